This is an optimization exercise on Yosys and OpenROAD, whose aim is small area and a short achievable clock period, not a production implementation. RTL that was checked went through simulation tests only; none was proved equivalent to the original. Runs are listed by start time; runs that overlapped did not see each other's results, and the first one shown may already differ from the original design. Not every run is shown, and edits may drop behaviour that the tests do not exercise. For runs 4 to 8, 14, 24 and 28, only the layout was checked, not whether the RTL still works. Power is estimated from default activity; no workload was simulated.

`run.sh`:
```
#!/bin/bash
# synth_recipe.tcl (not shown) runs the flow's synth.tcl, then flattens the netlist and writes it again
# the make line also repeats each setting of config.mk as NAME=value (left out here)
make -C /OpenROAD-flow-scripts/flow DESIGN_CONFIG=/design/flow/config.mk WORK_HOME=/design/flow/orfs CLKGATE_MAP_FILE= SYNTH_SCRIPT=/design/flow/synth_recipe.tcl finish
```
`config.mk`:
```
export PLATFORM = sky130hd
export DESIGN_NAME = process
export DESIGN_NICKNAME = process
export VERILOG_FILES = /design/flow/design.v
export SDC_FILE = /design/flow/constraint.sdc
export NUM_CORES = 4
export LEC_CHECK = 0
export CAP_MARGIN = 20
export CORE_MARGIN = 2
export CORE_UTILIZATION = 40
export SLEW_MARGIN = 20
```
`constraint.sdc`:
```
create_clock -name core_clock -period 7.5 [get_ports {clk}]
set_input_delay 1.5000 -clock core_clock [delete_from_list [all_inputs] [get_ports {clk}]]
set_output_delay 1.5000 -clock core_clock [all_outputs]
set_load 0.01 [all_outputs]
```
`design.v`:
```
module process(opcode,data,clk,rst,fout);
input [9:0]opcode;
input [4:0]data;
input clk,rst;
output [7:0]fout;
wire [7:0]r1,r2,r3,r4,a1,aout,bout,r11,r22,r33,r44;
wire [2:0]s,d;
wire [3:0]alf,de;
wire g;
control con(opcode,clk,alf,de,s,d,g);
muxl mu1(r11,r22,r33,r44,data,s,clk,a1);
alu al1(r1,a1,alf,clk,g,aout);
bus bu1(aout,clk,bout);
demux dd1(bout,d,clk,r1,r2,r3,r4);
regs reg1(r1,rst,clk,r11);
regs reg2(r2,rst,clk,r22);
regs reg3(r3,rst,clk,r33);
regs reg4(r4,rst,clk,r44);
assign fout=aout;
endmodule
module control(opcode,clk,alufn,dd,sou,des,r);
input [9:0]opcode;
input clk;
output reg[3:0]alufn,dd;
output reg[2:0]sou,des;
output reg r;
always@(posedge clk)
begin
dd<=opcode[9:6];
sou<=opcode[5:3];
des<=opcode[2:0];
case(opcode[9:6])
0:begin
r<=1'b1;
alufn<=4'b0000;
end
1:begin
r<=1'b0;
alufn<=4'b0000;
end
2:begin
r<=1'b0;
alufn<=4'b0001;
end
3:begin
r<=1'b0;
alufn<=4'b0010;
end
4:begin
r<=1'b0;
alufn<=4'b0011;
end
5:begin
r<=1'b0;
alufn<=4'b0100;
end
6:begin
r<=1'b0;
alufn<=4'b0101;
end
7:begin
r<=1'b0;
alufn<=4'b0110;
end
8:begin
r<=1'b0;
alufn<=4'b0111;
end
9:begin
r<=1'b0;
alufn<=4'b1000;
end
10:begin
r<=1'b0;
alufn<=4'b1001;
end
11:begin
r<=1'b0;
alufn<=4'b1010;
end
12:begin
r<=1'b0;
alufn<=4'b1011;
end
endcase
end
endmodule
module alu(a,b,ch,clk,rst,out);
input [7:0]a,b;
input clk,rst;
input[3:0]ch;
output [7:0]out;
reg [7:0]out;
wire [7:0]q;
div8 s1(a,b,q);
always@(posedge clk)
begin
if(rst)
begin
out<=8'b0;
end
else if(!rst)
begin
case(ch)
0 : out<=a+b;
1 : out<=a-b;
2 : out<=a*b;
3 : out<=q;
4 : out<=~a;
5 : out<=a&b;
6: out<=a|b;
7 : out<=a^b;
8 : out<=b<<1;
9 : out<=b>>1;
10 : out<={b[0],b[7:1]};
11 : out<={b[6:0],b[7]};
endcase
end
end
endmodule
module div8(divs,div,q);
input [7:0]divs,div;
output [7:0]q;
wire [3:0]r1,r2,r3,r4,r5;
assign q[7:5]=0;
div4 d1(divs[7:4],div[3:0],r1[3:0],q[4]);
div4 d2({r1[2:0],divs[3]},div[3:0],r2[3:0],q[3]);
div4 d3({r2[2:0],divs[2]},div[3:0],r3[3:0],q[2]);
div4 d4({r3[2:0],divs[1]},div[3:0],r4[3:0],q[1]);
div4 d5({r4[2:0],divs[0]},div[3:0],r5[3:0],q[0]);
endmodule
module div4(divs,div,rem,q);
input [3:0]divs,div;
output [3:0]rem;
output q;
reg [3:0]rem;
reg q;
wire [3:0]r,c;
cas1 c1(divs[0],div[0],1'b0,r[0],c[0]);
cas1 c2(divs[1],div[1],c[0],r[1],c[1]);
cas1 c3(divs[2],div[2],c[1],r[2],c[2]);
cas1 c4(divs[3],div[3],c[2],r[3],c[3]);
always@(divs or c or r)
begin
if(c[3])
begin
q=1'b0;
rem=divs;
end
else
begin
q=1'b1;
rem=r;
end
end
endmodule
module cas1(a,b,c,diff,brow);
input a,b,c;
output diff,brow;
assign diff=a^b^c;
assign brow=((~a)&b)|(b&c)|((~a)&c);
endmodule
module demux(busout,des,clk,rea,reb,rec,red);
input [7:0]busout;
input clk;
input[2:0]des;
output reg[7:0]rea,reb,rec,red;
always@(posedge clk)
begin
case(des)
0:begin
rea<=8'b0;
reb<=8'b0;
rec<=8'b0;
red<=8'b0;
end
1:rea<=busout;
2:reb<=busout;
3:rec<=busout;
4:red<=busout;
endcase
end
endmodule
module muxl(rea1,reb1,rec1,red1,exin,sou,clk,alin);
input [7:0] rea1,reb1,rec1,red1;
input	[4:0] exin;
input[2:0] sou;
input clk;
output reg [7:0]alin;
always@(posedge clk)
begin
case(sou)
0:alin<=8'b0;
1:alin<=rea1;
2:alin<=reb1;
3:alin<=rec1;
4:alin<=red1;
5:alin<=exin;
endcase
end
endmodule
module bus(aluout,clk,buout);
input[7:0]aluout;
input clk;
output[7:0]buout;
reg [7:0]buout;
always@(posedge clk)
begin
buout<=aluout;
end
endmodule
module regs(re,rst,clk,re1);
input [7:0]re;
input rst,clk;
output [7:0]re1;
reg [7:0]re1;
always@(posedge clk)
begin
if(rst)
begin
re1<=8'b0;
end
else
begin
re1<=re;
end
end
endmodule
```
==> results of run 1 <==
## timing repair
item                                    CTS  global route
endpoints found under the setup margin    1             1
pin swaps                                 4             9
hold buffers                              0             0
resized for setup                         2             5
setup buffers                             3             5
## power by group through the flow
| stage | clock [mW] | combinational [mW] | sequential [mW] |
|---|---|---|---|
| global route | 0.520 | 0.569 | 0.691 |
| global placement | 0 | 0.479 | 0.695 |
| CTS | 0.499 | 0.498 | 0.683 |
| floorplan | 0 | 0.363 | 0.665 |
| finish | 0.488 | 0.512 | 0.683 |
| detailed placement | 0 | 0.488 | 0.695 |
## state kept, by name, indices dropped and copies added (netlist names)
name and cells:
con.alufn 4, con.r 1, mu1.alin 8, dd1.red 8, reg1.re1 8, con.sou 3
reg3.re1 8, al1.out 8, reg4.re1 8, dd1.rea 8, dd1.reb 8, bu1.buout 8
reg2.re1 8, dd1.rec 8, con.des 3
## worst max-delay path, delay by kind of cell, from the launching register on
family / cells / cell delay (ns)
adder cells (fa/ha/maj): 11 / 3.77
multiplexers: 2 / 0.48
buffers and inverters: 3 / 0.21
AO/OA/AOI/OAI: 8 / 1.33
AND/OR/NAND/NOR: 7 / 0.93
flip-flops: 1 / 0.41
## per-stage QoR
step	setup slack (ns)	setup TNS, ns	hold slack [ns]
after floorplan	0.00811	0	0.393
after global placement	0.162	0	0.360
after detailed placement	-0.0684	-0.0684	0.362
after CTS	0.0300	0	0.379
after global routing	-0.00193	-0.00193	0.389
final	0.318	0	0.376
## metal layers
layer  vias up  part of all wire, %
met5         -                    0
met4         0                  2.2
met3        23                  6.5
met2       127                   46
met1      2115                   46
li1       2226                    -
## path summary, 6_finish.rpt
kind	start	to	slack (ns)	cells past startpoint
worst max-delay path	dd1.rea[4]	al1.out[0]	0.32	31
worst max register to register	dd1.rea[4]	al1.out[0]	0.32	31
worst min-delay path	al1.out[2]	bu1.buout[2]	0.38	0
worst min register to register	al1.out[2]	bu1.buout[2]	0.38	0
## layout by cell type, fill, tap and decap left out, types with 11 or more instances in the layout
cell type        instances
nor2_1                  59
dfxtp_1                 54
inv_1                   48
ha_1                    48
edfxtp_1                45
nand2_1                 41
nor2b_1                 31
a21oi_1                 31
and3_1                  26
xnor2_1                 25
clkdlybuf4s50_1         23
o21ai_0                 21
buf_4                   19
nor3_1                  15
fa_1                    15
and2_1                  11
## cell families after synthesis
| family | Yosys count |
|---|---|
| buffers and inverters | 83 |
| AO/OA/AOI/OAI | 113 |
| multiplexers | 20 |
| AND/OR/NAND/NOR | 210 |
| adder cells (fa/ha/maj) | 72 |
| flip-flops | 99 |
| XOR/XNOR | 33 |
## area by class of cell
class                   count  area, sq um  share of cell area, %
inverters                  53          199                   2.85
flip-flops and latches     99         2430                   34.8
clock buffers               9          225                   3.23
repair buffers             43          378                   5.41
clock inverters             7         97.6                   1.40
multi-input cells         448         3410                   48.9
well taps                 188          235                   3.37
==> qor.yml, run 1 <==
synth_xor_area_share_pct: 4.69
clkLatencyLatePin_ns: 0.35
yosys-top-cells-count: "nor2_1 (60), dfxtp_1 (54), ha_1 (49), inv_1 (49), edfxtp_1 (45)"
synth.distinct_cells: 65
pwr-share-comb_pct: 30.4
antenna_found_initial: 0
die_y_um: 128
cts_root_buffer: "clkbuf_16"
ys.flop_type: "dfxtp_1"
first_pass_iters: 6
synth-edff-count: 45
timing.hold.worst.class: "reg2reg"
insertedDiodeCount: 0
placed_area_sq_mm: 0.00659
die_area_sq_mm: 0.0164
synth_top_family_by_area: "simple AND/OR/NAND/NOR gates"
dieWidth_um: 128
synthSimpleGateAreaFrac_pct: 17.2
finalSetupViolCount: 0
drv_cap: 0
wire_per_inst_um: 17.4
port_buffers: 24
core_area_sq_mm: 0.0151
p_per_area_mw_per_mm2: 241
stdcell_area_sq_mm: 0.00698
clock_path_buffers: 2
yosys_warnings: 7
worst_slew_pin_slew_ns: 0.958
max_freq_ghz: 0.139
pwr-share-seq_pct: 40.6
slew_headroom_pct: 35.9
synth_area_sq_mm: 0.00616
synth_compound_area_share_pct: 12.5
netSwitchingPower_mw: 0.563
cts_num_sinks: 99
dp_cells: 823
clk_pin_slew_ns: 0.08
p_int_mw: 1.12
clockPowerShare_pct: 29.0
post_drt_via_cell_ratio: 5.30
fillers: 1441
grt_max_degree: 33
grt_util_met1_pct: 26.1
total_leakage_power_nw: 2.92
fin_util_pct: 46.1
busiest_layer: "met2"
final-hold-violation-count: 0
synth_fa_ha_area_share_pct: 16.8
grt_pass1_vias: 4411
clock_skew_ns: 0.0119
critPathKind: "reg2reg"
slowest_delay_ns: 0.43
synth_fp_nets: 715
yosysTopAreaCell: "edfxtp_1"
dp_hpwl_um: 10900
track_usage_pct: 19.0
initial_utilization_pct: 40.7
rows: 45
numCtsBuffers: 9
slew_violations: 0
ys_seq_area_share_pct: 39.5
drive_gt1_share_pct: 11.4
synth_top_area_share_pct: 21.9
gp_congestion: 0.899
crit_fanout: 6
ys_seq_elements: 99
grt_first_pass_wirelength_um: 24000
irDropWorstVdd_mv: 0.174
fin_crit_ns: 7.18
via_count: 4491
drt_iter0_drc: 285
nets: 739
cts_tree: "done"
finalWirelength_um: 14700
synth_area_leaders: "edfxtp_1 (22%), dfxtp_1 (18%), ha_1 (9.9%), fa_1 (6.2%), nor2_1 (3.7%)"
synth_most_common_cell: "nor2_1"
status: "complete, no violations"
synth.avg_cell_area_sq_um: 9.78
end_kind: "flop"
cp_slowest_cell: "fa_1"
final_cells: 847
syn2layout_area_growth_pct: 13.3
post-route-period-util_pct: 95.8
swShare_pct: 33.4
synthCells: 630
cp_data_required_time_ns: 7.79
arrival_ns: 7.47
cts_max_level: 3
gr-usage-met3_pct: 4.38
drc_errors: 0
start_kind: "flop"
async_flop_share_pct: 0
use_met2_pct: 29.5
drtAntennaViolNets: 0
io_pins: 25
synthMuxAreaShare_pct: 3.76
total_power_mw: 1.68
grt.overflow.total: 0
==> run 2, diff against run 1 <==
==> design.v (replaced) <==
module process(opcode,data,clk,rst,fout);
input [9:0]opcode;
input [4:0]data;
input clk,rst;
output [7:0]fout;
reg [3:0] fc;
reg sd, sh;
reg [2:0] d;
reg [7:0] qa;
reg [7:0] A, O, B;
reg [7:0] R1, R2, R3, R4;
wire [3:0] op = opcode[9:6];
wire [2:0] so = opcode[5:3];
always @(posedge clk) begin
  if (op <= 4'd12) fc <= op;
  sd <= (so == 3'd5);
  sh <= so[2] & so[1];
  d  <= opcode[2:0];
  if (rst) qa <= 8'b0;
  else case (so)
    3'd1: qa <= R1;
    3'd2: qa <= R2;
    3'd3: qa <= R3;
    3'd4: qa <= R4;
    default: qa <= 8'b0;
  endcase
  if (sd) A <= {3'b000, data};
  else if (!sh) A <= qa;
  B <= O;
  case (d)
    3'd0: begin R1 <= 8'b0; R2 <= 8'b0; R3 <= 8'b0; R4 <= 8'b0; end
    3'd1: R1 <= B;
    3'd2: R2 <= B;
    3'd3: R3 <= B;
    3'd4: R4 <= B;
    default: ;
  endcase
end
wire [7:0] a = R1;
wire [7:0] b = A;
wire [3:0] D = b[3:0];
wire [4:0] q;
wire [3:0] m4, m3, m2, m1;
wire [4:0] t4 = {1'b0, a[7:4]} - {1'b0, D};
assign q[4] = ~t4[4];
assign m4 = q[4] ? t4[3:0] : a[7:4];
wire [3:0] p3 = {m4[2:0], a[3]};
wire [4:0] t3 = {1'b0, p3} - {1'b0, D};
assign q[3] = ~t3[4];
assign m3 = q[3] ? t3[3:0] : p3;
wire [3:0] p2 = {m3[2:0], a[2]};
wire [4:0] t2 = {1'b0, p2} - {1'b0, D};
assign q[2] = ~t2[4];
assign m2 = q[2] ? t2[3:0] : p2;
wire [3:0] p1 = {m2[2:0], a[1]};
wire [4:0] t1 = {1'b0, p1} - {1'b0, D};
assign q[1] = ~t1[4];
assign m1 = q[1] ? t1[3:0] : p1;
wire [3:0] p0 = {m1[2:0], a[0]};
assign q[0] = (p0 >= D);
reg [7:0] y;
always @* begin
  case (fc)
    4'd1: y = a + b;
    4'd2: y = a - b;
    4'd3: y = a * b;
    4'd4: y = {3'b000, q};
    4'd5: y = ~a;
    4'd6: y = a & b;
    4'd7: y = a | b;
    4'd8: y = a ^ b;
    4'd9: y = {b[6:0], 1'b0};
    4'd10: y = {1'b0, b[7:1]};
    4'd11: y = {b[0], b[7:1]};
    4'd12: y = {b[6:0], b[7]};
    default: y = 8'b0;
  endcase
end
always @(posedge clk) O <= y;
assign fout = O;
endmodule
==> run 2 against run 1 <==
Against the previous run:
- via count decreased by 18%
- critical path depth decreased by 2
- utilization decreased by 0.074 points
- global-route usage decreased by 0.24 points
- total power decreased by 22%
- setup slack improved by 0.30 ns
- cell area decreased by 17%
- final cell count decreased by 18%
- first-iteration DRC count decreased by 4.6%
- largest cell class unchanged
- largest power group unchanged
- highest routed layer unchanged
==> qor.yml, run 2 <==
cts_setup_buffers: 0
initial_utilization_pct: 40.7
grt.overflow.total: 0
total_power_mw: 1.31
max_freq_ghz: 0.145
p_per_area_mw_per_mm2: 226
crit_family: "compound AO/OA/AOI/OAI gates"
grt_first_pass_wirelength_um: 19500
drv_cap: 0
grt_pass1_vias: 3637
ys_seq_elements: 73
critPathBufInv: 2
crit_fanout: 9
finalSetupViolCount: 0
arrival_ns: 7.09
gp_congestion: 0.887
synth_fp_nets: 590
p_int_mw: 0.886
port_buffers: 24
most-common-layout-cells: "ha_1 (60), nor2_1 (52), inv_1 (46)"
cts_num_sinks: 73
slew_headroom_pct: 35.2
cts_resized: 0
worst_slew_pin_slew_ns: 0.968
cp_slowest_cell: "edfxtp_1"
dp_slack_ns: 0.704
critPathKind: "reg2reg"
synth-edff-count: 41
slew_violations: 0
yosys_warnings: 1
start_kind: "flop"
synthCells: 496
synth.distinct_cells: 59
synth.avg_cell_area_sq_um: 10.3
finalWorstSetupSlack_ns: 0.623
die_y_um: 117
synth_area_leaders: "edfxtp_1 (24%), ha_1 (15%), dfxtp_1 (13%), fa_1 (6.6%), nor2_1 (3.8%)"
cts_max_level: 3
drtAntennaViolNets: 0
core_area_sq_mm: 0.0126
synth_most_common_cell: "ha_1"
cts_root_buffer: "clkbuf_16"
pwr-share-seq_pct: 38.8
yosys-top-cells-count: "ha_1 (60), nor2_1 (52), inv_1 (46), edfxtp_1 (41), dfxtp_1 (32)"
dieWidth_um: 117
synth_area_sq_mm: 0.00512
ys_seq_area_share_pct: 36.6
cts-hold-fix-buffers: 0
die_area_sq_mm: 0.0137
drc_errors: 0
post_drt_via_cell_ratio: 5.29
tns_ns: 0
antenna_found_initial: 0
yosysTopAreaCell: "edfxtp_1"
timing.hold.worst.class: "reg2reg"
drt_iter0_drc: 272
track_usage_pct: 18.7
drive_gt1_share_pct: 6.51
final-hold-violation-count: 0
layout_commonest_cell: "ha_1"
numCtsBuffers: 9
rsz0062_at_grt: "false"
clk_pin_slew_ns: 0.06
clock_skew_ns: 0.00830
irDropWorstVdd_mv: 0.196
async_flop_share_pct: 0
finalWirelength_um: 11900
clockPowerShare_pct: 29.0
synth_top_area_share_pct: 24.0
insertedDiodeCount: 0
rows: 41
slowest_delay_ns: 0.56
fin_crit_ns: 6.88
post-route-period-util_pct: 91.7
status: "complete, no violations"
cts_tree: "done"
clock_path_buffers: 2
whs_ns: 0.356
ys.flop_type: "edfxtp_1"
io_pins: 25
grt_max_degree: 18
swShare_pct: 32.3
dp_hpwl_um: 9000
first_pass_iters: 6
end_kind: "flop"
syn2layout_area_growth_pct: 13.0
cp_data_required_time_ns: 7.71
nets: 611
via_count: 3670
clkLatencyLatePin_ns: 0.33
wire_per_inst_um: 17.2
total_leakage_power_nw: 2.43
pwr-share-comb_pct: 32.2
netSwitchingPower_mw: 0.422
==> run 2: metal layers <==
metal / wire, um / global-route usage (%)
met1: 5500 / 25.8
met4: 84 / 4.55
met5: 0 / 0
met2: 5730 / 30.7
met3: 622 / 3.71
==> run 2: cell type report <==
| class | count | area, sq um |
|---|---|---|
| Tap cell | 172 | 215 |
| Sequential cell | 73 | 1870 |
| Fill cell | 1188 | 6780 |
| Timing Repair Buffer | 28 | 270 |
| Clock inverter | 6 | 33.8 |
| Clock buffer | 10 | 229 |
| Inverter | 46 | 173 |
| Multi-Input combinational cell | 359 | 2990 |
==> run 2: path summary, 6_finish.rpt <==
kind,to,start,slack (ns),depth (start not counted)
max,O[0],R1[4],0.62,29
min,B[5],O[5],0.36,0
max reg2reg,O[0],R1[4],0.62,29
min reg2reg,B[5],O[5],0.36,0
==> run 2: through the flow <==
step / cells / instance area (sq um) / utilization, %
floorplan: 496 / 5120 / -
global placement: 677 / 5510 / 43.9
detailed placement: 677 / 5510 / 43.9
CTS: 693 / 5780 / 46.0
global route: 694 / 5780 / 46.0
finish: 694 / 5780 / 46.0
==> run 2: cell families (layout without fill, tap and decap cells) <==
family	after synthesis	in the layout	synth area share, %
muxes	14	14	2.93
DFF	73	73	36.6
adders and majority gates	77	77	21.3
and+or+nand+nor	143	143	15.0
xor gates and xnor gates	32	32	6.16
AOI/OAI and AO/OA	93	93	13.1
buffers and inverters	64	90	5.01
==> run 2: power groups by stage <==
stage / Combinational, mW / Sequential, mW / Clock, mW
2_1_floorplan: 0.306 / 0.497 / 0
3_3_place_gp: 0.403 / 0.516 / 0
3_5_place_dp: 0.416 / 0.517 / 0
4_1_cts: 0.421 / 0.509 / 0.386
5_1_grt: 0.474 / 0.515 / 0.404
6_report: 0.421 / 0.507 / 0.379
==> run 3, diff against run 2 <==
--- a/config.mk
+++ b/config.mk
@@ -9,3 +9,4 @@
 export CORE_MARGIN = 2
 export CORE_UTILIZATION = 40
+export SETUP_SLACK_MARGIN = 3
 export SLEW_MARGIN = 20
==> run 3 against run 2 <==
Against the previous run:
- largest cell class unchanged
- clock power is essentially flat
- synthesized cell count is the same
- total power grew 11%
- first-iteration DRC count shrank 8.8%
- sequential share of layout area shrank 2.0 points
- routed wire length grew 6.3%
- combinational power grew 35%
- setup slack gained 1.1 ns
- sequential power is essentially flat
- area after synthesis is the same
- fmax grew 20%
==> qor.yml, run 3 <==
status: "complete, no violations"
drt_iter0_drc: 248
cp_data_required_time_ns: 7.72
synth_most_common_cell: "ha_1"
first_pass_iters: 4
ys_seq_area_share_pct: 36.6
layout_commonest_cell: "ha_1"
cts_root_buffer: "clkbuf_16"
cp_slowest_cell: "edfxtp_1"
synth_area_sq_mm: 0.00512
yosys_warnings: 1
synth_fp_nets: 590
yosysTopAreaCell: "edfxtp_1"
dp_hpwl_um: 9030
dp_cells: 676
drive_gt1_share_pct: 15.6
grt.overflow.total: 0
worst_slew_pin_slew_ns: 1.25
port_buffers: 24
numCtsBuffers: 9
total_leakage_power_nw: 2.59
p_per_area_mw_per_mm2: 236
dp_slack_ns: 1.11
timing.hold.worst.class: "reg2reg"
crit_path_end: "O[0]"
placed_area_sq_mm: 0.00558
grt_max_degree: 17
rsz0062_at_grt: "true"
crit_fanout: 6
synth_top_area_share_pct: 24.0
irDropWorstVdd_mv: 0.287
synth-edff-count: 41
slew_headroom_pct: 15.6
stdcell_area_sq_mm: 0.00616
ys.flop_type: "edfxtp_1"
core_area_sq_mm: 0.0126
post-route-period-util_pct: 76.7
r2r_start: "R1[4]"
initial_utilization_pct: 40.7
clock_path_buffers: 2
yosys-top-cells-count: "ha_1 (60), nor2_1 (52), inv_1 (46), edfxtp_1 (41), dfxtp_1 (32)"
synth.distinct_cells: 59
critPathKind: "reg2reg"
track_usage_pct: 19.7
whs_ns: 0.355
drv_cap: 0
clock_skew_ns: 0.00853
crit_top_cell: "o21a_1"
final_cells: 722
tns_ns: 0
clk_pin_slew_ns: 0.06
r2r_end: "O[0]"
grt_pass1_vias: 3823
dieWidth_um: 117
gp_congestion: 0.878
drtAntennaViolNets: 0
antenna_found_initial: 0
io_pins: 25
grt_first_pass_wirelength_um: 20100
synth_area_leaders: "edfxtp_1 (24%), ha_1 (15%), dfxtp_1 (13%), fa_1 (6.6%), nor2_1 (3.8%)"
cts_num_sinks: 73
fin_util_pct: 49.0
end_kind: "flop"
clkLatencyLatePin_ns: 0.33
most-common-layout-cells: "ha_1 (57), nor2_1 (52), inv_1 (42)"
cp-startpoint: "R1[4]"
async_flop_share_pct: 0
slowest_delay_ns: 0.45
cts-hold-fix-buffers: 0
total_power_mw: 1.45
die_y_um: 117
via_count: 3787
reg2regPathDepth: 29
fin_crit_ns: 5.75
cts_tree: "done"
finalWorstSetupSlack_ns: 1.75
cts_max_level: 3
nets: 639
rows: 41
die_area_sq_mm: 0.0137
ys_seq_elements: 73
ff2ff_setup_slack_ns: 1.75
max_freq_ghz: 0.174
wire_per_inst_um: 17.6
finalSetupViolCount: 0
final-hold-violation-count: 0
insertedDiodeCount: 0
start_kind: "flop"
arrival_ns: 5.97
syn2layout_area_growth_pct: 20.3
drc_errors: 0
synth.avg_cell_area_sq_um: 10.3
synthCells: 496
slew_violations: 0
finalWirelength_um: 12700
post_drt_via_cell_ratio: 5.25
## run 3: metal layers
layer / up-vias / track usage, % / share of wire [%]
met5: - / 0 / 0
met4: 0 / 7.45 / 2.6
met3: 26 / 2.63 / 4.9
met2: 94 / 32.9 / 48
met1: 1814 / 26.0 / 44
li1: 1853 / - / -
## run 3: how the worst min path moves through the flow
stage                     from  endpoint  slack (ns)  cells after the start
after floorplan           O[0]      B[0]        0.38                      0
after global placement    O[1]      B[1]        0.34                      0
after detailed placement  O[1]      B[1]        0.34                      0
after CTS                 O[5]      B[5]        0.36                      0
after global routing      O[3]      B[3]        0.36                      0
final                     O[5]      B[5]        0.36                      0
## run 3: cells by family (layout without fill, tap and decap cells)
family          after synthesis  count (layout)  synth area share [%]
compound gates               93              93                  13.1
xor+xnor                     32              32                  6.16
fa+ha+maj                    77              77                  21.3
buf+inv                      64             118                  5.01
flops                        73              73                  36.6
mux                          14              14                  2.93
simple gates                143             143                  15.0
## run 3: cell type report
cell class | instances | area [sq um]
flip-flops and latches | 73 | 1870
inverters | 46 | 180
repair buffers | 56 | 500
well taps | 172 | 215
clock inverters | 7 | 46.3
fillers | 1127 | 6410
multi-input cells | 359 | 3120
clock buffers | 9 | 225
## run 3: report_power, final
| part | switching, mW | internal [mW] | total [mW] |
|---|---|---|---|
| Clock | 0.156 | 0.223 | 0.379 |
| Combinational | 0.269 | 0.300 | 0.570 |
| Sequential | 0.0416 | 0.464 | 0.505 |
| Total | 0.467 | 0.986 | 1.45 |
## run 3: critical path, delay by kind of cell, from the launching register on
family                     cells  cell delay (ns)
DFF                            1             0.45
and+or+nand+nor                8             1.17
adders and majority gates      6             1.53
buffers and inverters          2             0.16
AOI/OAI and AO/OA             12             1.96
muxes                          1             0.34
## run 3: what timing repair did
item / in CTS / in global routing
pin swaps: 12 / 13
endpoints found under the setup margin: 4 / 3
buffers inserted: 24 / 6
endpoints found under the hold margin: 0 / 0
gates resized for setup: 11 / 9
==> run 4, diff against run 3 <==
--- a/design.v
+++ b/design.v
@@ -39,24 +39,22 @@
 wire [7:0] a = R1;
 wire [7:0] b = A;
+function [3:0] dstep;  
+  input [2:0] m; input aj; input [3:0] D;
+  reg q, b0, b1; reg [2:0] s;
+  begin
+    q = (m > D[3:1]) | ((m == D[3:1]) & (aj | ~D[0]));
+    b0 = ~aj & D[0];
+    b1 = (~m[0] & D[1]) | (~m[0] & b0) | (D[1] & b0);
+    s = {m[1] ^ D[2] ^ b1, m[0] ^ D[1] ^ b0, aj ^ D[0]};
+    dstep = {q, q ? s : {m[1:0], aj}};
+  end
+endfunction
 wire [3:0] D = b[3:0];
-wire [4:0] q;
-wire [3:0] m4, m3, m2, m1;
-wire [4:0] t4 = {1'b0, a[7:4]} - {1'b0, D};
-assign q[4] = ~t4[4];
-assign m4 = q[4] ? t4[3:0] : a[7:4];
-wire [3:0] p3 = {m4[2:0], a[3]};
-wire [4:0] t3 = {1'b0, p3} - {1'b0, D};
-assign q[3] = ~t3[4];
-assign m3 = q[3] ? t3[3:0] : p3;
-wire [3:0] p2 = {m3[2:0], a[2]};
-wire [4:0] t2 = {1'b0, p2} - {1'b0, D};
-assign q[2] = ~t2[4];
-assign m2 = q[2] ? t2[3:0] : p2;
-wire [3:0] p1 = {m2[2:0], a[1]};
-wire [4:0] t1 = {1'b0, p1} - {1'b0, D};
-assign q[1] = ~t1[4];
-assign m1 = q[1] ? t1[3:0] : p1;
-wire [3:0] p0 = {m1[2:0], a[0]};
-assign q[0] = (p0 >= D);
+wire [3:0] s4 = dstep(a[7:5], a[4], D);
+wire [3:0] s3 = dstep(s4[2:0], a[3], D);
+wire [3:0] s2 = dstep(s3[2:0], a[2], D);
+wire [3:0] s1 = dstep(s2[2:0], a[1], D);
+wire [3:0] s0 = dstep(s1[2:0], a[0], D);
+wire [4:0] q = {s4[3], s3[3], s2[3], s1[3], s0[3]};
 reg [7:0] y;
 always @* begin
==> flow/run.sh (new file) <==
#!/bin/bash
# Standard layout, but without mapping adders to the slow fa/ha cells, so
# abc can restructure the arithmetic for speed.
set -euo pipefail
bash standard.sh ADDER_MAP_FILE= finish > standard.log 2>&1
==> standard.sh (new file) <==
#!/bin/bash
# synth_recipe.tcl (not shown) runs the flow's synth.tcl, then flattens the netlist and writes it again
# the make line also repeats each setting of config.mk as NAME=value (left out here)
make -C /OpenROAD-flow-scripts/flow DESIGN_CONFIG=/design/flow/config.mk WORK_HOME=/design/flow/orfs CLKGATE_MAP_FILE= SYNTH_SCRIPT=/design/flow/synth_recipe.tcl "${@:-finish}"
removed: run.sh
==> run 4 against run 3 <==
Against the previous run:
- still clean
- fmax increased by 12%
- routed wire length rose by 35%
- setup slack better by 0.62 ns
- largest power group is now sequential cells
- highest routed layer unchanged
==> qor.yml, run 4 <==
async_flop_share_pct: 0
whs_ns: 0.358
final_cells: 921
die_area_sq_mm: 0.0155
stdcell_area_sq_mm: 0.00693
yosysTopAreaCell: "edfxtp_1"
cts_tree: "done"
min_from: "O[7]"
rsz0062_at_grt: "true"
synth_area_sq_mm: 0.00580
start_kind: "flop"
clock_skew_ns: 0.00545
cts_max_level: 3
first_pass_iters: 6
numCtsBuffers: 9
fin_crit_ns: 5.13
gp_congestion: 0.854
total_leakage_power_nw: 2.50
drv_cap: 0
fin_util_pct: 48.2
insertedDiodeCount: 0
synth_most_common_cell: "nand2_1"
layout_commonest_cell: "nand2_1"
synth.avg_cell_area_sq_um: 8.29
ys.flop_type: "edfxtp_1"
die_y_um: 124
synth_top_area_share_pct: 21.2
total_power_mw: 1.43
io_pins: 25
cp_data_required_time_ns: 7.77
clk_pin_slew_ns: 0.06
cts_num_sinks: 73
grt.overflow.total: 0
drive_gt1_share_pct: 16.7
synth.distinct_cells: 84
timing.hold.worst.class: "reg2reg"
wire_per_inst_um: 18.6
r2r_start: "R1[5]"
cts_root_buffer: "clkbuf_16"
drt_iter0_drc: 615
dp_hpwl_um: 11200
yosys-top-cells-count: "nand2_1 (80), nor2_1 (69), xnor2_1 (59), edfxtp_1 (41)"
finalWorstSetupSlack_ns: 2.37
dp_cells: 860
antenna_found_initial: 0
grt_max_degree: 31
worst_slew_pin_slew_ns: 1.01
yosys_warnings: 1
end_kind: "flop"
initial_utilization_pct: 40.4
dp_slack_ns: 1.29
slew_headroom_pct: 32.3
ys_seq_area_share_pct: 32.3
via_count: 5496
clkLatencyLatePin_ns: 0.33
clock_path_buffers: 2
arrival_ns: 5.40
drtAntennaViolNets: 0
post_drt_via_cell_ratio: 5.97
placed_area_sq_mm: 0.00610
ys_seq_elements: 73
core_area_sq_mm: 0.0144
final-hold-violation-count: 0
rows: 44
post-route-period-util_pct: 68.4
most-common-layout-cells: "nand2_1 (80), nor2_1 (67), xnor2_1 (58)"
cts-hold-fix-buffers: 0
cp-startpoint: "R1[5]"
synth_area_leaders: "edfxtp_1 (21%), dfxtp_1 (11%), xnor2_1 (8.9%), nand2_1 (5.2%), nor2_1 (4.5%)"
grt_pass1_vias: 5339
drc_errors: 0
max_freq_ghz: 0.195
syn2layout_area_growth_pct: 19.5
finalSetupViolCount: 0
irDropWorstVdd_mv: 0.290
synth-edff-count: 41
synthCells: 700
critPathKind: "reg2reg"
nets: 749
port_buffers: 24
dieWidth_um: 124
status: "complete, no violations"
finalWirelength_um: 17100
track_usage_pct: 21.2
slew_violations: 0
tns_ns: 0
crit_fanout: 6
synth_fp_nets: 717
p_per_area_mw_per_mm2: 207
grt_first_pass_wirelength_um: 26800
## run 4: timing repair
item / in CTS / in global routing
setup buffers: 38 / 7
gates resized for setup: 18 / 17
pin swaps: 11 / 11
endpoints found under the setup margin: 4 / 3
## run 4: critical path: stages (launching register included)
cell	delay, ns
edfxtp_1	0.48
buf_6	0.18
and2b_2	0.21
nor4_4	0.30
or2_4	0.21
o211ai_1	0.10
a211o_4	0.38
o31ai_4	0.33
o41ai_2	0.16
a31oi_1	0.25
a31oi_2	0.12
buf_4	0.17
a21oi_4	0.18
o22ai_1	0.15
a311oi_4	0.42
a31oi_4	0.16
o311a_1	0.33
a311o_1	0.34
xnor2_1	0.14
maj3_2	0.32
o21ai_2	0.13
## run 4: where the power goes
group	internal, mW	leakage (nW)	switching [mW]
registers	0.460	0.672	0.0417
logic	0.205	1.67	0.266
clock network	0.295	0.158	0.167
total	0.960	2.50	0.474
## run 4: path summary, 6_finish.rpt
kind / endpoint / slack, ns / cells past startpoint
min reg2reg: B[7] / 0.36 / 0
max reg2reg: O[0] / 2.37 / 20
max: O[0] / 2.37 / 20
min: B[7] / 0.36 / 0
## run 4: layout make-up
type | instances | area, sq um
multi-input cells | 560 | 3810
flip-flops and latches | 73 | 1870
clock buffers | 9 | 225
fillers | 1341 | 7440
well taps | 184 | 230
inverters | 13 | 56.3
repair buffers | 75 | 634
clock inverters | 7 | 101
## run 4: cell families after synthesis
group / after synthesis / synth area share [%]
DFF: 73 / 32.3
muxes: 13 / 2.44
adders and majority gates: 16 / 2.80
AOI/OAI and AO/OA: 183 / 23.1
buffers and inverters: 67 / 5.02
and+or+nand+nor: 270 / 22.6
xor gates and xnor gates: 78 / 11.8
## run 4: metal layers
layer | vias up | share of wire (%) | GRT usage (%)
met1 | 2645 | 43 | 26.9
met2 | 209 | 49 | 36.5
met3 | 34 | 5.9 | 3.44
li1 | 2608 | - | -
met4 | 0 | 2.3 | 7.73
met5 | - | 0 | 0
==> run 5, diff against run 4 <==
==> run.sh (new file) <==
#!/bin/bash
# synth_recipe.tcl (not shown) runs the flow's synth.tcl, then flattens the netlist and writes it again
# the make line also repeats each setting of config.mk as NAME=value (left out here)
make -C /OpenROAD-flow-scripts/flow DESIGN_CONFIG=/design/flow/config.mk WORK_HOME=/design/flow/orfs CLKGATE_MAP_FILE= SYNTH_SCRIPT=/design/flow/synth_recipe.tcl finish
removed: flow/run.sh
removed: standard.sh
==> run 5 against run 4 <==
Against the previous run:
- still clean on timing, DRC and antenna
- sequential share of layout area up 1.4 points
- critical path depth up 11
- synthesized cell count down 21%
- sequential power up 1%
- die area down 7.8%
- worst hold slack worse by 0.0039 ns
- clock power down 6.9%
- cell area down 4.8%
- total power up 16%
- highest routed layer unchanged
==> qor.yml, run 5 <==
status: "complete, no violations"
clkLatencyLatePin_ns: 0.32
wire_per_inst_um: 18.7
end_kind: "flop"
stdcell_area_sq_mm: 0.00660
synth_area_leaders: "edfxtp_1 (23%), ha_1 (15%), dfxtp_1 (12%), fa_1 (5.3%), xnor2_1 (4.9%)"
cts_num_sinks: 73
whs_ns: 0.355
dieWidth_um: 120
crit_fanout: 12
rows: 42
min_to: "B[4]"
cts_max_level: 3
drtAntennaViolNets: 0
max_freq_ghz: 0.167
final-hold-violation-count: 0
synth_top_area_share_pct: 23.1
syn2layout_area_growth_pct: 23.7
pwr-share-comb_pct: 43.7
slowest_delay_ns: 0.46
synth_most_common_cell: "ha_1"
ys.flop_type: "edfxtp_1"
nets: 704
finalSetupViolCount: 0
synth_fp_nets: 645
r2r_end: "O[0]"
antenna_found_initial: 0
p_int_mw: 1.10
cts_tree: "done"
timing.hold.worst.class: "reg2reg"
async_flop_share_pct: 0
drv_cap: 0
synth_area_sq_mm: 0.00534
crit_family: "adder cells"
r2r_start: "A[1]"
min_from: "O[4]"
synthCells: 552
ff2ff_setup_slack_ns: 1.53
grt_max_degree: 28
ys_seq_elements: 73
cp_slowest_cell: "fa_2"
arrival_ns: 6.15
yosysTopAreaCell: "edfxtp_1"
gp_congestion: 0.936
port_buffers: 24
worst_slew_pin_slew_ns: 1.00
placed_area_sq_mm: 0.00581
hold_depth: 0
post_drt_via_cell_ratio: 5.50
tns_ns: 0
numCtsBuffers: 9
layout_commonest_cell: "nor2_1"
slew_headroom_pct: 32.8
core_area_sq_mm: 0.0131
first_pass_iters: 5
clock_skew_ns: 0.00532
track_usage_pct: 20.9
grt_first_pass_wirelength_um: 23000
finalWirelength_um: 14800
drive_gt1_share_pct: 18.0
netSwitchingPower_mw: 0.566
insertedDiodeCount: 0
total_leakage_power_nw: 2.78
cp_data_required_time_ns: 7.68
rsz0062_at_grt: "true"
dp_hpwl_um: 10300
slew_violations: 0
ys_seq_area_share_pct: 35.1
io_pins: 25
drt_iter0_drc: 356
p_per_area_mw_per_mm2: 252
pwr-share-seq_pct: 30.5
synth.avg_cell_area_sq_um: 9.67
drc_errors: 0
total_power_mw: 1.66
grt_pass1_vias: 4293
clock_path_buffers: 2
synth-edff-count: 41
grt.overflow.total: 0
clockPowerShare_pct: 25.8
irDropWorstVdd_mv: 0.274
die_area_sq_mm: 0.0143
cts_root_buffer: "clkbuf_16"
cts-hold-fix-buffers: 0
yosys_warnings: 1
initial_utilization_pct: 40.6
fin_crit_ns: 5.97
most-common-layout-cells: "nor2_1 (59), ha_1 (56), edfxtp_1 (41)"
clk_pin_slew_ns: 0.06
synth.distinct_cells: 58
critPathKind: "reg2reg"
via_count: 4356
post-route-period-util_pct: 79.6
die_y_um: 120
yosys-top-cells-count: "ha_1 (62), nor2_1 (61), edfxtp_1 (41), nand2_1 (39), inv_1 (36)"
swShare_pct: 34.0
reg2regPathDepth: 31
critPathBufInv: 4
start_kind: "flop"
==> run 5: changes by cell type after synthesis, sizes merged, moves of 21 or more <==
cell,before,now
a21oi,42,21
clkbuf,39,17
ha,0,62
inv,12,37
nand2,80,39
xnor2,59,30
==> run 5: layout make-up <==
type,count,area (sq um)
fill,1228,6540
clock buffer,12,283
multi-input combinational,423,3440
tap,176,220
inverter,37,161
clock inverter,4,31.3
sequential,73,1870
timing repair buffer,67,596
==> run 5: power groups by stage <==
stage / clock [mW] / sequential, mW / combinational (mW)
3_3_place_gp: 0 / 0.517 / 0.551
5_1_grt: 0.458 / 0.512 / 0.786
6_report: 0.430 / 0.507 / 0.726
2_1_floorplan: 0 / 0.496 / 0.437
4_1_cts: 0.439 / 0.508 / 0.656
3_5_place_dp: 0 / 0.517 / 0.563
==> run 5: routing by layer <==
layer,routed length [um],up-vias,track usage (%)
met5,0,-,0
met4,444,0,8.97
met3,893,33,3.42
met2,6970,157,33.4
met1,6510,2068,28.2
li1,-,2098,-
==> run 5: what timing repair did <==
action | in CTS | in global routing
setup endpoints to repair | 4 | 4
cloned | 0 | 0
setup buffers | 21 | 18
pin swaps | 14 | 13
gates resized for setup | 29 | 10
==> run 5: kinds of logic after synthesis <==
| group | Yosys count | share of synthesized area, % |
|---|---|---|
| simple gates | 177 | 16.2 |
| compound gates | 119 | 16.0 |
| fa+ha+maj | 78 | 20.2 |
| flops | 73 | 35.1 |
| buf+inv | 56 | 3.94 |
| xor+xnor | 36 | 5.91 |
| mux | 13 | 2.72 |
==> run 5: worst max path at each step <==
stage / cells past startpoint / startpoint / to / slack (ns)
finish: 31 / A[1] / O[0] / 1.53
global route: 33 / A[1] / O[0] / 1.28
CTS: 33 / A[1] / O[0] / 1.67
detailed placement: 29 / A[2] / O[0] / 1.07
global placement: 32 / A[2] / O[0] / 1.26
floorplan: 32 / A[0] / O[0] / 1.62
==> run 5: worst register-to-register path, delay by kind of cell, from the launching register on <==
| family | cells | cell delay [ns] |
|---|---|---|
| simple gates | 8 | 0.74 |
| flops | 1 | 0.42 |
| fa+ha+maj | 5 | 1.66 |
| compound gates | 11 | 1.65 |
| buf+inv | 4 | 0.61 |
| mux | 2 | 0.60 |
| xor+xnor | 1 | 0.17 |
==> run 5: per-stage QoR <==
stage,util [%],setup WS [ns],cells
after detailed placement,44.2,1.07,737
after global placement,44.2,1.26,737
after CTS,48.8,1.67,774
final,50.2,1.53,792
after floorplan,-,1.62,552
after global routing,50.2,1.28,792
==> run 6, diff against run 5 <==
==> design.v (replaced) <==
module process(opcode,data,clk,rst,fout);
input [9:0]opcode;
input [4:0]data;
input clk,rst;
output [7:0]fout;
reg [3:0] fc;
reg sd, sh;
reg [2:0] d;
reg [7:0] qa;
reg [7:0] A, O, B;
reg [7:0] R1, R2, R3, R4;
reg [7:1] a3;       
reg [1:0] dq;       
reg [2:0] dm;       
wire [3:0] op = opcode[9:6];
wire [2:0] so = opcode[5:3];
wire [7:0] r1n = (d == 3'd0) ? 8'b0 : (d == 3'd1) ? B : R1;
wire [7:0] an = sd ? {3'b000, data} : sh ? A : qa;
function [3:0] dstep;  
  input [2:0] m; input aj; input [3:0] D;
  reg q, b0, b1; reg [2:0] s;
  begin
    q = (m > D[3:1]) | ((m == D[3:1]) & (aj | ~D[0]));
    b0 = ~aj & D[0];
    b1 = (~m[0] & D[1]) | (~m[0] & b0) | (D[1] & b0);
    s = {m[1] ^ D[2] ^ b1, m[0] ^ D[1] ^ b0, aj ^ D[0]};
    dstep = {q, q ? s : {m[1:0], aj}};
  end
endfunction
wire [3:0] n4 = dstep(r1n[7:5], r1n[4], an[3:0]);
wire [3:0] n3 = dstep(n4[2:0], r1n[3], an[3:0]);
always @(posedge clk) begin
  if (op <= 4'd12) fc <= op;
  sd <= (so == 3'd5);
  sh <= so[2] & so[1];
  d  <= opcode[2:0];
  if (rst) qa <= 8'b0;
  else case (so)
    3'd1: qa <= R1;
    3'd2: qa <= R2;
    3'd3: qa <= R3;
    3'd4: qa <= R4;
    default: qa <= 8'b0;
  endcase
  A <= an;
  B <= O;
  case (d)
    3'd0: begin R1 <= 8'b0; R2 <= 8'b0; R3 <= 8'b0; R4 <= 8'b0; end
    3'd1: R1 <= B;
    3'd2: R2 <= B;
    3'd3: R3 <= B;
    3'd4: R4 <= B;
    default: ;
  endcase
  a3 <= r1n[7:1] + r1n[6:0];
  dq <= {n4[3], n3[3]};
  dm <= n3[2:0];
end
wire [7:0] a = R1;
wire [7:0] b = A;
wire [3:0] s2 = dstep(dm, a[2], b[3:0]);
wire [3:0] s1 = dstep(s2[2:0], a[1], b[3:0]);
wire [3:0] s0 = dstep(s1[2:0], a[0], b[3:0]);
wire [4:0] q = {dq, s2[3], s1[3], s0[3]};
wire [7:0] m3 = {a3, a[0]};
function [7:0] pp;
  input [1:0] dg; input [7:0] x, x3;
  case (dg)
    2'd0: pp = 8'b0;
    2'd1: pp = x;
    2'd2: pp = {x[6:0], 1'b0};
    default: pp = x3;
  endcase
endfunction
wire [7:0] p0 = pp(b[1:0], a, m3);
wire [7:0] p1 = pp(b[3:2], a, m3);
wire [7:0] p2 = pp(b[5:4], a, m3);
wire [7:0] p3 = pp(b[7:6], a, m3);
wire [7:0] prod = p0 + {p1[5:0], 2'b0} + {p2[3:0], 4'b0} + {p3[1:0], 6'b0};
reg [7:0] y;
always @* begin
  case (fc)
    4'd1: y = a + b;
    4'd2: y = a - b;
    4'd3: y = prod;
    4'd4: y = {3'b000, q};
    4'd5: y = ~a;
    4'd6: y = a & b;
    4'd7: y = a | b;
    4'd8: y = a ^ b;
    4'd9: y = {b[6:0], 1'b0};
    4'd10: y = {1'b0, b[7:1]};
    4'd11: y = {b[0], b[7:1]};
    4'd12: y = {b[6:0], b[7]};
    default: y = 8'b0;
  endcase
end
always @(posedge clk) O <= y;
assign fout = O;
endmodule
==> flow/run.sh (new file) <==
#!/bin/bash
# Standard layout, but without mapping adders to the slow fa/ha cells, so
# abc can restructure the arithmetic for speed.
set -euo pipefail
bash standard.sh ADDER_MAP_FILE= finish > standard.log 2>&1
==> standard.sh (new file) <==
#!/bin/bash
# synth_recipe.tcl (not shown) runs the flow's synth.tcl, then flattens the netlist and writes it again
# the make line also repeats each setting of config.mk as NAME=value (left out here)
make -C /OpenROAD-flow-scripts/flow DESIGN_CONFIG=/design/flow/config.mk WORK_HOME=/design/flow/orfs CLKGATE_MAP_FILE= SYNTH_SCRIPT=/design/flow/synth_recipe.tcl "${@:-finish}"
--- a/config.mk
+++ b/config.mk
@@ -9,4 +9,4 @@
 export CORE_MARGIN = 2
 export CORE_UTILIZATION = 40
-export SETUP_SLACK_MARGIN = 3
+export SETUP_SLACK_MARGIN = 4
 export SLEW_MARGIN = 20
removed: run.sh
==> run 6 against run 5 <==
Against the previous run:
- sequential share of layout area grew 2.9 points
- via count grew 13%
- global-route usage grew 0.30 points
- count of clock-buffer cells in the layout grew 1
- non-clock buffer count grew 2
==> qor.yml, run 6 <==
status: "complete, no violations"
grt_max_degree: 32
final_cells: 846
tns_ns: 0
ys_seq_area_share_pct: 36.9
drv_cap: 0
die_area_sq_mm: 0.0150
ys_seq_elements: 85
crit_cells: 11
min_to: "B[2]"
drc_errors: 0
rows: 43
drt_iter0_drc: 501
min_from: "O[2]"
synth_fp_nets: 642
wire_per_inst_um: 18.9
p_per_area_mw_per_mm2: 215
port_buffers: 24
crit_family: "compound AO/OA/AOI/OAI gates"
max_freq_ghz: 0.292
synth_most_common_cell: "nor2_1"
critPathBufInv: 1
reg2regPathDepth: 10
hold_depth: 0
dieWidth_um: 122
synth-edff-count: 37
r2r_end: "O[7]"
post-route-period-util_pct: 45.7
whs_ns: 0.352
yosys-top-cells-count: "nor2_1 (57), dfxtp_1 (48), nand2_1 (46), xnor2_1 (39), edfxtp_1 (37)"
worst_slew_pin_slew_ns: 0.932
synth_area_leaders: "edfxtp_1 (20%), dfxtp_1 (17%), xnor2_1 (6.1%), nor2_1 (3.8%), and2_1 (3.7%)"
r2r_start: "fc[2]"
yosysTopAreaCell: "edfxtp_1"
crit_fanout: 6
cts_tree: "done"
synthCells: 625
drtAntennaViolNets: 0
finalSetupViolCount: 0
grt_pass1_vias: 4479
yosys_warnings: 1
clock_path_buffers: 2
clock_skew_ns: 0.0101
start_kind: "input pin"
fillers: 1336
slew_headroom_pct: 37.7
track_usage_pct: 21.2
async_flop_share_pct: 0
end_kind: "flop"
cts_num_sinks: 85
rsz0062_at_grt: "false"
nets: 678
clk_pin_slew_ns: 0.07
dp_cells: 793
timing.hold.worst.class: "reg2reg"
most-common-layout-cells: "nor2_1 (56), dfxtp_1 (48), buf_4 (44)"
die_y_um: 122
irDropWorstVdd_mv: 0.114
via_count: 4901
arrival_ns: 3.66
syn2layout_area_growth_pct: 17.9
crit_chain: "dlygate4sd2_1 > nand2_2 > o21ai_4 > nand2_1 > and4_1 > a211o_4 > a211oi_4 > a211oi_2 > maj3_2 > o21a_1 > a221o_1"
first_pass_iters: 5
insertedDiodeCount: 0
synth_top_area_share_pct: 19.8
synth_area_sq_mm: 0.00561
fin_crit_ns: 3.43
cts-hold-fix-buffers: 0
cts_root_buffer: "clkbuf_16"
critPathKind: "in2reg"
antenna_found_initial: 0
io_pins: 25
core_area_sq_mm: 0.0138
layout_commonest_cell: "nor2_1"
ys.flop_type: "dfxtp_1"
gp_congestion: 0.856
slew_violations: 0
slowest_delay_ns: 0.34
cp_data_required_time_ns: 7.74
ff2ff_setup_slack_ns: 4.12
total_power_mw: 1.42
post_drt_via_cell_ratio: 5.79
synth.avg_cell_area_sq_um: 8.98
finalWirelength_um: 16000
synth.distinct_cells: 74
total_leakage_power_nw: 2.42
dp_hpwl_um: 10600
cts_max_level: 3
final-hold-violation-count: 0
numCtsBuffers: 9
initial_utilization_pct: 40.8
clkLatencyLatePin_ns: 0.34
grt_first_pass_wirelength_um: 24400
cp_slowest_cell: "maj3_2"
drive_gt1_share_pct: 15.5
grt.overflow.total: 0
==> run 6: how the worst max path moves through the flow <==
stage                     endpoint  slack [ns]     from
final                        dm[1]        4.07  data[3]
after global routing         dm[1]        4.01  data[3]
after CTS                    dm[1]        3.99  data[1]
after detailed placement     dm[1]        3.28  data[1]
after global placement       dm[1]        3.36  data[1]
after floorplan              dm[1]        3.98  data[1]
==> run 6: cell type report <==
type / instances / area (sq um) / area share (%)
timing repair buffer: 69 / 574 / 8.68
clock buffer: 13 / 304 / 4.59
multi-input combinational: 485 / 3370 / 51.0
clock inverter: 3 / 28.8 / 0.435
inverter: 11 / 41.3 / 0.624
sequential: 85 / 2070 / 31.3
tap: 180 / 225 / 3.40
==> run 6: power breakdown <==
group	internal [mW]	total (mW)	switching, mW	leakage, nW
registers	0.531	0.584	0.0530	0.762
clock network	0.290	0.484	0.194	0.164
logic	0.166	0.356	0.190	1.50
==> run 6: metrics by stage <==
step                      util, %  area, sq um  worst slack [ns]
final                        48.1         6620              4.07
after global routing         48.1         6620              4.01
after CTS                    46.7         6430              3.99
after detailed placement     43.2         5950              3.28
after global placement       43.2         5950              3.36
after floorplan                 -         5620              3.98
==> run 6: worst reg2reg max path: cells and delay by family (launching register included) <==
family / cells / cell delay (ns)
compound gates: 5 / 1.12
xor+xnor: 1 / 0.15
fa+ha+maj: 2 / 0.58
flops: 1 / 0.52
simple gates: 2 / 0.87
==> run 6: routing by layer <==
layer	GRT usage (%)	wire, um
met1	28.9	7310
met2	34.3	7490
met3	3.53	917
met4	7.04	264
met5	0	0
==> run 6: timing repair <==
action | CTS | global route
resized for setup | 13 | 9
hold endpoints to repair | 0 | 0
pin swaps | 8 | 7
setup buffers | 15 | 22
setup endpoints to repair | 5 | 3
==> run 6: cells by family after synthesis <==
| logic type | after synthesis | synth area share [%] |
|---|---|---|
| compound gates | 169 | 22.1 |
| buf+inv | 55 | 4.21 |
| fa+ha+maj | 10 | 1.85 |
| xor+xnor | 54 | 8.69 |
| flops | 85 | 36.9 |
| simple gates | 225 | 20.8 |
| mux | 27 | 5.44 |
==> run 7, diff against run 6 <==
--- a/config.mk
+++ b/config.mk
@@ -9,4 +9,4 @@
 export CORE_MARGIN = 2
 export CORE_UTILIZATION = 40
-export SETUP_SLACK_MARGIN = 4
+export SETUP_SLACK_MARGIN = 3
 export SLEW_MARGIN = 20
==> run 7 against run 6 <==
Against the previous run:
- register-to-register slack worse by 0.39 ns
- clock power decreased by 2%
- non-clock buffer count decreased by 37
- area after synthesis stayed put
- worst hold slack got worse by 0.0079 ns
- sequential power grew 1%
- combinational power shrank 11%
- final cell count shrank 4.4%
- setup slack worse by 0.51 ns
==> qor.yml, run 7 <==
drive_gt1_share_pct: 8.74
post_drt_via_cell_ratio: 5.79
max_freq_ghz: 0.254
synth.avg_cell_area_sq_um: 8.98
finalWirelength_um: 15000
busiest_layer: "met2"
grt.overflow.total: 0
die_y_um: 122
clock_path_buffers: 2
grt_max_degree: 32
slew_headroom_pct: 34.4
first_pass_iters: 5
yosysTopAreaCell: "edfxtp_1"
synthSimpleGateAreaFrac_pct: 20.8
drv_cap: 0
dp_hpwl_um: 10500
synth.distinct_cells: 74
rsz0062_at_grt: "false"
synth_top_area_share_pct: 19.8
io_pins: 25
cts_setup_buffers: 0
syn2layout_area_growth_pct: 11.5
port_buffers: 24
cp_slowest_cell: "clkdlybuf4s50_1"
async_flop_share_pct: 0
status: "complete, no violations"
crit_chain: "clkdlybuf4s50_1 > mux2i_4 > inv_2 > o211ai_2 > and4_1 > a211o_1 > o21ai_0 > a211oi_2 > maj3_2 > o21a_1 > a221o_1"
layout_commonest_cell: "nor2_1"
worst_slew_pin_slew_ns: 0.980
yosys-top-cells-count: "nor2_1 (57), dfxtp_1 (48), nand2_1 (46), xnor2_1 (39), edfxtp_1 (37)"
synth_area_sq_mm: 0.00561
synthMuxAreaShare_pct: 5.44
cts_resized: 0
cts_root_buffer: "clkbuf_16"
most-common-layout-cells: "nor2_1 (57), dfxtp_1 (48), nand2_1 (46)"
synth_top_family_by_area: "compound AO/OA/AOI/OAI gates"
synth_most_common_cell: "nor2_1"
core_area_sq_mm: 0.0138
hold_depth: 0
critPathBufInv: 2
die_area_sq_mm: 0.0150
numCtsBuffers: 9
start_kind: "input pin"
ys_seq_elements: 85
final_cells: 809
tns_ns: 0
grt_pass1_vias: 4444
rows: 43
synth_area_leaders: "edfxtp_1 (20%), dfxtp_1 (17%), xnor2_1 (6.1%), nor2_1 (3.8%), and2_1 (3.7%)"
clkLatencyLatePin_ns: 0.35
synth_xor_area_share_pct: 8.69
critPathKind: "in2reg"
synth_compound_area_share_pct: 22.1
ys.flop_type: "dfxtp_1"
track_usage_pct: 20.7
drtAntennaViolNets: 0
initial_utilization_pct: 40.8
synthCells: 625
ys_seq_area_share_pct: 36.9
crit_cells: 11
arrival_ns: 4.17
insertedDiodeCount: 0
cts_tree: "done"
use_met2_pct: 33.0
synth_fa_ha_area_share_pct: 1.85
irDropWorstVdd_mv: 0.117
via_count: 4683
crit_fanout: 8
grt_first_pass_wirelength_um: 23800
slew_violations: 0
drt_iter0_drc: 443
yosys_warnings: 1
wire_per_inst_um: 18.5
crit_family: "compound AO/OA/AOI/OAI gates"
grt_util_met1_pct: 28.7
dp_cells: 793
reg2regPathDepth: 10
cts-hold-fix-buffers: 0
final-hold-violation-count: 0
fin_crit_ns: 3.93
drc_errors: 0
gp_congestion: 0.872
clk_pin_slew_ns: 0.07
slowest_delay_ns: 0.50
p_per_area_mw_per_mm2: 221
cp_data_required_time_ns: 7.74
timing.hold.worst.class: "reg2reg"
synth-edff-count: 37
finalSetupViolCount: 0
post-route-period-util_pct: 52.4
gr-usage-met3_pct: 3.30
whs_ns: 0.344
nets: 641
cts_max_level: 3
cts_num_sinks: 85
end_kind: "flop"
dieWidth_um: 122
synth_fp_nets: 642
total_leakage_power_nw: 2.21
clock_skew_ns: 0.0124
antenna_found_initial: 0
[run 7: cell counts after synthesis]
Identical to the previous run, type by type.
[run 7: per-layer routing]
metal  vias up  wire [um]
met3        16        703
met4         0        265
met1      2243       7090
li1       2303          -
met2       121       6920
met5         -          0
[run 7: final timing paths]
check	from	to	slack [ns]
worst max-delay path	data[1]	dm[1]	3.57
worst max register to register	fc[1]	O[7]	3.73
worst min-delay path	O[2]	B[2]	0.34
worst min register to register	O[2]	B[2]	0.34
[run 7: cells by family after synthesis]
kind of cell,Yosys count
AOI/OAI and AO/OA,169
adders and majority gates,10
DFF,85
and+or+nand+nor,225
buffers and inverters,55
xor gates and xnor gates,54
muxes,27
[run 7: layout make-up]
class	instances	area, sq um
timing repair buffer	32	300
inverter	11	41.3
tap	180	225
clock inverter	7	91.3
clock buffer	9	225
multi-input combinational	485	3300
fill	1347	7510
sequential	85	2070
[run 7: per-stage QoR]
stage | worst slack, ns | power [mW] | area (sq um) | util (%)
after detailed placement | 3.21 | 0.913 | 5940 | 43.2
after floorplan | 3.89 | 0.813 | 5610 | -
after CTS | 3.59 | 1.39 | 6260 | 45.4
after global placement | 3.32 | 0.904 | 5940 | 43.2
after global routing | 3.43 | 1.45 | 6260 | 45.4
final | 3.57 | 1.38 | 6260 | 45.4
[run 7: report_power, final]
part	total, mW	switching (mW)	internal, mW
Clock	0.476	0.209	0.267
Sequential	0.591	0.0610	0.530
Combinational	0.317	0.171	0.146
Total	1.38	0.440	0.944
==> run 8, diff against run 7 <==
--- a/config.mk
+++ b/config.mk
@@ -8,5 +8,6 @@
 export CAP_MARGIN = 20
 export CORE_MARGIN = 2
-export CORE_UTILIZATION = 40
-export SETUP_SLACK_MARGIN = 3
+export CORE_UTILIZATION = 65
+export CTS_BUF_LIST = sky130_fd_sc_hd__clkbuf_4 sky130_fd_sc_hd__clkbuf_8
+export SETUP_SLACK_MARGIN = 4
 export SLEW_MARGIN = 20
==> run 8 against run 7 <==
Against the previous run:
- area after synthesis unchanged
- sequential power down 0.8%
- critical path depth unchanged
- utilization up 31 points
- routed wire length up 3.5%
- critical path type unchanged
- critical endpoint unchanged
==> qor.yml, run 8 <==
synth_area_sq_mm: 0.00561
grt_max_degree: 32
port_buffers: 24
clk_pin_slew_ns: 0.10
most-common-layout-cells: "nor2_1 (56), dfxtp_1 (46), nand2_1 (45)"
synth_most_common_cell: "nor2_1"
cts_tree: "done"
ys_seq_area_share_pct: 36.9
total_power_mw: 1.25
yosys-top-cells-count: "nor2_1 (57), dfxtp_1 (48), nand2_1 (46), xnor2_1 (39), edfxtp_1 (37)"
crit_path_end: "dm[1]"
final-hold-violation-count: 0
ys_seq_elements: 85
async_flop_share_pct: 0
cts_root_buffer: "clkbuf_8"
synth_fp_nets: 642
numCtsBuffers: 9
arrival_ns: 3.68
crit_chain: "dlygate4sd2_1 > mux2_4 > o211ai_2 > a21o_1 > a211o_4 > and4_1 > a211oi_2 > maj3_2 > buf_4 > nor2_1 > a221o_1"
syn2layout_area_growth_pct: 12.8
layout_commonest_cell: "nor2_1"
via_count: 5081
finalSetupViolCount: 0
max_freq_ghz: 0.292
cts_max_level: 3
track_usage_pct: 32.7
timing.hold.worst.class: "reg2reg"
grt.overflow.total: 0
initial_utilization_pct: 67.6
reg2regPathDepth: 11
total_leakage_power_nw: 2.33
worst_slew_pin_slew_ns: 0.964
status: "complete, no violations"
synth_top_area_share_pct: 19.8
critPathKind: "in2reg"
post_drt_via_cell_ratio: 6.62
drive_gt1_share_pct: 15.1
cp-startpoint: "data[0]"
drv_cap: 0
dp_hpwl_um: 10400
grt_first_pass_wirelength_um: 24600
crit_fanout: 7
antenna_found_initial: 0
finalWirelength_um: 15500
yosysTopAreaCell: "edfxtp_1"
ff2ff_setup_slack_ns: 4.13
clock_path_buffers: 2
fin_crit_ns: 3.42
r2r_end: "O[7]"
nets: 675
tns_ns: 0
start_kind: "input pin"
first_pass_iters: 6
rows: 33
cp_slowest_cell: "a211o_4"
slowest_delay_ns: 0.37
drtAntennaViolNets: 0
core_area_sq_mm: 0.00830
slew_violations: 0
synth.distinct_cells: 74
die_area_sq_mm: 0.00939
cts_num_sinks: 85
ys.flop_type: "dfxtp_1"
dieWidth_um: 96.9
die_y_um: 96.9
rsz0062_at_grt: "true"
drt_iter0_drc: 629
slew_headroom_pct: 35.2
post-route-period-util_pct: 45.7
gp_congestion: 0.881
drc_errors: 0
clock_skew_ns: 0.0156
clkLatencyLatePin_ns: 0.37
yosys_warnings: 1
p_per_area_mw_per_mm2: 197
synth_area_leaders: "edfxtp_1 (20%), dfxtp_1 (17%), xnor2_1 (6.1%), nor2_1 (3.8%), and2_1 (3.7%)"
insertedDiodeCount: 0
synth-edff-count: 37
irDropWorstVdd_mv: 0.156
r2r_start: "A[1]"
fillers: 601
synth.avg_cell_area_sq_um: 8.98
grt_pass1_vias: 4706
synthCells: 625
wire_per_inst_um: 20.2
cp_data_required_time_ns: 7.76
io_pins: 25
end_kind: "flop"
[run 8: layout make-up]
type                            instances  area, sq um  share of cell area (%)
Clock inverter                          7         57.6                   0.909
Timing Repair Buffer                   66          548                    8.66
Sequential cell                        85         2070                    32.8
Tap cell                              105          131                    2.08
Clock buffer                            9          124                    1.96
Inverter                               11         41.3                   0.652
Multi-Input combinational cell        485         3350                    53.0
[run 8: per-layer routing]
layer | GRT usage, % | vias to the layer above | part of all wire (%)
met2 | 52.6 | 261 | 46
met1 | 45.3 | 2404 | 43
met4 | 9.43 | 0 | 3.2
met5 | 0 | - | 0
met3 | 5.92 | 56 | 7.9
li1 | - | 2360 | -
[run 8: worst min-delay path by stage]
stage          slack (ns)  cells past startpoint  startpoint    to
2_1_floorplan        0.38                      0        O[0]  B[0]
3_3_place_gp         0.33                      0        O[3]  B[3]
3_5_place_dp         0.34                      0        O[3]  B[3]
4_1_cts              0.37                      0        O[3]  B[3]
5_1_grt              0.37                      0        O[7]  B[7]
6_report             0.36                      0        O[7]  B[7]
[run 8: power breakdown]
group	switching [mW]	internal, mW	total [mW]
Sequential	0.0555	0.530	0.586
Combinational	0.188	0.165	0.352
Clock	0.185	0.126	0.310
Total	0.428	0.821	1.25
[run 8: repair_timing]
| action | in CTS | in global routing |
|---|---|---|
| endpoints found under the setup margin | 5 | 3 |
| buffers inserted | 18 | 18 |
| gates resized for setup | 10 | 8 |
| hold buffers | 0 | 0 |
| pin swaps | 8 | 8 |
[run 8: cell families (layout without fill, tap and decap cells)]
kind of cell	after synthesis	in the layout	synth area share (%)
AOI/OAI and AO/OA	169	169	22.1
xor gates and xnor gates	54	54	8.69
adders and majority gates	10	10	1.85
buffers and inverters	55	93	4.21
DFF	85	85	36.9
muxes	27	27	5.44
and+or+nand+nor	225	225	20.8
[run 8: critical path, delay by kind of cell]
kind                     cells  cell delay (ns)
AO/OA/AOI/OAI                5             1.24
buffers and inverters        2             0.30
adder cells (fa/ha/maj)      1             0.24
AND/OR/NAND/NOR              2             0.22
multiplexers                 1             0.16
[run 8: per-stage QoR]
step           worst slack (ns)  cells  hold slack (ns)  utilization, %  instance area [sq um]
2_1_floorplan              3.98    625            0.382               -                   5620
3_3_place_gp               3.37    716            0.334            70.3                   5840
3_5_place_dp               3.23    716            0.339            70.3                   5840
4_1_cts                    4.01    750            0.370            74.3                   6170
5_1_grt                    3.96    768            0.373            76.3                   6330
6_report                   4.08    768            0.363            76.3                   6330
==> run 9, diff against run 8 <==
--- a/design.v
+++ b/design.v
@@ -28,8 +28,37 @@
   end
 endfunction
-wire [3:0] n4 = dstep(r1n[7:5], r1n[4], an[3:0]);
-wire [3:0] n3 = dstep(n4[2:0], r1n[3], an[3:0]);
+wire [4:0] w = r1n[7:3];
+wire [3:0] dn = an[3:0];
+wire [3:0] dn2 = {dn[2:0], 1'b0};
+wire [2:0] dn3 = dn[2:0] + {dn[1:0], 1'b0};
+wire nq4 = (w[4:1] >= dn);
+wire [3:0] wr = w[3:0] - dn2;
+wire nq3 = nq4 ? (wr >= dn) : (w[3:0] >= dn);
+reg [2:0] nm3;
+always @* begin
+  case ({nq4, nq3})
+    2'b00: nm3 = w[2:0];
+    2'b01: nm3 = w[2:0] - dn[2:0];
+    2'b10: nm3 = w[2:0] - dn2[2:0];
+    default: nm3 = w[2:0] - dn3;
+  endcase
+end
 always @(posedge clk) begin
-  if (op <= 4'd12) fc <= op;
+  case (op)
+    4'd0:  fc <= 4'b0010;
+    4'd1:  fc <= 4'b0000;
+    4'd2:  fc <= 4'b0001;
+    4'd3:  fc <= 4'b0100;
+    4'd4:  fc <= 4'b0101;
+    4'd5:  fc <= 4'b1000;
+    4'd6:  fc <= 4'b1001;
+    4'd7:  fc <= 4'b1010;
+    4'd8:  fc <= 4'b1011;
+    4'd9:  fc <= 4'b1100;
+    4'd10: fc <= 4'b1101;
+    4'd11: fc <= 4'b1111;
+    4'd12: fc <= 4'b1110;
+    default: ;
+  endcase
   sd <= (so == 3'd5);
   sh <= so[2] & so[1];
@@ -54,6 +83,6 @@
   endcase
   a3 <= r1n[7:1] + r1n[6:0];
-  dq <= {n4[3], n3[3]};
-  dm <= n3[2:0];
+  dq <= {nq4, nq3};
+  dm <= nm3;
 end
 wire [7:0] a = R1;
@@ -78,20 +107,25 @@
 wire [7:0] p3 = pp(b[7:6], a, m3);
 wire [7:0] prod = p0 + {p1[5:0], 2'b0} + {p2[3:0], 4'b0} + {p3[1:0], 6'b0};
-reg [7:0] y;
+wire [7:0] bx = b ^ {8{fc[0]}};
+wire [7:0] sum = a + bx + {7'b0, fc[0]};
+reg [7:0] lg, sh8, y;
 always @* begin
-  case (fc)
-    4'd1: y = a + b;
-    4'd2: y = a - b;
-    4'd3: y = prod;
-    4'd4: y = {3'b000, q};
-    4'd5: y = ~a;
-    4'd6: y = a & b;
-    4'd7: y = a | b;
-    4'd8: y = a ^ b;
-    4'd9: y = {b[6:0], 1'b0};
-    4'd10: y = {1'b0, b[7:1]};
-    4'd11: y = {b[0], b[7:1]};
-    4'd12: y = {b[6:0], b[7]};
-    default: y = 8'b0;
+  case (fc[1:0])
+    2'd0: lg = ~a;
+    2'd1: lg = a & b;
+    2'd2: lg = a | b;
+    default: lg = a ^ b;
+  endcase
+  case (fc[1:0])
+    2'd0: sh8 = {b[6:0], 1'b0};
+    2'd1: sh8 = {1'b0, b[7:1]};
+    2'd2: sh8 = {b[6:0], b[7]};
+    default: sh8 = {b[0], b[7:1]};
+  endcase
+  case (fc[3:2])
+    2'd0: y = fc[1] ? 8'b0 : sum;
+    2'd1: y = fc[0] ? {3'b000, q} : prod;
+    2'd2: y = lg;
+    default: y = sh8;
   endcase
 end
==> flow/run.sh (replaced) <==
#!/bin/bash
# Standard layout with two changes to how it is made:
# - adders are not mapped to the slow fa/ha cells, so abc can restructure
#   the arithmetic for speed;
# - the port buffers are plain buf_2 cells instead of the delay cells that
#   buffer_ports picks on its own.
set -euo pipefail
bash standard.sh ADDER_MAP_FILE= "BUFFER_PORTS_ARGS=-buffer_cell sky130_fd_sc_hd__buf_2" finish > standard.log 2>&1
--- a/config.mk
+++ b/config.mk
@@ -10,4 +10,4 @@
 export CORE_UTILIZATION = 65
 export CTS_BUF_LIST = sky130_fd_sc_hd__clkbuf_4 sky130_fd_sc_hd__clkbuf_8
-export SETUP_SLACK_MARGIN = 4
+export SETUP_SLACK_MARGIN = 4.5
 export SLEW_MARGIN = 20
==> run 9 against run 8 <==
Against the previous run:
- still clean
- largest power group unchanged
- first-iteration DRC count down 8.3%
- critical path type unchanged
- largest cell class unchanged
- global-route usage down 0.37 points
- combinational power up 16%
==> qor.yml, run 9 <==
grt_max_degree: 43
numCtsBuffers: 9
final_cells: 815
synth_top_area_share_pct: 18.9
synth_area_leaders: "edfxtp_1 (19%), dfxtp_1 (16%), xnor2_1 (6.1%), a21oi_1 (4.4%), mux2i_1 (3.7%)"
dp_slack_ns: 3.41
syn2layout_area_growth_pct: 13.5
wire_per_inst_um: 19.5
finalWirelength_um: 15900
finalSetupViolCount: 0
drtAntennaViolNets: 0
async_flop_share_pct: 0
start_kind: "input pin"
irDropWorstVdd_mv: 0.131
worst_slew_pin_slew_ns: 0.944
stdcell_area_sq_mm: 0.00668
end_kind: "flop"
rsz0062_at_grt: "true"
layout_commonest_cell: "nor2_1"
clkLatencyLatePin_ns: 0.36
synth.distinct_cells: 79
slowest_delay_ns: 0.34
synth_fp_nets: 690
initial_utilization_pct: 67.2
die_y_um: 99.2
dieWidth_um: 99.2
synthSimpleGateAreaFrac_pct: 18.1
synth_xor_area_share_pct: 9.93
rows: 34
cp_slowest_cell: "maj3_2"
insertedDiodeCount: 0
slew_headroom_pct: 37.1
synth_area_sq_mm: 0.00589
synthCells: 673
drive_gt1_share_pct: 21.9
synth_fa_ha_area_share_pct: 1.47
finalWorstSetupSlack_ns: 4.33
first_pass_iters: 7
ys_seq_elements: 85
critPathKind: "in2reg"
clock_skew_ns: 0.0101
p_per_area_mw_per_mm2: 205
dp_hpwl_um: 10300
cts_root_buffer: "clkbuf_8"
ys_seq_area_share_pct: 35.2
placed_area_sq_mm: 0.00594
grt_first_pass_wirelength_um: 25300
synthMuxAreaShare_pct: 5.85
swShare_pct: 35.1
yosys_warnings: 1
grt.overflow.total: 0
critPathBufInv: 2
gp_congestion: 0.888
clock_path_buffers: 2
post-route-period-util_pct: 42.3
ys.flop_type: "dfxtp_1"
synth.avg_cell_area_sq_um: 8.75
die_area_sq_mm: 0.00983
p_int_mw: 0.887
cts_num_sinks: 85
most-common-layout-cells: "nor2_1 (57), nand2_1 (54), a21oi_1 (51)"
drt_iter0_drc: 577
io_pins: 25
tns_ns: 0
cts-hold-fix-buffers: 0
cts_max_level: 3
synth_compound_area_share_pct: 23.9
timing.hold.worst.class: "reg2reg"
track_usage_pct: 32.3
arrival_ns: 3.47
synth-edff-count: 37
dp_cells: 755
post_drt_via_cell_ratio: 6.57
cts_tree: "done"
grt_pass1_vias: 4992
pwr-share-seq_pct: 44.8
yosys-top-cells-count: "nand2_1 (58), nor2_1 (58), a21oi_1 (52), dfxtp_1 (48), xnor2_1 (41)"
status: "complete, no violations"
crit_fanout: 6
max_freq_ghz: 0.315
drc_errors: 0
yosysTopAreaCell: "edfxtp_1"
pwr-share-comb_pct: 29.9
clk_pin_slew_ns: 0.09
nets: 719
synth_top_family_by_area: "compound AO/OA/AOI/OAI gates"
total_power_mw: 1.37
via_count: 5353
crit_family: "adder cells"
antenna_found_initial: 0
final-hold-violation-count: 0
fin_crit_ns: 3.17
cp_data_required_time_ns: 7.80
core_area_sq_mm: 0.00876
slew_violations: 0
total_leakage_power_nw: 2.63
port_buffers: 24
crit_chain: "buf_6 > nand2_2 > o21a_4 > inv_8 > nand2_2 > maj3_2 > maj3_2 > maj3_2 > or2_1 > a21boi_4 > nand2_2 > xnor2_1"
drv_cap: 0
netSwitchingPower_mw: 0.480
clockPowerShare_pct: 25.3
run 9: cell types whose count changed in the layout (fill, tap and decap cells not counted), moves of 6 or more:
| cell | delta |
|---|---|
| a211oi_1 | +6 |
| a21oi_1 | +27 |
| a22o_1 | -7 |
| and2_1 | -12 |
| and3_1 | +14 |
| buf_2 | +21 |
| buf_6 | +7 |
| clkdlybuf4s50_1 | -20 |
| inv_1 | +7 |
| mux2i_1 | +11 |
| nand2_1 | +9 |
| nand2b_1 | -7 |
| nand3_1 | +8 |
| nor2b_1 | -11 |
run 9: kinds of logic after synthesis:
logic type,count (synthesis)
AO/OA/AOI/OAI,193
multiplexers,32
buffers and inverters,73
AND/OR/NAND/NOR,220
flip-flops,85
adder cells (fa/ha/maj),8
XOR/XNOR,62
run 9: what timing repair did:
action	in CTS	in global routing
pin swaps	17	7
setup endpoints to repair	10	9
setup buffers	24	20
resized for setup	30	13
run 9: power groups by stage:
| stage | clock [mW] | sequential, mW | combinational [mW] |
|---|---|---|---|
| floorplan | 0 | 0.581 | 0.293 |
| global placement | 0 | 0.623 | 0.335 |
| detailed placement | 0 | 0.625 | 0.344 |
| CTS | 0.346 | 0.613 | 0.371 |
| global route | 0.369 | 0.618 | 0.443 |
| finish | 0.345 | 0.612 | 0.409 |
run 9: stage by stage:
step / utilization [%] / hold WS (ns)
2_1_floorplan: - / 0.382
3_3_place_gp: 67.8 / 0.341
5_1_grt: 76.2 / 0.363
3_5_place_dp: 67.8 / 0.346
6_report: 76.2 / 0.360
4_1_cts: 73.7 / 0.361
run 9: final cells by class:
type	instances	area, sq um
clock buffer	9	124
clock inverter	7	92.6
fill	635	2080
inverter	18	87.6
multi-input combinational	515	3630
sequential	85	2080
tap	108	135
timing repair buffer	73	536
run 9: layer usage:
metal	up-vias	wire [um]	track usage, %
li1	2497	-	-
met1	2554	6650	44.9
met2	266	7510	51.6
met3	36	1410	6.54
met4	0	339	9.27
met5	-	0	0
run 9: final timing paths:
check	from	endpoint	slack [ns]	cells past startpoint
worst max register to register	fc[1]	O[0]	4.43	9
worst max-delay path	data[0]	dm[0]	4.33	12
worst min register to register	O[2]	B[2]	0.36	0
worst min-delay path	O[2]	B[2]	0.36	0
run 9: worst reg2reg max path, cell delays in order, from the launching register on:
cell and delay, ns:
edfxtp_1 0.98, nor2_1 0.34, a211oi_1 0.31, a21oi_1 0.06, o21a_1 0.17, a21oi_1 0.32
nand2_1 0.12, a2111oi_0 0.38, and3_1 0.22, a22oi_1 0.07
==> run 10, diff against run 9 <==
--- a/config.mk
+++ b/config.mk
@@ -10,4 +10,4 @@
 export CORE_UTILIZATION = 65
 export CTS_BUF_LIST = sky130_fd_sc_hd__clkbuf_4 sky130_fd_sc_hd__clkbuf_8
-export SETUP_SLACK_MARGIN = 4.5
+export SETUP_SLACK_MARGIN = 4
 export SLEW_MARGIN = 20
==> run 10 against run 9 <==
Against the previous run:
- still clean
- register-to-register slack got worse by 0.27 ns
- count of clock-buffer cells in the layout unchanged
- total power shrank 5.0%
- sequential share of layout area up 2.4 points
- final cell count down 4.8%
- setup slack lost 0.18 ns
- combinational power down 12%
- critical path depth is the same
- first-iteration DRC count is 35% lower
- non-clock buffer count down 39
- highest routed layer unchanged
==> qor.yml, run 10 <==
status: "complete, no violations"
ys_seq_area_share_pct: 35.2
p_per_area_mw_per_mm2: 210
tns_ns: 0
final-hold-violation-count: 0
yosysTopAreaCell: "edfxtp_1"
cp-startpoint: "data[0]"
min_from: "O[2]"
grt_max_degree: 43
start_kind: "input pin"
pwr-share-seq_pct: 47.3
synth_area_leaders: "edfxtp_1 (19%), dfxtp_1 (16%), xnor2_1 (6.1%), a21oi_1 (4.4%), mux2i_1 (3.7%)"
most-common-layout-cells: "nand2_1 (58), nor2_1 (57), a21oi_1 (52)"
crit_fanout: 12
grt_pass1_vias: 4593
finalWirelength_um: 14600
finalSetupViolCount: 0
synth-edff-count: 37
track_usage_pct: 29.8
clock_skew_ns: 0.0127
nets: 680
ys_seq_elements: 85
ys.flop_type: "dfxtp_1"
async_flop_share_pct: 0
multi_input_area_sq_mm: 0.00351
port_buffers: 24
clockPowerShare_pct: 25.1
wire_per_inst_um: 18.9
antenna_found_initial: 0
synth.distinct_cells: 79
pwr-share-comb_pct: 27.6
post_drt_via_cell_ratio: 6.60
rows: 34
rsz0062_at_grt: "true"
drtAntennaViolNets: 0
layout_commonest_cell: "nand2_1"
post-route-period-util_pct: 44.7
drt_iter0_drc: 374
swShare_pct: 34.5
insertedDiodeCount: 0
cts_tree: "done"
irDropWorstVdd_mv: 0.167
synth_fp_nets: 690
seq_area_sq_mm: 0.00207
netSwitchingPower_mw: 0.449
dp_hpwl_um: 10100
yosys_warnings: 1
synth_top_area_share_pct: 18.9
max_freq_ghz: 0.298
grt_first_pass_wirelength_um: 23400
r2r_start: "R1[2]"
p_int_mw: 0.850
initial_utilization_pct: 67.2
end_kind: "flop"
grt.overflow.total: 0
cts_max_level: 3
yosys-top-cells-count: "nand2_1 (58), nor2_1 (58), a21oi_1 (52), dfxtp_1 (48), xnor2_1 (41)"
dieWidth_um: 99.2
timing.hold.worst.class: "reg2reg"
die_area_sq_mm: 0.00983
synth.avg_cell_area_sq_um: 8.75
worst_slew_pin_slew_ns: 0.932
synth_area_sq_mm: 0.00589
total_leakage_power_nw: 2.38
drive_gt1_share_pct: 14.1
slew_violations: 0
arrival_ns: 3.60
slew_headroom_pct: 37.8
gp_congestion: 0.911
fin_crit_ns: 3.35
first_pass_iters: 7
via_count: 5124
clock_path_buffers: 2
drv_cap: 0
fillers: 714
critPathKind: "in2reg"
whs_ns: 0.355
synthCells: 673
cts_root_buffer: "clkbuf_8"
cp_data_required_time_ns: 7.75
numCtsBuffers: 9
clkLatencyLatePin_ns: 0.36
total_power_mw: 1.30
die_y_um: 99.2
fin_util_pct: 70.5
cts_num_sinks: 85
io_pins: 25
drc_errors: 0
clk_pin_slew_ns: 0.09
core_area_sq_mm: 0.00876
syn2layout_area_growth_pct: 5.04
-- run 10: cells by family after synthesis --
| family | share of synthesized area, % |
|---|---|
| adder cells (fa/ha/maj) | 1.47 |
| flip-flops | 35.2 |
| XOR/XNOR | 9.93 |
| buffers and inverters | 5.57 |
| AND/OR/NAND/NOR | 18.1 |
| multiplexers | 5.85 |
| AO/OA/AOI/OAI | 23.9 |
-- run 10: timing repair --
item | 4_1_cts | 5_1_grt
endpoints found under the setup margin | 4 | 5
hold buffers | 0 | 0
buffers inserted | 0 | 5
cloned | 0 | 0
pin swaps | 0 | 2
resized for setup | 3 | 6
-- run 10: critical path, cell delays in order --
cell and delay (ns):
buf_2 0.07, nand2_1 0.05, o21a_4 0.19, inv_2 0.17, nand2_1 0.09, maj3_2 0.35, maj3_2 0.32, maj3_2 0.31
or2_1 0.23, o21ai_0 0.11, a21oi_1 0.08, xnor2_1 0.13
-- run 10: final timing paths --
kind              endpoint  slack, ns  cells after the start
hold / removal        B[2]       0.36                      0
setup reg to reg      O[0]       4.16                      9
setup / recovery     dm[1]       4.15                     12
hold reg to reg       B[2]       0.36                      0
-- run 10: layout make-up --
class | count | share of cell area, %
sequential | 85 | 33.5
clock buffer | 9 | 2.00
inverter | 18 | 1.15
tap | 108 | 2.19
clock inverter | 7 | 1.17
multi-input combinational | 515 | 56.8
timing repair buffer | 34 | 3.16
-- run 10: power by group through the flow --
| stage | combinational [mW] | clock [mW] | sequential [mW] |
|---|---|---|---|
| after floorplan | 0.291 | 0 | 0.581 |
| after global placement | 0.333 | 0 | 0.622 |
| after detailed placement | 0.341 | 0 | 0.622 |
| after CTS | 0.343 | 0.329 | 0.613 |
| after global routing | 0.388 | 0.349 | 0.622 |
| final | 0.359 | 0.326 | 0.615 |
-- run 10: per-layer routing --
metal | vias up | GRT usage (%) | part of all wire (%)
li1 | 2414 | - | -
met5 | - | 0 | 0
met4 | 0 | 8.54 | 2.5
met2 | 262 | 47.2 | 45
met3 | 43 | 6.04 | 8.6
met1 | 2405 | 41.8 | 44
-- run 10: metrics by stage --
step | setup WS [ns] | instances | instance area [sq um]
after detailed placement | 3.42 | 755 | 5920
final | 4.15 | 776 | 6180
after floorplan | 4.09 | 673 | 5890
after global placement | 3.48 | 755 | 5920
after global routing | 3.95 | 776 | 6180
after CTS | 3.95 | 771 | 6120
==> run 11, diff against run 10 <==
--- a/design.v
+++ b/design.v
@@ -10,5 +10,4 @@
 reg [7:0] A, O, B;
 reg [7:0] R1, R2, R3, R4;
-reg [7:1] a3;       
 reg [1:0] dq;       
 reg [2:0] dm;       
@@ -82,5 +81,4 @@
     default: ;
   endcase
-  a3 <= r1n[7:1] + r1n[6:0];
   dq <= {nq4, nq3};
   dm <= nm3;
@@ -92,19 +90,5 @@
 wire [3:0] s0 = dstep(s1[2:0], a[0], b[3:0]);
 wire [4:0] q = {dq, s2[3], s1[3], s0[3]};
-wire [7:0] m3 = {a3, a[0]};
-function [7:0] pp;
-  input [1:0] dg; input [7:0] x, x3;
-  case (dg)
-    2'd0: pp = 8'b0;
-    2'd1: pp = x;
-    2'd2: pp = {x[6:0], 1'b0};
-    default: pp = x3;
-  endcase
-endfunction
-wire [7:0] p0 = pp(b[1:0], a, m3);
-wire [7:0] p1 = pp(b[3:2], a, m3);
-wire [7:0] p2 = pp(b[5:4], a, m3);
-wire [7:0] p3 = pp(b[7:6], a, m3);
-wire [7:0] prod = p0 + {p1[5:0], 2'b0} + {p2[3:0], 4'b0} + {p3[1:0], 6'b0};
+wire [7:0] prod = a * b;
 wire [7:0] bx = b ^ {8{fc[0]}};
 wire [7:0] sum = a + bx + {7'b0, fc[0]};
--- a/config.mk
+++ b/config.mk
@@ -6,4 +6,5 @@
 export NUM_CORES = 4
 export LEC_CHECK = 0
+export ABC_AREA = 1
 export CAP_MARGIN = 20
 export CORE_MARGIN = 2
==> run 11 against run 10 <==
Against the previous run:
- non-clock buffer count shrank 9
- routed wire length grew 3.7%
- total power up 5.6%
- synthesized cell count grew 24%
- critical path type is now reg2reg
- largest power group unchanged
- highest routed layer unchanged
==> qor.yml, run 11 <==
status: "complete, no violations"
synth.distinct_cells: 53
slew_headroom_pct: 28.0
track_usage_pct: 33.9
cts_root_buffer: "clkbuf_8"
crit_top_cell: "nand2_1"
post-route-period-util_pct: 40.6
end_kind: "flop"
initial_utilization_pct: 67.3
grt.overflow.total: 0
synth_most_common_cell: "nand2_1"
insertedDiodeCount: 0
yosys_warnings: 1
rows: 33
synth.avg_cell_area_sq_um: 6.68
placed_area_sq_mm: 0.00568
fin_crit_ns: 3.04
first_pass_iters: 6
drtAntennaViolNets: 0
cts_resized: 0
numCtsBuffers: 9
grt_max_degree: 32
ys_seq_elements: 78
clock_skew_ns: 0.0119
tns_ns: 0
stdcell_area_sq_mm: 0.00590
via_count: 5610
synth_fp_nets: 849
cts_max_level: 3
io_pins: 25
p_per_area_mw_per_mm2: 232
synth_area_sq_mm: 0.00555
clk_pin_slew_ns: 0.09
crit_fanout: 11
cp_slowest_cell: "dfxtp_1"
dieWidth_um: 96.4
synthCells: 832
final-hold-violation-count: 0
async_flop_share_pct: 0
irDropWorstVdd_mv: 0.204
drc_errors: 0
layout_commonest_cell: "nand2_1"
rsz0062_at_grt: "false"
arrival_ns: 3.27
yosys-top-cells-count: "nand2_1 (255), inv_1 (105), nor2_1 (81), nand3_1 (77), dfxtp_1 (41)"
cp_data_required_time_ns: 7.73
drive_gt1_share_pct: 13.6
start_kind: "flop"
gp_congestion: 1.04
finalWirelength_um: 15200
syn2layout_area_growth_pct: 6.26
grt_first_pass_wirelength_um: 23800
crit_chain: "inv_2 > nor2_1 > nand2_1 > nor2_2 > nand2_2 > nand2_4 > nand2_1 > nand3_1 > nand2_1 > nor2_1 > nand3_1 > nand2_2 > nand2_1 > nand2_1 > nor2_1 > nor2_1 > nand2_1 > nand2_1 > nand4_1"
fillers: 723
drv_cap: 0
drt_iter0_drc: 580
synth-edff-count: 37
max_freq_ghz: 0.329
dp_hpwl_um: 11400
hold_depth: 0
ys.flop_type: "dfxtp_1"
antenna_found_initial: 0
die_y_um: 96.4
most-common-layout-cells: "nand2_1 (255), inv_1 (105), nor2_1 (81)"
yosysTopAreaCell: "edfxtp_1"
reg2regPathDepth: 19
critPathKind: "reg2reg"
wire_per_inst_um: 15.9
slew_violations: 0
core_area_sq_mm: 0.00826
worst_slew_pin_slew_ns: 1.07
cts_tree: "done"
clkLatencyLatePin_ns: 0.36
synth_top_area_share_pct: 20.0
ys_seq_area_share_pct: 34.8
post_drt_via_cell_ratio: 5.86
nets: 864
grt_pass1_vias: 5126
cts_num_sinks: 78
timing.hold.worst.class: "reg2reg"
finalSetupViolCount: 0
total_leakage_power_nw: 2.97
clock_path_buffers: 2
port_buffers: 24
die_area_sq_mm: 0.00930
slowest_delay_ns: 0.73
synth_area_leaders: "edfxtp_1 (20%), nand2_1 (17%), dfxtp_1 (15%), inv_1 (7.1%), nand3_1 (6.9%)"
[run 11: kinds of logic (layout without fill, tap and decap cells)]
group / after synthesis / after routing / share of synthesized area [%]
flops: 78 / 78 / 34.8
compound gates: 117 / 117 / 13.7
simple gates: 473 / 473 / 37.7
buf+inv: 146 / 166 / 10.8
xor+xnor: 18 / 18 / 3.09
[run 11: path summary, 6_finish.rpt]
path / start / endpoint / slack [ns]
worst max register to register: A[0] / O[0] / 4.46
worst min-delay path: O[0] / B[0] / 0.36
worst min register to register: O[0] / B[0] / 0.36
worst max-delay path: A[0] / O[0] / 4.46
[run 11: layer usage]
layer	global-route usage (%)	part of all wire, %	vias up
met2	53.8	45	281
li1	-	-	2725
met4	14.7	3.3	0
met3	6.90	9.7	54
met1	45.0	42	2550
met5	0	0	-
[run 11: worst max-delay path: cells and delay by family (launching register included)]
kind	cells	cell delay (ns)
flops	1	0.73
simple gates	18	1.89
buf+inv	1	0.26
[run 11: power by group]
part | internal [mW] | switching, mW
Sequential | 0.499 | 0.0497
Combinational | 0.153 | 0.313
Clock | 0.189 | 0.168
[run 11: through the flow]
| stage | instances | setup WS (ns) | hold WS (ns) | utilization, % | total power [mW] |
|---|---|---|---|---|---|
| 4_1_cts | 956 | 4.36 | 0.357 | 71.4 | 1.36 |
| 3_3_place_gp | 940 | 4.33 | 0.334 | 68.7 | 0.984 |
| 5_1_grt | 957 | 4.18 | 0.361 | 71.5 | 1.44 |
| 3_5_place_dp | 940 | 4.24 | 0.340 | 68.7 | 1.00 |
| 2_1_floorplan | 832 | 4.57 | 0.382 | - | 0.892 |
| 6_report | 957 | 4.46 | 0.357 | 71.5 | 1.37 |
[run 11: cell type report]
| type | instances | area [sq um] | share of cell area [%] |
|---|---|---|---|
| Multi-Input combinational cell | 608 | 3020 | 51.2 |
| Sequential cell | 78 | 1930 | 32.7 |
| Inverter | 125 | 469 | 7.95 |
| Tap cell | 105 | 131 | 2.23 |
| Timing Repair Buffer | 25 | 128 | 2.16 |
| Clock buffer | 9 | 124 | 2.10 |
| Clock inverter | 7 | 95.1 | 1.61 |
[run 11: what timing repair did]
item,CTS,global route
setup buffers,0,1
hold buffers,0,0
setup endpoints to repair,0,1
hold endpoints to repair,0,0
==> run 12, diff against run 11 <==
--- a/design.v
+++ b/design.v
@@ -10,5 +10,5 @@
 reg [7:0] A, O, B;
 reg [7:0] R1, R2, R3, R4;
-reg [1:0] dq;       
+reg dq;             
 reg [2:0] dm;       
 wire [3:0] op = opcode[9:6];
@@ -27,20 +27,7 @@
   end
 endfunction
-wire [4:0] w = r1n[7:3];
 wire [3:0] dn = an[3:0];
-wire [3:0] dn2 = {dn[2:0], 1'b0};
-wire [2:0] dn3 = dn[2:0] + {dn[1:0], 1'b0};
-wire nq4 = (w[4:1] >= dn);
-wire [3:0] wr = w[3:0] - dn2;
-wire nq3 = nq4 ? (wr >= dn) : (w[3:0] >= dn);
-reg [2:0] nm3;
-always @* begin
-  case ({nq4, nq3})
-    2'b00: nm3 = w[2:0];
-    2'b01: nm3 = w[2:0] - dn[2:0];
-    2'b10: nm3 = w[2:0] - dn2[2:0];
-    default: nm3 = w[2:0] - dn3;
-  endcase
-end
+wire nq4 = (r1n[7:4] >= dn);
+wire [2:0] nm4 = nq4 ? r1n[6:4] - dn[2:0] : r1n[6:4];
 always @(posedge clk) begin
   case (op)
@@ -81,13 +68,30 @@
     default: ;
   endcase
-  dq <= {nq4, nq3};
-  dm <= nm3;
+  dq <= nq4;
+  dm <= nm4;
 end
 wire [7:0] a = R1;
 wire [7:0] b = A;
-wire [3:0] s2 = dstep(dm, a[2], b[3:0]);
-wire [3:0] s1 = dstep(s2[2:0], a[1], b[3:0]);
-wire [3:0] s0 = dstep(s1[2:0], a[0], b[3:0]);
-wire [4:0] q = {dq, s2[3], s1[3], s0[3]};
+wire [3:0] db = b[3:0];
+wire [3:0] v3 = {dm, a[3]};
+wire [3:0] v2 = {dm[1:0], a[3:2]};
+wire [3:0] v1 = {dm[0], a[3:1]};
+wire [3:0] v0 = a[3:0];
+wire [3:0] dx1 = {db[2:0], 1'b0};    
+wire [3:0] dx2 = {db[1:0], 2'b0};
+wire [3:0] dx4 = {db[0], 3'b0};
+wire [3:0] dx3 = dx2 + dx1;
+wire [3:0] dx5 = dx4 + dx1;
+wire [3:0] dx6 = dx4 + dx2;
+wire [3:0] dx7 = 4'd0 - dx1;
+wire q3 = (v3 >= db);
+wire c2a = (v2 >= db), c2b = (v2 - dx1 >= db);
+wire q2 = q3 ? c2b : c2a;
+wire c1a = (v1 >= db), c1b = (v1 - dx1 >= db), c1c = (v1 - dx2 >= db), c1d = (v1 - dx3 >= db);
+wire q1 = q2 ? (q3 ? c1d : c1b) : (q3 ? c1c : c1a);
+wire [7:0] c0 = {v0 - dx7 >= db, v0 - dx6 >= db, v0 - dx5 >= db, v0 - dx4 >= db,
+                 v0 - dx3 >= db, v0 - dx2 >= db, v0 - dx1 >= db, v0 >= db};
+wire q0 = c0[{q3, q2, q1}];
+wire [4:0] q = {dq, q3, q2, q1, q0};
 wire [7:0] prod = a * b;
 wire [7:0] bx = b ^ {8{fc[0]}};
--- a/config.mk
+++ b/config.mk
@@ -11,4 +11,4 @@
 export CORE_UTILIZATION = 65
 export CTS_BUF_LIST = sky130_fd_sc_hd__clkbuf_4 sky130_fd_sc_hd__clkbuf_8
-export SETUP_SLACK_MARGIN = 4
+export SETUP_SLACK_MARGIN = 5
 export SLEW_MARGIN = 20
==> run 12 against run 11 <==
Against the previous run:
- largest power group is now combinational cells
- utilization rose by 8.8 points
- register-to-register slack improved by 0.51 ns
- synthesized cell count rose by 3.8%
- cell area rose by 17%
- first-iteration DRC count fell by 1.0%
- total power rose by 2.4%
- final cell count rose by 8.6%
- routed wire length rose by 16%
- sequential power fell by 2%
- global-route usage rose by 1.2 points
- count of clock-buffer cells in the layout rose by 2
==> qor.yml, run 12 <==
status: "complete, no violations"
initial_utilization_pct: 65.8
post-route-period-util_pct: 34.9
grt.overflow.total: 0
die_y_um: 97.3
ys.flop_type: "dfxtp_1"
fin_util_pct: 80.3
fin_crit_ns: 2.62
cts_max_level: 3
r2r_start: "d[0]"
drc_errors: 0
ys_seq_area_share_pct: 33.8
syn2layout_area_growth_pct: 22.0
drtAntennaViolNets: 0
drive_gt1_share_pct: 25.3
gp_congestion: 0.969
irDropWorstVdd_mv: 0.231
rows: 34
synth_fp_nets: 881
start_kind: "input pin"
final-hold-violation-count: 0
grt_max_degree: 20
clock_path_buffers: 2
end_kind: "flop"
synth.avg_cell_area_sq_um: 6.54
synth_area_sq_mm: 0.00565
grt_pass1_vias: 5698
post_drt_via_cell_ratio: 6.02
track_usage_pct: 35.1
clk_pin_slew_ns: 0.08
antenna_found_initial: 0
crit_path_end: "dm[0]"
cts-hold-fix-buffers: 0
cts_tree: "done"
synth.distinct_cells: 51
first_pass_iters: 7
ys_seq_elements: 77
critPathKind: "in2reg"
core_area_sq_mm: 0.00859
nets: 943
p_per_area_mw_per_mm2: 203
ff2ff_setup_slack_ns: 4.97
min_from: "O[7]"
finalSetupViolCount: 0
cts_num_sinks: 77
clockPowerShare_pct: 22.8
reg2regPathDepth: 13
die_area_sq_mm: 0.00946
cp-startpoint: "data[1]"
finalWirelength_um: 17600
crit_fanout: 6
arrival_ns: 2.85
swShare_pct: 39.2
insertedDiodeCount: 0
async_flop_share_pct: 0
layout_commonest_cell: "nand2_1"
synth_area_leaders: "edfxtp_1 (20%), nand2_1 (18%), dfxtp_1 (14%), inv_1 (7.4%), nand3_1 (6.6%)"
port_buffers: 24
total_leakage_power_nw: 3.31
clkLatencyLatePin_ns: 0.35
via_count: 6254
drv_cap: 0
synth_top_area_share_pct: 19.7
wire_per_inst_um: 17.0
yosys-top-cells-count: "nand2_1 (267), inv_1 (111), nor2_1 (100), nand3_1 (75), o21ai_0 (44)"
hold_depth: 0
pwr-share-seq_pct: 38.4
cts_root_buffer: "clkbuf_8"
synthCells: 864
worst_slew_pin_slew_ns: 0.944
rsz0062_at_grt: "true"
slew_violations: 0
numCtsBuffers: 9
dp_hpwl_um: 11800
pwr-share-comb_pct: 38.8
tns_ns: 0
synth_most_common_cell: "nand2_1"
io_pins: 25
netSwitchingPower_mw: 0.550
drt_iter0_drc: 574
dieWidth_um: 97.3
yosysTopAreaCell: "edfxtp_1"
grt_first_pass_wirelength_um: 26800
r2r_end: "dm[0]"
synth-edff-count: 37
slew_headroom_pct: 36.6
cp_data_required_time_ns: 7.73
most-common-layout-cells: "nand2_1 (214), inv_1 (102), nor2_1 (93)"
yosys_warnings: 1
timing.hold.worst.class: "reg2reg"
p_int_mw: 0.853
clock_skew_ns: 0.0103
max_freq_ghz: 0.382
[run 12: changes by cell type after synthesis, moves of 4 or more]
cell | before | now
nor2_2 | 6 | 1
nand2_2 | 22 | 10
maj3_1 | 0 | 4
inv_2 | 19 | 8
nand2_1 | 255 | 267
o21ai_0 | 32 | 44
nor2_1 | 81 | 100
o21ai_1 | 9 | 4
inv_1 | 105 | 111
[run 12: power groups by stage]
stage	sequential [mW]	clock (mW)	combinational, mW
global route	0.544	0.337	0.595
global placement	0.553	0	0.417
floorplan	0.528	0	0.340
finish	0.538	0.320	0.545
detailed placement	0.554	0	0.429
CTS	0.539	0.320	0.456
[run 12: timing repair]
action | in CTS | in global routing
cloned | 0 | 1
buffers inserted | 19 | 31
endpoints found under the hold margin | 0 | 0
pin swaps | 2 | 41
gates resized for setup | 23 | 124
setup endpoints to repair | 12 | 11
[run 12: cell type report]
| class | instances | area [sq um] |
|---|---|---|
| clock inverter | 5 | 56.3 |
| multi-input combinational | 643 | 3620 |
| timing repair buffer | 74 | 546 |
| sequential | 77 | 1930 |
| tap | 108 | 135 |
| fill | 585 | 1700 |
| clock buffer | 11 | 145 |
| inverter | 121 | 469 |
[run 12: logic make-up after synthesis]
kind of cell    Yosys count  synth area share (%)
simple gates            485                  36.5
buf+inv                 145                  10.6
xor+xnor                 22                  3.65
compound gates          130                  14.5
flops                    77                  33.8
fa+ha+maj                 5                 0.907
[run 12: how the worst min path moves through the flow]
| stage | slack, ns | end |
|---|---|---|
| 5_1_grt | 0.36 | B[3] |
| 3_5_place_dp | 0.33 | B[7] |
| 3_3_place_gp | 0.34 | B[2] |
| 2_1_floorplan | 0.38 | B[0] |
| 4_1_cts | 0.36 | B[7] |
| 6_report | 0.36 | B[7] |
[run 12: routing by layer]
metal  global-route usage [%]  up-vias  routed length (um)
li1                         -     2946                   -
met1                     41.8     2887                6700
met2                     61.3      328                8660
met3                     5.32       93                1320
met4                     18.1        0                 960
met5                        0        -                   0
[run 12: stage by stage]
step / hold slack, ns / power [mW] / area, sq um / setup slack, ns / instances
2_1_floorplan: 0.382 / 0.867 / 5680 / 4.80 / 864
3_3_place_gp: 0.337 / 0.970 / 5790 / 4.49 / 972
3_5_place_dp: 0.335 / 0.983 / 5790 / 4.45 / 972
4_1_cts: 0.357 / 1.32 / 6210 / 5.00 / 1007
5_1_grt: 0.360 / 1.48 / 6900 / 4.80 / 1039
6_report: 0.356 / 1.40 / 6900 / 4.88 / 1039
[run 12: critical path: stages]
cell	delay, ns
buf_6	0.09
a22oi_2	0.14
o21a_1	0.20
inv_2	0.06
nand2_2	0.08
nand3_2	0.09
nand2_2	0.10
nand3_4	0.08
a31oi_4	0.24
nand2_2	0.09
xor2_1	0.16
==> run 13, diff against run 12 <==
--- a/config.mk
+++ b/config.mk
@@ -9,6 +9,7 @@
 export CAP_MARGIN = 20
 export CORE_MARGIN = 2
-export CORE_UTILIZATION = 65
+export CORE_UTILIZATION = 75
 export CTS_BUF_LIST = sky130_fd_sc_hd__clkbuf_4 sky130_fd_sc_hd__clkbuf_8
-export SETUP_SLACK_MARGIN = 5
+export PLACE_DENSITY = 0.8
+export SETUP_SLACK_MARGIN = 4.5
 export SLEW_MARGIN = 20
==> run 13 against run 12 <==
Against the previous run:
- still clean on timing, DRC and antenna
- clock power is 15% higher
- first-iteration DRC count is 67% higher
- cell area is 11% lower
- die area is 13% lower
- setup slack worse by 0.29 ns
- sequential cell count stayed put
- critical path type is now reg2reg
==> qor.yml, run 13 <==
antenna_found_initial: 0
fin_crit_ns: 2.91
swShare_pct: 39.5
cts_root_buffer: "clkbuf_8"
r2r_end: "dm[1]"
clockPowerShare_pct: 26.4
finalWorstSetupSlack_ns: 4.59
drtAntennaViolNets: 0
synth_area_leaders: "edfxtp_1 (20%), nand2_1 (18%), dfxtp_1 (14%), inv_1 (7.4%), nand3_1 (6.6%)"
cts_max_level: 3
die_y_um: 90.8
port_buffers: 24
p_per_area_mw_per_mm2: 227
ff2ff_setup_slack_ns: 4.59
status: "complete, no violations"
clk_pin_slew_ns: 0.09
arrival_ns: 3.18
synth.distinct_cells: 51
pwr-share-comb_pct: 34.5
grt_first_pass_wirelength_um: 29200
tns_ns: 0
cts_tree: "done"
ys.flop_type: "dfxtp_1"
netSwitchingPower_mw: 0.550
synth_area_sq_mm: 0.00565
post-route-period-util_pct: 38.8
clock_path_buffers: 2
async_flop_share_pct: 0
critPathKind: "reg2reg"
grt_pass1_vias: 6085
pwr-share-seq_pct: 39.2
end_kind: "flop"
io_pins: 25
gp_congestion: 1.12
crit_path_end: "dm[1]"
cp_data_required_time_ns: 7.77
syn2layout_area_growth_pct: 8.57
post_drt_via_cell_ratio: 6.49
irDropWorstVdd_mv: 0.302
ys_seq_area_share_pct: 33.8
finalWirelength_um: 18900
finalSetupViolCount: 0
clkLatencyLatePin_ns: 0.36
worst_slew_pin_slew_ns: 1.21
drv_cap: 0
insertedDiodeCount: 0
r2r_start: "d[0]"
die_area_sq_mm: 0.00825
wire_per_inst_um: 18.9
synth.avg_cell_area_sq_um: 6.54
timing.hold.worst.class: "reg2reg"
synth_most_common_cell: "nand2_1"
yosys_warnings: 1
first_pass_iters: 7
total_leakage_power_nw: 3.05
dp_hpwl_um: 12500
yosysTopAreaCell: "edfxtp_1"
p_int_mw: 0.844
core_area_sq_mm: 0.00729
rsz0062_at_grt: "true"
nets: 909
ys_seq_elements: 77
cts_num_sinks: 77
cts-hold-fix-buffers: 0
synthCells: 864
cp-startpoint: "d[0]"
synth-edff-count: 37
crit_fanout: 10
via_count: 6461
numCtsBuffers: 9
most-common-layout-cells: "nand2_1 (266), inv_1 (111), nor2_1 (99)"
layout_commonest_cell: "nand2_1"
track_usage_pct: 44.1
slew_headroom_pct: 18.5
dieWidth_um: 90.8
max_freq_ghz: 0.344
whs_ns: 0.367
final-hold-violation-count: 0
drc_errors: 0
dp_slack_ns: 4.36
drt_iter0_drc: 961
grt.overflow.total: 0
initial_utilization_pct: 77.5
drive_gt1_share_pct: 11.3
reg2regPathDepth: 13
start_kind: "flop"
yosys-top-cells-count: "nand2_1 (267), inv_1 (111), nor2_1 (100), nand3_1 (75), o21ai_0 (44)"
slew_violations: 0
synth_top_area_share_pct: 19.7
clock_skew_ns: 0.0140
fillers: 477
rows: 31
synth_fp_nets: 881
grt_max_degree: 20
## run 13: critical path, stage by stage, from the launching register on
cell     delay, ns
dfxtp_1       0.39
nor2_4        0.32
nand2_1       0.17
nand2_2       0.26
inv_1         0.14
a21oi_1       0.38
inv_1         0.10
nand2_1       0.12
nand3_1       0.12
nand2_1       0.12
nand3_1       0.12
a31oi_2       0.27
nand3_1       0.16
o21ai_0       0.14
## run 13: worst min path at each step
stage          endpoint  depth (start not counted)  from  slack (ns)
2_1_floorplan      B[0]                          0  O[0]        0.38
3_3_place_gp       B[3]                          0  O[3]        0.33
3_5_place_dp       B[7]                          0  O[7]        0.34
4_1_cts            B[4]                          0  O[4]        0.36
5_1_grt            B[7]                          0  O[7]        0.37
6_report           B[7]                          0  O[7]        0.37
## run 13: cells by family (layout without fill, tap and decap cells)
logic type                 after synthesis  in the layout  synth area share [%]
DFF                                     77             77                  33.8
and+or+nand+nor                        485            485                  36.5
AOI/OAI and AO/OA                      130            130                  14.5
adders and majority gates                5              5                 0.907
buffers and inverters                  145            178                  10.6
xor gates and xnor gates                22             22                  3.65
## run 13: layout make-up
type	instances	area [sq um]	area share [%]
clock buffer	10	131	2.14
tap	99	124	2.02
multi-input combinational	642	3150	51.4
timing repair buffer	41	260	4.24
inverter	121	457	7.44
sequential	77	1920	31.2
clock inverter	6	95.1	1.55
## run 13: power groups by stage
stage	Combinational (mW)	Sequential, mW	Clock [mW]
6_report	0.481	0.547	0.368
5_1_grt	0.518	0.549	0.371
4_1_cts	0.440	0.545	0.355
3_5_place_dp	0.428	0.555	0
3_3_place_gp	0.408	0.552	0
2_1_floorplan	0.336	0.528	0
## run 13: through the flow
step           utilization [%]  instances  cell area, sq um  power (mW)
6_report                  84.2        996              6140        1.39
5_1_grt                   84.2        996              6140        1.44
4_1_cts                   82.2        980              5990        1.34
3_5_place_dp              78.9        963              5750       0.983
3_3_place_gp              78.9        963              5750       0.960
2_1_floorplan                -        864              5650       0.864
## run 13: layer usage
layer | global-route usage, % | up-vias | part of all wire [%]
met3 | 6.09 | 168 | 12
met5 | 0 | - | 0
met2 | 77.1 | 589 | 47
met1 | 51.8 | 2838 | 34
li1 | - | 2866 | -
met4 | 25.0 | 0 | 7.5
## run 13: repair_timing
item,CTS,global route
setup endpoints to repair,7,9
gates resized for setup,1,7
setup buffers,1,16
==> run 14, diff against run 13 <==
--- a/design.v
+++ b/design.v
@@ -10,5 +10,5 @@
 reg [7:0] A, O, B;
 reg [7:0] R1, R2, R3, R4;
-reg dq;             
+reg [1:0] dq;       
 reg [2:0] dm;       
 wire [3:0] op = opcode[9:6];
@@ -27,7 +27,20 @@
   end
 endfunction
+wire [4:0] w = r1n[7:3];
 wire [3:0] dn = an[3:0];
-wire nq4 = (r1n[7:4] >= dn);
-wire [2:0] nm4 = nq4 ? r1n[6:4] - dn[2:0] : r1n[6:4];
+wire [3:0] dn2 = {dn[2:0], 1'b0};
+wire [2:0] dn3 = dn[2:0] + {dn[1:0], 1'b0};
+wire nq4 = (w[4:1] >= dn);
+wire [3:0] wr = w[3:0] - dn2;
+wire nq3 = nq4 ? (wr >= dn) : (w[3:0] >= dn);
+reg [2:0] nm3;
+always @* begin
+  case ({nq4, nq3})
+    2'b00: nm3 = w[2:0];
+    2'b01: nm3 = w[2:0] - dn[2:0];
+    2'b10: nm3 = w[2:0] - dn2[2:0];
+    default: nm3 = w[2:0] - dn3;
+  endcase
+end
 always @(posedge clk) begin
   case (op)
@@ -68,30 +81,32 @@
     default: ;
   endcase
-  dq <= nq4;
-  dm <= nm4;
+  dq <= {nq4, nq3};
+  dm <= nm3;
 end
 wire [7:0] a = R1;
 wire [7:0] b = A;
 wire [3:0] db = b[3:0];
-wire [3:0] v3 = {dm, a[3]};
-wire [3:0] v2 = {dm[1:0], a[3:2]};
-wire [3:0] v1 = {dm[0], a[3:1]};
-wire [3:0] v0 = a[3:0];
-wire [3:0] dx1 = {db[2:0], 1'b0};    
-wire [3:0] dx2 = {db[1:0], 2'b0};
-wire [3:0] dx4 = {db[0], 3'b0};
-wire [3:0] dx3 = dx2 + dx1;
-wire [3:0] dx5 = dx4 + dx1;
-wire [3:0] dx6 = dx4 + dx2;
-wire [3:0] dx7 = 4'd0 - dx1;
-wire q3 = (v3 >= db);
-wire c2a = (v2 >= db), c2b = (v2 - dx1 >= db);
-wire q2 = q3 ? c2b : c2a;
-wire c1a = (v1 >= db), c1b = (v1 - dx1 >= db), c1c = (v1 - dx2 >= db), c1d = (v1 - dx3 >= db);
-wire q1 = q2 ? (q3 ? c1d : c1b) : (q3 ? c1c : c1a);
-wire [7:0] c0 = {v0 - dx7 >= db, v0 - dx6 >= db, v0 - dx5 >= db, v0 - dx4 >= db,
-                 v0 - dx3 >= db, v0 - dx2 >= db, v0 - dx1 >= db, v0 >= db};
-wire q0 = c0[{q3, q2, q1}];
-wire [4:0] q = {dq, q3, q2, q1, q0};
+wire [3:0] v2 = {dm, a[2]};
+wire [3:0] v1 = {dm[1:0], a[2:1]};
+wire [3:0] v0 = {dm[0], a[2:0]};
+wire [3:0] d2x = {db[2:0], 1'b0};
+wire [3:0] d4x = {db[1:0], 2'b0};
+wire [3:0] d6x = d4x + d2x;
+wire q2 = (v2 >= db);
+wire [3:0] v1s = v1 - d2x;
+wire q1 = q2 ? (v1s >= db) : (v1 >= db);
+wire [3:0] v0a = v0 - d2x;
+wire [3:0] v0b = v0 - d4x;
+wire [3:0] v0c = v0 - d6x;
+reg q0;
+always @* begin
+  case ({q2, q1})
+    2'b00: q0 = (v0 >= db);
+    2'b01: q0 = (v0a >= db);
+    2'b10: q0 = (v0b >= db);
+    default: q0 = (v0c >= db);
+  endcase
+end
+wire [4:0] q = {dq, q2, q1, q0};
 wire [7:0] prod = a * b;
 wire [7:0] bx = b ^ {8{fc[0]}};
--- a/config.mk
+++ b/config.mk
@@ -9,7 +9,6 @@
 export CAP_MARGIN = 20
 export CORE_MARGIN = 2
-export CORE_UTILIZATION = 75
+export CORE_UTILIZATION = 65
 export CTS_BUF_LIST = sky130_fd_sc_hd__clkbuf_4 sky130_fd_sc_hd__clkbuf_8
-export PLACE_DENSITY = 0.8
 export SETUP_SLACK_MARGIN = 4.5
 export SLEW_MARGIN = 20
==> run 14 against run 13 <==
Against the previous run:
- first-iteration DRC count shrank 39%
- final cell count shrank 4.3%
- worst hold slack lost 0.017 ns
- area after synthesis shrank 3.7%
- via count shrank 12%
- clock power shrank 5.4%
- routed wire length shrank 21%
- utilization shrank 11 points
- non-clock buffer count shrank 7
- critical endpoint is now dq[0]
- largest power group unchanged
==> qor.yml, run 14 <==
status: "complete, no violations"
finalSetupViolCount: 0
post_drt_via_cell_ratio: 5.97
dp_hpwl_um: 10800
cts_max_level: 3
crit_chain: "buf_2 > a22oi_2 > o21ai_4 > inv_2 > nand2_4 > nand2_2 > or2_4 > nand2_4 > xor2_2 > or2_1 > nand2_2 > nor2_4 > or2_1"
timing.hold.worst.class: "reg2reg"
numCtsBuffers: 9
initial_utilization_pct: 66.6
track_usage_pct: 33.2
grt.overflow.total: 0
reg2regPathDepth: 19
arrival_ns: 3.25
final-hold-violation-count: 0
first_pass_iters: 6
post-route-period-util_pct: 40.0
fin_crit_ns: 3.00
crit_path_end: "dq[0]"
antenna_found_initial: 0
synth_area_leaders: "edfxtp_1 (20%), nand2_1 (17%), dfxtp_1 (15%), inv_1 (7.2%), nand3_1 (6.6%)"
stdcell_area_sq_mm: 0.00595
yosys-top-cells-count: "nand2_1 (247), inv_1 (105), nor2_1 (96), nand3_1 (72), o21ai_0 (48)"
synth.avg_cell_area_sq_um: 6.64
slowest_delay_ns: 0.27
irDropWorstVdd_mv: 0.198
finalWirelength_um: 14900
die_area_sq_mm: 0.00913
worst_slew_pin_slew_ns: 1.11
ys_seq_area_share_pct: 35.5
synth_fp_nets: 837
synth_most_common_cell: "nand2_1"
port_buffers: 24
p_per_area_mw_per_mm2: 226
most-common-layout-cells: "nand2_1 (246), inv_1 (103), nor2_1 (95)"
synth-edff-count: 37
start_kind: "input pin"
cts_num_sinks: 78
dieWidth_um: 95.5
p_int_mw: 0.855
drtAntennaViolNets: 0
cp_data_required_time_ns: 7.75
core_area_sq_mm: 0.00818
nets: 860
die_y_um: 95.5
rows: 33
drt_iter0_drc: 584
layout_commonest_cell: "nand2_1"
r2r_end: "O[7]"
end_kind: "flop"
tns_ns: 0
slew_headroom_pct: 25.2
ys_seq_elements: 78
crit_fanout: 5
synth.distinct_cells: 56
clk_pin_slew_ns: 0.08
synth_top_area_share_pct: 20.4
yosys_warnings: 1
async_flop_share_pct: 0
rsz0062_at_grt: "true"
slew_violations: 0
clockPowerShare_pct: 25.8
synthCells: 820
grt_max_degree: 17
yosysTopAreaCell: "edfxtp_1"
grt_pass1_vias: 4898
cts_root_buffer: "clkbuf_8"
io_pins: 25
clock_path_buffers: 2
clkLatencyLatePin_ns: 0.35
max_freq_ghz: 0.333
total_leakage_power_nw: 2.92
drive_gt1_share_pct: 11.1
swShare_pct: 36.6
wire_per_inst_um: 15.6
netSwitchingPower_mw: 0.494
cts_tree: "done"
cp-startpoint: "data[1]"
placed_area_sq_mm: 0.00558
pwr-share-seq_pct: 41.3
r2r_start: "fc[0]"
grt_first_pass_wirelength_um: 23200
gp_congestion: 0.924
syn2layout_area_growth_pct: 9.35
ys.flop_type: "dfxtp_1"
synth_area_sq_mm: 0.00545
fillers: 687
via_count: 5694
cp_slowest_cell: "a22oi_2"
clock_skew_ns: 0.00759
drv_cap: 0
pwr-share-comb_pct: 32.9
ff2ff_setup_slack_ns: 4.73
insertedDiodeCount: 0
drc_errors: 0
cts-hold-fix-buffers: 0
critPathKind: "in2reg"
-- run 14: cell types whose count changed in the layout (fill, tap and decap cells not counted), sizes merged, moves of 4 or more --
cell | previous run | this run
nand2 | 278 | 253
o21ai | 50 | 54
a21oi | 33 | 21
buf | 41 | 34
inv | 122 | 111
nand3 | 81 | 73
-- run 14: layout make-up --
class / count / area [sq um] / area share [%]
Tap cell: 105 / 131 / 2.21
Clock inverter: 5 / 82.6 / 1.39
Inverter: 112 / 424 / 7.12
Timing Repair inverter: 1 / 5.00 / 0.0841
Sequential cell: 78 / 1940 / 32.5
Multi-Input combinational cell: 607 / 3030 / 50.9
Timing Repair Buffer: 34 / 208 / 3.49
Clock buffer: 11 / 139 / 2.33
-- run 14: kinds of logic after synthesis --
family | count (synthesis) | synth area share, %
flops | 78 | 35.5
xor+xnor | 21 | 3.63
fa+ha+maj | 2 | 0.391
buf+inv | 135 | 9.90
simple gates | 454 | 35.4
compound gates | 130 | 15.2
-- run 14: what timing repair did --
item | CTS | global route
hold endpoints to repair | 0 | 0
setup endpoints to repair | 5 | 7
gates cloned | 1 | 0
setup buffers | 2 | 8
pin swaps | 0 | 3
gates resized for setup | 3 | 16
-- run 14: through the flow --
stage / hold slack (ns) / cells / power (mW) / setup WS, ns / util [%]
final: 0.350 / 953 / 1.35 / 4.50 / 72.8
after global routing: 0.356 / 953 / 1.42 / 4.46 / 72.8
after CTS: 0.354 / 945 / 1.32 / 4.52 / 71.3
after detailed placement: 0.337 / 926 / 0.975 / 4.10 / 68.2
after global placement: 0.330 / 926 / 0.962 / 4.19 / 68.2
after floorplan: 0.382 / 820 / 0.864 / 4.51 / -
-- run 14: power groups by stage --
| stage | Sequential [mW] | Clock (mW) | Combinational (mW) |
|---|---|---|---|
| after floorplan | 0.541 | 0 | 0.322 |
| after global placement | 0.570 | 0 | 0.392 |
| after detailed placement | 0.570 | 0 | 0.405 |
| after CTS | 0.558 | 0.348 | 0.416 |
| after global routing | 0.562 | 0.366 | 0.494 |
| final | 0.557 | 0.348 | 0.444 |
-- run 14: per-layer routing --
layer	vias up	share of wire, %	track usage, %
met2	331	46	52.3
met4	0	3.4	13.3
met3	48	10	6.32
met5	-	0	0
met1	2581	41	44.9
li1	2734	-	-
-- run 14: worst min-delay path by stage --
| stage | slack (ns) | to | startpoint | cells after the start |
|---|---|---|---|---|
| after floorplan | 0.38 | B[0] | O[0] | 0 |
| after global placement | 0.33 | B[0] | O[0] | 0 |
| after detailed placement | 0.34 | B[0] | O[0] | 0 |
| after CTS | 0.35 | B[0] | O[0] | 0 |
| after global routing | 0.36 | B[4] | O[4] | 0 |
| final | 0.35 | B[4] | O[4] | 0 |
-- run 14: critical path, delay by kind of cell --
kind	cells	cell delay, ns
buffers and inverters	2	0.23
AOI/OAI and AO/OA	2	0.40
xor gates and xnor gates	1	0.15
and+or+nand+nor	8	0.97
==> run 15, diff against run 14 <==
--- a/design.v
+++ b/design.v
@@ -10,5 +10,5 @@
 reg [7:0] A, O, B;
 reg [7:0] R1, R2, R3, R4;
-reg [1:0] dq;       
+reg dq;             
 reg [2:0] dm;       
 wire [3:0] op = opcode[9:6];
@@ -27,20 +27,7 @@
   end
 endfunction
-wire [4:0] w = r1n[7:3];
 wire [3:0] dn = an[3:0];
-wire [3:0] dn2 = {dn[2:0], 1'b0};
-wire [2:0] dn3 = dn[2:0] + {dn[1:0], 1'b0};
-wire nq4 = (w[4:1] >= dn);
-wire [3:0] wr = w[3:0] - dn2;
-wire nq3 = nq4 ? (wr >= dn) : (w[3:0] >= dn);
-reg [2:0] nm3;
-always @* begin
-  case ({nq4, nq3})
-    2'b00: nm3 = w[2:0];
-    2'b01: nm3 = w[2:0] - dn[2:0];
-    2'b10: nm3 = w[2:0] - dn2[2:0];
-    default: nm3 = w[2:0] - dn3;
-  endcase
-end
+wire nq4 = (r1n[7:4] >= dn);
+wire [2:0] nm4 = nq4 ? r1n[6:4] - dn[2:0] : r1n[6:4];
 always @(posedge clk) begin
   case (op)
@@ -81,32 +68,30 @@
     default: ;
   endcase
-  dq <= {nq4, nq3};
-  dm <= nm3;
+  dq <= nq4;
+  dm <= nm4;
 end
 wire [7:0] a = R1;
 wire [7:0] b = A;
 wire [3:0] db = b[3:0];
-wire [3:0] v2 = {dm, a[2]};
-wire [3:0] v1 = {dm[1:0], a[2:1]};
-wire [3:0] v0 = {dm[0], a[2:0]};
-wire [3:0] d2x = {db[2:0], 1'b0};
-wire [3:0] d4x = {db[1:0], 2'b0};
-wire [3:0] d6x = d4x + d2x;
-wire q2 = (v2 >= db);
-wire [3:0] v1s = v1 - d2x;
-wire q1 = q2 ? (v1s >= db) : (v1 >= db);
-wire [3:0] v0a = v0 - d2x;
-wire [3:0] v0b = v0 - d4x;
-wire [3:0] v0c = v0 - d6x;
-reg q0;
-always @* begin
-  case ({q2, q1})
-    2'b00: q0 = (v0 >= db);
-    2'b01: q0 = (v0a >= db);
-    2'b10: q0 = (v0b >= db);
-    default: q0 = (v0c >= db);
-  endcase
-end
-wire [4:0] q = {dq, q2, q1, q0};
+wire [3:0] v3 = {dm, a[3]};
+wire [3:0] v2 = {dm[1:0], a[3:2]};
+wire [3:0] v1 = {dm[0], a[3:1]};
+wire [3:0] v0 = a[3:0];
+wire [3:0] dx1 = {db[2:0], 1'b0};    
+wire [3:0] dx2 = {db[1:0], 2'b0};
+wire [3:0] dx4 = {db[0], 3'b0};
+wire [3:0] dx3 = dx2 + dx1;
+wire [3:0] dx5 = dx4 + dx1;
+wire [3:0] dx6 = dx4 + dx2;
+wire [3:0] dx7 = 4'd0 - dx1;
+wire q3 = (v3 >= db);
+wire c2a = (v2 >= db), c2b = (v2 - dx1 >= db);
+wire q2 = q3 ? c2b : c2a;
+wire c1a = (v1 >= db), c1b = (v1 - dx1 >= db), c1c = (v1 - dx2 >= db), c1d = (v1 - dx3 >= db);
+wire q1 = q2 ? (q3 ? c1d : c1b) : (q3 ? c1c : c1a);
+wire [7:0] c0 = {v0 - dx7 >= db, v0 - dx6 >= db, v0 - dx5 >= db, v0 - dx4 >= db,
+                 v0 - dx3 >= db, v0 - dx2 >= db, v0 - dx1 >= db, v0 >= db};
+wire q0 = c0[{q3, q2, q1}];
+wire [4:0] q = {dq, q3, q2, q1, q0};
 wire [7:0] prod = a * b;
 wire [7:0] bx = b ^ {8{fc[0]}};
==> run 15 against run 14 <==
Against the previous run:
- still clean
- clock power down 8.0%
- area after synthesis is 3.8% higher
- non-clock buffer count unchanged
- setup slack better by 0.15 ns
- fmax grew 5.2%
- clock skew rose by 0.0029 ns
- combinational power up 2%
==> qor.yml, run 15 <==
status: "complete, no violations"
pwr-share-seq_pct: 41.1
critPathKind: "reg2reg"
drtAntennaViolNets: 0
syn2layout_area_growth_pct: 7.10
ys_seq_elements: 77
yosys-top-cells-count: "nand2_1 (267), inv_1 (111), nor2_1 (100), nand3_1 (75), o21ai_0 (44)"
end_kind: "flop"
via_count: 5862
max_freq_ghz: 0.350
finalWirelength_um: 15800
synth_top_area_share_pct: 19.7
synth_fp_nets: 881
rsz0062_at_grt: "true"
yosys_warnings: 1
grt_pass1_vias: 5474
irDropWorstVdd_mv: 0.254
synthCells: 864
dp_hpwl_um: 11800
placed_area_sq_mm: 0.00577
gp_congestion: 1.05
insertedDiodeCount: 0
drv_cap: 0
tns_ns: 0
grt.overflow.total: 0
cts-hold-fix-buffers: 0
hold_depth: 0
crit_fanout: 15
synth.avg_cell_area_sq_um: 6.54
initial_utilization_pct: 65.8
grt_max_degree: 20
most-common-layout-cells: "nand2_1 (267), inv_1 (111), nor2_1 (99)"
numCtsBuffers: 9
ff2ff_setup_slack_ns: 4.65
wl_met1_um: 6290
async_flop_share_pct: 0
cts_root_buffer: "clkbuf_8"
min_from: "O[3]"
p_int_mw: 0.804
drt_iter0_drc: 470
cts_tree: "done"
total_power_mw: 1.32
slew_violations: 0
io_pins: 25
first_pass_iters: 8
track_usage_pct: 33.6
clkLatencyLatePin_ns: 0.35
nets: 902
rows: 34
dieWidth_um: 97.3
die_y_um: 97.3
grt_first_pass_wirelength_um: 25700
ys_seq_area_share_pct: 33.8
p_per_area_mw_per_mm2: 217
min_to: "B[3]"
finalSetupViolCount: 0
yosysTopAreaCell: "edfxtp_1"
top_layer_used: "met4"
synth.distinct_cells: 51
fin_util_pct: 70.5
dp_slack_ns: 4.42
clk_pin_slew_ns: 0.08
netSwitchingPower_mw: 0.512
post_drt_via_cell_ratio: 5.87
slew_headroom_pct: 24.9
clock_skew_ns: 0.0105
fin_crit_ns: 2.85
cts_max_level: 3
worst_slew_pin_slew_ns: 1.12
reg2regPathDepth: 17
r2r_end: "O[7]"
synth_most_common_cell: "nand2_1"
core_area_sq_mm: 0.00859
fillers: 743
cts_num_sinks: 77
route.met3.wl_um: 1210
antenna_found_initial: 0
start_kind: "flop"
multi_input_area_sq_mm: 0.00315
synth_area_sq_mm: 0.00565
total_leakage_power_nw: 2.99
post-route-period-util_pct: 38.1
synth_area_leaders: "edfxtp_1 (20%), nand2_1 (18%), dfxtp_1 (14%), inv_1 (7.4%), nand3_1 (6.6%)"
cp_data_required_time_ns: 7.71
timing.hold.worst.class: "reg2reg"
die_area_sq_mm: 0.00946
wire_per_inst_um: 15.9
ys.flop_type: "dfxtp_1"
seq_area_sq_mm: 0.00192
port_buffers: 24
stdcell_area_sq_mm: 0.00605
layout_commonest_cell: "nand2_1"
pwr-share-comb_pct: 34.6
drc_errors: 0
synth-edff-count: 37
r2r_start: "A[0]"
wl_met2_um: 7590
arrival_ns: 3.06
clock_path_buffers: 2
finalWorstSetupSlack_ns: 4.65
drive_gt1_share_pct: 10.4
final-hold-violation-count: 0
swShare_pct: 38.9
clockPowerShare_pct: 24.3
[run 15: power by group through the flow]
stage	Combinational (mW)	Clock [mW]	Sequential [mW]
after floorplan	0.336	0	0.528
after global placement	0.413	0	0.551
after detailed placement	0.425	0	0.553
after CTS	0.433	0.321	0.542
after global routing	0.504	0.342	0.546
final	0.455	0.320	0.541
[run 15: worst max path at each step]
stage	startpoint	endpoint	depth (start not counted)
final	A[0]	O[7]	17
after global routing	R1[3]	O[7]	21
after CTS	d[0]	dm[0]	13
after detailed placement	fc[0]	O[6]	18
after global placement	fc[0]	O[7]	20
after floorplan	data[2]	dm[0]	7
[run 15: cells by family after synthesis]
logic type	Yosys count	synth area share, %
AND/OR/NAND/NOR	485	36.5
adder cells (fa/ha/maj)	5	0.907
flip-flops	77	33.8
XOR/XNOR	22	3.65
buffers and inverters	145	10.6
AO/OA/AOI/OAI	130	14.5
[run 15: critical path, stage by stage (launching register included)]
cell,delay (ns)
dfxtp_1,0.74
inv_2,0.25
o21ai_0,0.30
inv_1,0.08
nor2_1,0.10
inv_1,0.06
nor2_2,0.10
nand3_1,0.13
nand3_1,0.13
nand2_1,0.07
inv_1,0.08
nand4_2,0.10
nand2_1,0.10
nand3_1,0.10
nand2_1,0.07
nand2_1,0.04
nand3_1,0.11
nand3_1,0.15
[run 15: cell type report]
| type | count | area share (%) |
|---|---|---|
| flip-flops and latches | 77 | 31.6 |
| well taps | 108 | 2.23 |
| clock buffers | 10 | 2.17 |
| inverters | 121 | 7.50 |
| repair buffers | 34 | 3.22 |
| clock inverters | 6 | 1.18 |
| multi-input cells | 642 | 52.1 |
[run 15: per-layer routing]
layer  vias up  global-route usage, %
met1      2680                   40.4
met4         0                   17.0
met5         -                      0
met2       255                   57.9
met3        72                   6.04
li1       2855                      -
[run 15: per-stage QoR]
| step | std cells | hold slack [ns] |
|---|---|---|
| after CTS | 989 | 0.356 |
| after detailed placement | 972 | 0.336 |
| after global routing | 998 | 0.360 |
| after global placement | 972 | 0.333 |
| after floorplan | 864 | 0.382 |
| final | 998 | 0.357 |
[run 15: what timing repair did]
item | in CTS | in global routing
resized for setup | 1 | 4
setup endpoints to repair | 6 | 9
cloned | 0 | 0
setup buffers | 1 | 9
==> run 16, diff against run 15 <==
--- a/config.mk
+++ b/config.mk
@@ -11,4 +11,4 @@
 export CORE_UTILIZATION = 65
 export CTS_BUF_LIST = sky130_fd_sc_hd__clkbuf_4 sky130_fd_sc_hd__clkbuf_8
-export SETUP_SLACK_MARGIN = 4.5
+export SETUP_SLACK_MARGIN = 4.7
 export SLEW_MARGIN = 20
==> run 16 against run 15 <==
Against the previous run:
- still clean
- non-clock buffer count grew 15
- total power grew 1.4%
- synthesized cell count is the same
- critical path depth grew 3
- sequential share of layout area shrank 0.63 points
- critical path type unchanged
- critical endpoint unchanged
- highest routed layer unchanged
==> qor.yml, run 16 <==
status: "complete, no violations"
drive_gt1_share_pct: 12.7
track_usage_pct: 33.7
clk_pin_slew_ns: 0.08
yosys-top-cells-count: "nand2_1 (267), inv_1 (111), nor2_1 (100), nand3_1 (75), o21ai_0 (44)"
r2r_start: "R1[2]"
grt_max_degree: 20
drtAntennaViolNets: 0
critPathKind: "reg2reg"
async_flop_share_pct: 0
ys.flop_type: "dfxtp_1"
drv_cap: 0
whs_ns: 0.355
cts-hold-fix-buffers: 0
crit_fanout: 7
fin_crit_ns: 2.72
clock_path_buffers: 2
cts_max_level: 3
start_kind: "flop"
ys_seq_elements: 77
arrival_ns: 2.94
drt_iter0_drc: 533
io_pins: 25
drc_errors: 0
max_freq_ghz: 0.367
numCtsBuffers: 9
synth.distinct_cells: 51
cp-startpoint: "R1[2]"
core_area_sq_mm: 0.00859
synth_area_leaders: "edfxtp_1 (20%), nand2_1 (18%), dfxtp_1 (14%), inv_1 (7.4%), nand3_1 (6.6%)"
fin_util_pct: 72.1
cp_data_required_time_ns: 7.71
slew_violations: 0
synth_fp_nets: 881
yosys_warnings: 1
dp_hpwl_um: 11800
grt_first_pass_wirelength_um: 25800
wire_per_inst_um: 16.2
clkLatencyLatePin_ns: 0.36
cts_root_buffer: "clkbuf_8"
end_kind: "flop"
post-route-period-util_pct: 36.3
worst_slew_pin_slew_ns: 1.17
min_from: "O[3]"
dieWidth_um: 97.3
synth_top_area_share_pct: 19.7
initial_utilization_pct: 65.8
timing.hold.worst.class: "reg2reg"
gp_congestion: 1.05
synthCells: 864
via_count: 6029
synth_area_sq_mm: 0.00565
slew_headroom_pct: 21.6
clock_skew_ns: 0.0125
synth.avg_cell_area_sq_um: 6.54
antenna_found_initial: 0
cts_tree: "done"
total_leakage_power_nw: 3.07
ys_seq_area_share_pct: 33.8
finalSetupViolCount: 0
layout_commonest_cell: "nand2_1"
insertedDiodeCount: 0
cts_num_sinks: 77
irDropWorstVdd_mv: 0.248
grt_pass1_vias: 5477
most-common-layout-cells: "nand2_1 (265), inv_1 (111), nor2_1 (99)"
final-hold-violation-count: 0
rsz0062_at_grt: "true"
nets: 917
synth-edff-count: 37
finalWirelength_um: 16400
post_drt_via_cell_ratio: 5.95
rows: 34
finalWorstSetupSlack_ns: 4.78
first_pass_iters: 8
syn2layout_area_growth_pct: 9.65
port_buffers: 24
die_y_um: 97.3
fillers: 710
synth_most_common_cell: "nand2_1"
yosysTopAreaCell: "edfxtp_1"
die_area_sq_mm: 0.00946
dp_slack_ns: 4.42
p_per_area_mw_per_mm2: 215
grt.overflow.total: 0
tns_ns: 0
## run 16: cell types whose count changed in the layout (fill, tap and decap cells not counted), sizes merged
| cell | change |
|---|---|
| clkbuf | +1 |
| buf | +14 |
## run 16: stage by stage
step / cell area, sq um / cells / total power, mW
2_1_floorplan: 5650 / 864 / 0.864
3_3_place_gp: 5770 / 972 / 0.964
3_5_place_dp: 5770 / 972 / 0.979
4_1_cts: 6010 / 992 / 1.30
5_1_grt: 6200 / 1013 / 1.41
6_report: 6200 / 1013 / 1.33
## run 16: cell families after synthesis
kind of cell / Yosys count / synth area share, %
AOI/OAI and AO/OA: 130 / 14.5
and+or+nand+nor: 485 / 36.5
xor gates and xnor gates: 22 / 3.65
adders and majority gates: 5 / 0.907
DFF: 77 / 33.8
buffers and inverters: 145 / 10.6
## run 16: power by group
group	leakage, nW	switching [mW]	total (mW)	internal [mW]
Combinational	2.28	0.312	0.469	0.158
Clock	0.0965	0.165	0.325	0.160
Sequential	0.697	0.0464	0.540	0.494
Total	3.07	0.523	1.33	0.811
## run 16: final cells by class
cell class	count	area, sq um	share of cell area [%]
clock buffers	10	131	2.12
well taps	108	135	2.18
flip-flops and latches	77	1920	31.0
clock inverters	6	71.3	1.15
repair buffers	49	307	4.95
multi-input cells	642	3180	51.2
inverters	121	457	7.37
## run 16: what timing repair did
action	CTS	global route
endpoints found under the setup margin	10	10
pin swaps	0	2
gates resized for setup	5	15
setup buffers	4	21
## run 16: critical path, stage by stage, from the launching register on
cell      delay, ns
edfxtp_1       0.57
nand2_1        0.20
nand2_1        0.10
a21oi_1        0.29
nor2_1         0.10
inv_1          0.08
nand2_1        0.05
nand2_1        0.05
nand2_1        0.06
nand2_2        0.08
nand2_1        0.07
nand2_1        0.07
nand3_1        0.09
nand2_1        0.12
nand2_1        0.08
nand2_1        0.11
nand3_1        0.10
nand2_1        0.07
nand2_1        0.04
nand3_1        0.11
nand3_1        0.14
## run 16: path summary, 6_finish.rpt
path / to / slack [ns] / depth (start not counted)
max: O[7] / 4.78 / 20
min: B[3] / 0.35 / 0
max reg2reg: O[7] / 4.78 / 20
min reg2reg: B[3] / 0.35 / 0
## run 16: metal layers
layer | GRT usage, % | routed length, um | vias to the layer above
li1 | - | - | 2885
met1 | 40.6 | 6270 | 2716
met2 | 58.0 | 7750 | 332
met3 | 6.12 | 1510 | 96
met4 | 16.7 | 856 | 0
met5 | 0 | 0 | -
==> run 17, diff against run 16 <==
--- a/config.mk
+++ b/config.mk
@@ -11,4 +11,4 @@
 export CORE_UTILIZATION = 65
 export CTS_BUF_LIST = sky130_fd_sc_hd__clkbuf_4 sky130_fd_sc_hd__clkbuf_8
-export SETUP_SLACK_MARGIN = 4.7
+export SETUP_SLACK_MARGIN = 4.85
 export SLEW_MARGIN = 20
==> run 17 against run 16 <==
Against the previous run:
- still clean on timing, DRC and antenna
- combinational power up 7.7%
- clock power grew 8.6%
- fmax increased by 7.3%
- sequential share of layout area fell by 1.4 points
- count of clock-buffer cells in the layout is 1 higher
- highest routed layer unchanged
- synthesized cell count unchanged
- sequential cell count unchanged
- sequential power about the same
- worst hold slack gained 0.0068 ns
==> qor.yml, run 17 <==
finalSetupViolCount: 0
start_kind: "flop"
nets: 920
dieWidth_um: 97.3
synth_most_common_cell: "nand2_1"
synth.avg_cell_area_sq_um: 6.54
yosys_warnings: 1
most-common-layout-cells: "nand2_1 (239), inv_1 (107), nor2_1 (96)"
final-hold-violation-count: 0
total_power_mw: 1.40
grt_max_degree: 20
fin_crit_ns: 2.54
post_drt_via_cell_ratio: 5.91
synth_fp_nets: 881
p_int_mw: 0.868
max_freq_ghz: 0.394
post-route-period-util_pct: 33.8
wire_per_inst_um: 16.5
rows: 34
gp_congestion: 1.05
cts_max_level: 3
first_pass_iters: 8
rsz0062_at_grt: "true"
port_buffers: 24
yosys-top-cells-count: "nand2_1 (267), inv_1 (111), nor2_1 (100), nand3_1 (75), o21ai_0 (44)"
die_area_sq_mm: 0.00946
layout_commonest_cell: "nand2_1"
clk_pin_slew_ns: 0.08
synth_top_area_share_pct: 19.7
die_y_um: 97.3
cp_data_required_time_ns: 7.71
worst_slew_pin_slew_ns: 1.06
core_area_sq_mm: 0.00859
yosysTopAreaCell: "edfxtp_1"
irDropWorstVdd_mv: 0.216
busiest_layer: "met2"
swShare_pct: 37.9
cts-hold-fix-buffers: 0
ff2ff_setup_slack_ns: 4.96
status: "complete, no violations"
drc_errors: 0
initial_utilization_pct: 65.8
syn2layout_area_growth_pct: 14.8
drv_cap: 0
finalWirelength_um: 16700
p_per_area_mw_per_mm2: 215
io_pins: 25
cts_tree: "done"
netSwitchingPower_mw: 0.529
synth.distinct_cells: 51
drtAntennaViolNets: 0
total_leakage_power_nw: 3.13
clkLatencyLatePin_ns: 0.36
cts_num_sinks: 77
critPathKind: "reg2reg"
crit_fanout: 7
numCtsBuffers: 9
synth_area_sq_mm: 0.00565
slew_violations: 0
drt_iter0_drc: 490
clockPowerShare_pct: 25.3
clock_path_buffers: 2
via_count: 6001
track_usage_pct: 34.5
grt_pass1_vias: 5669
ys.flop_type: "dfxtp_1"
clock_skew_ns: 0.00960
cts_root_buffer: "clkbuf_8"
synth_area_leaders: "edfxtp_1 (20%), nand2_1 (18%), dfxtp_1 (14%), inv_1 (7.4%), nand3_1 (6.6%)"
grt.overflow.total: 0
async_flop_share_pct: 0
pwr-share-seq_pct: 38.6
slew_headroom_pct: 29.0
pwr-share-comb_pct: 36.1
ys_seq_elements: 77
synth-edff-count: 37
antenna_found_initial: 0
use_met2_pct: 59.8
tns_ns: 0
end_kind: "flop"
drive_gt1_share_pct: 18.7
timing.hold.worst.class: "reg2reg"
insertedDiodeCount: 0
ys_seq_area_share_pct: 33.8
grt_util_met1_pct: 41.2
arrival_ns: 2.75
synthCells: 864
dp_hpwl_um: 11800
grt_first_pass_wirelength_um: 26400
gr-usage-met3_pct: 6.04
==> run 17: cell counts after synthesis <==
Identical to the previous run, type by type.
==> run 17: critical path: stages (launching register included) <==
cell and delay (ns):
edfxtp_1 0.38, buf_6 0.16, buf_4 0.16, nand2_1 0.07
inv_1 0.06, a21oi_2 0.19, inv_2 0.05, nand2_1 0.12
nand3_1 0.10, nand3_1 0.16, nand3b_1 0.15, nand2_1 0.11
nand2_2 0.07, nand2_2 0.09, nand2_2 0.06, nand2_2 0.09
nand2_2 0.07, nand2_1 0.05, nand2_1 0.05, nand3_2 0.07
nand4_1 0.14
==> run 17: per-layer routing <==
metal  part of all wire [%]  routed length [um]
met3                    7.5                1260
met4                    4.9                 816
met2                     49                8140
met1                     39                6510
met5                      0                   0
==> run 17: area by class of cell <==
type / instances / area (sq um)
multi-input cells: 642 / 3400
fillers: 692 / 2100
flip-flops and latches: 77 / 1920
inverters: 121 / 462
repair buffers: 52 / 343
clock buffers: 11 / 145
well taps: 108 / 135
clock inverters: 5 / 81.3
==> run 17: kinds of logic (layout without fill, tap and decap cells) <==
family          Yosys count  count (layout)  synth area share, %
simple gates            485             485                 36.5
flops                    77              77                 33.8
compound gates          130             130                 14.5
fa+ha+maj                 5               5                0.907
xor+xnor                 22              22                 3.65
buf+inv                 145             189                 10.6
==> run 17: stage by stage <==
step | hold slack (ns) | std cells | setup WS, ns | utilization (%) | instance area, sq um
finish | 0.362 | 1016 | 4.96 | 75.5 | 6490
global route | 0.371 | 1016 | 4.72 | 75.5 | 6490
CTS | 0.359 | 1001 | 4.84 | 71.3 | 6120
detailed placement | 0.339 | 972 | 4.40 | 67.3 | 5780
global placement | 0.334 | 972 | 4.43 | 67.3 | 5780
floorplan | 0.382 | 864 | 4.80 | - | 5670
==> run 17: power groups by stage <==
stage	Combinational [mW]	Clock [mW]	Sequential [mW]
2_1_floorplan	0.339	0	0.528
3_3_place_gp	0.418	0	0.553
3_5_place_dp	0.431	0	0.553
4_1_cts	0.449	0.355	0.538
5_1_grt	0.554	0.371	0.545
6_report	0.505	0.353	0.539
==> run 17: final timing paths <==
check             cells past startpoint  start  endpoint
setup / recovery                     20  R1[2]      O[6]
hold / removal                        0   O[2]      B[2]
setup reg to reg                     20  R1[2]      O[6]
hold reg to reg                       0   O[2]      B[2]
==> run 17: what timing repair did <==
item | CTS | global route
resized for setup | 7 | 75
pin swaps | 0 | 21
setup endpoints to repair | 11 | 11
buffers inserted | 13 | 15
==> run 18, diff against run 17 <==
--- a/config.mk
+++ b/config.mk
@@ -10,5 +10,7 @@
 export CORE_MARGIN = 2
 export CORE_UTILIZATION = 65
-export CTS_BUF_LIST = sky130_fd_sc_hd__clkbuf_4 sky130_fd_sc_hd__clkbuf_8
-export SETUP_SLACK_MARGIN = 4.85
+export CTS_BUF_LIST = sky130_fd_sc_hd__clkbuf_8
+export CTS_CLUSTER_DIAMETER = 150
+export CTS_CLUSTER_SIZE = 40
+export SETUP_SLACK_MARGIN = 4.7
 export SLEW_MARGIN = 20
==> run 18 against run 17 <==
Against the previous run:
- first-iteration DRC count is 1.0% lower
- die area did not move
- sequential cell count is the same
- via count about the same
- sequential power about the same
- routed wire length down 2.7%
- clock power is about 10% lower
- critical path type unchanged
==> qor.yml, run 18 <==
cts-hold-fix-buffers: 0
crit_chain: "buf_4 > nand2_1 > inv_1 > xor2_1 > nor2_1 > o21ai_0 > nand2_1 > nand2_1 > nand2_1 > nand2_2 > nand2_2 > nand3_1 > nand3_1 > nand2_1 > nand2_1 > nand2_1 > nand4_1"
antenna_found_initial: 0
die_y_um: 97.3
synth-edff-count: 37
dp_hpwl_um: 11800
cp_slowest_cell: "edfxtp_1"
crit_top_cell: "nand2_1"
finalWirelength_um: 16300
ys_seq_area_share_pct: 33.8
gp_congestion: 1.05
critPathKind: "reg2reg"
clock_path_buffers: 2
drv_cap: 0
finalWorstSetupSlack_ns: 4.83
end_kind: "flop"
clkLatencyLatePin_ns: 0.35
hold_depth: 0
grt_first_pass_wirelength_um: 25700
critPathBufInv: 2
timing.hold.worst.class: "reg2reg"
synth_area_leaders: "edfxtp_1 (20%), nand2_1 (18%), dfxtp_1 (14%), inv_1 (7.4%), nand3_1 (6.6%)"
worst_slew_pin_slew_ns: 1.14
slew_headroom_pct: 23.2
synth.avg_cell_area_sq_um: 6.54
cts_num_sinks: 77
arrival_ns: 2.90
yosys-top-cells-count: "nand2_1 (267), inv_1 (111), nor2_1 (100), nand3_1 (75), o21ai_0 (44)"
rows: 34
dp_cells: 972
fillers: 718
port_buffers: 24
cts_root_buffer: "clkbuf_8"
drc_errors: 0
synth_top_area_share_pct: 19.7
insertedDiodeCount: 0
track_usage_pct: 33.6
cts_max_level: 3
first_pass_iters: 8
initial_utilization_pct: 65.8
syn2layout_area_growth_pct: 10.0
ys_seq_elements: 77
max_freq_ghz: 0.374
dp_slack_ns: 4.42
grt.overflow.total: 0
cp_data_required_time_ns: 7.73
via_count: 5999
numCtsBuffers: 9
clk_pin_slew_ns: 0.08
dieWidth_um: 97.3
total_leakage_power_nw: 3.08
grt_pass1_vias: 5477
ys.flop_type: "dfxtp_1"
crit_cells: 17
drtAntennaViolNets: 0
synth_fp_nets: 881
placed_area_sq_mm: 0.00577
clock_skew_ns: 0.0117
most-common-layout-cells: "nand2_1 (263), inv_1 (111), nor2_1 (99)"
start_kind: "flop"
drt_iter0_drc: 485
reg2regPathDepth: 17
async_flop_share_pct: 0
fin_util_pct: 72.4
p_per_area_mw_per_mm2: 213
stdcell_area_sq_mm: 0.00622
post-route-period-util_pct: 35.6
post_drt_via_cell_ratio: 5.91
yosysTopAreaCell: "edfxtp_1"
status: "complete, no violations"
synth_most_common_cell: "nand2_1"
die_area_sq_mm: 0.00946
crit_family: "simple AND/OR/NAND/NOR gates"
final-hold-violation-count: 0
nets: 919
crit_fanout: 7
layout_commonest_cell: "nand2_1"
yosys_warnings: 1
io_pins: 25
grt_max_degree: 20
slowest_delay_ns: 0.60
tns_ns: 0
core_area_sq_mm: 0.00859
irDropWorstVdd_mv: 0.247
rsz0062_at_grt: "true"
finalSetupViolCount: 0
synthCells: 864
synth_area_sq_mm: 0.00565
final_cells: 1015
fin_crit_ns: 2.67
slew_violations: 0
cts_tree: "done"
wire_per_inst_um: 16.0
ff2ff_setup_slack_ns: 4.83
drive_gt1_share_pct: 13.3
synth.distinct_cells: 51
## run 18: final timing paths
path / startpoint / to
setup reg to reg: R1[2] / O[0]
setup / recovery: R1[2] / O[0]
hold / removal: O[3] / B[3]
hold reg to reg: O[3] / B[3]
## run 18: layout make-up
class | instances | area (sq um) | area share, %
clock inverters | 7 | 75.1 | 1.21
flip-flops and latches | 77 | 1920 | 30.9
well taps | 108 | 135 | 2.17
inverters | 121 | 457 | 7.34
repair buffers | 51 | 319 | 5.13
multi-input cells | 642 | 3190 | 51.3
clock buffers | 9 | 124 | 1.99
## run 18: worst register-to-register path, delay by kind of cell (launching register included)
family                 cells  cell delay [ns]
flip-flops                 1             0.60
XOR/XNOR                   1             0.26
buffers and inverters      2             0.46
AO/OA/AOI/OAI              1             0.18
AND/OR/NAND/NOR           13             1.06
## run 18: timing repair
action	in CTS	in global routing
setup buffers	4	23
gates resized for setup	5	18
pin swaps	0	2
endpoints found under the setup margin	10	10
## run 18: stage by stage
step | hold slack [ns] | power (mW)
global placement | 0.333 | 0.964
detailed placement | 0.336 | 0.979
floorplan | 0.382 | 0.864
CTS | 0.356 | 1.29
global route | 0.360 | 1.40
finish | 0.355 | 1.33
## run 18: cell families (layout without fill, tap and decap cells)
logic type	Yosys count	in the layout	share of synthesized area, %
flip-flops	77	77	33.8
buffers and inverters	145	188	10.6
AO/OA/AOI/OAI	130	130	14.5
adder cells (fa/ha/maj)	5	5	0.907
AND/OR/NAND/NOR	485	485	36.5
XOR/XNOR	22	22	3.65
## run 18: where the power goes
part           switching [mW]  internal [mW]
Clock                   0.162          0.155
Combinational           0.313          0.158
Sequential             0.0453          0.494
Total                   0.521          0.807
## run 18: metal layers
metal / GRT usage [%] / share of wire [%] / vias up
met5: 0 / 0 / -
met4: 16.9 / 5.1 / 0
met3: 6.04 / 8.2 / 87
met2: 57.9 / 47 / 303
met1: 40.4 / 39 / 2717
li1: - / - / 2892
==> run 19, diff against run 18 <==
--- a/config.mk
+++ b/config.mk
@@ -10,7 +10,5 @@
 export CORE_MARGIN = 2
 export CORE_UTILIZATION = 65
-export CTS_BUF_LIST = sky130_fd_sc_hd__clkbuf_8
-export CTS_CLUSTER_DIAMETER = 150
-export CTS_CLUSTER_SIZE = 40
-export SETUP_SLACK_MARGIN = 4.7
+export CTS_BUF_LIST = sky130_fd_sc_hd__clkbuf_4 sky130_fd_sc_hd__clkbuf_8
+export SETUP_SLACK_MARGIN = 4.95
 export SLEW_MARGIN = 20
==> run 19 against run 18 <==
Against the previous run:
- critical endpoint unchanged
- utilization is 6.6 points higher
- largest cell class unchanged
- setup slack improved by 0.028 ns
- sequential power about the same
- highest routed layer unchanged
- still clean on timing, DRC and antenna
==> qor.yml, run 19 <==
status: "complete, no violations"
finalWirelength_um: 17400
end_kind: "flop"
io_pins: 25
finalWorstSetupSlack_ns: 4.86
dp_cells: 972
timing.hold.worst.class: "reg2reg"
yosysTopAreaCell: "edfxtp_1"
slew_violations: 0
drc_errors: 0
worst_slew_pin_slew_ns: 1.05
rsz0062_at_grt: "true"
fillers: 638
multi_input_area_sq_mm: 0.00354
initial_utilization_pct: 65.8
async_flop_share_pct: 0
synth_top_area_share_pct: 19.7
insertedDiodeCount: 0
cp_slowest_cell: "edfxtp_1"
slowest_delay_ns: 0.57
yosys_warnings: 1
drive_gt1_share_pct: 24.0
top_layer_used: "met4"
antenna_found_initial: 0
start_kind: "flop"
cts_root_buffer: "clkbuf_8"
layout_commonest_cell: "nand2_1"
via_count: 6190
first_pass_iters: 7
slew_headroom_pct: 29.2
die_y_um: 97.3
wire_per_inst_um: 16.7
nets: 943
ys.flop_type: "dfxtp_1"
cts_num_sinks: 77
drtAntennaViolNets: 0
fin_crit_ns: 2.64
ys_seq_elements: 77
synth.avg_cell_area_sq_um: 6.54
crit_top_cell: "nand2_1"
finalSetupViolCount: 0
ys_seq_area_share_pct: 33.8
grt.overflow.total: 0
critPathKind: "reg2reg"
track_usage_pct: 33.9
route.met3.wl_um: 1670
drt_iter0_drc: 572
total_leakage_power_nw: 3.23
clkLatencyLatePin_ns: 0.35
yosys-top-cells-count: "nand2_1 (267), inv_1 (111), nor2_1 (100), nand3_1 (75), o21ai_0 (44)"
synth.distinct_cells: 51
port_buffers: 24
cts_max_level: 3
syn2layout_area_growth_pct: 20.1
critPathBufInv: 3
synth_area_sq_mm: 0.00565
grt_first_pass_wirelength_um: 25800
crit_fanout: 7
irDropWorstVdd_mv: 0.346
rows: 34
dp_hpwl_um: 11500
crit_family: "simple AND/OR/NAND/NOR gates"
seq_area_sq_mm: 0.00193
die_area_sq_mm: 0.00946
tns_ns: 0
grt_pass1_vias: 5520
synth-edff-count: 37
synth_fp_nets: 881
clk_pin_slew_ns: 0.09
cp_data_required_time_ns: 7.73
drv_cap: 0
clock_skew_ns: 0.0139
dieWidth_um: 97.3
final_cells: 1039
p_per_area_mw_per_mm2: 202
post_drt_via_cell_ratio: 5.96
core_area_sq_mm: 0.00859
cts_tree: "done"
most-common-layout-cells: "nand2_1 (231), inv_1 (100), nor2_1 (89)"
clock_path_buffers: 2
whs_ns: 0.364
total_power_mw: 1.37
synth_most_common_cell: "nand2_1"
final-hold-violation-count: 0
gp_congestion: 1.00
arrival_ns: 2.88
post-route-period-util_pct: 35.3
grt_max_degree: 20
crit_chain: "buf_4 > buf_6 > nand2_4 > clkinvlp_4 > xor2_2 > nor2_1 > o21ai_1 > nand2_1 > nand2_1 > nand2_2 > nand2_4 > nand2_4 > nand3_1 > nand3_1 > nand2_1 > nand2_1 > nand2_1 > nand4_1"
max_freq_ghz: 0.378
synthCells: 864
dp_slack_ns: 4.40
wl_met2_um: 8350
numCtsBuffers: 9
synth_area_leaders: "edfxtp_1 (20%), nand2_1 (18%), dfxtp_1 (14%), inv_1 (7.4%), nand3_1 (6.6%)"
wl_met1_um: 6350
==> run 19: cell families after synthesis <==
family	synth area share [%]
buffers and inverters	10.6
flip-flops	33.8
XOR/XNOR	3.65
AND/OR/NAND/NOR	36.5
adder cells (fa/ha/maj)	0.907
AO/OA/AOI/OAI	14.5
==> run 19: area by class of cell <==
cell class,instances,share of cell area (%)
multi-input combinational,642,52.2
inverter,121,6.91
clock inverter,7,0.737
clock buffer,9,1.82
tap,108,1.99
sequential,77,28.4
timing repair inverter,1,0.111
timing repair buffer,74,7.87
==> run 19: where the power goes <==
part | switching, mW | internal [mW] | total [mW]
clock | 0.156 | 0.121 | 0.276
combinational | 0.362 | 0.197 | 0.559
sequential | 0.0443 | 0.493 | 0.538
==> run 19: final timing paths <==
check	from	end	slack [ns]	cells past startpoint
setup / recovery	R1[2]	O[0]	4.86	18
hold / removal	O[3]	B[3]	0.36	0
setup reg to reg	R1[2]	O[0]	4.86	18
hold reg to reg	O[3]	B[3]	0.36	0
==> run 19: metal layers <==
metal	track usage, %	vias to the layer above
li1	-	2948
met1	40.1	2770
met2	59.1	365
met3	6.83	107
met4	15.9	0
met5	0	-
==> run 19: repair_timing <==
action | 4_1_cts | 5_1_grt
pin swaps | 0 | 36
buffers inserted | 23 | 27
resized for setup | 16 | 114
hold buffers | 0 | 0
setup endpoints to repair | 12 | 12
cloned | 0 | 1
==> run 19: per-stage QoR <==
step	util (%)	cell area, sq um
floorplan	-	5670
global placement	67.3	5790
detailed placement	67.3	5790
CTS	71.9	6180
global route	79.0	6790
finish	79.0	6790
==> run 20, diff against run 19 <==
--- a/config.mk
+++ b/config.mk
@@ -11,4 +11,4 @@
 export CORE_UTILIZATION = 65
 export CTS_BUF_LIST = sky130_fd_sc_hd__clkbuf_4 sky130_fd_sc_hd__clkbuf_8
-export SETUP_SLACK_MARGIN = 4.95
+export SETUP_SLACK_MARGIN = 4.8
 export SLEW_MARGIN = 20
==> run 20 against run 19 <==
Against the previous run:
- still clean on timing, DRC and antenna
- count of clock-buffer cells in the layout increased by 2
- register-to-register slack improved by 0.11 ns
- utilization decreased by 5.8 points
- routed wire length decreased by 7.5%
- total power about the same
- combinational power decreased by 14%
- critical path type unchanged
- largest cell class unchanged
==> qor.yml, run 20 <==
dp_hpwl_um: 11800
ys_seq_area_share_pct: 33.8
multi_input_area_sq_mm: 0.00323
synthSimpleGateAreaFrac_pct: 36.5
via_count: 5946
crit_chain: "buf_4 > nand2_2 > inv_1 > nand2_1 > nand2_1 > nand2_1 > nand2_1 > nand2_2 > nand3_1 > nand3_1 > nand2_1 > inv_1 > nand4_2 > nand2_1 > nand2_1 > nand2_1 > nand2_1 > nand3_1 > nand4_1"
antenna_found_initial: 1
fin_util_pct: 73.2
synth_area_sq_mm: 0.00565
synth_xor_area_share_pct: 3.65
numCtsBuffers: 9
finalSetupViolCount: 0
cts_root_buffer: "clkbuf_8"
most-common-layout-cells: "nand2_1 (262), inv_1 (110), nor2_1 (99)"
p_per_area_mw_per_mm2: 218
initial_utilization_pct: 65.8
grt_max_degree: 20
worst_slew_pin_slew_ns: 1.10
dp_cells: 972
fin_crit_ns: 2.53
grt_pass1_vias: 5650
stdcell_area_sq_mm: 0.00629
die_area_sq_mm: 0.00946
ys_seq_elements: 77
finalWirelength_um: 16000
synth_most_common_cell: "nand2_1"
p_int_mw: 0.857
syn2layout_area_growth_pct: 11.2
timing.hold.worst.class: "reg2reg"
nets: 917
tns_ns: 0
wire_per_inst_um: 15.8
end_kind: "flop"
insertedDiodeCount: 0
synth_top_family_by_area: "simple AND/OR/NAND/NOR gates"
synth_top_area_share_pct: 19.7
synthMuxAreaShare_pct: 0
fillers: 740
pwr-share-seq_pct: 39.1
drt_iter0_drc: 482
synth.distinct_cells: 51
status: "complete, no violations"
total_leakage_power_nw: 3.10
cp_data_required_time_ns: 7.71
critPathKind: "reg2reg"
cts_num_sinks: 77
critPathBufInv: 3
max_freq_ghz: 0.395
pwr-share-comb_pct: 35.2
clock_path_buffers: 2
cts_tree: "done"
yosys-top-cells-count: "nand2_1 (267), inv_1 (111), nor2_1 (100), nand3_1 (75), o21ai_0 (44)"
synth_area_leaders: "edfxtp_1 (20%), nand2_1 (18%), dfxtp_1 (14%), inv_1 (7.4%), nand3_1 (6.6%)"
final_cells: 1013
clkLatencyLatePin_ns: 0.35
start_kind: "flop"
yosysTopAreaCell: "edfxtp_1"
layout_commonest_cell: "nand2_1"
crit_fanout: 7
io_pins: 25
slew_headroom_pct: 25.9
post_drt_via_cell_ratio: 5.87
synthCells: 864
swShare_pct: 37.6
cts_max_level: 3
clk_pin_slew_ns: 0.08
post-route-period-util_pct: 33.8
seq_area_sq_mm: 0.00192
rsz0062_at_grt: "true"
gp_congestion: 1.05
crit_top_cell: "nand2_1"
synth.avg_cell_area_sq_um: 6.54
track_usage_pct: 34.2
ys.flop_type: "dfxtp_1"
synth_compound_area_share_pct: 14.5
arrival_ns: 2.74
slowest_delay_ns: 0.53
dieWidth_um: 97.3
crit_family: "simple AND/OR/NAND/NOR gates"
yosys_warnings: 1
synth_fa_ha_area_share_pct: 0.907
cp_slowest_cell: "edfxtp_1"
cts-hold-fix-buffers: 0
netSwitchingPower_mw: 0.515
drive_gt1_share_pct: 13.7
async_flop_share_pct: 0
rows: 34
grt.overflow.total: 0
core_area_sq_mm: 0.00859
grt_first_pass_wirelength_um: 26100
first_pass_iters: 5
placed_area_sq_mm: 0.00578
final-hold-violation-count: 0
drv_cap: 0
drc_errors: 0
die_y_um: 97.3
synth_fp_nets: 881
drtAntennaViolNets: 0
port_buffers: 24
slew_violations: 0
synth-edff-count: 37
clock_skew_ns: 0.00892
irDropWorstVdd_mv: 0.215
clockPowerShare_pct: 25.7
## run 20: through the flow
stage	setup slack, ns	hold WS [ns]	power, mW
detailed placement	4.40	0.339	0.984
global route	4.74	0.371	1.44
finish	4.97	0.362	1.37
floorplan	4.80	0.382	0.867
global placement	4.43	0.334	0.971
CTS	4.75	0.359	1.34
## run 20: path summary, 6_finish.rpt
kind | from | to | slack [ns] | cells past startpoint
worst max-delay path | R1[3] | O[6] | 4.97 | 19
worst min-delay path | O[2] | B[2] | 0.36 | 0
worst max register to register | R1[3] | O[6] | 4.97 | 19
worst min register to register | O[2] | B[2] | 0.36 | 0
## run 20: final cells by class
| class | instances | share of cell area (%) |
|---|---|---|
| clock buffers | 11 | 2.31 |
| repair buffers | 48 | 4.89 |
| inverters | 121 | 7.38 |
| clock inverters | 5 | 1.29 |
| flip-flops and latches | 77 | 30.6 |
| well taps | 108 | 2.15 |
| multi-input cells | 643 | 51.4 |
## run 20: power by group through the flow
stage	combinational, mW	clock, mW	sequential, mW
2_1_floorplan	0.339	0	0.528
3_3_place_gp	0.418	0	0.553
3_5_place_dp	0.431	0	0.553
4_1_cts	0.441	0.355	0.542
5_1_grt	0.532	0.370	0.543
6_report	0.483	0.353	0.536
## run 20: timing repair
action	4_1_cts	5_1_grt
buffers inserted	5	19
hold endpoints to repair	0	0
setup endpoints to repair	11	11
pin swaps	0	7
gates cloned	0	1
resized for setup	6	25
## run 20: routing by layer
layer | global-route usage [%] | vias up | routed length, um
met4 | 16.8 | 0 | 657
met2 | 59.8 | 272 | 7750
met1 | 40.2 | 2716 | 6350
met5 | 0 | - | 0
li1 | - | 2893 | -
met3 | 6.62 | 65 | 1290
## run 20: logic make-up after synthesis
family,after synthesis
xor+xnor,22
fa+ha+maj,5
simple gates,485
flops,77
buf+inv,145
compound gates,130
==> run 21, diff against run 20 <==
--- a/config.mk
+++ b/config.mk
@@ -11,4 +11,5 @@
 export CORE_UTILIZATION = 65
 export CTS_BUF_LIST = sky130_fd_sc_hd__clkbuf_4 sky130_fd_sc_hd__clkbuf_8
-export SETUP_SLACK_MARGIN = 4.8
+export SETUP_SLACK_MARGIN = 4.95
 export SLEW_MARGIN = 20
+export TNS_END_PERCENT = 0
==> run 21 against run 20 <==
Against the previous run:
- sequential power about the same
- combinational power increased by 14%
- via count is 4.4% higher
- setup slack improved by 0.018 ns
- synthesized cell count did not move
- fmax rose by 0.71%
==> qor.yml, run 21 <==
io_pins: 25
cp-startpoint: "fc[0]"
crit_family: "simple AND/OR/NAND/NOR gates"
crit_fanout: 7
reg2regPathDepth: 18
track_usage_pct: 34.7
cts_num_sinks: 77
worst_slew_pin_slew_ns: 1.12
clock_path_buffers: 2
critPathKind: "reg2reg"
layout_commonest_cell: "nand2_1"
arrival_ns: 2.72
syn2layout_area_growth_pct: 20.7
fillers: 623
first_pass_iters: 6
tns_ns: 0
cts-hold-fix-buffers: 0
synth_fp_nets: 881
final-hold-violation-count: 0
synth_area_sq_mm: 0.00565
start_kind: "flop"
r2r_end: "O[6]"
yosysTopAreaCell: "edfxtp_1"
via_count: 6207
swShare_pct: 38.3
drt_iter0_drc: 590
p_per_area_mw_per_mm2: 211
status: "complete, no violations"
synthCells: 864
ys.flop_type: "dfxtp_1"
initial_utilization_pct: 65.8
critPathBufInv: 1
cp_slowest_cell: "edfxtp_1"
yosys_warnings: 1
crit_top_cell: "nand2_1"
crit_path_end: "O[6]"
rsz0062_at_grt: "true"
port_buffers: 24
grt_pass1_vias: 5691
crit_cells: 18
grt_max_degree: 20
clk_pin_slew_ns: 0.08
drtAntennaViolNets: 0
core_area_sq_mm: 0.00859
gp_congestion: 1.05
end_kind: "flop"
pwr-share-seq_pct: 37.2
synth_top_area_share_pct: 19.7
clock_skew_ns: 0.0117
post_drt_via_cell_ratio: 5.97
cts_tree: "done"
cts_max_level: 3
ys_seq_area_share_pct: 33.8
total_leakage_power_nw: 3.30
irDropWorstVdd_mv: 0.284
wire_per_inst_um: 16.6
drc_errors: 0
post-route-period-util_pct: 33.5
insertedDiodeCount: 0
slowest_delay_ns: 0.56
synth.avg_cell_area_sq_um: 6.54
finalWirelength_um: 17200
p_int_mw: 0.888
yosys-top-cells-count: "nand2_1 (267), inv_1 (111), nor2_1 (100), nand3_1 (75), o21ai_0 (44)"
crit_chain: "clkinv_4 > nand2_2 > nand2_1 > nand2_1 > nand2_1 > or2_1 > nand2_2 > nand3_2 > nand2_2 > nand2_1 > nand2_2 > nand3_2 > nand2_2 > nand2_1 > nand2_1 > a21oi_1 > o21ai_0 > nand4_1"
synth_most_common_cell: "nand2_1"
die_y_um: 97.3
grt_first_pass_wirelength_um: 26500
numCtsBuffers: 9
fin_crit_ns: 2.51
max_freq_ghz: 0.398
synth_area_leaders: "edfxtp_1 (20%), nand2_1 (18%), dfxtp_1 (14%), inv_1 (7.4%), nand3_1 (6.6%)"
slew_violations: 0
clkLatencyLatePin_ns: 0.36
finalSetupViolCount: 0
most-common-layout-cells: "nand2_1 (226), inv_1 (103), nor2_1 (93)"
cp_data_required_time_ns: 7.70
slew_headroom_pct: 24.8
timing.hold.worst.class: "reg2reg"
r2r_start: "fc[0]"
antenna_found_initial: 1
whs_ns: 0.361
nets: 944
rows: 34
drv_cap: 0
netSwitchingPower_mw: 0.551
async_flop_share_pct: 0
synth-edff-count: 37
drive_gt1_share_pct: 23.6
clockPowerShare_pct: 24.5
grt.overflow.total: 0
die_area_sq_mm: 0.00946
ff2ff_setup_slack_ns: 4.99
dp_hpwl_um: 11800
pwr-share-comb_pct: 38.2
cts_root_buffer: "clkbuf_8"
ys_seq_elements: 77
synth.distinct_cells: 51
dieWidth_um: 97.3
run 21: changes by cell type in the layout (fill, tap and decap cells not counted), sizes merged:
cell,previous run,this run
buf,48,75
inv,121,120
clkinv,3,4
run 21: metrics by stage:
| step | setup slack [ns] | power (mW) | instance area, sq um | instances | util [%] |
|---|---|---|---|---|---|
| final | 4.99 | 1.44 | 6820 | 1040 | 79.4 |
| after global routing | 4.84 | 1.51 | 6820 | 1040 | 79.4 |
| after CTS | 4.94 | 1.34 | 6150 | 1004 | 71.6 |
| after detailed placement | 4.40 | 0.984 | 5780 | 972 | 67.3 |
| after global placement | 4.43 | 0.971 | 5780 | 972 | 67.3 |
| after floorplan | 4.80 | 0.867 | 5670 | 864 | - |
run 21: cells by family (layout without fill, tap and decap cells):
| kind of cell | count (synthesis) | in the layout | synth area share [%] |
|---|---|---|---|
| XOR/XNOR | 22 | 22 | 3.65 |
| buffers and inverters | 145 | 212 | 10.6 |
| AND/OR/NAND/NOR | 485 | 485 | 36.5 |
| AO/OA/AOI/OAI | 130 | 131 | 14.5 |
| flip-flops | 77 | 77 | 33.8 |
| adder cells (fa/ha/maj) | 5 | 5 | 0.907 |
run 21: how the worst min path moves through the flow:
| stage | start | endpoint | slack (ns) | depth (start not counted) |
|---|---|---|---|---|
| 4_1_cts | O[1] | B[1] | 0.36 | 0 |
| 3_3_place_gp | O[2] | B[2] | 0.33 | 0 |
| 5_1_grt | O[5] | B[5] | 0.37 | 0 |
| 3_5_place_dp | O[1] | B[1] | 0.34 | 0 |
| 2_1_floorplan | O[0] | B[0] | 0.38 | 0 |
| 6_report | O[1] | B[1] | 0.36 | 0 |
run 21: metal layers:
metal	share of wire (%)	track usage, %
met1	38	41.7
met2	48	60.5
met3	8.2	5.61
met4	5.3	16.7
met5	0.076	0
run 21: repair_timing:
| item | in CTS | in global routing |
|---|---|---|
| pin swaps | 0 | 35 |
| gates cloned | 0 | 1 |
| resized for setup | 9 | 115 |
| setup buffers | 16 | 35 |
| setup endpoints to repair | 12 | 14 |
run 21: power by group through the flow:
stage | clock [mW] | sequential (mW) | combinational (mW)
after CTS | 0.355 | 0.537 | 0.452
after global placement | 0 | 0.553 | 0.418
after global routing | 0.371 | 0.541 | 0.599
after floorplan | 0 | 0.528 | 0.339
final | 0.353 | 0.536 | 0.550
after detailed placement | 0 | 0.553 | 0.431
run 21: cell type report:
type / count / area, sq um / area share (%)
Clock buffer: 11 / 145 / 2.13
Clock inverter: 5 / 81.3 / 1.19
Inverter: 121 / 464 / 6.80
Multi-Input combinational cell: 643 / 3540 / 51.9
Sequential cell: 77 / 1930 / 28.3
Tap cell: 108 / 135 / 1.98
Timing Repair Buffer: 75 / 526 / 7.70
==> run 22, diff against run 21 <==
--- a/config.mk
+++ b/config.mk
@@ -11,5 +11,5 @@
 export CORE_UTILIZATION = 65
 export CTS_BUF_LIST = sky130_fd_sc_hd__clkbuf_4 sky130_fd_sc_hd__clkbuf_8
-export SETUP_SLACK_MARGIN = 4.95
+export SETUP_SLACK_MARGIN = 4.8
 export SLEW_MARGIN = 20
 export TNS_END_PERCENT = 0
==> run 22 against run 21 <==
Against the previous run:
- worst hold slack lost 0.00098 ns
- synthesized cell count stayed put
- sequential power about the same
- critical endpoint unchanged
- register-to-register slack got worse by 0.08 ns
- total power fell by 4.6%
- utilization fell by 5.9 points
- first-iteration DRC count decreased by 6.9%
- global-route usage decreased by 0.81 points
- via count fell by 4.9%
==> qor.yml, run 22 <==
status: "complete, no violations"
finalWirelength_um: 16100
start_kind: "flop"
die_y_um: 97.3
ys_seq_area_share_pct: 33.8
worst_slew_pin_slew_ns: 1.08
finalSetupViolCount: 0
p_per_area_mw_per_mm2: 217
track_usage_pct: 33.8
post_drt_via_cell_ratio: 5.83
irDropWorstVdd_mv: 0.231
synthCells: 864
total_power_mw: 1.37
synth.distinct_cells: 51
ys.flop_type: "dfxtp_1"
dp_hpwl_um: 11800
insertedDiodeCount: 0
syn2layout_area_growth_pct: 11.7
max_freq_ghz: 0.386
drt_iter0_drc: 549
io_pins: 25
synth_area_sq_mm: 0.00565
grt_pass1_vias: 5645
cts_root_buffer: "clkbuf_8"
cts_tree: "done"
critPathKind: "reg2reg"
clkLatencyLatePin_ns: 0.35
yosys-top-cells-count: "nand2_1 (267), inv_1 (111), nor2_1 (100), nand3_1 (75), o21ai_0 (44)"
timing.hold.worst.class: "reg2reg"
synth_area_leaders: "edfxtp_1 (20%), nand2_1 (18%), dfxtp_1 (14%), inv_1 (7.4%), nand3_1 (6.6%)"
crit_fanout: 18
synth_fp_nets: 881
ys_seq_elements: 77
grt.overflow.total: 0
core_area_sq_mm: 0.00859
grt_first_pass_wirelength_um: 25900
dp_cells: 972
synth_most_common_cell: "nand2_1"
cts_max_level: 3
grt_max_degree: 20
drv_cap: 0
fillers: 735
end_kind: "flop"
synth.avg_cell_area_sq_um: 6.54
drc_errors: 0
synth_top_area_share_pct: 19.7
antenna_found_initial: 0
rsz0062_at_grt: "true"
yosysTopAreaCell: "edfxtp_1"
final-hold-violation-count: 0
drtAntennaViolNets: 0
drive_gt1_share_pct: 14.9
rows: 34
cp_data_required_time_ns: 7.70
first_pass_iters: 6
tns_ns: 0
cts_num_sinks: 77
fin_crit_ns: 2.59
layout_commonest_cell: "nand2_1"
clock_skew_ns: 0.0119
port_buffers: 24
final_cells: 1012
numCtsBuffers: 9
slew_headroom_pct: 27.2
total_leakage_power_nw: 3.10
slew_violations: 0
initial_utilization_pct: 65.8
clk_pin_slew_ns: 0.08
gp_congestion: 1.05
post-route-period-util_pct: 34.5
nets: 916
die_area_sq_mm: 0.00946
clock_path_buffers: 2
via_count: 5901
most-common-layout-cells: "nand2_1 (251), inv_1 (109), nor2_1 (99)"
dieWidth_um: 97.3
yosys_warnings: 1
synth-edff-count: 37
async_flop_share_pct: 0
arrival_ns: 2.79
wire_per_inst_um: 15.9
==> run 22: cell type report <==
class                           instances  area (sq um)  area share, %
Inverter                              121           463           7.33
Sequential cell                        77          1920           30.5
Clock inverter                          5          81.3           1.29
Tap cell                              108           135           2.14
Clock buffer                           11           145           2.30
Timing Repair Buffer                   48           312           4.93
Multi-Input combinational cell        642          3260           51.5
==> run 22: cell families (layout without fill, tap and decap cells) <==
| family | Yosys count | after routing | synth area share [%] |
|---|---|---|---|
| fa+ha+maj | 5 | 5 | 0.907 |
| simple gates | 485 | 485 | 36.5 |
| flops | 77 | 77 | 33.8 |
| compound gates | 130 | 130 | 14.5 |
| buf+inv | 145 | 185 | 10.6 |
| xor+xnor | 22 | 22 | 3.65 |
==> run 22: critical path, stage by stage (launching register included) <==
cell and delay, ns:
edfxtp_1 0.55, inv_4 0.25, nand2_1 0.15, nand2_2 0.12, nand2_1 0.07, or2_1 0.23
nand2_2 0.09, nand3_2 0.09, nand2_2 0.09, nand2_1 0.06, nand2_2 0.10, nand3_2 0.10
nand2_2 0.09, nand2_1 0.07, nand2_1 0.08, a21oi_1 0.06, o21ai_0 0.09, nand4_1 0.17
==> run 22: per-layer routing <==
layer | up-vias | track usage, % | share of wire [%]
met3 | 61 | 5.68 | 6.8
li1 | 2890 | - | -
met4 | 0 | 17.2 | 4.2
met2 | 267 | 59.7 | 49
met1 | 2683 | 39.7 | 40
met5 | - | 0 | 0
==> run 22: what timing repair did <==
| action | 4_1_cts | 5_1_grt |
|---|---|---|
| hold buffers | 0 | 0 |
| buffers inserted | 1 | 23 |
| resized for setup | 3 | 41 |
| pin swaps | 0 | 8 |
| endpoints found under the setup margin | 11 | 11 |
==> run 22: where the power goes <==
part           switching [mW]  internal, mW  leakage (nW)
sequential             0.0459         0.494         0.698
clock                   0.152         0.201         0.118
combinational           0.317         0.163          2.28
==> run 22: final timing paths <==
path	start	endpoint	slack (ns)	cells after the start
worst max-delay path	fc[0]	O[6]	4.91	17
worst min-delay path	O[1]	B[1]	0.36	0
worst min register to register	O[1]	B[1]	0.36	0
worst max register to register	fc[0]	O[6]	4.91	17
==> run 22: per-stage QoR <==
step           worst slack (ns)  instance area (sq um)  hold slack [ns]  util [%]
2_1_floorplan              4.80                   5670            0.382         -
3_3_place_gp               4.43                   5780            0.334      67.3
3_5_place_dp               4.40                   5780            0.339      67.3
4_1_cts                    4.65                   6030            0.359      70.1
5_1_grt                    4.72                   6320            0.371      73.5
6_report                   4.91                   6320            0.360      73.5
==> run 23, diff against run 22 <==
--- a/config.mk
+++ b/config.mk
@@ -9,7 +9,7 @@
 export CAP_MARGIN = 20
 export CORE_MARGIN = 2
-export CORE_UTILIZATION = 65
+export CORE_UTILIZATION = 60
 export CTS_BUF_LIST = sky130_fd_sc_hd__clkbuf_4 sky130_fd_sc_hd__clkbuf_8
+export PLACE_DENSITY = 0.7
 export SETUP_SLACK_MARGIN = 4.8
 export SLEW_MARGIN = 20
-export TNS_END_PERCENT = 0
==> run 23 against run 22 <==
Against the previous run:
- area after synthesis unchanged
- setup slack worse by 0.010 ns
- non-clock buffer count up 13
- clock power shrank 6.5%
- cell area up 1.7%
- utilization fell by 3.6 points
- total power shrank 0.95%
- largest power group unchanged
- combinational power up 2%
==> qor.yml, run 23 <==
status: "complete, no violations"
grt_max_degree: 20
drive_gt1_share_pct: 16.5
synth_fp_nets: 881
drt_iter0_drc: 595
critPathKind: "in2reg"
slew_violations: 0
wire_per_inst_um: 16.1
synth.avg_cell_area_sq_um: 6.54
synthCells: 864
grt_first_pass_wirelength_um: 26300
post-route-period-util_pct: 34.7
antenna_found_initial: 0
multi_input_area_sq_mm: 0.00329
clkLatencyLatePin_ns: 0.35
synth_area_leaders: "edfxtp_1 (20%), nand2_1 (18%), dfxtp_1 (14%), inv_1 (7.4%), nand3_1 (6.6%)"
initial_utilization_pct: 61.5
nets: 929
yosysTopAreaCell: "edfxtp_1"
layout_commonest_cell: "nand2_1"
gp_congestion: 1.03
numCtsBuffers: 9
start_kind: "input pin"
io_pins: 25
hold_depth: 0
finalWirelength_um: 16500
reg2regPathDepth: 20
via_count: 5939
post_drt_via_cell_ratio: 5.78
tns_ns: 0
cts_max_level: 3
cts-hold-fix-buffers: 0
rsz0062_at_grt: "true"
dieWidth_um: 101
die_y_um: 101
cts_root_buffer: "clkbuf_8"
timing.hold.worst.class: "reg2reg"
synth_area_sq_mm: 0.00565
ys.flop_type: "dfxtp_1"
ys_seq_area_share_pct: 33.8
fin_crit_ns: 2.60
grt_pass1_vias: 5577
insertedDiodeCount: 0
track_usage_pct: 33.0
synth.distinct_cells: 51
clock_path_buffers: 2
finalSetupViolCount: 0
synth_most_common_cell: "nand2_1"
worst_slew_pin_slew_ns: 1.11
p_per_area_mw_per_mm2: 212
port_buffers: 24
end_kind: "flop"
yosys_warnings: 1
crit_fanout: 5
irDropWorstVdd_mv: 0.208
fillers: 800
cp_data_required_time_ns: 7.76
slew_headroom_pct: 25.3
synth-edff-count: 37
cts_tree: "done"
drv_cap: 0
clock_skew_ns: 0.0100
total_leakage_power_nw: 3.17
max_freq_ghz: 0.385
synth_top_area_share_pct: 19.7
ys_seq_elements: 77
async_flop_share_pct: 0
total_power_mw: 1.36
syn2layout_area_growth_pct: 13.6
die_area_sq_mm: 0.0102
dp_hpwl_um: 11800
clk_pin_slew_ns: 0.09
drtAntennaViolNets: 0
first_pass_iters: 6
core_area_sq_mm: 0.00920
grt.overflow.total: 0
seq_area_sq_mm: 0.00192
rows: 35
yosys-top-cells-count: "nand2_1 (267), inv_1 (111), nor2_1 (100), nand3_1 (75), o21ai_0 (44)"
cts_num_sinks: 77
most-common-layout-cells: "nand2_1 (254), inv_1 (111), nor2_1 (97)"
drc_errors: 0
final-hold-violation-count: 0
arrival_ns: 2.86
run 23: cell count changes in the layout (fill, tap and decap cells not counted), moves of 3 or more:
cell / before / now
buf_4: 21 / 34
nand2_2: 26 / 21
nand3_1: 73 / 68
nand2_1: 251 / 254
nand3_2: 7 / 12
run 23: cell families (layout without fill, tap and decap cells):
| kind of cell | Yosys count | in the layout | synth area share, % |
|---|---|---|---|
| adders and majority gates | 5 | 5 | 0.907 |
| xor gates and xnor gates | 22 | 22 | 3.65 |
| buffers and inverters | 145 | 198 | 10.6 |
| DFF | 77 | 77 | 33.8 |
| AOI/OAI and AO/OA | 130 | 130 | 14.5 |
| and+or+nand+nor | 485 | 485 | 36.5 |
run 23: per-layer routing:
layer  up-vias  track usage (%)  share of wire, %
met3        62             5.96               6.9
met1      2709             39.3                41
met5         -                0                 0
li1       2905                -                 -
met4         0             16.0               3.5
met2       263             57.1                49
run 23: layout make-up:
type                            count  share of cell area [%]
Clock buffer                        9                    1.93
Inverter                          121                    7.15
Sequential cell                    77                    30.0
Clock inverter                      7                    1.29
Tap cell                          111                    2.16
Timing Repair Buffer               61                    6.27
Multi-Input combinational cell    642                    51.2
run 23: worst paths after layout:
kind                            startpoint    end  slack (ns)
worst min-delay path                  O[7]   B[7]        0.36
worst min register to register        O[7]   B[7]        0.36
worst max register to register       R1[1]   O[7]        4.91
worst max-delay path               data[2]  dm[1]        4.90
run 23: per-stage QoR:
stage	setup WS [ns]	cell area, sq um	hold slack (ns)	util (%)	cells
global placement	4.39	5790	0.334	62.9	975
floorplan	4.80	5670	0.382	-	864
finish	4.90	6420	0.360	69.9	1028
CTS	4.79	6080	0.358	66.1	1000
global route	4.77	6420	0.365	69.9	1028
detailed placement	4.41	5790	0.339	62.9	975
run 23: where the power goes:
part / switching (mW) / internal, mW
Combinational: 0.320 / 0.170
Sequential: 0.0464 / 0.493
Clock: 0.171 / 0.159
Total: 0.537 / 0.822
run 23: what timing repair did:
action / in CTS / in global routing
setup buffers: 9 / 28
setup endpoints to repair: 11 / 11
resized for setup: 6 / 43
pin swaps: 0 / 11
run 23: critical path, cell delays in order:
cell     delay, ns
buf_2         0.09
a22oi_1       0.17
o21a_1        0.14
inv_1         0.05
or2_2         0.32
nand3_2       0.12
a31oi_4       0.11
buf_4         0.15
o21ai_0       0.21
==> run 24, diff against run 23 <==
--- a/design.v
+++ b/design.v
@@ -50,11 +50,10 @@
   sh <= so[2] & so[1];
   d  <= opcode[2:0];
-  if (rst) qa <= 8'b0;
-  else case (so)
-    3'd1: qa <= R1;
-    3'd2: qa <= R2;
-    3'd3: qa <= R3;
-    3'd4: qa <= R4;
-    default: qa <= 8'b0;
+  if (rst | (so == 3'd0)) qa <= 8'b0;
+  else case (so[1:0])
+    2'd0: qa <= R4;
+    2'd1: qa <= R1;
+    2'd2: qa <= R2;
+    default: qa <= R3;
   endcase
   A <= an;
==> flow/run.sh (replaced) <==
#!/bin/bash
# Standard layout with three changes to how it is made:
# - adders are not mapped to the slow fa/ha cells, so abc can restructure
#   the arithmetic for speed;
# - the port buffers are plain buf_2 cells instead of the delay cells that
#   buffer_ports picks on its own;
# - timing repair does not clone gates.
set -euo pipefail
bash standard.sh ADDER_MAP_FILE= "BUFFER_PORTS_ARGS=-buffer_cell sky130_fd_sc_hd__buf_2" SKIP_GATE_CLONING=1 finish > standard.log 2>&1
--- a/config.mk
+++ b/config.mk
@@ -9,7 +9,6 @@
 export CAP_MARGIN = 20
 export CORE_MARGIN = 2
-export CORE_UTILIZATION = 60
+export CORE_UTILIZATION = 65
 export CTS_BUF_LIST = sky130_fd_sc_hd__clkbuf_4 sky130_fd_sc_hd__clkbuf_8
-export PLACE_DENSITY = 0.7
 export SETUP_SLACK_MARGIN = 4.8
 export SLEW_MARGIN = 20
==> run 24 against run 23 <==
Against the previous run:
- still clean
- combinational power rose by 8.8%
- non-clock buffer count decreased by 2
- clock skew is 0.0027 ns higher
- via count rose by 1.1%
- sequential share of layout area up 0.38 points
- routed wire length fell by 2.7%
- critical path type unchanged
- highest routed layer unchanged
==> qor.yml, run 24 <==
cts_max_level: 3
arrival_ns: 2.83
initial_utilization_pct: 67.9
fin_crit_ns: 2.60
nets: 926
max_freq_ghz: 0.385
synth.distinct_cells: 48
via_count: 6005
total_leakage_power_nw: 3.13
synthCells: 863
grt_pass1_vias: 5696
tns_ns: 0
synth-edff-count: 37
clkLatencyLatePin_ns: 0.36
grt.overflow.total: 0
irDropWorstVdd_mv: 0.228
first_pass_iters: 8
grt_max_degree: 21
synth_fp_nets: 880
syn2layout_area_growth_pct: 12.7
insertedDiodeCount: 0
placed_area_sq_mm: 0.00577
clock_skew_ns: 0.0127
drv_cap: 0
ys.flop_type: "dfxtp_1"
reg2regPathDepth: 13
track_usage_pct: 33.8
final-hold-violation-count: 0
slew_headroom_pct: 32.3
clk_pin_slew_ns: 0.09
rows: 33
die_area_sq_mm: 0.00943
ff2ff_setup_slack_ns: 4.97
cts_root_buffer: "clkbuf_8"
cp_data_required_time_ns: 7.73
worst_slew_pin_slew_ns: 1.01
post_drt_via_cell_ratio: 5.89
rsz0062_at_grt: "true"
stdcell_area_sq_mm: 0.00635
wire_per_inst_um: 15.8
timing.hold.worst.class: "reg2reg"
start_kind: "input pin"
layout_commonest_cell: "nand2_1"
die_y_um: 97.1
yosys-top-cells-count: "nand2_1 (273), inv_1 (105), nor2_1 (99), nand3_1 (67), o21ai_0 (41)"
synth_area_leaders: "edfxtp_1 (20%), nand2_1 (18%), dfxtp_1 (14%), inv_1 (7.0%), nor2_1 (6.6%)"
numCtsBuffers: 9
grt_first_pass_wirelength_um: 25900
cts_num_sinks: 77
dieWidth_um: 97.1
ys_seq_area_share_pct: 33.9
p_per_area_mw_per_mm2: 218
antenna_found_initial: 0
synth_area_sq_mm: 0.00563
cts_tree: "done"
r2r_end: "dm[0]"
gp_congestion: 1.00
async_flop_share_pct: 0
io_pins: 25
core_area_sq_mm: 0.00830
clock_path_buffers: 2
slew_violations: 0
drc_errors: 0
yosysTopAreaCell: "edfxtp_1"
synth_most_common_cell: "nand2_1"
finalSetupViolCount: 0
crit_fanout: 6
critPathKind: "in2reg"
drtAntennaViolNets: 0
r2r_start: "d[0]"
cp-startpoint: "data[2]"
dp_hpwl_um: 11300
most-common-layout-cells: "nand2_1 (263), inv_1 (101), nor2_1 (97)"
status: "complete, no violations"
yosys_warnings: 1
port_buffers: 24
synth_top_area_share_pct: 19.7
drive_gt1_share_pct: 17.7
ys_seq_elements: 77
drt_iter0_drc: 536
crit_path_end: "dm[0]"
synth.avg_cell_area_sq_um: 6.53
finalWirelength_um: 16100
post-route-period-util_pct: 34.7
end_kind: "flop"
==> run 24: changes by cell type in the layout (fill, tap and decap cells not counted), sizes merged, moves of 5 or more <==
cell | previous run | this run
nor2 | 101 | 106
a21oi | 33 | 39
nand2 | 278 | 292
inv | 122 | 110
maj3 | 5 | 0
nand3 | 81 | 74
==> run 24: worst max-delay path, stage by stage <==
cell     delay, ns
buf_2         0.10
a22oi_1       0.19
o21a_1        0.15
inv_1         0.05
or2_2         0.33
a31oi_4       0.27
nand2_1       0.10
xor2_1        0.14
==> run 24: area by class of cell <==
class                           instances  area (sq um)
Timing Repair Buffer                   59           398
Sequential cell                        77          1930
Tap cell                              105           131
Clock inverter                          4          32.5
Fill cell                             666          1950
Inverter                              114           447
Multi-Input combinational cell        648          3260
Clock buffer                           12           153
==> run 24: cell families after synthesis <==
logic type             after synthesis  synth area share, %
AND/OR/NAND/NOR                    490                 37.0
AO/OA/AOI/OAI                      138                 15.7
XOR/XNOR                            20                 3.35
flip-flops                          77                 33.9
buffers and inverters              138                 9.99
==> run 24: worst min-delay path by stage <==
stage               from  endpoint  slack (ns)  cells past startpoint
finish              O[6]      B[6]        0.35                      0
global route        O[4]      B[4]        0.36                      0
CTS                 O[6]      B[6]        0.35                      0
detailed placement  O[3]      B[3]        0.33                      0
global placement    O[4]      B[4]        0.33                      0
floorplan           O[0]      B[0]        0.38                      0
==> run 24: layer usage <==
metal	track usage [%]	wire length, um	part of all wire (%)	vias to the layer above
met3	6.83	1330	8.3	74
met5	0	0	0	-
met4	20.7	834	5.2	0
li1	-	-	-	2905
met2	57.6	7810	49	294
met1	38.9	6130	38	2732
==> run 24: repair_timing <==
action | 4_1_cts | 5_1_grt
setup endpoints to repair | 11 | 10
hold buffers | 0 | 0
pin swaps | 0 | 4
resized for setup | 8 | 36
setup buffers | 6 | 29
==> run 24: report_power, final <==
group | switching, mW | internal (mW) | total, mW
sequential | 0.0526 | 0.498 | 0.550
clock | 0.160 | 0.139 | 0.299
combinational | 0.350 | 0.183 | 0.533
==> run 24: stage by stage <==
step	instances	setup slack, ns	power (mW)	util, %	hold slack (ns)
finish	1019	4.90	1.38	76.5	0.355
global route	1019	4.70	1.46	76.5	0.364
CTS	990	4.75	1.34	72.5	0.355
detailed placement	968	4.35	1.04	69.5	0.333
global placement	968	4.52	1.02	69.5	0.334
floorplan	863	4.80	0.919	-	0.382
==> run 25, diff against run 24 <==
--- a/design.v
+++ b/design.v
@@ -50,10 +50,11 @@
   sh <= so[2] & so[1];
   d  <= opcode[2:0];
-  if (rst | (so == 3'd0)) qa <= 8'b0;
-  else case (so[1:0])
-    2'd0: qa <= R4;
-    2'd1: qa <= R1;
-    2'd2: qa <= R2;
-    default: qa <= R3;
+  if (rst) qa <= 8'b0;
+  else case (so)
+    3'd1: qa <= R1;
+    3'd2: qa <= R2;
+    3'd3: qa <= R3;
+    3'd4: qa <= R4;
+    default: qa <= 8'b0;
   endcase
   A <= an;
--- a/config.mk
+++ b/config.mk
@@ -10,5 +10,7 @@
 export CORE_MARGIN = 2
 export CORE_UTILIZATION = 65
-export CTS_BUF_LIST = sky130_fd_sc_hd__clkbuf_4 sky130_fd_sc_hd__clkbuf_8
+export CTS_BUF_LIST = sky130_fd_sc_hd__clkbuf_8
+export CTS_CLUSTER_DIAMETER = 150
+export CTS_CLUSTER_SIZE = 40
 export SETUP_SLACK_MARGIN = 4.8
 export SLEW_MARGIN = 20
==> run 25 against run 24 <==
Against the previous run:
- still clean on timing, DRC and antenna
- setup slack better by 0.065 ns
- routed wire length rose by 0.99%
- fmax is 2.6% higher
- count of clock-buffer cells in the layout shrank 2
- utilization shrank 2.4 points
- worst hold slack improved by 0.0078 ns
- first-iteration DRC count is 0.19% higher
- synthesized cell count is 0.12% higher
- critical endpoint is now O[0]
- largest power group unchanged
- highest routed layer unchanged
==> qor.yml, run 25 <==
synth_fp_nets: 881
core_area_sq_mm: 0.00859
reg2regPathDepth: 16
ys_seq_area_share_pct: 33.8
numCtsBuffers: 9
worst_slew_pin_slew_ns: 1.06
cts_tree: "done"
port_buffers: 24
min_to: "B[1]"
rows: 34
yosys_warnings: 1
clock_skew_ns: 0.0125
wire_per_inst_um: 16.0
drc_errors: 0
dp_cells: 972
most-common-layout-cells: "nand2_1 (253), inv_1 (111), nor2_1 (98)"
slew_headroom_pct: 28.7
async_flop_share_pct: 0
ys.flop_type: "dfxtp_1"
arrival_ns: 2.78
finalSetupViolCount: 0
status: "complete, no violations"
track_usage_pct: 34.2
synth_most_common_cell: "nand2_1"
nets: 921
synth_area_sq_mm: 0.00565
end_kind: "flop"
yosys-top-cells-count: "nand2_1 (267), inv_1 (111), nor2_1 (100), nand3_1 (75), o21ai_0 (44)"
timing.hold.worst.class: "reg2reg"
irDropWorstVdd_mv: 0.226
antenna_found_initial: 0
cts-hold-fix-buffers: 0
die_area_sq_mm: 0.00946
tns_ns: 0
drv_cap: 0
synthCells: 864
synth.avg_cell_area_sq_um: 6.54
p_per_area_mw_per_mm2: 216
r2r_end: "O[0]"
final-hold-violation-count: 0
layout_commonest_cell: "nand2_1"
fin_util_pct: 74.1
drtAntennaViolNets: 0
clkLatencyLatePin_ns: 0.36
clk_pin_slew_ns: 0.09
grt_first_pass_wirelength_um: 26100
cts_max_level: 3
syn2layout_area_growth_pct: 12.6
synth-edff-count: 37
die_y_um: 97.3
final_cells: 1017
critPathKind: "reg2reg"
cts_num_sinks: 77
crit_fanout: 9
total_power_mw: 1.38
fin_crit_ns: 2.53
drt_iter0_drc: 537
insertedDiodeCount: 0
total_leakage_power_nw: 3.14
cp_data_required_time_ns: 7.75
grt_pass1_vias: 5654
dp_hpwl_um: 11800
first_pass_iters: 8
min_from: "O[1]"
clock_path_buffers: 2
finalWirelength_um: 16300
dieWidth_um: 97.3
initial_utilization_pct: 65.8
slew_violations: 0
post-route-period-util_pct: 33.8
max_freq_ghz: 0.395
grt.overflow.total: 0
ys_seq_elements: 77
cts_root_buffer: "clkbuf_8"
r2r_start: "R1[3]"
synth_top_area_share_pct: 19.7
fillers: 722
hold_depth: 0
ff2ff_setup_slack_ns: 4.97
synth_area_leaders: "edfxtp_1 (20%), nand2_1 (18%), dfxtp_1 (14%), inv_1 (7.4%), nand3_1 (6.6%)"
gp_congestion: 1.05
yosysTopAreaCell: "edfxtp_1"
rsz0062_at_grt: "true"
post_drt_via_cell_ratio: 5.88
drive_gt1_share_pct: 15.4
io_pins: 25
grt_max_degree: 20
via_count: 5981
start_kind: "flop"
synth.distinct_cells: 51
run 25: cell count changes after synthesis, sizes merged, moves of 3 or more:
cell | before | now
inv | 113 | 119
a21oi | 39 | 33
a311oi | 3 | 0
nand3b | 6 | 10
nand4 | 3 | 6
nor2 | 106 | 101
nand3 | 74 | 81
maj3 | 0 | 5
nand2 | 292 | 278
run 25: final cells by class:
cell class                      instances  area, sq um  share of cell area (%)
Multi-Input combinational cell        642         3270                    51.4
Sequential cell                        77         1920                    30.2
Inverter                              121          464                    7.29
Timing Repair Buffer                   53          347                    5.44
Clock buffer                           10          138                    2.16
Tap cell                              108          135                    2.12
Clock inverter                          6         85.1                    1.34
run 25: timing repair:
item | CTS | global route
gates resized for setup | 6 | 42
endpoints found under the hold margin | 0 | 0
setup endpoints to repair | 11 | 11
buffers inserted | 5 | 24
pin swaps | 0 | 13
run 25: cells by family (layout without fill, tap and decap cells):
group	Yosys count	count (layout)	synth area share [%]
simple gates	485	485	36.5
buf+inv	145	190	10.6
compound gates	130	130	14.5
flops	77	77	33.8
xor+xnor	22	22	3.65
fa+ha+maj	5	5	0.907
run 25: report_power, final:
part | internal [mW] | switching [mW]
logic | 0.166 | 0.325
clock network | 0.196 | 0.153
registers | 0.493 | 0.0419
run 25: routing by layer:
layer	vias up	global-route usage [%]	wire length, um
met1	2714	40.2	6350
met2	298	59.8	7800
met3	73	6.47	1330
li1	2896	-	-
met5	-	0	0
met4	0	16.8	773
run 25: metrics by stage:
| stage | area, sq um | hold slack, ns | setup WS [ns] |
|---|---|---|---|
| after CTS | 6060 | 0.359 | 4.75 |
| after floorplan | 5670 | 0.382 | 4.80 |
| after global routing | 6370 | 0.371 | 4.76 |
| after global placement | 5780 | 0.334 | 4.43 |
| after detailed placement | 5780 | 0.339 | 4.40 |
| final | 6370 | 0.363 | 4.97 |
run 25: worst max-delay path by stage:
| stage | start | end | cells past startpoint |
|---|---|---|---|
| after floorplan | data[1] | dm[0] | 10 |
| after global placement | fc[0] | O[6] | 18 |
| after detailed placement | fc[0] | O[6] | 18 |
| after CTS | fc[0] | O[6] | 18 |
| after global routing | R1[2] | O[6] | 20 |
| final | R1[3] | O[0] | 16 |
run 25: worst max-delay path, cell delays in order (launching register included):
cell	delay, ns
edfxtp_1	0.56
buf_4	0.19
inv_4	0.06
nand2_2	0.09
a21boi_1	0.08
or2_4	0.26
a21oi_4	0.21
clkbuf_2	0.20
o21ai_2	0.12
nand2_2	0.14
nand2_2	0.07
nand3_1	0.08
nand3_1	0.09
nand2_1	0.08
nand2_1	0.05
nand2_1	0.08
nand4_1	0.07
==> run 26, diff against run 25 <==
--- a/config.mk
+++ b/config.mk
@@ -10,7 +10,5 @@
 export CORE_MARGIN = 2
 export CORE_UTILIZATION = 65
-export CTS_BUF_LIST = sky130_fd_sc_hd__clkbuf_8
-export CTS_CLUSTER_DIAMETER = 150
-export CTS_CLUSTER_SIZE = 40
+export CTS_BUF_LIST = sky130_fd_sc_hd__clkbuf_4 sky130_fd_sc_hd__clkbuf_8
 export SETUP_SLACK_MARGIN = 4.8
 export SLEW_MARGIN = 20
==> run 26 against run 25 <==
Against the previous run:
- total power down 0.55%
- utilization is 0.96 points lower
- count of clock-buffer cells in the layout up 1
- sequential share of layout area rose by 0.40 points
- clock skew barely moved
- area after synthesis stayed put
- first-iteration DRC count up 1.1%
- cell area shrank 1.3%
- clock power grew 1%
- sequential power about the same
==> qor.yml, run 26 <==
status: "complete, no violations"
hold_depth: 0
drv_cap: 0
pwr-share-seq_pct: 39.2
ys_seq_area_share_pct: 33.8
yosysTopAreaCell: "edfxtp_1"
p_per_area_mw_per_mm2: 218
cp_data_required_time_ns: 7.74
first_pass_iters: 6
fin_crit_ns: 2.53
die_area_sq_mm: 0.00946
core_area_sq_mm: 0.00859
drive_gt1_share_pct: 13.7
synth_area_sq_mm: 0.00565
syn2layout_area_growth_pct: 11.2
slew_violations: 0
pwr-share-comb_pct: 35.0
final-hold-violation-count: 0
io_pins: 25
layout_commonest_cell: "nand2_1"
drt_iter0_drc: 543
synth.avg_cell_area_sq_um: 6.54
port_buffers: 24
irDropWorstVdd_mv: 0.215
wire_per_inst_um: 15.8
cts_tree: "done"
synth.distinct_cells: 51
cts_max_level: 3
async_flop_share_pct: 0
grt_pass1_vias: 5650
grt.overflow.total: 0
post_drt_via_cell_ratio: 5.84
synthCells: 864
yosys_warnings: 1
worst_slew_pin_slew_ns: 1.11
ys.flop_type: "dfxtp_1"
clock_skew_ns: 0.0122
track_usage_pct: 34.2
insertedDiodeCount: 0
rows: 34
synth_most_common_cell: "nand2_1"
cts_num_sinks: 77
antenna_found_initial: 1
ys_seq_elements: 77
finalWirelength_um: 16000
placed_area_sq_mm: 0.00578
synth_top_area_share_pct: 19.7
most-common-layout-cells: "nand2_1 (262), inv_1 (110), nor2_1 (99)"
yosys-top-cells-count: "nand2_1 (267), inv_1 (111), nor2_1 (100), nand3_1 (75), o21ai_0 (44)"
crit_fanout: 6
slowest_delay_ns: 0.33
total_leakage_power_nw: 3.10
clk_pin_slew_ns: 0.08
start_kind: "input pin"
stdcell_area_sq_mm: 0.00628
gp_congestion: 1.05
end_kind: "flop"
slew_headroom_pct: 25.6
crit_cells: 8
clockPowerShare_pct: 25.8
critPathBufInv: 2
tns_ns: 0
p_int_mw: 0.857
clkLatencyLatePin_ns: 0.36
synth_fp_nets: 881
cp_slowest_cell: "or2_2"
crit_family: "compound AO/OA/AOI/OAI gates"
reg2regPathDepth: 19
netSwitchingPower_mw: 0.511
drtAntennaViolNets: 0
dp_hpwl_um: 11800
numCtsBuffers: 9
arrival_ns: 2.77
cts-hold-fix-buffers: 0
finalSetupViolCount: 0
die_y_um: 97.3
via_count: 5915
max_freq_ghz: 0.395
crit_chain: "buf_2 > a22oi_1 > o21a_1 > inv_1 > or2_2 > a31oi_4 > nand2_1 > xor2_1"
clock_path_buffers: 2
critPathKind: "in2reg"
swShare_pct: 37.4
synth-edff-count: 37
post-route-period-util_pct: 33.8
synth_area_leaders: "edfxtp_1 (20%), nand2_1 (18%), dfxtp_1 (14%), inv_1 (7.4%), nand3_1 (6.6%)"
grt_first_pass_wirelength_um: 26100
cts_root_buffer: "clkbuf_8"
drc_errors: 0
grt_max_degree: 20
initial_utilization_pct: 65.8
dieWidth_um: 97.3
timing.hold.worst.class: "reg2reg"
rsz0062_at_grt: "true"
nets: 917
-- run 26: cell counts after synthesis --
Identical to the previous run, type by type.
-- run 26: layout make-up --
type / count / area (sq um)
clock buffers: 11 / 145
clock inverters: 5 / 81.3
fillers: 739 / 2310
inverters: 121 / 464
multi-input cells: 642 / 3220
flip-flops and latches: 77 / 1920
well taps: 108 / 135
repair buffers: 49 / 313
-- run 26: through the flow --
| step | power, mW | hold slack [ns] | setup slack [ns] | cells | utilization [%] |
|---|---|---|---|---|---|
| 3_5_place_dp | 0.984 | 0.339 | 4.40 | 972 | 67.3 |
| 4_1_cts | 1.34 | 0.359 | 4.75 | 993 | 70.5 |
| 5_1_grt | 1.44 | 0.371 | 4.74 | 1013 | 73.1 |
| 6_report | 1.37 | 0.362 | 4.97 | 1013 | 73.1 |
| 2_1_floorplan | 0.867 | 0.382 | 4.80 | 864 | - |
| 3_3_place_gp | 0.971 | 0.334 | 4.43 | 972 | 67.3 |
-- run 26: final timing paths --
check	startpoint	endpoint	slack [ns]
worst min-delay path	O[2]	B[2]	0.36
worst min register to register	O[2]	B[2]	0.36
worst max register to register	R1[3]	O[7]	4.98
worst max-delay path	data[2]	dm[0]	4.97
-- run 26: cells by family (layout without fill, tap and decap cells) --
logic type	count (synthesis)	count (layout)	synth area share, %
AO/OA/AOI/OAI	130	130	14.5
XOR/XNOR	22	22	3.65
adder cells (fa/ha/maj)	5	5	0.907
buffers and inverters	145	186	10.6
flip-flops	77	77	33.8
AND/OR/NAND/NOR	485	485	36.5
-- run 26: timing repair --
| action | CTS | global route |
|---|---|---|
| resized for setup | 6 | 25 |
| buffers inserted | 5 | 20 |
| pin swaps | 0 | 7 |
| endpoints found under the setup margin | 11 | 11 |
| hold endpoints to repair | 0 | 0 |
-- run 26: power groups by stage --
stage                     logic, mW  registers (mW)  clock network [mW]
final                         0.479           0.536               0.353
after global placement        0.418           0.553                   0
after detailed placement      0.431           0.553                   0
after floorplan               0.339           0.528                   0
after global routing          0.530           0.543               0.370
after CTS                     0.441           0.542               0.355
-- run 26: per-layer routing --
layer	routed length, um	track usage [%]
met1	6180	40.2
met2	7760	59.8
met3	1400	6.62
met4	646	16.8
met5	0	0
==> run 27, diff against run 26 <==
--- a/config.mk
+++ b/config.mk
@@ -11,4 +11,4 @@
 export CORE_UTILIZATION = 65
 export CTS_BUF_LIST = sky130_fd_sc_hd__clkbuf_4 sky130_fd_sc_hd__clkbuf_8
-export SETUP_SLACK_MARGIN = 4.8
+export SETUP_SLACK_MARGIN = 4.9
 export SLEW_MARGIN = 20
==> run 27 against run 26 <==
Against the previous run:
- die area unchanged
- routed wire length increased by 13%
- count of clock-buffer cells in the layout did not move
- critical path depth rose by 3
- global-route usage is 1.5 points higher
- sequential cell count did not move
- largest power group is now combinational cells
- highest routed layer unchanged
==> qor.yml, run 27 <==
status: "complete, no violations"
grt_pass1_vias: 5752
synthCells: 864
async_flop_share_pct: 0
netSwitchingPower_mw: 0.568
nets: 942
cp_data_required_time_ns: 7.74
arrival_ns: 2.77
first_pass_iters: 7
min_from: "O[3]"
start_kind: "input pin"
cts_max_level: 3
synth_fp_nets: 881
tns_ns: 0
ys_seq_elements: 77
grt.overflow.total: 0
dp_hpwl_um: 11800
dp_slack_ns: 4.46
synth_area_leaders: "edfxtp_1 (20%), nand2_1 (18%), dfxtp_1 (14%), inv_1 (7.4%), nand3_1 (6.6%)"
worst_slew_pin_slew_ns: 1.07
cts_tree: "done"
p_int_mw: 0.859
slew_violations: 0
clock_skew_ns: 0.0158
critPathKind: "in2reg"
ys.flop_type: "dfxtp_1"
post-route-period-util_pct: 33.7
synth_area_sq_mm: 0.00565
drt_iter0_drc: 543
final-hold-violation-count: 0
r2r_start: "R1[3]"
swShare_pct: 39.8
irDropWorstVdd_mv: 0.329
max_freq_ghz: 0.395
drc_errors: 0
gp_congestion: 1.02
reg2regPathDepth: 14
crit_fanout: 6
rsz0062_at_grt: "true"
timing.hold.worst.class: "reg2reg"
grt_max_degree: 20
total_leakage_power_nw: 3.30
clock_path_buffers: 2
pwr-share-seq_pct: 37.8
cts_root_buffer: "clkbuf_8"
cts_num_sinks: 77
drtAntennaViolNets: 0
die_y_um: 97.3
ys_seq_area_share_pct: 33.8
finalSetupViolCount: 0
critPathBufInv: 2
cts-hold-fix-buffers: 0
numCtsBuffers: 9
p_per_area_mw_per_mm2: 210
port_buffers: 24
hold_depth: 0
crit_chain: "buf_2 > a22oi_2 > o21a_1 > inv_2 > nand2_2 > nand3_2 > nand2_2 > nand3_4 > a31oi_4 > nand2_1 > xor2_1"
end_kind: "flop"
synth_most_common_cell: "nand2_1"
grt_first_pass_wirelength_um: 27100
slew_headroom_pct: 28.1
syn2layout_area_growth_pct: 20.3
yosys-top-cells-count: "nand2_1 (267), inv_1 (111), nor2_1 (100), nand3_1 (75), o21ai_0 (44)"
die_area_sq_mm: 0.00946
rows: 34
min_to: "B[3]"
clk_pin_slew_ns: 0.08
crit_family: "compound AO/OA/AOI/OAI gates"
pwr-share-comb_pct: 39.5
insertedDiodeCount: 0
dieWidth_um: 97.3
wire_per_inst_um: 17.4
layout_commonest_cell: "nand2_1"
drive_gt1_share_pct: 23.4
io_pins: 25
cp-startpoint: "data[1]"
ff2ff_setup_slack_ns: 5.00
synth_top_area_share_pct: 19.7
post_drt_via_cell_ratio: 6.06
track_usage_pct: 35.6
initial_utilization_pct: 65.8
synth-edff-count: 37
r2r_end: "O[1]"
synth.distinct_cells: 51
clockPowerShare_pct: 22.8
most-common-layout-cells: "nand2_1 (229), inv_1 (105), nor2_1 (94)"
finalWirelength_um: 18000
drv_cap: 0
slowest_delay_ns: 0.21
crit_cells: 11
cp_slowest_cell: "a31oi_4"
yosys_warnings: 1
synth.avg_cell_area_sq_um: 6.54
yosysTopAreaCell: "edfxtp_1"
crit_top_cell: "nand2_2"
via_count: 6291
core_area_sq_mm: 0.00859
finalWorstSetupSlack_ns: 4.97
fin_crit_ns: 2.53
clkLatencyLatePin_ns: 0.36
antenna_found_initial: 0
-- run 27: cell count changes in the layout (fill, tap and decap cells not counted), moves of 3 or more --
cell and change:
nand2_1 -33, inv_2 +3, o21ai_0 -4, nor2_1 -5, nor2_2 +4, nand3_2 +16, nand2_4 +5, inv_1 -5
nand2_2 +28, nand3_1 -20, nand3_4 +4, buf_4 +21
-- run 27: timing repair --
| action | in CTS | in global routing |
|---|---|---|
| setup endpoints to repair | 13 | 10 |
| pin swaps | 0 | 37 |
| buffers inserted | 13 | 37 |
| cloned | 0 | 0 |
| gates resized for setup | 9 | 113 |
-- run 27: final cells by class --
class,instances,area [sq um]
clock buffer,11,139
clock inverter,5,57.6
fill,618,1790
inverter,121,469
multi-input combinational,642,3530
sequential,77,1930
tap,108,135
timing repair buffer,74,543
-- run 27: routing by layer --
metal  wire length (um)  vias up  GRT usage (%)
met5                  0        -              0
met4               1050        0           16.3
met2               8880      376           63.8
met1               6400     2850           41.8
li1                   -     2944              -
met3               1680      121           5.83
-- run 27: logic make-up (layout without fill, tap and decap cells) --
logic type / count (synthesis) / in the layout / synth area share (%)
compound gates: 130 / 130 / 14.5
xor+xnor: 22 / 22 / 3.65
fa+ha+maj: 5 / 5 / 0.907
buf+inv: 145 / 211 / 10.6
flops: 77 / 77 / 33.8
simple gates: 485 / 485 / 36.5
-- run 27: stage by stage --
step / utilization, % / cells / instance area [sq um] / hold WS, ns / total power, mW
final: 79.1 / 1038 / 6800 / 0.358 / 1.43
after global routing: 79.1 / 1038 / 6800 / 0.363 / 1.50
after CTS: 71.2 / 1001 / 6120 / 0.358 / 1.31
after detailed placement: 67.3 / 972 / 5790 / 0.335 / 0.984
after global placement: 67.3 / 972 / 5790 / 0.337 / 0.970
after floorplan: - / 864 / 5670 / 0.382 / 0.867
-- run 27: power by group through the flow --
stage / registers, mW / logic [mW] / clock network (mW)
after floorplan: 0.528 / 0.339 / 0
after global placement: 0.552 / 0.418 / 0
after detailed placement: 0.554 / 0.430 / 0
after CTS: 0.539 / 0.451 / 0.318
after global routing: 0.543 / 0.613 / 0.339
final: 0.539 / 0.563 / 0.325
-- run 27: worst max path at each step --
stage,end,slack (ns)
6_report,dm[0],4.97
5_1_grt,O[7],4.82
4_1_cts,dm[0],4.92
3_5_place_dp,dm[0],4.46
3_3_place_gp,O[7],4.42
2_1_floorplan,dm[0],4.80
==> run 28, diff against run 27 <==
--- a/design.v
+++ b/design.v
@@ -10,4 +10,5 @@
 reg [7:0] A, O, B;
 reg [7:0] R1, R2, R3, R4;
+reg [7:1] a3;       
 reg dq;             
 reg [2:0] dm;       
@@ -50,11 +51,10 @@
   sh <= so[2] & so[1];
   d  <= opcode[2:0];
-  if (rst) qa <= 8'b0;
-  else case (so)
-    3'd1: qa <= R1;
-    3'd2: qa <= R2;
-    3'd3: qa <= R3;
-    3'd4: qa <= R4;
-    default: qa <= 8'b0;
+  if (rst | (so == 3'd0)) qa <= 8'b0;
+  else case (so[1:0])
+    2'd0: qa <= R4;
+    2'd1: qa <= R1;
+    2'd2: qa <= R2;
+    default: qa <= R3;
   endcase
   A <= an;
@@ -68,4 +68,5 @@
     default: ;
   endcase
+  a3 <= r1n[7:1] + r1n[6:0];
   dq <= nq4;
   dm <= nm4;
@@ -94,5 +95,19 @@
 wire q0 = c0[{q3, q2, q1}];
 wire [4:0] q = {dq, q3, q2, q1, q0};
-wire [7:0] prod = a * b;
+wire [7:0] m3 = {a3, a[0]};
+function [7:0] pp;
+  input [1:0] dg; input [7:0] x, x3;
+  case (dg)
+    2'd0: pp = 8'b0;
+    2'd1: pp = x;
+    2'd2: pp = {x[6:0], 1'b0};
+    default: pp = x3;
+  endcase
+endfunction
+wire [7:0] p0 = pp(b[1:0], a, m3);
+wire [7:0] p1 = pp(b[3:2], a, m3);
+wire [7:0] p2 = pp(b[5:4], a, m3);
+wire [7:0] p3 = pp(b[7:6], a, m3);
+wire [7:0] prod = p0 + {p1[5:0], 2'b0} + {p2[3:0], 4'b0} + {p3[1:0], 6'b0};
 wire [7:0] bx = b ^ {8{fc[0]}};
 wire [7:0] sum = a + bx + {7'b0, fc[0]};
--- a/config.mk
+++ b/config.mk
@@ -11,4 +11,4 @@
 export CORE_UTILIZATION = 65
 export CTS_BUF_LIST = sky130_fd_sc_hd__clkbuf_4 sky130_fd_sc_hd__clkbuf_8
-export SETUP_SLACK_MARGIN = 4.9
+export SETUP_SLACK_MARGIN = 4.8
 export SLEW_MARGIN = 20
==> run 28 against run 27 <==
Against the previous run:
- worst hold slack improved by 0.0060 ns
- cell area down 7.5%
- largest cell class unchanged
- via count down 1.1%
- critical endpoint is now O[3]
- routed wire length fell by 4.6%
- area after synthesis increased by 4.7%
- count of clock-buffer cells in the layout shrank 2
- final cell count shrank 1.4%
- sequential cell count grew 7
- sequential power increased by 14%
- fmax down 2.9%
- die area grew 4.5%
==> qor.yml, run 28 <==
status: "complete, no violations"
grt_max_degree: 26
cts-hold-fix-buffers: 0
yosys_warnings: 1
first_pass_iters: 12
synthCells: 890
r2r_end: "O[3]"
cts_max_level: 3
clock_path_buffers: 2
total_leakage_power_nw: 3.11
dp_hpwl_um: 13000
hold_depth: 0
synth_top_area_share_pct: 18.8
drv_cap: 0
wire_per_inst_um: 16.8
cp_data_required_time_ns: 7.67
ys.flop_type: "dfxtp_1"
crit_fanout: 11
finalWorstSetupSlack_ns: 4.90
end_kind: "flop"
drc_errors: 0
die_area_sq_mm: 0.00988
grt.overflow.total: 0
drt_iter0_drc: 691
rsz0062_at_grt: "true"
tns_ns: 0
yosysTopAreaCell: "edfxtp_1"
clk_pin_slew_ns: 0.10
synth_area_leaders: "edfxtp_1 (19%), nand2_1 (19%), dfxtp_1 (16%), nand3_1 (7.9%), nor2_1 (5.6%)"
grt_first_pass_wirelength_um: 27900
syn2layout_area_growth_pct: 6.28
clock_skew_ns: 0.0169
initial_utilization_pct: 67.5
drive_gt1_share_pct: 12.5
cts_tree: "done"
finalWirelength_um: 17200
max_freq_ghz: 0.384
dp_slack_ns: 4.56
core_area_sq_mm: 0.00876
final_cells: 1023
crit_top_cell: "o21ai_0"
slew_violations: 0
antenna_found_initial: 0
post_drt_via_cell_ratio: 6.08
slowest_delay_ns: 0.61
worst_slew_pin_slew_ns: 1.02
port_buffers: 24
rows: 34
synth_fp_nets: 907
timing.hold.worst.class: "reg2reg"
dieWidth_um: 99.4
fillers: 760
ys_seq_elements: 84
ys_seq_area_share_pct: 34.7
critPathBufInv: 1
slew_headroom_pct: 31.2
drtAntennaViolNets: 0
ff2ff_setup_slack_ns: 4.90
yosys-top-cells-count: "nand2_1 (295), nand3_1 (93), nor2_1 (88), inv_1 (85), o21ai_0 (50)"
synth_area_sq_mm: 0.00592
dp_cells: 996
whs_ns: 0.364
async_flop_share_pct: 0
crit_family: "compound AO/OA/AOI/OAI gates"
synth.distinct_cells: 50
min_from: "O[4]"
fin_util_pct: 71.8
most-common-layout-cells: "nand2_1 (294), nand3_1 (93), nor2_1 (88)"
final-hold-violation-count: 0
numCtsBuffers: 9
seq_area_sq_mm: 0.00206
r2r_start: "R1[0]"
cts_num_sinks: 84
grt_pass1_vias: 5812
cts_root_buffer: "clkbuf_8"
multi_input_area_sq_mm: 0.00332
via_count: 6222
reg2regPathDepth: 10
die_y_um: 99.4
critPathKind: "reg2reg"
layout_commonest_cell: "nand2_1"
synth.avg_cell_area_sq_um: 6.65
finalSetupViolCount: 0
arrival_ns: 2.77
start_kind: "flop"
irDropWorstVdd_mv: 0.167
p_per_area_mw_per_mm2: 236
crit_chain: "o21ai_0 > o21ai_0 > o21ai_0 > nor2_2 > inv_1 > nand2_1 > o21ai_0 > a21oi_1 > a221oi_1 > nand3_1"
nets: 926
cp_slowest_cell: "edfxtp_1"
track_usage_pct: 35.6
gp_congestion: 0.979
synth_most_common_cell: "nand2_1"
min_to: "B[4]"
post-route-period-util_pct: 34.7
synth-edff-count: 37
io_pins: 25
clkLatencyLatePin_ns: 0.37
fin_crit_ns: 2.60
-- run 28: cell count changes in the layout (fill, tap and decap cells not counted), moves of 11 or more --
cell     change
buf_4       -33
o21ai_0     +11
nand3_1     +41
nand3_2     -15
inv_1       -20
a21oi_1     +14
nand2_1     +65
nand2_2     -33
-- run 28: layout make-up --
type	count	share of cell area, %
Multi-Input combinational cell	681	52.8
Sequential cell	84	32.8
Inverter	99	5.97
Timing Repair Buffer	34	3.10
Tap cell	108	2.15
Clock buffer	9	1.97
Clock inverter	7	1.21
Antenna cell	1	0.0398
-- run 28: stage by stage --
stage,area [sq um],total power [mW]
final,6290,1.49
after global routing,6290,1.57
after CTS,6200,1.46
after detailed placement,5990,1.14
after global placement,5990,1.12
after floorplan,5920,1.00
-- run 28: how the worst max path moves through the flow --
stage / cells after the start / start / end / slack [ns]
final: 10 / R1[0] / O[3] / 4.90
after global routing: 15 / A[3] / O[6] / 4.80
after CTS: 15 / A[3] / O[0] / 4.81
after detailed placement: 10 / data[1] / dm[2] / 4.56
after global placement: 10 / data[1] / dm[2] / 4.65
after floorplan: 11 / data[1] / dm[0] / 4.84
-- run 28: routing by layer --
layer	vias to the layer above	routed length, um	share of wire [%]	global-route usage (%)
met5	-	0	0	0
met4	0	710	4.1	18.4
met3	65	1620	9.4	5.48
met2	374	8210	48	60.3
met1	2804	6660	39	44.1
li1	2979	-	-	-
-- run 28: repair_timing --
item / 4_1_cts / 5_1_grt
resized for setup: 3 / 7
endpoints found under the setup margin: 7 / 10
setup buffers: 1 / 9
hold endpoints to repair: 0 / 0
-- run 28: power breakdown --
group          switching (mW)  total (mW)  internal (mW)
registers              0.0670       0.612          0.545
logic                   0.365       0.542          0.177
clock network           0.199       0.332          0.133
-- run 28: cells by family (layout without fill, tap and decap cells) --
logic type                after synthesis  count (layout)  share of synthesized area [%]
DFF                                    84              84                           34.7
AOI/OAI and AO/OA                     145             145                           15.4
other                                   0               1                              0
and+or+nand+nor                       521             521                           38.3
buffers and inverters                 125             149                           9.37
xor gates and xnor gates               15              15                           2.22
==> run 29, diff against run 28 <==
--- a/design.v
+++ b/design.v
@@ -10,5 +10,4 @@
 reg [7:0] A, O, B;
 reg [7:0] R1, R2, R3, R4;
-reg [7:1] a3;       
 reg dq;             
 reg [2:0] dm;       
@@ -51,10 +50,11 @@
   sh <= so[2] & so[1];
   d  <= opcode[2:0];
-  if (rst | (so == 3'd0)) qa <= 8'b0;
-  else case (so[1:0])
-    2'd0: qa <= R4;
-    2'd1: qa <= R1;
-    2'd2: qa <= R2;
-    default: qa <= R3;
+  if (rst) qa <= 8'b0;
+  else case (so)
+    3'd1: qa <= R1;
+    3'd2: qa <= R2;
+    3'd3: qa <= R3;
+    3'd4: qa <= R4;
+    default: qa <= 8'b0;
   endcase
   A <= an;
@@ -68,5 +68,4 @@
     default: ;
   endcase
-  a3 <= r1n[7:1] + r1n[6:0];
   dq <= nq4;
   dm <= nm4;
@@ -95,19 +94,5 @@
 wire q0 = c0[{q3, q2, q1}];
 wire [4:0] q = {dq, q3, q2, q1, q0};
-wire [7:0] m3 = {a3, a[0]};
-function [7:0] pp;
-  input [1:0] dg; input [7:0] x, x3;
-  case (dg)
-    2'd0: pp = 8'b0;
-    2'd1: pp = x;
-    2'd2: pp = {x[6:0], 1'b0};
-    default: pp = x3;
-  endcase
-endfunction
-wire [7:0] p0 = pp(b[1:0], a, m3);
-wire [7:0] p1 = pp(b[3:2], a, m3);
-wire [7:0] p2 = pp(b[5:4], a, m3);
-wire [7:0] p3 = pp(b[7:6], a, m3);
-wire [7:0] prod = p0 + {p1[5:0], 2'b0} + {p2[3:0], 4'b0} + {p3[1:0], 6'b0};
+wire [7:0] prod = a * b;
 wire [7:0] bx = b ^ {8{fc[0]}};
 wire [7:0] sum = a + bx + {7'b0, fc[0]};
--- a/config.mk
+++ b/config.mk
@@ -9,5 +9,5 @@
 export CAP_MARGIN = 20
 export CORE_MARGIN = 2
-export CORE_UTILIZATION = 65
+export CORE_UTILIZATION = 70
 export CTS_BUF_LIST = sky130_fd_sc_hd__clkbuf_4 sky130_fd_sc_hd__clkbuf_8
 export SETUP_SLACK_MARGIN = 4.8
==> run 29 against run 28 <==
Against the previous run:
- still clean
- combinational power fell by 3.9%
- routed wire length rose by 12%
- clock skew fell by 0.00089 ns
- setup slack got worse by 0.26 ns
- worst hold slack got worse by 0.0054 ns
- global-route usage rose by 5.0 points
- count of clock-buffer cells in the layout rose by 1
==> qor.yml, run 29 <==
post_drt_via_cell_ratio: 6.34
synth_top_family_by_area: "simple AND/OR/NAND/NOR gates"
yosysTopAreaCell: "edfxtp_1"
cp_data_required_time_ns: 7.76
hold_depth: 0
io_pins: 25
tns_ns: 0
ff2ff_setup_slack_ns: 4.66
r2r_start: "d[2]"
port_buffers: 24
cp_slowest_cell: "nand3b_1"
wire_per_inst_um: 19.0
crit_top_cell: "nand2_2"
core_area_sq_mm: 0.00777
drt_iter0_drc: 868
cts-hold-fix-buffers: 0
synth-edff-count: 37
synthMuxAreaShare_pct: 0
cts_num_sinks: 77
stdcell_area_sq_mm: 0.00637
clock_skew_ns: 0.0161
drc_errors: 0
timing.hold.worst.class: "reg2reg"
synthCells: 864
post-route-period-util_pct: 38.2
arrival_ns: 3.13
synth_top_area_share_pct: 19.7
p_per_area_mw_per_mm2: 218
finalSetupViolCount: 0
synthSimpleGateAreaFrac_pct: 36.5
dp_hpwl_um: 12000
grt_max_degree: 20
end_kind: "flop"
yosys_warnings: 1
track_usage_pct: 40.6
synth_most_common_cell: "nand2_1"
slew_violations: 0
crit_family: "compound AO/OA/AOI/OAI gates"
crit_path_end: "dm[2]"
finalWorstSetupSlack_ns: 4.63
start_kind: "input pin"
synth_area_leaders: "edfxtp_1 (20%), nand2_1 (18%), dfxtp_1 (14%), inv_1 (7.4%), nand3_1 (6.6%)"
most-common-layout-cells: "nand2_1 (247), inv_1 (111), nor2_1 (96)"
slowest_delay_ns: 0.29
cts_max_level: 3
dp_slack_ns: 4.43
yosys-top-cells-count: "nand2_1 (267), inv_1 (111), nor2_1 (100), nand3_1 (75), o21ai_0 (44)"
synth_fa_ha_area_share_pct: 0.907
drive_gt1_share_pct: 16.5
crit_cells: 11
reg2regPathDepth: 13
placed_area_sq_mm: 0.00578
irDropWorstVdd_mv: 0.251
drtAntennaViolNets: 0
slew_headroom_pct: 34.3
grt_first_pass_wirelength_um: 27900
die_area_sq_mm: 0.00881
critPathBufInv: 2
r2r_end: "dm[2]"
synth_fp_nets: 881
whs_ns: 0.358
finalWirelength_um: 19200
clock_path_buffers: 2
grt.overflow.total: 0
grt_pass1_vias: 5956
initial_utilization_pct: 72.8
cp-startpoint: "data[1]"
gp_congestion: 1.08
via_count: 6420
rsz0062_at_grt: "false"
fillers: 514
ys.flop_type: "dfxtp_1"
first_pass_iters: 7
dieWidth_um: 93.9
status: "complete, no violations"
syn2layout_area_growth_pct: 12.8
synth.avg_cell_area_sq_um: 6.54
synth.distinct_cells: 51
drv_cap: 0
max_freq_ghz: 0.349
crit_chain: "buf_2 > a22oi_2 > o21a_1 > inv_1 > nand2_2 > nand3_2 > nand2_2 > nand3_4 > a31oi_4 > nand3b_1 > o21ai_2"
crit_fanout: 6
critPathKind: "in2reg"
nets: 922
worst_slew_pin_slew_ns: 0.978
clkLatencyLatePin_ns: 0.36
ys_seq_elements: 77
antenna_found_initial: 2
total_leakage_power_nw: 3.13
ys_seq_area_share_pct: 33.8
synth_xor_area_share_pct: 3.65
fin_crit_ns: 2.87
rows: 32
layout_commonest_cell: "nand2_1"
cts_tree: "done"
final-hold-violation-count: 0
synth_area_sq_mm: 0.00565
cts_root_buffer: "clkbuf_8"
die_y_um: 93.9
synth_compound_area_share_pct: 14.5
async_flop_share_pct: 0
numCtsBuffers: 9
clk_pin_slew_ns: 0.10
[run 29: cell types whose count changed after synthesis, moves of 5 or more]
cell	before	now
a21oi_1	37	28
buf_2	9	3
buf_6	8	3
dfxtp_1	47	40
inv_1	85	111
inv_2	13	8
nand2_1	295	267
nand3_1	93	75
nand3b_1	4	10
nor2_1	88	100
o21ai_0	50	44
[run 29: worst min-delay path by stage]
stage,to,from
final,B[5],O[5]
after global routing,B[5],O[5]
after CTS,B[4],O[4]
after detailed placement,B[3],O[3]
after global placement,B[2],O[2]
after floorplan,B[0],O[0]
[run 29: final cells by class]
type / count / area, sq um / area share [%]
Clock inverter: 6 / 62.6 / 0.981
Inverter: 121 / 459 / 7.20
Tap cell: 102 / 128 / 2.00
Timing Repair Buffer: 54 / 357 / 5.59
Multi-Input combinational cell: 642 / 3310 / 51.9
Clock buffer: 10 / 131 / 2.06
Antenna cell: 1 / 2.50 / 0.0393
Sequential cell: 77 / 1930 / 30.2
[run 29: power by group]
group	switching (mW)	leakage [nW]	internal, mW
clock	0.171	0.0954	0.157
sequential	0.0470	0.698	0.494
combinational	0.353	2.33	0.168
[run 29: kinds of logic (layout without fill, tap and decap cells)]
family	after synthesis	count (layout)
AOI/OAI and AO/OA	130	130
xor gates and xnor gates	22	22
adders and majority gates	5	5
buffers and inverters	145	191
DFF	77	77
other	0	1
and+or+nand+nor	485	485
[run 29: repair_timing]
| item | 4_1_cts | 5_1_grt |
|---|---|---|
| pin swaps | 1 | 11 |
| gates cloned | 0 | 0 |
| endpoints found under the setup margin | 11 | 8 |
| buffers inserted | 9 | 21 |
| gates resized for setup | 8 | 51 |
| hold endpoints to repair | 0 | 0 |
[run 29: metrics by stage]
stage	util (%)	std cells	power, mW
2_1_floorplan	-	864	0.867
3_3_place_gp	74.4	966	0.965
3_5_place_dp	74.4	966	0.985
4_1_cts	78.0	991	1.30
5_1_grt	82.0	1012	1.44
6_report	82.1	1013	1.39
[run 29: metal layers]
layer	up-vias	global-route usage, %	share of wire (%)
li1	2896	-	-
met1	2822	43.7	33
met2	519	73.3	46
met3	181	7.30	12
met4	2	24.8	9.6
met5	-	0	0.068
==> run 30, diff against run 29 <==
--- a/design.v
+++ b/design.v
@@ -16,15 +16,4 @@
 wire [7:0] r1n = (d == 3'd0) ? 8'b0 : (d == 3'd1) ? B : R1;
 wire [7:0] an = sd ? {3'b000, data} : sh ? A : qa;
-function [3:0] dstep;  
-  input [2:0] m; input aj; input [3:0] D;
-  reg q, b0, b1; reg [2:0] s;
-  begin
-    q = (m > D[3:1]) | ((m == D[3:1]) & (aj | ~D[0]));
-    b0 = ~aj & D[0];
-    b1 = (~m[0] & D[1]) | (~m[0] & b0) | (D[1] & b0);
-    s = {m[1] ^ D[2] ^ b1, m[0] ^ D[1] ^ b0, aj ^ D[0]};
-    dstep = {q, q ? s : {m[1:0], aj}};
-  end
-endfunction
 wire [3:0] dn = an[3:0];
 wire nq4 = (r1n[7:4] >= dn);
--- a/config.mk
+++ b/config.mk
@@ -9,5 +9,5 @@
 export CAP_MARGIN = 20
 export CORE_MARGIN = 2
-export CORE_UTILIZATION = 70
+export CORE_UTILIZATION = 65
 export CTS_BUF_LIST = sky130_fd_sc_hd__clkbuf_4 sky130_fd_sc_hd__clkbuf_8
 export SETUP_SLACK_MARGIN = 4.8
==> run 30 against run 29 <==
Against the previous run:
- still clean on timing, DRC and antenna
- sequential cell count is the same
- fmax grew 13%
- clock skew shrank 0.0038 ns
- worst hold slack gained 0.0038 ns
- cell area shrank 1.4%
- utilization shrank 8.9 points
- critical endpoint is now dm[0]
- largest power group unchanged
==> qor.yml, run 30 <==
most-common-layout-cells: "nand2_1 (262), inv_1 (110), nor2_1 (99)"
cts_root_buffer: "clkbuf_8"
post-route-period-util_pct: 33.8
core_area_sq_mm: 0.00859
drv_cap: 0
fin_crit_ns: 2.53
first_pass_iters: 6
rsz0062_at_grt: "true"
clockPowerShare_pct: 25.8
track_usage_pct: 34.2
gp_congestion: 1.05
critPathBufInv: 2
dieWidth_um: 97.3
slowest_delay_ns: 0.33
clk_pin_slew_ns: 0.08
die_y_um: 97.3
clock_skew_ns: 0.0122
grt.overflow.total: 0
grt_max_degree: 20
netSwitchingPower_mw: 0.511
numCtsBuffers: 9
dp_hpwl_um: 11800
max_freq_ghz: 0.395
p_per_area_mw_per_mm2: 218
clock_path_buffers: 2
finalWorstSetupSlack_ns: 4.97
final_cells: 1013
synth_area_sq_mm: 0.00565
yosys-top-cells-count: "nand2_1 (267), inv_1 (111), nor2_1 (100), nand3_1 (75), o21ai_0 (44)"
slew_headroom_pct: 25.6
cts_max_level: 3
post_drt_via_cell_ratio: 5.84
async_flop_share_pct: 0
start_kind: "input pin"
crit_fanout: 6
synth.distinct_cells: 51
drive_gt1_share_pct: 13.7
io_pins: 25
irDropWorstVdd_mv: 0.215
wire_per_inst_um: 15.8
initial_utilization_pct: 65.8
swShare_pct: 37.4
ff2ff_setup_slack_ns: 4.98
timing.hold.worst.class: "reg2reg"
syn2layout_area_growth_pct: 11.2
grt_pass1_vias: 5650
synth_most_common_cell: "nand2_1"
port_buffers: 24
fin_util_pct: 73.1
crit_family: "compound AO/OA/AOI/OAI gates"
synthSimpleGateAreaFrac_pct: 36.5
dp_slack_ns: 4.40
dp_cells: 972
cts_num_sinks: 77
nets: 917
p_int_mw: 0.857
synthCells: 864
drc_errors: 0
final-hold-violation-count: 0
synth.avg_cell_area_sq_um: 6.54
clkLatencyLatePin_ns: 0.36
synth_compound_area_share_pct: 14.5
total_leakage_power_nw: 3.10
arrival_ns: 2.77
grt_first_pass_wirelength_um: 26100
synth_top_area_share_pct: 19.7
critPathKind: "in2reg"
cts_tree: "done"
drtAntennaViolNets: 0
status: "complete, no violations"
rows: 34
slew_violations: 0
ys.flop_type: "dfxtp_1"
finalSetupViolCount: 0
yosysTopAreaCell: "edfxtp_1"
synthMuxAreaShare_pct: 0
via_count: 5915
end_kind: "flop"
tns_ns: 0
crit_chain: "buf_2 > a22oi_1 > o21a_1 > inv_1 > or2_2 > a31oi_4 > nand2_1 > xor2_1"
synth_xor_area_share_pct: 3.65
worst_slew_pin_slew_ns: 1.11
synth_top_family_by_area: "simple AND/OR/NAND/NOR gates"
yosys_warnings: 1
die_area_sq_mm: 0.00946
synth_fp_nets: 881
insertedDiodeCount: 0
finalWirelength_um: 16000
layout_commonest_cell: "nand2_1"
cts-hold-fix-buffers: 0
pwr-share-seq_pct: 39.2
synth_area_leaders: "edfxtp_1 (20%), nand2_1 (18%), dfxtp_1 (14%), inv_1 (7.4%), nand3_1 (6.6%)"
antenna_found_initial: 1
synth_fa_ha_area_share_pct: 0.907
pwr-share-comb_pct: 35.0
ys_seq_elements: 77
cp_data_required_time_ns: 7.74
cp_slowest_cell: "or2_2"
drt_iter0_drc: 543
ys_seq_area_share_pct: 33.8
synth-edff-count: 37
## run 30: cell count changes in the layout (fill, tap and decap cells not counted), moves of 2 or more
cell	previous run	this run
buf_4	27	22
clkinv_1	4	2
inv_4	0	3
nand2_1	247	262
nand2_2	30	15
nand3_1	67	72
nand3_2	13	9
nor2_1	96	99
nor2_2	3	1
o21ai_0	40	42
o21ai_2	4	2
## run 30: layout make-up
| cell class | instances | area (sq um) |
|---|---|---|
| multi-input combinational | 642 | 3220 |
| timing repair buffer | 49 | 313 |
| sequential | 77 | 1920 |
| clock inverter | 5 | 81.3 |
| tap | 108 | 135 |
| clock buffer | 11 | 145 |
| fill | 739 | 2310 |
| inverter | 121 | 464 |
## run 30: repair_timing
| action | in CTS | in global routing |
|---|---|---|
| setup endpoints to repair | 11 | 11 |
| endpoints found under the hold margin | 0 | 0 |
| setup buffers | 5 | 20 |
| pin swaps | 0 | 7 |
| gates cloned | 0 | 0 |
| resized for setup | 6 | 25 |
## run 30: kinds of logic (layout without fill, tap and decap cells)
family          Yosys count  after routing
fa+ha+maj                 5              5
xor+xnor                 22             22
simple gates            485            485
flops                    77             77
buf+inv                 145            186
compound gates          130            130
## run 30: metrics by stage
step / total power, mW / cell area [sq um] / hold WS (ns)
floorplan: 0.867 / 5670 / 0.382
global placement: 0.971 / 5780 / 0.334
detailed placement: 0.984 / 5780 / 0.339
CTS: 1.34 / 6060 / 0.359
global route: 1.44 / 6280 / 0.371
finish: 1.37 / 6280 / 0.362
## run 30: worst paths after layout
path,from,endpoint,cells past startpoint
worst max-delay path,data[2],dm[0],8
worst min-delay path,O[2],B[2],0
worst max register to register,R1[3],O[7],19
worst min register to register,O[2],B[2],0
## run 30: metal layers
layer  vias to the layer above  part of all wire [%]  global-route usage [%]
met1                      2658                    39                    40.2
li1                       2896                     -                       -
met3                        61                   8.7                    6.62
met2                       300                    49                    59.8
met5                         -                     0                       0
met4                         0                   4.0                    16.8
## run 30: power groups by stage
stage | clock network [mW] | registers [mW] | logic [mW]
3_3_place_gp | 0 | 0.553 | 0.418
6_report | 0.353 | 0.536 | 0.479
5_1_grt | 0.370 | 0.543 | 0.530
4_1_cts | 0.355 | 0.542 | 0.441
3_5_place_dp | 0 | 0.553 | 0.431
2_1_floorplan | 0 | 0.528 | 0.339

static timing again, ports no longer ideal:
In the flow no input, the clock included, has a driving cell. The finished layouts below were timed again as built, in two steps.
Step 1: set_driving_cell puts a clkbuf_16 on clk and a buf_2 on each other input, an assumption about the parent block.
Step 2 adds t to the input delays and takes it off the output delays; t is the mean of the earliest and latest rising clock arrival at the registers after step 1. Input paths then give back, and output paths get back, about the clock's delay inside the block.
Three values: ideal, step 1, step 2; two values: the first two.
run | t, ns | setup WS [ns] | clock arrival spread, ns | worst data-port slew with drivers (ns)
run 1 | 0.383 | 0.318 / 0.318 / 0.318 | 0.012 / 0.013 | 0.03
run 2 | 0.357 | 0.623 / 0.623 / 0.623 | 0.008 / 0.009 | 0.04
run 3 | 0.359 | 1.747 / 1.747 / 1.747 | 0.009 / 0.008 | 0.04
run 4 | 0.364 | 2.371 / 2.371 / 2.371 | 0.006 / 0.006 | 0.04
run 5 | 0.359 | 1.529 / 1.529 / 1.529 | 0.007 / 0.007 | 0.05
run 6 | 0.379 | 4.074 / 4.094 / 3.715 | 0.012 / 0.011 | 0.03
run 7 | 0.381 | 3.567 / 3.582 / 3.201 | 0.013 / 0.013 | 0.03
run 8 | 0.398 | 4.076 / 4.079 / 3.681 | 0.017 / 0.016 | 0.05
run 9 | 0.394 | 4.329 / 4.326 / 3.932 | 0.010 / 0.010 | 0.05
run 10 | 0.387 | 4.145 / 4.155 / 3.768 | 0.012 / 0.013 | 0.03
run 11 | 0.392 | 4.456 / 4.456 / 4.188 | 0.013 / 0.013 | 0.04
run 12 | 0.371 | 4.884 / 4.882 / 4.511 | 0.011 / 0.011 | 0.04
run 13 | 0.388 | 4.589 / 4.589 / 4.361 | 0.015 / 0.014 | 0.04
run 14 | 0.380 | 4.498 / 4.511 / 4.131 | 0.008 / 0.007 | 0.04
run 15 | 0.381 | 4.646 / 4.646 / 4.489 | 0.011 / 0.011 | 0.03
run 16 | 0.382 | 4.776 / 4.776 / 4.501 | 0.013 / 0.013 | 0.03
run 17 | 0.381 | 4.962 / 4.962 / 4.592 | 0.010 / 0.010 | 0.04
run 18 | 0.379 | 4.828 / 4.828 / 4.481 | 0.012 / 0.012 | 0.03
run 19 | 0.370 | 4.856 / 4.856 / 4.603 | 0.015 / 0.014 | 0.04
run 20 | 0.380 | 4.968 / 4.968 / 4.596 | 0.009 / 0.010 | 0.04
run 21 | 0.380 | 4.986 / 4.986 / 4.631 | 0.012 / 0.011 | 0.04
run 22 | 0.376 | 4.910 / 4.910 / 4.592 | 0.012 / 0.012 | 0.04
run 23 | 0.379 | 4.900 / 4.911 / 4.533 | 0.010 / 0.011 | 0.03
run 24 | 0.381 | 4.901 / 4.908 / 4.527 | 0.013 / 0.013 | 0.04
run 25 | 0.381 | 4.966 / 4.966 / 4.595 | 0.013 / 0.013 | 0.03
run 26 | 0.380 | 4.966 / 4.972 / 4.592 | 0.012 / 0.012 | 0.03
run 27 | 0.380 | 4.971 / 4.982 / 4.602 | 0.015 / 0.016 | 0.03
run 28 | 0.392 | 4.895 / 4.895 / 4.525 | 0.017 / 0.017 | 0.03
run 29 | 0.382 | 4.633 / 4.639 / 4.257 | 0.016 / 0.017 | 0.04
run 30 | 0.380 | 4.966 / 4.972 / 4.592 | 0.012 / 0.012 | 0.03
After both steps every run listed still meets setup and hold. For run 9, which loses most, drivers alone change the setup slack by -0.003 ns; drivers and shift together by -0.397 ns.
